What follows belongs to an exercise in optimizing a design on an open flow for small area; a production flow would make more cautious choices.
The RTL was checked by simulation tests, not by an equivalence proof against the original design.
Runs are listed by start time; runs that overlapped did not see each other's results, and the first one shown may already differ from the original design.
Some runs may be left out. An edit can pass the tests and still lose a function that they never use.
No activity file was given, so power comes from the tool's default toggle rates.

**design/flow/run.sh**
```bash
#!/bin/bash
# synth_recipe.tcl (not shown) runs the flow's synth.tcl, then flattens the netlist and writes it again
# the make line also repeats each setting of config.mk as NAME=value (left out here)
make -C /OpenROAD-flow-scripts/flow DESIGN_CONFIG=/design/flow/config.mk WORK_HOME=/design/flow/orfs CLKGATE_MAP_FILE= SYNTH_SCRIPT=/design/flow/synth_recipe.tcl finish
```
**design/flow/config.mk**
```make
export PLATFORM = sky130hd
export DESIGN_NAME = pico9
export DESIGN_NICKNAME = pico9
export VERILOG_FILES = /design/flow/design.v
export SDC_FILE = /design/flow/constraint.sdc
export NUM_CORES = 4
export LEC_CHECK = 0
export CAP_MARGIN = 20
export CORE_MARGIN = 2
export CORE_UTILIZATION = 40
export SLEW_MARGIN = 20
```
**design/flow/constraint.sdc**
```tcl
create_clock -name core_clock -period 6.5 [get_ports {clk}]
set_input_delay 1.3000 -clock core_clock [delete_from_list [all_inputs] [get_ports {clk}]]
set_output_delay 1.3000 -clock core_clock [all_outputs]
set_load 0.01 [all_outputs]
```
**design/flow/design.v**
```verilog
module pico9(clk, reset, port, iord, iowr, data_in, data_out,
	rom_addr, rom_data, mem_addr, mem_we, mem_rdata);
input clk, reset;
input [8:0] data_in;
output iord, iowr;
output [8:0] data_out;
output [IOMSB-1:0] port;
output [8:0] rom_addr;
input [31:0] rom_data;
output [10:0] mem_addr;
output mem_we;
input [8:0] mem_rdata;
localparam PCMSB = 8;
localparam ADRMSB = 10;
localparam IOMSB = 3;
wire [31:0] i = rom_data;
wire [ADRMSB:0] adr;
wire [8:0] data;
reg [3:0] flags;
wire wr;
localparam M1 = 0;
localparam M2 = 1;
localparam M3 = 2;
localparam M4 = 3;
reg [3:0] s;
reg [1:0] cnt;
wire contd = ~i[31] & |cnt;
always @(posedge clk)
	if (reset) s <= 0;
	else s <= { s[2:1], s[3] & contd | s[0], s[3] & ~contd | ~|s };
always @(posedge clk)
	if (~i[31])
		if (s[M1]) cnt <= i[29:28];
		else if (s[M4]) cnt <= cnt - 2'b1;
reg [PCMSB:0] pc;
wire [PCMSB:0] pc_next = pc + 1'b1;
wire cond_ok = ~i[27] | flags[i[26:25]] ^ i[24];
always @(posedge clk)
	if (reset) pc <= 0;
	else if (s[M3])
		if (i[31] ? ~i[30] | ~i[29] & ~cond_ok : ~|cnt)
			pc <= pc_next;
		else if (&i[31:30])
			if (i[29:28] == 2'b10) begin
				pc[PCMSB:PCMSB-8] <= data;
			end
			else pc <= i[PCMSB:0];
assign rom_addr = pc;
wire isio = ~|adr[ADRMSB:IOMSB+1];
reg io_q;
reg [8:0] data_in_q;
always @(posedge clk) begin
	io_q <= isio & ~adr[IOMSB];
	data_in_q <= data_in;
end
assign data = io_q ? data_in_q : mem_rdata;
assign mem_addr = adr;
assign mem_we = wr;
reg [ADRMSB:0] srcptr, srcadr, dstptr, dstadr;
wire [ADRMSB:0] srcadd_a, srcadd_b, srcadd_y, srcadr_d;
wire [ADRMSB:0] dstadd_a, dstadd_b, dstadd_y;
wire [ADRMSB:0] ptr_d = i[29] ? i[ADRMSB:0] : { data[ADRMSB-8:0], data[7:0] };
assign srcadd_a = |i[10:9] ? srcptr : 0;
assign srcadd_b = { {ADRMSB-8{ |i[10:9] & i[8] }}, i[8:0] };
assign srcadd_y = srcadd_a + srcadd_b;
assign dstadd_a = |i[22:21] ? dstptr : 0;
assign dstadd_b = { {ADRMSB-8{ |i[22:21] & i[20] }}, i[20:12] };
assign dstadd_y = dstadd_a + dstadd_b;
wire shr = ~i[31] & &i[26:25];
wire ptr2 = s[M2] & i[31:30] == 2'b10;
wire ptr3 = s[M3] & i[31:30] == 2'b10;
wire ptr4 = s[M4] & i[31:30] == 2'b10;
wire ptr_ld = (ptr3 | ptr4) & ~i[28];
wire ptr_st = (ptr2 | ptr3) &  i[28];
always @(posedge clk)
	if (reset) srcadr <= 0;
	else if (s[M1] | s[M4] & ~i[31] | s[M2] & i[31:30] == 2'b10)
		srcadr <= s[M1] ? srcadd_y : srcadr + { {ADRMSB{ shr }}, 1'b1 };
always @(posedge clk)
	if (reset) dstadr <= 0;
	else if (s[M1] | s[M4] & ~i[31])
		dstadr <= s[M1] ? dstadd_y : dstadr + { {ADRMSB{ shr }}, 1'b1 };
always @(posedge clk)
	if (reset) srcptr <= 0;
	else if (s[M4] & ~i[31] & i[10] | ptr_ld & ~i[24])
		srcptr <= ptr3 ? { srcptr[ADRMSB:8], ptr_d[7:0] } :
			ptr4 ? { ptr_d[ADRMSB:8], srcptr[7:0] } :
			srcptr + { {ADRMSB{ i[9] }}, 1'b1 };
always @(posedge clk)
	if (reset) dstptr <= 0;
	else if (s[M4] & ~i[31] & i[22] | ptr_ld & i[24])
		dstptr <= ptr3 ? { dstptr[ADRMSB:8], ptr_d[7:0] } :
			ptr4 ? { ptr_d[ADRMSB:8], dstptr[7:0] } :
			dstptr + { {ADRMSB{ i[21] }}, 1'b1 };
assign adr = |s[M4:M3] & ~i[31] | s[M2] & &i[31:30] ? dstadr : srcadr;
assign port = adr[IOMSB-1:0];
assign wr = s[M4] & ~i[31] & i[27] | s[M2] & &i[31:28] | ptr_st;
assign iord = s[M2] & ~i[31] & isio & ~adr[IOMSB] & ~i[11];
assign iowr = wr & isio & adr[IOMSB];
reg [8:0] src;
always @(posedge clk)
	if (s[M3] & ~i[31])
		src <= i[11] ? cnt == i[29:28] ? i[8:0] : 9'b0 : data;
wire cy = flags[2];
wire [8:0] logic_y = i[25] ?
	i[24] ? src | data : src ^ data :
	i[24] ? src & data : src;
wire [9:0] add_y = data + (src ^ {9{ i[24] }}) + (cy ^ i[24]);
wire [8:0] shr_y = { |i[29:28] ? { 1'b0, cy } : { cy, src[8] }, src[7:1] };
wire [9:0] alu_y = i[26] ? i[25] ? shr_y : add_y : logic_y;
wire [8:0] ptr_y = i[24] ? ptr3 ? dstptr[ADRMSB:8] : dstptr[7:0] :
                           ptr3 ? srcptr[ADRMSB:8] : srcptr[7:0];
assign data_out = s[M2] & &i[31:28] ? pc_next[PCMSB:PCMSB-8] :
	ptr_st ? ptr_y : { ~|cnt & alu_y[8], alu_y[7:0] };
always @(posedge clk)
	if (reset) flags <= 0;
	else if (~i[31])
		if (s[M1]) flags <= 4'b0011;
		else if (s[M4])
			flags <= {
				shr ? src[0] : add_y[9],
				shr ? src[0] : add_y[8],
				flags[1] & ~|alu_y[8:0],
				flags[0] & ~|alu_y[7:0]
			};
endmodule
```
==> run notes, run 1 <==
run status no timing/DRC/antenna violations; crit path max-delay cell type clkdlybuf4s50_1; vias in the first global route 7387; worst setup path class in -> out; post-synth cell types 70; final setup skew 0.0117 ns; post-DR vias/cell 5.64; die footprint 0.0217 mm²; Tcrit/Tclk final 0.952; slew at the pin closest to its max-slew limit 1.09 ns; final instance area 0.00965 mm²; antenna violations before repair 1; CP startpoint mem_rdata[0]; Avg Synthesized Cell Area 7.80 µm²; Buf+Inv Stages, Crit Path 3; initial core utilization 0.407; final hold vios 0; register area share after synthesis 0.213; crit-path max cell delay 0.59 ns; Synth Cell Area 0.00823 mm²; Critical Path, Cell by Cell clkdlybuf4s50_1 > mux2i_2 > fa_1 > inv_1 > fa_1 > a211oi_1 > o21ai_0 > a31oi_1 > xor2_1 > o32ai_1 > mux2i_1 > o32ai_2 > clkdlybuf4s50_1; crit path max fanout 3; GRT Total Usage 0.239; Nets 1260; endpoint class of the critical path output pin; Core Region 0.0202 mm²; Max Freq 0.162 GHz; RSZ-0062 raised after global routing no; final hold slack 0.479 ns; Inserted Clock Buffers 9; IR drop worst, VDD 0.000119 V; hpwl dp 19800 µm; ratio of cells with drive above 1 in the final layout 0.0598; hold_buf cts 0; Data arrival, critical path 4.89 ns; crit start category input pin; most frequent cells in the layout nor2_1, nand2_1, ha_1, clkdlybuf4s50_1, a21oi_1; post-CTS sizing 0; Die Ht 147 µm; die width 147 µm; RR Startpoint io_q; Min-Delay Startpoint flags[0]; Async SR Flop Fraction 0; clock root cell clkbuf_16; CP top delay family compound AO/OA/AOI/OAI gates; RePlAce Congestion 0.952; latest clock arrival within the worst-skew pair 0.35 ns; TritonCTS Sinks 82; Post-CTS Setup Bufs 0; Final ANT Viol Nets 0; Setup Total Neg Slack 0 ns; Cell Area, Placed 0.00932 mm²; row cnt 52; EDFF count, synth 11; min Tclk post-route 6.19 ns; Overflow after GRT 0; WP data required 5.20 ns; Mapped Nets 1199; final setup vio count 0; # diodes 0; Avg WL per Cell 18.5 µm; Max-cap violations 0; wirelength, routed 25700 µm; synthesized flop and latch total 82; largest net degree at the start of global routing 63; total number of vias 7852; clock transition at the registers of the reported paths 0.06 ns; htree depth 3; Fill cells 2041; Synth Flop Type dfxtp_1; drt drc 0; global-route wire length before repair 40700 µm; most common cell after layout, fill and taps aside nor2_1; power density over cell area 185 mW/mm²; Slew HR 0.275; number of I/O pins 87; area growth from synthesis to layout 17.3%; drt first pass iters 6; Leak Pwr 3.92 nW; # port buffers 85; Max clock buf depth 2; Slew Viols, Final 0; DR iter-0 viols 628; CTS tree done; Ys Warns 1; Cells after Synth 1055; hold crit path type reg -> reg
-- flip-flops by register name, indices dropped and copies added, names as in the netlist --
signal     flops
srcptr        11
dstptr        11
s              4
pc             9
cnt            2
data_in_q      9
src            9
flags          4
srcadr        11
dstadr        11
io_q           1
-- routing by layer --
metal	vias to the layer above	GRT usage	routed length (µm)
li1	3944	-	-
met1	3627	0.351	12500
met2	254	0.367	11200
met3	27	0.0355	1620
met4	0	0.0606	438
met5	-	0	0
-- through the flow --
stage	worst slack [ns]	util	power, mW	instances
detailed placement	0.216	0.460	1.21	1375
global route	0.0533	0.477	1.89	1391
finish	0.310	0.477	1.78	1391
CTS	0.208	0.476	1.79	1391
floorplan	0.488	-	0.991	1055
global placement	0.237	0.460	1.21	1375
-- cells by family after synthesis --
group | Yosys count | share of synthesized area
AND/OR/NAND/NOR | 335 | 0.191
adder cells (fa/ha/maj) | 92 | 0.147
buffers and inverters | 118 | 0.0573
XOR/XNOR | 69 | 0.0734
flip-flops | 82 | 0.213
multiplexers | 45 | 0.0701
AO/OA/AOI/OAI | 314 | 0.248
-- cell type report --
cell class	count	area (µm²)	share of cell area
tap	270	338	0.0350
inverter	64	240	0.0249
sequential	82	1750	0.182
clock inverter	6	90.1	0.00934
timing repair buffer	104	983	0.102
clock buffer	10	229	0.0237
multi-input combinational	855	6020	0.624
-- power breakdown --
part           switching [mW]  internal (mW)  leakage, nW  total, mW
Combinational           0.344          0.282         3.08      0.626
Clock                   0.234          0.339        0.153      0.572
Sequential             0.0400          0.545        0.682      0.584
Total                   0.618           1.17         3.92       1.78
-- synthesized netlist by cell type (all sizes together), types with 14 or more instances --
cell type  count  area, µm²
a21o          14        105
o211ai        20        150
mux2i         25        250
buf           17       92.6
dfxtp         71       1420
xnor2         43        377
nor2         107        402
nor2b         37        231
o21ai         73        365
a211oi        35        263
nand2b        19        119
inv           63        236
nor3          28        140
nand3         16       80.1
xor2          26        228
nand2         88        330
clkbuf        37        139
ha            84       1050
a21oi         79        395
-- worst min-delay path, delay by kind of cell, from the launching register on --
kind	cells	cell delay, ns
DFF	1	0.33
and+or+nand+nor	2	0.12
-- worst paths after layout --
path	endpoint	slack [ns]	cells past startpoint
max reg2reg	flags[1]	2.83	12
max	data_out[8]	0.31	13
min reg2reg	flags[0]	0.48	2
min	flags[0]	0.48	2
==> inputs of run 2 (changes only) <==
==> design/flow/design.v (replaced) <==
module pico9(clk, reset, port, iord, iowr, data_in, data_out,
	rom_addr, rom_data, mem_addr, mem_we, mem_rdata);
input clk, reset;
input [8:0] data_in;
output iord, iowr;
output [8:0] data_out;
output [IOMSB-1:0] port;
output [8:0] rom_addr;
input [31:0] rom_data;
output [10:0] mem_addr;
output mem_we;
input [8:0] mem_rdata;
localparam IOMSB = 3;
wire [31:0] i = rom_data;
wire [8:0] data;
reg [3:0] flags;
reg [1:0] ph;
reg idle;
reg [1:0] k;			 
wire m1 = ph == 2'd0;
wire m2 = ph == 2'd1;
wire m3 = ph == 2'd2;
wire m4 = ph == 2'd3;
wire alu = ~i[31];
wire pop = i[31] & ~i[30];	 
wire last = k == i[29:28];
wire contd = alu & ~last;
always @(posedge clk) begin
	idle <= reset;
	if (reset | idle) ph <= 2'd0;
	else ph <= { ph[1] ^ ph[0], ~ph[0] | ph[1] & contd };
	if (m1) k <= 2'd0;
	else if (m4 | m2 & i[31]) k <= k + 2'd1;
end
reg [8:0] pc;
wire [8:0] pc_next = pc + 1'b1;
wire cond_ok = ~i[27] | flags[i[26:25]] ^ i[24];
always @(posedge clk)
	if (reset) pc <= 0;
	else if (m3)
		if (i[31] ? ~i[30] | ~i[29] & ~cond_ok : last)
			pc <= pc_next;
		else if (i[31])
			pc <= i[29:28] == 2'b10 ? data : i[8:0];
assign rom_addr = pc;
reg [10:0] srcptr, dstptr;
wire shr = alu & &i[26:25];
wire seld = i[31] ? i[30] : ~m2;
wire [1:0] mode = seld ? i[22:21] : i[10:9];
wire [8:0] off = seld ? i[20:12] : i[8:0];
wire pen = |mode;
wire [10:0] base = pen ? (seld ? dstptr : srcptr) : 11'd0;
wire pmod = alu & mode[1];
wire [2:0] f = pmod ? (shr ? (mode[0] ? 3'd0 : 3'b110) : (mode[0] ? 3'd2 : 3'd0)) :
	(shr ? 3'b111 : 3'd1);
wire [3:0] fk = { f[2], f } * { 2'b00, k };
wire [10:0] adr = base + { {2{ pen & off[8] }}, off } + { {7{ fk[3] }}, fk };
wire isio = ~|adr[10:IOMSB+1];
reg io_q;
reg [8:0] data_in_q;
always @(posedge clk) begin
	io_q <= isio & ~adr[IOMSB];
	data_in_q <= data_in;
end
assign data = io_q ? data_in_q : mem_rdata;
assign mem_addr = adr;
wire ptr_st = pop & i[28] & (ph[1] ^ ph[0]);
wire ptr_ld = pop & ~i[28] & ph[1];
wire [10:0] ptr_d = i[29] ? i[10:0] : { data[2:0], data[7:0] };
wire src_step = m4 & alu & i[10];
wire dst_step = m4 & alu & i[22];
always @(posedge clk)
	if (reset) srcptr <= 0;
	else if (src_step | ptr_ld & ~i[24])
		srcptr <= ptr_ld ? (m3 ? { srcptr[10:8], ptr_d[7:0] } : { ptr_d[10:8], srcptr[7:0] }) :
			srcptr + { {10{ i[9] }}, 1'b1 };
always @(posedge clk)
	if (reset) dstptr <= 0;
	else if (dst_step | ptr_ld & i[24])
		dstptr <= ptr_ld ? (m3 ? { dstptr[10:8], ptr_d[7:0] } : { ptr_d[10:8], dstptr[7:0] }) :
			dstptr + { {10{ i[21] }}, 1'b1 };
wire wr = m4 & alu & i[27] | m2 & &i[31:28] | ptr_st;
assign mem_we = wr;
assign port = adr[IOMSB-1:0];
assign iord = m2 & alu & isio & ~adr[IOMSB] & ~i[11];
assign iowr = wr & isio & adr[IOMSB];
reg [8:0] src;
always @(posedge clk)
	src <= i[11] ? k == 2'd0 ? i[8:0] : 9'b0 : data;
wire cy = flags[2];
wire [8:0] logic_y = i[25] ?
	i[24] ? src | data : src ^ data :
	i[24] ? src & data : src;
wire [9:0] add_y = data + (src ^ {9{ i[24] }}) + (cy ^ i[24]);
wire [8:0] shr_y = { |i[29:28] ? { 1'b0, cy } : { cy, src[8] }, src[7:1] };
wire [8:0] alu_y = i[26] ? i[25] ? shr_y : add_y[8:0] : logic_y;
wire [10:0] ptr_v = i[24] ? dstptr : srcptr;
wire [8:0] ptr_y = m3 ? { 6'd0, ptr_v[10:8] } : { 1'b0, ptr_v[7:0] };
assign data_out = i[31] ? i[30] ? pc_next : ptr_y : { last & alu_y[8], alu_y[7:0] };
always @(posedge clk)
	if (reset) flags <= 0;
	else if (alu)
		if (m1 & ~idle) flags <= 4'b0011;
		else if (m4)
			flags <= {
				shr ? src[0] : add_y[9],
				shr ? src[0] : add_y[8],
				flags[1] & ~|alu_y[8:0],
				flags[0] & ~|alu_y[7:0]
			};
endmodule
==> run 2 against run 1 <==
Net effect: the layout now fails its checks (negative setup slack); clock skew fell by 0.0037 ns; first-iteration DRC count fell by 14%; register-to-register slack got worse by 1.9 ns; die area fell by 22%; wire length fell by 17%; area after synthesis fell by 22%; sequential power fell by 34%; non-clock buffer count rose by 92; setup slack got worse by 1.3 ns; critical path type unchanged; highest routed layer unchanged.
==> run notes, run 2 <==
run status finished with violations (was no timing/DRC/antenna violations); SO Viols negative setup slack; Slew HR 0.423 (was 0.275); Reg area 0.00118 mm² (was 0.00175 mm²); hold depth 1 (was 2); post-synth cell types 69 (was 70); drt first pass iters 5 (was 6); xor/xnor cell area share of the yosys netlist 0.0759 (was 0.0734); GRT Total Usage 0.249 (was 0.239); RePlAce Congestion 0.952 (about the same); Slew Viols, Final 0 (unchanged); endpoint class of the critical path output pin (unchanged); Ys Warns 1 (unchanged); Synth Flop Type dfxtp_1 (unchanged); Synth top area share 0.185 (was 0.173); clock transition at the registers of the reported paths 0.05 ns (was 0.06 ns); synthesized flop and latch total 59 (was 82); hold crit path type reg -> reg (unchanged); Top cell by count, worst path o21ai_2; latest clock arrival within the worst-skew pair 0.34 ns (was 0.35 ns); ratio of cells with drive above 1 in the final layout 0.223 (was 0.0598); top cells by area, synth dfxtp_1, ha_1, mux2i_1 (was dfxtp_1, ha_1, nor2_1); multi-input logic area 0.00497 mm² (was 0.00602 mm²); DR iter-0 viols 543 (was 628); R2R Path End io_q (was flags[1]); clock root cell clkbuf_16 (unchanged); Cells after Synth 801 (was 1055); CTS tree done (unchanged); Overflow after GRT 0 (unchanged); IR drop worst, VDD 0.000116 V (was 0.000119 V); htree depth 3 (unchanged); initial core utilization 0.405 (was 0.407); final instance area 0.00869 mm² (was 0.00965 mm²); area growth from synthesis to layout 35.9% (was 17.3%); Max-cap violations 0 (unchanged); r2r worst-path depth 27 (was 12); EDFF count, synth 0 (was 11); total number of vias 6433 (was 7852); Final ANT Viol Nets 0 (unchanged); hpwl dp 16700 µm (was 19800 µm); min Tclk post-route 7.50 ns (was 6.19 ns); most common cell after layout, fill and taps aside buf_4 (was nor2_1); die footprint 0.0170 mm² (was 0.0217 mm²); Leak Pwr 3.75 nW (was 3.92 nW); leading registers by flop count dstptr: 11 flops, srcptr: 11 flops; simple-gate portion of the synthesized area 0.182 (was 0.191); final core utilization 0.551 (was 0.477); # port buffers 85 (unchanged); post-DR vias/cell 5.41 (was 5.64); most frequent cell after synthesis nor2_1 (unchanged); Synth Cell Area 0.00639 mm² (was 0.00823 mm²); Avg WL per Cell 17.9 µm (was 18.5 µm); Inserted Clock Buffers 9 (unchanged); Mapped Nets 931 (was 1199); Min-Delay Startpoint idle (was flags[0]); Hold Path Sink ph[1] (was flags[0]); register area share after synthesis 0.185 (was 0.213); crit-path max cell delay 0.59 ns (about the same); antenna violations before repair 0 (was 1); post-synthesis mux area share 0.112 (was 0.0701); Avg Synthesized Cell Area 7.98 µm² (was 7.80 µm²); Buf+Inv Stages, Crit Path 7 (was 3); vias in the first global route 6104 (was 7387); Max Freq 0.133 GHz (was 0.162 GHz); crit path max-delay cell type or4_4 (was clkdlybuf4s50_1); CP top delay family simple AND/OR/NAND/NOR gates (was compound AO/OA/AOI/OAI gates); Async SR Flop Fraction 0 (unchanged); final worst slack -0.997 ns (was 0.310 ns); Cell Area, Placed 0.00805 mm² (was 0.00932 mm²); Data arrival, critical path 6.20 ns (was 4.89 ns); Setup Total Neg Slack -3.25 ns (was 0 ns); global-route wire length before repair 32400 µm (was 40700 µm); area leader, netlist dfxtp_1 (unchanged); crit path max fanout 5 (was 3); RR Startpoint ph[1] (was io_q); WP data required 5.20 ns (about the same); CP Depth 26 (was 13); crit start category input pin (unchanged); post-synthesis compound-gate area fraction 0.199 (was 0.248); most frequent cells in the layout buf_4, nor2_1, clkdlybuf4s50_1, inv_1, dfxtp_1 (was nor2_1, nand2_1, ha_1, clkdlybuf4s50_1, a21oi_1); RSZ-0062 raised after global routing yes (was no); leading cell types by count after synthesis nor2_1, inv_1, ha_1, dfxtp_1, o21ai_0 (was nor2_1, nand2_1, ha_1, a21oi_1); adder-cell share of the synthesized area 0.171 (was 0.147); largest net degree at the start of global routing 44 (was 63); Max clock buf depth 2 (unchanged); largest family of logic cells by synthesized area compound AO/OA/AOI/OAI gates (unchanged); Core Region 0.0158 mm² (was 0.0202 mm²); Tcrit/Tclk final 1.15 (was 0.952); final hold slack 0.458 ns (was 0.479 ns); final setup vio count 6 (was 0); Nets 1097 (was 1260); number of I/O pins 87 (unchanged); drt drc 0 (unchanged); wirelength, routed 21300 µm (was 25700 µm); final hold vios 0 (unchanged); Fill cells 1518 (was 2041); worst setup path class in -> out (unchanged); final setup skew 0.00796 ns (was 0.0117 ns); row cnt 46 (was 52); die width 130 µm (was 147 µm); flop2flop setup slack 0.97 ns (was 2.83 ns); TritonCTS Sinks 59 (was 82); Die Ht 130 µm (was 147 µm); # diodes 0 (unchanged); slew at the pin closest to its max-slew limit 0.862 ns (was 1.09 ns); power density over cell area 159 mW/mm² (was 185 mW/mm²)
## run 2: cell families (layout without fill, tap and decap cells)
family | Yosys count | after routing
and+or+nand+nor | 239 | 239
DFF | 59 | 59
adders and majority gates | 78 | 78
xor gates and xnor gates | 53 | 53
buffers and inverters | 113 | 284
muxes | 58 | 58
AOI/OAI and AO/OA | 201 | 201
## run 2: worst max-delay path by stage
stage | slack [ns] | from | to
floorplan | -0.77 | rom_data[31] | iord
global placement | -1.73 | rom_data[31] | iord
detailed placement | -1.79 | rom_data[31] | iord
CTS | -0.94 | rom_data[31] | iowr
global route | -1.23 | rom_data[31] | iowr
finish | -1.0 | rom_data[31] | iowr
## run 2: layout make-up
type / count / share of cell area
multi-input combinational: 629 / 0.572
timing repair buffer: 196 / 0.192
sequential: 59 / 0.136
inverter: 72 / 0.0314
tap: 216 / 0.0311
clock buffer: 9 / 0.0259
clock inverter: 7 / 0.0115
## run 2: what timing repair did
item                       CTS  global route
pin swaps                   28            22
cloned                       0             0
hold buffers                 0             0
setup endpoints to repair   12             9
resized for setup           61            29
buffers inserted            14            10
## run 2: report_power, final
| group | leakage, nW | internal, mW | switching [mW] | total (mW) |
|---|---|---|---|---|
| registers | 0.483 | 0.374 | 0.0128 | 0.387 |
| logic | 3.12 | 0.230 | 0.233 | 0.463 |
| clock network | 0.148 | 0.337 | 0.196 | 0.534 |
| total | 3.75 | 0.942 | 0.442 | 1.38 |
## run 2: through the flow
stage               cells  setup slack [ns]  power, mW
floorplan             801            -0.772      0.649
global placement     1149             -1.73      0.830
detailed placement   1149             -1.79      0.832
CTS                  1178            -0.941       1.37
global route         1188             -1.23       1.45
finish               1188            -0.997       1.38
## run 2: routing by layer
metal,up-vias,part of all wire,GRT usage
met2,212,0.47,0.408
met1,3042,0.45,0.342
li1,3152,-,-
met5,-,0,0
met4,0,0.019,0.0607
met3,27,0.059,0.0444
## run 2: worst reg2reg max path: stages, from the launching register on
cell	delay [ns]
dfxtp_1	0.31
inv_1	0.07
ha_1	0.23
or2b_1	0.29
a21oi_2	0.14
a21oi_2	0.06
ha_1	0.29
o21ai_2	0.12
nor3b_2	0.18
ha_2	0.20
inv_2	0.04
fa_2	0.39
xor2_4	0.18
inv_4	0.07
buf_4	0.14
fa_1	0.49
inv_2	0.05
ha_4	0.21
o21ai_2	0.06
nor2_2	0.08
o21ai_2	0.18
nand2_2	0.08
xnor2_2	0.16
or4_4	0.52
or4_4	0.59
buf_6	0.15
nor2_1	0.08
buf_4	0.14
==> inputs of run 3 (changes only) <==
--- a/design/flow/design.v
+++ b/design/flow/design.v
@@ -12,4 +12,72 @@
 input [8:0] mem_rdata;
 localparam IOMSB = 3;
+function [11:0] bk11;
+	input [10:0] a, b;
+	input c;
+	integer n, d;
+	reg [10:0] g, p, x;
+	begin
+		x = a ^ b;
+		g = a & b;
+		p = x;
+		g[0] = g[0] | p[0] & c;
+		for (d = 1; d < 11; d = d * 2)
+			for (n = 2 * d - 1; n < 11; n = n + 2 * d) begin
+				g[n] = g[n] | p[n] & g[n - d];
+				p[n] = p[n] & p[n - d];
+			end
+		for (d = 4; d > 0; d = d / 2)
+			for (n = 3 * d - 1; n < 11; n = n + 2 * d) begin
+				g[n] = g[n] | p[n] & g[n - d];
+				p[n] = p[n] & p[n - d];
+			end
+		bk11 = { g[10], x ^ { g[9:0], c } };
+	end
+endfunction
+function [9:0] bk9;
+	input [8:0] a, b;
+	input c;
+	integer n, d;
+	reg [8:0] g, p, x;
+	begin
+		x = a ^ b;
+		g = a & b;
+		p = x;
+		g[0] = g[0] | p[0] & c;
+		for (d = 1; d < 9; d = d * 2)
+			for (n = 2 * d - 1; n < 9; n = n + 2 * d) begin
+				g[n] = g[n] | p[n] & g[n - d];
+				p[n] = p[n] & p[n - d];
+			end
+		for (d = 4; d > 0; d = d / 2)
+			for (n = 3 * d - 1; n < 9; n = n + 2 * d) begin
+				g[n] = g[n] | p[n] & g[n - d];
+				p[n] = p[n] & p[n - d];
+			end
+		bk9 = { g[8], x ^ { g[7:0], c } };
+	end
+endfunction
+function [11:0] add11;
+	input [10:0] a, b;
+	input c;
+	integer n;
+	reg [11:0] r;
+	begin
+		r[0] = c;
+		for (n = 0; n < 11; n = n + 1) r[n + 1] = a[n] & b[n] | (a[n] ^ b[n]) & r[n];
+		add11 = { r[11], a ^ b ^ r[10:0] };
+	end
+endfunction
+function [9:0] add9;
+	input [8:0] a, b;
+	input c;
+	integer n;
+	reg [9:0] r;
+	begin
+		r[0] = c;
+		for (n = 0; n < 9; n = n + 1) r[n + 1] = a[n] & b[n] | (a[n] ^ b[n]) & r[n];
+		add9 = { r[9], a ^ b ^ r[8:0] };
+	end
+endfunction
 wire [31:0] i = rom_data;
 wire [8:0] data;
@@ -30,9 +98,9 @@
 	if (reset | idle) ph <= 2'd0;
 	else ph <= { ph[1] ^ ph[0], ~ph[0] | ph[1] & contd };
-	if (m1) k <= 2'd0;
-	else if (m4 | m2 & i[31]) k <= k + 2'd1;
+	if (reset | m4 & ~contd) k <= 2'd0;
+	else if (m4) k <= k + 2'd1;
 end
 reg [8:0] pc;
-wire [8:0] pc_next = pc + 1'b1;
+wire [8:0] pc_next = add9(pc, 9'd0, 1'b1);
 wire cond_ok = ~i[27] | flags[i[26:25]] ^ i[24];
 always @(posedge clk)
@@ -45,6 +113,8 @@
 assign rom_addr = pc;
 reg [10:0] srcptr, dstptr;
+reg [10:0] adr;			 
 wire shr = alu & &i[26:25];
-wire seld = i[31] ? i[30] : ~m2;
+wire nm2 = ph[1] ~^ ph[0];
+wire seld = nm2 ? i[31] & i[30] : alu;
 wire [1:0] mode = seld ? i[22:21] : i[10:9];
 wire [8:0] off = seld ? i[20:12] : i[8:0];
@@ -54,6 +124,13 @@
 wire [2:0] f = pmod ? (shr ? (mode[0] ? 3'd0 : 3'b110) : (mode[0] ? 3'd2 : 3'd0)) :
 	(shr ? 3'b111 : 3'd1);
-wire [3:0] fk = { f[2], f } * { 2'b00, k };
-wire [10:0] adr = base + { {2{ pen & off[8] }}, off } + { {7{ fk[3] }}, fk };
+wire [1:0] j = k + (m4 | m2 & i[31]);
+wire [3:0] fj = { f[2], f } * { 2'b00, j };
+wire [10:0] offx = { {2{ pen & off[8] }}, off };
+wire [10:0] dx = { {7{ fj[3] }}, fj };
+wire [10:0] cs_s = base ^ offx ^ dx;
+wire [10:0] cs_c = base & offx | (base ^ offx) & dx;
+wire [11:0] adr_y = bk11(cs_s, { cs_c[9:0], 1'b0 }, 1'b0);
+always @(posedge clk)
+	adr <= adr_y[10:0];
 wire isio = ~|adr[10:IOMSB+1];
 reg io_q;
@@ -68,5 +145,5 @@
 wire ptr_ld = pop & ~i[28] & ph[1];
 wire [10:0] ptr_d = i[29] ? i[10:0] : { data[2:0], data[7:0] };
-wire src_step = m4 & alu & i[10];
+wire src_step = m2 & alu & i[10];
 wire dst_step = m4 & alu & i[22];
 always @(posedge clk)
@@ -74,10 +151,10 @@
 	else if (src_step | ptr_ld & ~i[24])
 		srcptr <= ptr_ld ? (m3 ? { srcptr[10:8], ptr_d[7:0] } : { ptr_d[10:8], srcptr[7:0] }) :
-			srcptr + { {10{ i[9] }}, 1'b1 };
+			add11(srcptr, { {10{ i[9] }}, 1'b1 }, 1'b0);
 always @(posedge clk)
 	if (reset) dstptr <= 0;
 	else if (dst_step | ptr_ld & i[24])
 		dstptr <= ptr_ld ? (m3 ? { dstptr[10:8], ptr_d[7:0] } : { ptr_d[10:8], dstptr[7:0] }) :
-			dstptr + { {10{ i[21] }}, 1'b1 };
+			add11(dstptr, { {10{ i[21] }}, 1'b1 }, 1'b0);
 wire wr = m4 & alu & i[27] | m2 & &i[31:28] | ptr_st;
 assign mem_we = wr;
@@ -86,11 +163,12 @@
 assign iowr = wr & isio & adr[IOMSB];
 reg [8:0] src;
+wire inv = i[24] & ~(i[26] & i[25]);
 always @(posedge clk)
-	src <= i[11] ? k == 2'd0 ? i[8:0] : 9'b0 : data;
+	src <= (i[11] ? k == 2'd0 ? i[8:0] : 9'b0 : data) ^ {9{ inv }};
 wire cy = flags[2];
 wire [8:0] logic_y = i[25] ?
-	i[24] ? src | data : src ^ data :
-	i[24] ? src & data : src;
-wire [9:0] add_y = data + (src ^ {9{ i[24] }}) + (cy ^ i[24]);
+	i[24] ? ~src | data : src ^ data :
+	i[24] ? ~src & data : src;
+wire [9:0] add_y = bk9(data, src, cy ^ i[24]);
 wire [8:0] shr_y = { |i[29:28] ? { 1'b0, cy } : { cy, src[8] }, src[7:1] };
 wire [8:0] alu_y = i[26] ? i[25] ? shr_y : add_y[8:0] : logic_y;
==> run 3 against run 2 <==
Net effect: the run now finishes clean; first-iteration DRC count decreased by 19%; sequential share of layout area increased by 4.9 points; clock power decreased by 7.1%; largest power group unchanged; highest routed layer unchanged; wire length decreased by 17%.
==> run notes, run 3 <==
run status no timing/DRC/antenna violations (was finished with violations); register area share after synthesis 0.228 (was 0.185); synthesized flop and latch total 70 (was 59); Max-cap violations 0 (unchanged); DR iter-0 viols 440 (was 543); crit start category input pin (unchanged); top cells by area, synth dfxtp_1, fa_1, ha_1 (was dfxtp_1, ha_1, mux2i_1); initial core utilization 0.408 (was 0.405); slew at the pin closest to its max-slew limit 0.848 ns (was 0.862 ns); global-route wire length before repair 27600 µm (was 32400 µm); RePlAce Congestion 0.942 (was 0.952); non-filler cells, final 970 (was 1188); ratio of cells with drive above 1 in the final layout 0.116 (was 0.223); hold crit path type reg -> reg (unchanged); Ys Warns 1 (unchanged); final instance area 0.00759 mm² (was 0.00869 mm²); clock transition at the registers of the reported paths 0.06 ns (was 0.05 ns); Min-Delay Startpoint idle (unchanged); post-DR vias/cell 5.43 (was 5.41); Tcrit/Tclk final 0.962 (was 1.15); Hold Path Sink ph[0] (was ph[1]); M3 GR Usage 0.0551 (was 0.0444); WP data required 5.20 ns (about the same); hold depth 1 (unchanged); vias in the first global route 5128 (was 6104); largest net degree at the start of global routing 35 (was 44); Overflow after GRT 0 (unchanged); Reg area 0.00140 mm² (was 0.00118 mm²); most used routing layer met2 (unchanged); Nets 916 (was 1097); TritonCTS Sinks 70 (was 59); hold_buf cts 0 (unchanged); Fill cells 1443 (was 1518); htree depth 3 (unchanged); most common cell after layout, fill and taps aside clkdlybuf4s50_1 (was buf_4); # port buffers 85 (unchanged); R2R Path End adr[9] (was io_q); Async SR Flop Fraction 0 (unchanged); Mapped Nets 828 (was 931); RR Startpoint ph[1] (unchanged); Max clock buf depth 2 (unchanged); worst setup path class in -> out (unchanged); IR drop worst, VDD 0.000130 V (was 0.000116 V); Post-CTS Setup Bufs 0 (was 14); die width 128 µm (was 130 µm); drt first pass iters 5 (unchanged); min Tclk post-route 6.25 ns (was 7.50 ns); Core Region 0.0151 mm² (was 0.0158 mm²); drt drc 0 (unchanged); clock root cell clkbuf_16 (unchanged); final hold vios 0 (unchanged); Avg WL per Cell 18.2 µm (was 17.9 µm); met2 usage 0.349 (was 0.408); Synth top area share 0.228 (was 0.185); power density over cell area 190 mW/mm² (was 159 mW/mm²); Inst Count DP 954 (was 1149); endpoint class of the critical path output pin (unchanged); flop2flop setup slack 0.93 ns (was 0.97 ns); die footprint 0.0164 mm² (was 0.0170 mm²); area leader, netlist dfxtp_1 (unchanged); Avg Synthesized Cell Area 8.93 µm² (was 7.98 µm²); Leak Pwr 3.29 nW (was 3.75 nW); Synth Flop Type dfxtp_1 (unchanged); Slew HR 0.433 (was 0.423); Die Ht 128 µm (was 130 µm); Cells after Synth 689 (was 801); met1 Use GR 0.295 (was 0.342); multi-input logic area 0.00430 mm² (was 0.00497 mm²); latest clock arrival within the worst-skew pair 0.34 ns (about the same); post-synth cell types 62 (was 69); CTS tree done (unchanged); Cell Area, Placed 0.00727 mm² (was 0.00805 mm²); row cnt 45 (was 46); GRT Total Usage 0.222 (was 0.249); number of I/O pins 87 (unchanged); wirelength, routed 17700 µm (was 21300 µm); total number of vias 5263 (was 6433); # diodes 0 (unchanged); Max Freq 0.160 GHz (was 0.133 GHz); hpwl dp 14500 µm (was 16700 µm); Final ANT Viol Nets 0 (unchanged); crit path max fanout 2 (was 5); Slew Viols, Final 0 (unchanged); RSZ-0062 raised after global routing no (was yes); leading cell types by count after synthesis dfxtp_1, inv_1, nor2_1, ha_1 (was nor2_1, inv_1, ha_1, dfxtp_1, o21ai_0); final setup vio count 0 (was 6); Inserted Clock Buffers 9 (unchanged); Setup Total Neg Slack 0 ns (was -3.25 ns); area growth from synthesis to layout 23.5% (was 35.9%); Data arrival, critical path 4.95 ns (was 6.20 ns); antenna violations before repair 0 (unchanged); leading registers by flop count adr: 11 flops, dstptr: 11 flops, srcptr: 11 flops (was dstptr: 11 flops, srcptr: 11 flops); final setup skew 0.00903 ns (was 0.00796 ns); final core utilization 0.503 (was 0.551); Synth Cell Area 0.00615 mm² (was 0.00639 mm²); most frequent cells in the layout clkdlybuf4s50_1, inv_1, dfxtp_1, nor2_1, ha_1 (was buf_4, nor2_1, clkdlybuf4s50_1, inv_1, dfxtp_1); r2r worst-path depth 23 (was 27); EDFF count, synth 0 (unchanged)
## run 3: cell types whose count changed in the layout (fill, tap and decap cells not counted), sizes merged, moves of 9 or more
| cell | before | now |
|---|---|---|
| nor2 | 76 | 58 |
| and3 | 9 | 0 |
| xnor2 | 30 | 13 |
| buf | 122 | 32 |
| dfxtp | 59 | 70 |
| ha | 62 | 48 |
| fa | 16 | 39 |
| nand2 | 59 | 45 |
| o21ai | 59 | 47 |
| clkdlybuf4s50 | 68 | 82 |
| a21oi | 47 | 36 |
## run 3: cell type report
type,instances,share of cell area
multi-input cells,506,0.566
flip-flops and latches,70,0.185
repair buffers,117,0.143
inverters,73,0.0361
clock buffers,13,0.0330
well taps,188,0.0310
clock inverters,3,0.00577
## run 3: metrics by stage
| step | hold WS [ns] | worst slack [ns] | power, mW |
|---|---|---|---|
| finish | 0.459 | 0.246 | 1.44 |
| detailed placement | 0.456 | -0.389 | 0.946 |
| global route | 0.485 | 0.0317 | 1.52 |
| floorplan | 0.426 | 0.00119 | 0.763 |
| CTS | 0.466 | 0.00927 | 1.45 |
| global placement | 0.446 | -0.361 | 0.934 |
## run 3: critical path, stage by stage
cell and delay (ns):
clkdlybuf4s50_1 0.40, mux2i_1 0.19, inv_1 0.10, fa_2 0.35
fa_2 0.36, a21o_1 0.22, a21oi_2 0.17, o21bai_1 0.08
a21o_1 0.21, a221oi_2 0.29, fa_1 0.46, nor2_1 0.10
a311oi_1 0.05, a21o_1 0.21, o32ai_2 0.27, clkbuf_2 0.18
## run 3: worst max path at each step
stage / start / endpoint / slack [ns]
CTS: mem_rdata[0] / data_out[8] / 0.009
detailed placement: mem_rdata[0] / data_out[8] / -0.39
finish: mem_rdata[0] / data_out[8] / 0.25
floorplan: rom_data[30] / adr[9] / 0.001
global placement: mem_rdata[0] / data_out[8] / -0.36
global route: mem_rdata[0] / data_out[8] / 0.03
## run 3: cell families after synthesis
kind of cell | after synthesis | share of synthesized area
flops | 70 | 0.228
buf+inv | 113 | 0.0777
xor+xnor | 31 | 0.0442
mux | 70 | 0.142
simple gates | 170 | 0.132
compound gates | 148 | 0.152
fa+ha+maj | 87 | 0.225
## run 3: per-layer routing
layer  vias to the layer above  routed length (µm)
met5                         -                   0
met4                         0                 644
met3                        42                1120
met2                       162                8110
met1                      2508                7820
li1                       2551                   -
## run 3: repair_timing
action,in CTS,in global routing
pin swaps,0,2
gates resized for setup,6,8
hold endpoints to repair,0,0
endpoints found under the setup margin,3,3
## run 3: power by group
| part | switching [mW] | internal [mW] |
|---|---|---|
| Sequential | 0.0290 | 0.462 |
| Clock | 0.188 | 0.308 |
| Combinational | 0.232 | 0.220 |
| Total | 0.449 | 0.990 |
==> inputs of run 4 (changes only) <==
--- a/design/flow/config.mk
+++ b/design/flow/config.mk
@@ -8,4 +8,5 @@
 export CAP_MARGIN = 20
 export CORE_MARGIN = 2
-export CORE_UTILIZATION = 40
+export CORE_UTILIZATION = 60
+export CTS_BUF_LIST = sky130_fd_sc_hd__clkbuf_4
 export SLEW_MARGIN = 20
==> run 4 against run 3 <==
Net effect: via count up 4.7%; non-clock buffer count down 4; clock-buffer cell count down 1; combinational power down 0.9%; worst hold slack better by 0.019 ns; setup slack worse by 0.15 ns; critical endpoint unchanged; largest cell class unchanged.
==> run notes, run 4 <==
Tot Pwr 1.23 mW (was 1.44 mW); Critical Path, Cell by Cell clkdlybuf4s50_1 > mux2i_2 > inv_1 > fa_1 > fa_2 > a21o_1 > a21oi_2 > o21bai_1 > a21o_1 > a221oi_4 > fa_1 > nor2_1 > a311oi_1 > a21o_1 > o32ai_1 > buf_2 (was clkdlybuf4s50_1 > mux2i_1 > inv_1 > fa_2 > fa_2 > a21o_1 > a21oi_2 > o21bai_1 > a21o_1 > a221oi_2 > fa_1 > nor2_1 > a311oi_1 > a21o_1 > o32ai_2 > clkbuf_2); hpwl dp 14100 µm (was 14500 µm); WP data required 5.20 ns (about the same); crit path max-delay cell type fa_1 (unchanged); GRT Total Usage 0.329 (was 0.222); die footprint 0.0111 mm² (was 0.0164 mm²); Buf+Inv Stages, Crit Path 3 (unchanged); area growth from synthesis to layout 19.3% (was 23.5%); largest net degree at the start of global routing 35 (unchanged); Setup Total Neg Slack 0 ns (unchanged); Max-cap violations 0 (unchanged); Ys Warns 1 (unchanged); Avg Synthesized Cell Area 8.93 µm² (unchanged); Final ANT Viol Nets 0 (unchanged); Nets 912 (was 916); TritonCTS Sinks 70 (unchanged); Inst Count DP 895 (was 954); Avg WL per Cell 19.4 µm (was 18.2 µm); Mapped Nets 828 (unchanged); drt drc 0 (unchanged); Data arrival, critical path 5.10 ns (was 4.95 ns); final instance area 0.00734 mm² (was 0.00759 mm²); Cells after Synth 689 (unchanged); Async SR Flop Fraction 0 (unchanged); IR drop worst, VDD 0.000107 V (was 0.000130 V); drt first pass iters 6 (was 5); global-route wire length before repair 28100 µm (was 27600 µm); Synth Cell Area 0.00615 mm² (unchanged); register area share after synthesis 0.228 (unchanged); DP Worst Slack -0.526 ns (was -0.389 ns); RSZ-0062 raised after global routing yes (was no); slew at the pin closest to its max-slew limit 0.977 ns (was 0.848 ns); final hold vios 0 (unchanged); M3 GR Usage 0.0594 (was 0.0551); final hold slack 0.478 ns (was 0.459 ns); post-synth cell types 62 (unchanged); Max Freq 0.156 GHz (was 0.160 GHz); EDFF count, synth 0 (unchanged); final setup skew 0.0176 ns (was 0.00903 ns); non-filler cells, final 911 (was 970); Post-CTS Setup Bufs 0 (unchanged); Slew HR 0.347 (was 0.433); endpoint class of the critical path output pin (unchanged); post-DR vias/cell 6.05 (was 5.43); antenna violations before repair 0 (unchanged); Core Region 0.00986 mm² (was 0.0151 mm²); crit-path max cell delay 0.46 ns (about the same); Cell Area, Placed 0.00717 mm² (was 0.00727 mm²); min Tclk post-route 6.40 ns (was 6.25 ns); vias in the first global route 5351 (was 5128); row cnt 36 (was 45); CP top delay family compound AO/OA/AOI/OAI gates (unchanged); Fill cells 764 (was 1443); Tcrit/Tclk final 0.985 (was 0.962); # port buffers 85 (unchanged); Overflow after GRT 0 (unchanged); Inserted Clock Buffers 9 (unchanged); run status no timing/DRC/antenna violations (unchanged); most common cell after layout, fill and taps aside clkdlybuf4s50_1 (unchanged); power density over cell area 168 mW/mm² (was 190 mW/mm²); area leader, netlist dfxtp_1 (unchanged); Die Ht 105 µm (was 128 µm); ratio of cells with drive above 1 in the final layout 0.111 (was 0.116); latest clock arrival within the worst-skew pair 0.44 ns (was 0.34 ns); clock transition at the registers of the reported paths 0.12 ns (was 0.06 ns); Slew Viols, Final 0 (unchanged); Leak Pwr 3.22 nW (was 3.29 nW); Max clock buf depth 2 (unchanged); top cells by area, synth dfxtp_1, fa_1, ha_1 (unchanged); Synth top area share 0.228 (unchanged); number of I/O pins 87 (unchanged); crit path max fanout 2 (unchanged); most used routing layer met2 (unchanged); worst setup path class in -> out (unchanged); htree depth 3 (unchanged); DR iter-0 viols 591 (was 440); CTS tree done (unchanged); final worst slack 0.0950 ns (was 0.246 ns); final setup vio count 0 (unchanged); hold crit path type reg -> reg (unchanged); flop2flop setup slack 0.88 ns (was 0.93 ns); Top cell by count, worst path a21o_1 (unchanged); crit start category input pin (unchanged); initial core utilization 0.623 (was 0.408); wirelength, routed 17700 µm (about the same); clock root cell clkbuf_4 (was clkbuf_16); leading cell types by count after synthesis dfxtp_1, inv_1, nor2_1, ha_1 (unchanged); die width 105 µm (was 128 µm); Synth Flop Type dfxtp_1 (unchanged); leading registers by flop count adr: 11 flops, dstptr: 11 flops, srcptr: 11 flops (unchanged); # diodes 0 (unchanged); total number of vias 5511 (was 5263); final core utilization 0.744 (was 0.503); synthesized flop and latch total 70 (unchanged); most frequent cells in the layout clkdlybuf4s50_1, inv_1, dfxtp_1, nor2_1, ha_1 (unchanged); met2 usage 0.526 (was 0.349); met1 Use GR 0.454 (was 0.295); RePlAce Congestion 0.986 (was 0.942)
-- run 4: final timing paths --
kind	from	end	depth (start not counted)
max reg2reg	ph[1]	adr[9]	22
min	adr[3]	io_q	1
min reg2reg	adr[3]	io_q	1
max	mem_rdata[0]	data_out[8]	16
-- run 4: power breakdown --
part / total, mW / switching [mW] / internal (mW)
clock network: 0.296 / 0.167 / 0.129
registers: 0.490 / 0.0292 / 0.461
logic: 0.448 / 0.232 / 0.216
-- run 4: cell type report --
type / count / area, µm² / share of cell area
repair buffers: 113 / 1060 / 0.145
clock inverters: 4 / 47.5 / 0.00648
clock buffers: 12 / 90.1 / 0.0123
well taps: 133 / 166 / 0.0227
multi-input cells: 506 / 4300 / 0.586
inverters: 73 / 274 / 0.0373
flip-flops and latches: 70 / 1400 / 0.191
-- run 4: repair_timing --
item	4_1_cts	5_1_grt
hold buffers	0	0
resized for setup	9	4
hold endpoints to repair	0	0
pin swaps	2	0
gates cloned	0	0
endpoints found under the setup margin	3	3
-- run 4: layer usage --
layer	vias up	wire (µm)
li1	2537	-
met2	309	8260
met5	-	0
met4	0	465
met3	49	1710
met1	2616	7270
-- run 4: worst register-to-register path: cells and delay by family, from the launching register on --
kind	cells	cell delay (ns)
muxes	1	0.30
and+or+nand+nor	5	0.68
AOI/OAI and AO/OA	4	0.76
xor gates and xnor gates	1	0.15
buffers and inverters	4	0.50
DFF	1	0.47
adders and majority gates	7	2.68
-- run 4: logic make-up (layout without fill, tap and decap cells) --
kind of cell               after synthesis  count (layout)  share of synthesized area
AOI/OAI and AO/OA                      148             148                      0.152
xor gates and xnor gates                31              31                     0.0442
adders and majority gates               87              87                      0.225
buffers and inverters                  113             202                     0.0777
DFF                                     70              70                      0.228
muxes                                   70              70                      0.142
and+or+nand+nor                        170             170                      0.132
==> inputs of run 5 (changes only) <==
--- a/design/flow/config.mk
+++ b/design/flow/config.mk
@@ -8,5 +8,6 @@
 export CAP_MARGIN = 20
 export CORE_MARGIN = 2
-export CORE_UTILIZATION = 60
+export CORE_UTILIZATION = 70
 export CTS_BUF_LIST = sky130_fd_sc_hd__clkbuf_4
+export GPL_TIMING_DRIVEN = 0
 export SLEW_MARGIN = 20
==> run 5 against run 4 <==
Net effect: clock skew up 0.0052 ns; sequential share of layout area up 0.11 points; first-iteration DRC count up 18%; register-to-register slack worse by 0.50 ns; area after synthesis unchanged; total power down 3.0%; via count up 5.9%; highest routed layer unchanged.
==> run notes, run 5 <==
run status no timing/DRC/antenna violations (unchanged); clock network fraction of design power 0.202 (was 0.240); most frequent cells in the layout clkdlybuf4s50_1, dfxtp_1, inv_1, nor2_1, ha_1 (was clkdlybuf4s50_1, inv_1, dfxtp_1, nor2_1, ha_1); TritonCTS Sinks 70 (unchanged); Internal 0.754 mW (was 0.806 mW); Slew Viols, Final 0 (unchanged); WP data required 5.20 ns (about the same); Synth Cell Area 0.00615 mm² (unchanged); R2R Path End adr[9] (unchanged); drt first pass iters 6 (unchanged); crit start category input pin (unchanged); Leak Pwr 3.21 nW (was 3.22 nW); largest net degree at the start of global routing 20 (was 35); power density over cell area 164 mW/mm² (was 168 mW/mm²); post-synth cell types 62 (unchanged); die width 97.7 µm (was 105 µm); Net Sw Frac 0.370 (was 0.347); Tcrit/Tclk final 0.977 (was 0.985); final setup skew 0.0228 ns (was 0.0176 ns); CTS tree done (unchanged); latest clock arrival within the worst-skew pair 0.45 ns (was 0.44 ns); Avg WL per Cell 21.6 µm (was 19.4 µm); Psw 0.444 mW (was 0.428 mW); min Tclk post-route 6.35 ns (was 6.40 ns); drt drc 0 (unchanged); final worst slack 0.149 ns (was 0.0950 ns); initial core utilization 0.712 (was 0.623); register area share after synthesis 0.228 (unchanged); Max clock buf depth 2 (unchanged); ratio of cells with drive above 1 in the final layout 0.109 (was 0.111); # diodes 0 (unchanged); Slew HR 0.367 (was 0.347); wirelength, routed 19400 µm (was 17700 µm); Final ANT Viol Nets 0 (unchanged); IR drop worst, VDD 0.000119 V (was 0.000107 V); synthesized flop and latch total 70 (unchanged); leading cell types by count after synthesis dfxtp_1, inv_1, nor2_1, ha_1 (unchanged); final setup vio count 0 (unchanged); total number of vias 5837 (was 5511); met2 usage 0.658 (was 0.526); Data arrival, critical path 5.05 ns (was 5.10 ns); Hold Path Sink io_q (unchanged); Logic pwr share 0.387 (was 0.363); clock root cell clkbuf_4 (unchanged); Overflow after GRT 0 (unchanged); hold depth 1 (unchanged); Die Ht 97.7 µm (was 105 µm); endpoint class of the critical path output pin (unchanged); antenna violations before repair 0 (unchanged); Nets 922 (was 912); clock transition at the registers of the reported paths 0.12 ns (about the same); Fill cells 521 (was 764); GRT Total Usage 0.416 (was 0.329); Tot Pwr 1.20 mW (was 1.23 mW); RePlAce Congestion 0.974 (was 0.986); area growth from synthesis to layout 18.7% (was 19.3%); EDFF count, synth 0 (unchanged); vias in the first global route 5814 (was 5351); Ys Warns 1 (unchanged); leading registers by flop count adr: 11 flops, dstptr: 11 flops, srcptr: 11 flops (unchanged); Inserted Clock Buffers 9 (unchanged); Synth Flop Type dfxtp_1 (unchanged); Synth top area share 0.228 (unchanged); RR Startpoint ph[1] (unchanged); RSZ-0062 raised after global routing no (was yes); hold crit path type reg -> reg (unchanged); met1 Use GR 0.562 (was 0.454); post-DR vias/cell 6.53 (was 6.05); Mapped Nets 828 (unchanged); r2r worst-path depth 24 (was 22); Core Region 0.00864 mm² (was 0.00986 mm²); hpwl dp 14900 µm (was 14100 µm); crit path max fanout 5 (was 2); DR iter-0 viols 699 (was 591); slew at the pin closest to its max-slew limit 0.949 ns (was 0.977 ns); area leader, netlist dfxtp_1 (unchanged); Avg Synthesized Cell Area 8.93 µm² (unchanged); most used routing layer met2 (unchanged); final hold vios 0 (unchanged); M3 GR Usage 0.0895 (was 0.0594); Max-cap violations 0 (unchanged); global-route wire length before repair 30800 µm (was 28100 µm); flop2flop setup slack 0.38 ns (was 0.88 ns); row cnt 34 (was 36); number of I/O pins 87 (unchanged); Cells after Synth 689 (unchanged); top cells by area, synth dfxtp_1, fa_1, ha_1 (unchanged); Min-Delay Startpoint adr[3] (unchanged); worst setup path class in -> out (unchanged); die footprint 0.00955 mm² (was 0.0111 mm²); Seq pwr share 0.411 (was 0.397); Max Freq 0.157 GHz (was 0.156 GHz); most common cell after layout, fill and taps aside clkdlybuf4s50_1 (unchanged); htree depth 3 (unchanged); # port buffers 78 (was 85); Async SR Flop Fraction 0 (unchanged); DP Worst Slack -1.12 ns (was -0.526 ns)
==> run 5: cell count changes in the layout (fill, tap and decap cells not counted), moves of 2 or more <==
cell	delta
clkinv_1	+3
clkbuf_4	-2
dlymetal6s2s_1	+2
buf_2	+9
buf_4	-15
buf_6	+3
clkdlybuf4s50_1	-10
clkbuf_1	+18
==> run 5: worst max path at each step <==
stage / from / to / slack (ns) / depth (start not counted)
after floorplan: rom_data[30] / adr[9] / 0.001 / 22
after global placement: mem_rdata[0] / data_out[8] / -0.91 / 16
after detailed placement: mem_rdata[0] / data_out[8] / -1.12 / 16
after CTS: mem_rdata[0] / data_out[8] / 0.02 / 16
after global routing: rom_data[24] / data_out[7] / 0.03 / 15
final: mem_rdata[1] / data_out[8] / 0.15 / 15
==> run 5: cells by family (layout without fill, tap and decap cells) <==
| group | count (synthesis) | count (layout) | share of synthesized area |
|---|---|---|---|
| AO/OA/AOI/OAI | 148 | 148 | 0.152 |
| XOR/XNOR | 31 | 31 | 0.0442 |
| adder cells (fa/ha/maj) | 87 | 87 | 0.225 |
| buffers and inverters | 113 | 210 | 0.0777 |
| flip-flops | 70 | 70 | 0.228 |
| multiplexers | 70 | 70 | 0.142 |
| AND/OR/NAND/NOR | 170 | 170 | 0.132 |
==> run 5: area by class of cell <==
cell class                 instances  area [µm²]  share of cell area
multi-input combinational        506        4350               0.596
sequential                        70        1400               0.192
timing repair buffer              84         830               0.114
inverter                          73         274              0.0376
buffer                            39         218              0.0298
tap                              108         135              0.0185
clock buffer                      10        75.1              0.0103
clock inverter                     4        16.3             0.00223
==> run 5: layer usage <==
metal / wire, µm / part of all wire
met1: 7200 / 0.37
met2: 8610 / 0.44
met3: 2610 / 0.13
met4: 930 / 0.048
met5: 0 / 0
==> run 5: what timing repair did <==
action,in CTS,in global routing
gates resized for setup,18,16
endpoints found under the setup margin,9,6
setup buffers,4,2
pin swaps,7,9
hold buffers,0,0
==> run 5: metrics by stage <==
stage	hold WS (ns)	utilization	TNS, ns	instance area (µm²)	std cells
final	0.481	0.845	0	7300	894
after global routing	0.519	0.845	0	7300	894
after CTS	0.477	0.838	0	7230	892
after detailed placement	0.455	0.818	-7.36	7070	875
after global placement	0.441	0.818	-5.37	7070	875
after floorplan	0.426	-	0	6150	689
==> run 5: worst max-delay path: stages <==
cell and delay, ns:
clkdlybuf4s50_1 0.42, mux2i_2 0.41, inv_1 0.18, fa_2 0.40
a21o_1 0.20, a21oi_2 0.18, o21bai_1 0.09, a21o_1 0.26
a221oi_4 0.27, fa_1 0.48, nor2_1 0.15, a311oi_1 0.07
a21o_1 0.22, o32ai_2 0.24, buf_2 0.18
==> run 5: power groups by stage <==
stage                     registers, mW  clock network [mW]  logic [mW]
after floorplan                   0.500                   0       0.263
after global placement            0.497                   0       0.412
after detailed placement          0.500                   0       0.434
after CTS                         0.491               0.233       0.444
after global routing              0.497               0.255       0.502
final                             0.492               0.242       0.464
==> inputs of run 6 (changes only) <==
--- a/design/flow/design.v
+++ b/design/flow/design.v
@@ -115,22 +115,20 @@
 reg [10:0] adr;			 
 wire shr = alu & &i[26:25];
-wire nm2 = ph[1] ~^ ph[0];
-wire seld = nm2 ? i[31] & i[30] : alu;
+wire upd = m3 | m4 & last;
+wire seld = m1 ? i[31] & i[30] : m2 ? alu : m4 & last;
 wire [1:0] mode = seld ? i[22:21] : i[10:9];
-wire [8:0] off = seld ? i[20:12] : i[8:0];
-wire pen = |mode;
+wire [8:0] off = upd ? 9'd0 : seld ? i[20:12] : i[8:0];
+wire pen = upd | |mode;
 wire [10:0] base = pen ? (seld ? dstptr : srcptr) : 11'd0;
-wire pmod = alu & mode[1];
-wire [2:0] f = pmod ? (shr ? (mode[0] ? 3'd0 : 3'b110) : (mode[0] ? 3'd2 : 3'd0)) :
-	(shr ? 3'b111 : 3'd1);
-wire [1:0] j = k + (m4 | m2 & i[31]);
-wire [3:0] fj = { f[2], f } * { 2'b00, j };
+wire neg = upd ? mode[0] : shr;
+wire [2:0] j = k + (m3 | m4 | m2 & i[31]);
+wire [3:0] dj = neg ? 4'd0 - { 1'b0, j } : { 1'b0, j };
 wire [10:0] offx = { {2{ pen & off[8] }}, off };
-wire [10:0] dx = { {7{ fj[3] }}, fj };
+wire [10:0] dx = { {7{ dj[3] }}, dj };
 wire [10:0] cs_s = base ^ offx ^ dx;
 wire [10:0] cs_c = base & offx | (base ^ offx) & dx;
 wire [11:0] adr_y = bk11(cs_s, { cs_c[9:0], 1'b0 }, 1'b0);
 always @(posedge clk)
-	adr <= adr_y[10:0];
+	if (~m3) adr <= adr_y[10:0];
 wire isio = ~|adr[10:IOMSB+1];
 reg io_q;
@@ -145,16 +143,16 @@
 wire ptr_ld = pop & ~i[28] & ph[1];
 wire [10:0] ptr_d = i[29] ? i[10:0] : { data[2:0], data[7:0] };
-wire src_step = m2 & alu & i[10];
-wire dst_step = m4 & alu & i[22];
+wire src_step = m3 & alu & last & i[10];
+wire dst_step = m4 & alu & last & i[22];
 always @(posedge clk)
 	if (reset) srcptr <= 0;
 	else if (src_step | ptr_ld & ~i[24])
 		srcptr <= ptr_ld ? (m3 ? { srcptr[10:8], ptr_d[7:0] } : { ptr_d[10:8], srcptr[7:0] }) :
-			add11(srcptr, { {10{ i[9] }}, 1'b1 }, 1'b0);
+			adr_y[10:0];
 always @(posedge clk)
 	if (reset) dstptr <= 0;
 	else if (dst_step | ptr_ld & i[24])
 		dstptr <= ptr_ld ? (m3 ? { dstptr[10:8], ptr_d[7:0] } : { ptr_d[10:8], dstptr[7:0] }) :
-			add11(dstptr, { {10{ i[21] }}, 1'b1 }, 1'b0);
+			adr_y[10:0];
 wire wr = m4 & alu & i[27] | m2 & &i[31:28] | ptr_st;
 assign mem_we = wr;
==> design/flow/flow/run.sh (new file) <==
#!/bin/bash
# Own layout flow: the standard flow, with the port buffers made from the
# smallest buffer cell instead of the one buffer_ports picks by default.
set -euo pipefail
bash standard.sh synth > synth.log 2>&1
bash standard.sh "BUFFER_PORTS_ARGS=-buffer_cell sky130_fd_sc_hd__buf_1" finish > layout.log 2>&1
==> design/flow/standard.sh (new file) <==
#!/bin/bash
# synth_recipe.tcl (not shown) runs the flow's synth.tcl, then flattens the netlist and writes it again
# the make line also repeats each setting of config.mk as NAME=value (left out here)
make -C /OpenROAD-flow-scripts/flow DESIGN_CONFIG=/design/flow/config.mk WORK_HOME=/design/flow/orfs CLKGATE_MAP_FILE= SYNTH_SCRIPT=/design/flow/synth_recipe.tcl "${@:-finish}"
--- a/design/flow/config.mk
+++ b/design/flow/config.mk
@@ -8,6 +8,5 @@
 export CAP_MARGIN = 20
 export CORE_MARGIN = 2
-export CORE_UTILIZATION = 70
-export CTS_BUF_LIST = sky130_fd_sc_hd__clkbuf_4
-export GPL_TIMING_DRIVEN = 0
+export CORE_UTILIZATION = 60
+export CTS_BUF_LIST = sky130_fd_sc_hd__clkbuf_8
 export SLEW_MARGIN = 20
removed: design/flow/run.sh
==> run 6 against run 5 <==
Net effect: clock-buffer cell count unchanged; first-iteration DRC count shrank 46%; clock power grew 51%; critical path depth up 3; via count decreased by 6.4%; die area rose by 13%; clock skew shrank 0.011 ns; global-route usage down 10 points.
==> run notes, run 6 <==
GRT Total Usage 0.316 (was 0.416); # port buffers 85 (was 78); run status no timing/DRC/antenna violations (unchanged); ratio of cells with drive above 1 in the final layout 0.0794 (was 0.109); final setup skew 0.0116 ns (was 0.0228 ns); Setup Total Neg Slack 0 ns (unchanged); Final ANT Viol Nets 0 (unchanged); Core Region 0.00973 mm² (was 0.00864 mm²); initial core utilization 0.617 (was 0.712); CTS tree done (unchanged); IR drop worst, VDD 0.000130 V (was 0.000119 V); RR Startpoint ph[0] (was ph[1]); Inserted Clock Buffers 9 (unchanged); final hold vios 0 (unchanged); flop2flop setup slack 1.11 ns (was 0.38 ns); area leader, netlist dfxtp_1 (unchanged); DP Worst Slack 0.382 ns (was -1.12 ns); post-synth cell types 72 (was 62); Avg Synthesized Cell Area 8.38 µm² (was 8.93 µm²); most frequent cells in the layout nand2_1, buf_1, inv_1, dfxtp_1, nor2_1 (was clkdlybuf4s50_1, dfxtp_1, inv_1, nor2_1, ha_1); register area share after synthesis 0.252 (was 0.228); hpwl dp 13000 µm (was 14900 µm); Avg WL per Cell 17.8 µm (was 21.6 µm); global-route wire length before repair 27000 µm (was 30800 µm); final worst slack 0.401 ns (was 0.149 ns); slew at the pin closest to its max-slew limit 0.857 ns (was 0.949 ns); die footprint 0.0108 mm² (was 0.00955 mm²); post-CTS sizing 0 (was 18); # diodes 0 (unchanged); latest clock arrival within the worst-skew pair 0.36 ns (was 0.45 ns); Max-cap violations 0 (unchanged); number of I/O pins 87 (unchanged); wirelength, routed 16500 µm (was 19400 µm); area growth from synthesis to layout 10.1% (was 18.7%); Die Ht 104 µm (was 97.7 µm); hold depth 1 (unchanged); die width 104 µm (was 97.7 µm); R2R Path End dstptr[9] (was adr[9]); htree depth 3 (unchanged); vias in the first global route 5269 (was 5814); Synth Cell Area 0.00601 mm² (was 0.00615 mm²); crit path max fanout 4 (was 5); most frequent cell after synthesis nand2_1; Max clock buf depth 2 (unchanged); WP data required 5.20 ns (about the same); Synth top area share 0.197 (was 0.228); Slew HR 0.423 (was 0.367); Cells after Synth 717 (was 689); RePlAce Congestion 0.889 (was 0.974); Min-Delay Startpoint idle (was adr[3]); TritonCTS Sinks 70 (unchanged); Ys Warns 1 (unchanged); EDFF count, synth 11 (was 0); min Tclk post-route 6.10 ns (was 6.35 ns); row cnt 36 (was 34); Post-CTS Setup Bufs 0 (was 4); largest net degree at the start of global routing 43 (was 20); RSZ-0062 raised after global routing no (unchanged); post-DR vias/cell 5.90 (was 6.53); Max Freq 0.164 GHz (was 0.157 GHz); Mapped Nets 838 (was 828); power density over cell area 188 mW/mm² (was 164 mW/mm²); leading registers by flop count adr: 11 flops, dstptr: 11 flops, srcptr: 11 flops (unchanged); top cells by area, synth dfxtp_1, ha_1, mux2i_1 (was dfxtp_1, fa_1, ha_1); drt first pass iters 5 (was 6); Hold Path Sink ph[0] (was io_q); clock transition at the registers of the reported paths 0.09 ns (was 0.12 ns); Slew Viols, Final 0 (unchanged); drt drc 0 (unchanged); Tot Pwr 1.24 mW (was 1.20 mW); Nets 909 (was 922); antenna violations before repair 0 (unchanged); Tcrit/Tclk final 0.938 (was 0.977); Async SR Flop Fraction 0 (unchanged); leading cell types by count after synthesis nand2_1, inv_1, dfxtp_1, nor2_1, o21ai_0 (was dfxtp_1, inv_1, nor2_1, ha_1); worst setup path class in -> out (unchanged); hold_buf cts 0 (unchanged); clock root cell clkbuf_8 (was clkbuf_4); Synth Flop Type dfxtp_1 (unchanged); Overflow after GRT 0 (unchanged); r2r worst-path depth 25 (was 24); Leak Pwr 2.90 nW (was 3.21 nW); final setup vio count 0 (unchanged); DR iter-0 viols 374 (was 699); Data arrival, critical path 4.80 ns (was 5.05 ns); endpoint class of the critical path output pin (unchanged); hold crit path type reg -> reg (unchanged); most common cell after layout, fill and taps aside nand2_1 (was clkdlybuf4s50_1); total number of vias 5461 (was 5837); crit start category input pin (unchanged); synthesized flop and latch total 70 (unchanged); final core utilization 0.680 (was 0.845)
-- run 6: changes by cell type after synthesis, moves of 5 or more --
| cell | before | now |
|---|---|---|
| o31ai_1 | 0 | 5 |
| a22oi_1 | 8 | 3 |
| o21ai_0 | 44 | 50 |
| edfxtp_1 | 0 | 11 |
| o211ai_1 | 6 | 12 |
| nor2b_1 | 12 | 4 |
| mux2_2 | 15 | 3 |
| dfxtp_1 | 70 | 59 |
| nor3_1 | 19 | 8 |
| fa_1 | 39 | 20 |
| a211oi_1 | 22 | 8 |
| buf_2 | 13 | 7 |
| xnor2_1 | 13 | 6 |
| nand2_1 | 44 | 99 |
-- run 6: critical path, stage by stage --
cell	delay [ns]
buf_1	0.07
mux2i_1	0.33
inv_1	0.16
fa_1	0.42
fa_1	0.42
nand2b_1	0.09
a21oi_1	0.08
o21bai_1	0.12
a21oi_1	0.10
o21ai_0	0.16
a21oi_1	0.09
nor2_1	0.18
fa_1	0.47
nor2_1	0.10
a31oi_1	0.04
mux2_2	0.31
o31ai_1	0.19
buf_1	0.17
-- run 6: where the power goes --
group / total [mW] / switching, mW / internal, mW
sequential: 0.500 / 0.0271 / 0.473
clock: 0.365 / 0.179 / 0.187
combinational: 0.379 / 0.228 / 0.151
-- run 6: how the worst max path moves through the flow --
stage / startpoint / end / slack [ns] / cells past startpoint
2_1_floorplan: rom_data[24] / data_out[8] / 0.48 / 18
4_1_cts: mem_rdata[0] / data_out[8] / 0.44 / 18
3_5_place_dp: rom_data[28] / srcptr[9] / 0.38 / 21
6_report: mem_rdata[0] / data_out[8] / 0.40 / 18
3_3_place_gp: mem_rdata[0] / data_out[8] / 0.45 / 18
5_1_grt: mem_rdata[0] / data_out[8] / 0.04 / 18
-- run 6: final cells by class --
| type | instances | area (µm²) |
|---|---|---|
| multi-input combinational | 535 | 4040 |
| timing repair buffer | 99 | 422 |
| clock inverter | 6 | 61.3 |
| tap | 133 | 166 |
| inverter | 73 | 274 |
| sequential | 70 | 1510 |
| clock buffer | 10 | 138 |
| fill | 881 | 3110 |
-- run 6: per-layer routing --
| layer | global-route usage | vias up | wire (µm) |
|---|---|---|---|
| li1 | - | 2617 | - |
| met1 | 0.437 | 2576 | 7230 |
| met2 | 0.513 | 245 | 7650 |
| met3 | 0.0451 | 23 | 1340 |
| met4 | 0.104 | 0 | 282 |
| met5 | 0 | - | 0 |
-- run 6: metrics by stage --
| step | area (µm²) | instances | hold WS, ns |
|---|---|---|---|
| after floorplan | 6010 | 717 | 0.414 |
| after global placement | 6410 | 909 | 0.436 |
| after detailed placement | 6410 | 909 | 0.437 |
| after CTS | 6610 | 925 | 0.452 |
| after global routing | 6620 | 926 | 0.473 |
| final | 6620 | 926 | 0.462 |
-- run 6: cells by family after synthesis --
family | after synthesis | synth area share
simple gates | 224 | 0.171
compound gates | 159 | 0.171
buf+inv | 112 | 0.0754
flops | 70 | 0.252
fa+ha+maj | 69 | 0.169
mux | 60 | 0.126
xor+xnor | 23 | 0.0360
==> inputs of run 7 (changes only) <==
==> design/flow/flow/run.sh (replaced) <==
#!/bin/bash
# Own layout flow: the standard flow with two changes.
# 1. Synthesis is the standard flow's synthesis script with ABC's area-oriented mapping
#    script (flow/abc_area.script) in place of ORFS's speed script; nothing
#    else in synthesis changes, so the registers are the standard ones.
# 2. The port buffers are the smallest buffer cell.
# Each tool's output goes to a log file in the work folder (and ORFS's logs).
set -euo pipefail
W=$PWD
F=$W/flow
sed "s|log_cmd abc {\*}\$abc_args|log_cmd abc -script $F/abc_area.script {*}[lrange \$abc_args 2 end]|" \
  "$FLOW_HOME/scripts/synth.tcl" > "$W/synth_area.tcl"
grep -q "abc_area.script" "$W/synth_area.tcl"
sed "s|source \$::env(SCRIPTS_DIR)/synth.tcl|source $W/synth_area.tcl|" "$W/synth_recipe.tcl" > "$W/my_synth.tcl"
grep -q "synth_area.tcl" "$W/my_synth.tcl"
sed "s|$W/synth_recipe.tcl|$W/my_synth.tcl|" "$W/standard.sh" > "$W/my_standard.sh"
grep -q "my_synth.tcl" "$W/my_standard.sh"
bash "$W/my_standard.sh" synth > "$W/synth.log" 2>&1
bash "$W/my_standard.sh" "BUFFER_PORTS_ARGS=-buffer_cell sky130_fd_sc_hd__buf_1" finish > "$W/layout.log" 2>&1
==> design/flow/flow/abc_area.script (new file) <==
strash
dch
map -a
topo
stime -c
==> run 7 against run 6 <==
Net effect: combinational power shrank 2%; setup slack lost 0.052 ns; critical path depth shrank 3; critical path type unchanged.
==> run notes, run 7 <==
final setup vio count 0 (unchanged); Max-cap violations 0 (unchanged); area leader, netlist dfxtp_1 (unchanged); Seq pwr share 0.409 (was 0.402); Core Region 0.00868 mm² (was 0.00973 mm²); Overflow after GRT 0 (unchanged); power density over cell area 199 mW/mm² (was 188 mW/mm²); global-route wire length before repair 26700 µm (was 27000 µm); slew at the pin closest to its max-slew limit 1.12 ns (was 0.857 ns); endpoint class of the critical path output pin (unchanged); worst setup path class in -> out (unchanged); final setup skew 0.00713 ns (was 0.0116 ns); # diodes 0 (unchanged); Avg WL per Cell 17.4 µm (was 17.8 µm); htree depth 3 (unchanged); ratio of cells with drive above 1 in the final layout 0.0483 (was 0.0794); Async SR Flop Fraction 0 (unchanged); Synth Cell Area 0.00537 mm² (was 0.00601 mm²); crit path max fanout 2 (was 4); hold crit path type reg -> reg (unchanged); Nets 967 (was 909); Data arrival, critical path 4.85 ns (was 4.80 ns); IR drop worst, VDD 0.000122 V (was 0.000130 V); final hold vios 0 (unchanged); vias in the first global route 5423 (was 5269); drt drc 0 (unchanged); DR iter-0 viols 432 (was 374); Net Sw Frac 0.348 (was 0.349); initial core utilization 0.619 (was 0.617); Synth top area share 0.220 (was 0.197); Mapped Nets 852 (was 838); GRT Total Usage 0.350 (was 0.316); leading registers by flop count adr: 11 flops, dstptr: 11 flops, srcptr: 11 flops (unchanged); most frequent cell after synthesis clkinv_1 (was nand2_1); Tcrit/Tclk final 0.946 (was 0.938); row cnt 34 (was 36); Final ANT Viol Nets 0 (unchanged); Max clock buf depth 2 (unchanged); Slew Viols, Final 0 (unchanged); RSZ-0062 raised after global routing no (unchanged); latest clock arrival within the worst-skew pair 0.35 ns (was 0.36 ns); die width 98.6 µm (was 104 µm); WP data required 5.20 ns (about the same); Inst Count DP 943 (was 909); Ys Warns 1 (unchanged); Avg Synthesized Cell Area 7.34 µm² (was 8.38 µm²); Max Freq 0.163 GHz (was 0.164 GHz); Inserted Clock Buffers 9 (unchanged); die footprint 0.00972 mm² (was 0.0108 mm²); post-synth cell types 32 (was 72); area growth from synthesis to layout 14.9% (was 10.1%); Tot Pwr 1.23 mW (was 1.24 mW); TritonCTS Sinks 70 (unchanged); # port buffers 85 (unchanged); most frequent cells in the layout clkinv_1, o21ai_0, nand2_1, buf_1, nor2_1 (was nand2_1, buf_1, inv_1, dfxtp_1, nor2_1); register area share after synthesis 0.282 (was 0.252); Setup Total Neg Slack 0 ns (unchanged); leading cell types by count after synthesis clkinv_1, o21ai_0, nand2_1, nor2_1, a21oi_1 (was nand2_1, inv_1, dfxtp_1, nor2_1, o21ai_0); wirelength, routed 16600 µm (was 16500 µm); total number of vias 5775 (was 5461); Cells after Synth 731 (was 717); top cells by area, synth dfxtp_1, ha_1, o21ai_0 (was dfxtp_1, ha_1, mux2i_1); most common cell after layout, fill and taps aside clkinv_1 (was nand2_1); Die Ht 98.6 µm (was 104 µm); DP Worst Slack 0.0500 ns (was 0.382 ns); final core utilization 0.711 (was 0.680); EDFF count, synth 11 (unchanged); synthesized flop and latch total 70 (unchanged); Psw 0.427 mW (was 0.434 mW); antenna violations before repair 1 (was 0); drt first pass iters 5 (unchanged); non-filler cells, final 957 (was 926); clock root cell clkbuf_8 (unchanged); Slew HR 0.254 (was 0.423); Logic pwr share 0.302 (was 0.304); final worst slack 0.349 ns (was 0.401 ns); number of I/O pins 87 (unchanged); CTS tree done (unchanged); post-DR vias/cell 6.03 (was 5.90); hold_buf cts 0 (unchanged); Leak Pwr 2.40 nW (was 2.90 nW); Internal 0.801 mW (was 0.810 mW); hpwl dp 13200 µm (was 13000 µm); run status no timing/DRC/antenna violations (unchanged); Synth Flop Type dfxtp_1 (unchanged); crit start category input pin (unchanged); min Tclk post-route 6.15 ns (was 6.10 ns); largest net degree at the start of global routing 40 (was 43); clock transition at the registers of the reported paths 0.07 ns (was 0.09 ns); RePlAce Congestion 0.956 (was 0.889); clock network fraction of design power 0.289 (was 0.294)
[run 7: timing repair]
action,in CTS,in global routing
hold endpoints to repair,0,0
setup endpoints to repair,0,2
setup buffers,0,0
resized for setup,0,2
[run 7: cell type report]
type                            count  area [µm²]
Clock buffer                       11         151
Multi-Input combinational cell    541        3410
Fill cell                         788        2510
Sequential cell                    70        1510
Clock inverter                      3        37.5
Timing Repair Buffer              107         484
Tap cell                          108         135
Inverter                          117         439
[run 7: power by group through the flow]
stage	Clock (mW)	Combinational [mW]	Sequential, mW
finish	0.355	0.371	0.502
global route	0.372	0.411	0.506
CTS	0.359	0.364	0.502
detailed placement	0	0.362	0.512
global placement	0	0.347	0.509
floorplan	0	0.228	0.515
[run 7: kinds of logic after synthesis]
group	synth area share
and+or+nand+nor	0.149
xor gates and xnor gates	0.0343
muxes	0.00373
adders and majority gates	0.189
AOI/OAI and AO/OA	0.256
buffers and inverters	0.0860
DFF	0.282
[run 7: worst paths after layout]
path                                     to  cells after the start          from  slack [ns]
worst max-delay path            data_out[8]                     15  mem_rdata[0]        0.35
worst min-delay path              srcptr[6]                      2     srcptr[6]        0.46
worst max register to register    srcptr[9]                     28         ph[1]        0.96
worst min register to register    srcptr[6]                      2     srcptr[6]        0.46
[run 7: critical path: stages]
cell and delay (ns):
buf_1 0.07, o21ai_0 0.21, clkinv_1 0.16, fa_1 0.42, fa_1 0.45, a221oi_1 0.46, o31ai_1 0.19, a21oi_1 0.17
nor2_1 0.05, nor2_1 0.19, fa_1 0.46, o21ai_0 0.15, nand2_1 0.11, o32ai_1 0.27, buf_1 0.19
[run 7: metal layers]
metal  part of all wire  GRT usage  routed length [µm]
met2               0.45      0.552                7550
met4              0.039      0.159                 643
met1               0.41      0.469                6760
met5            0.00078          0                  13
met3              0.099     0.0660                1650
[run 7: per-stage QoR]
stage / cell area (µm²) / hold slack, ns
2_1_floorplan: 5370 / 0.419
3_3_place_gp: 5970 / 0.439
3_5_place_dp: 5970 / 0.448
4_1_cts: 6160 / 0.460
5_1_grt: 6170 / 0.476
6_report: 6170 / 0.465
==> inputs of run 8 (changes only) <==
--- a/design/flow/config.mk
+++ b/design/flow/config.mk
@@ -10,3 +10,6 @@
 export CORE_UTILIZATION = 60
 export CTS_BUF_LIST = sky130_fd_sc_hd__clkbuf_8
+export CTS_CLUSTER_DIAMETER = 150
+export CTS_CLUSTER_SIZE = 40
+export GPL_TIMING_DRIVEN = 0
 export SLEW_MARGIN = 20
==> run 8 against run 7 <==
Net effect: clock power up 15%; total power rose by 4.5%; critical path type unchanged; final cell count fell by 0.73%; sequential share of layout area shrank 0.10 points; first-iteration DRC count increased by 23%; sequential cell count stayed put; die area is the same; critical path depth is 1 lower; global-route usage decreased by 1.2 points.
==> run notes, run 8 <==
final setup vio count 0 (unchanged); # diodes 0 (unchanged); crit path max fanout 40 (was 2); Data arrival, critical path 4.96 ns (was 4.85 ns); IR drop worst, VDD 0.000121 V (was 0.000122 V); largest net degree at the start of global routing 41 (was 40); clock transition at the registers of the reported paths 0.08 ns (was 0.07 ns); Synth top area share 0.220 (unchanged); ratio of cells with drive above 1 in the final layout 0.0594 (was 0.0483); Buf+Inv Stages, Crit Path 2 (was 3); die width 98.6 µm (unchanged); most frequent cell after synthesis clkinv_1 (unchanged); Reg area 0.00151 mm² (unchanged); drt drc 0 (unchanged); Synth Cell Area 0.00537 mm² (unchanged); run status no timing/DRC/antenna violations (unchanged); area growth from synthesis to layout 15.4% (was 14.9%); Synth Flop Type dfxtp_1 (unchanged); hold crit path type reg -> reg (unchanged); adder-cell share of the synthesized area 0.189 (unchanged); final hold vios 0 (unchanged); hpwl dp 12500 µm (was 13200 µm); Fill cells 765 (was 788); antenna violations before repair 1 (unchanged); final setup skew 0.0127 ns (was 0.00713 ns); Inst Count DP 925 (was 943); xor/xnor cell area share of the yosys netlist 0.0343 (unchanged); Min-Delay Startpoint idle (was srcptr[6]); Nets 958 (was 967); top cells by area, synth dfxtp_1, ha_1, o21ai_0 (unchanged); largest family of logic cells by synthesized area compound AO/OA/AOI/OAI gates (unchanged); post-synth cell types 32 (unchanged); Hold Path Sink ph[1] (was srcptr[6]); Avg WL per Cell 17.1 µm (was 17.4 µm); Tcrit/Tclk final 0.963 (was 0.946); die footprint 0.00972 mm² (unchanged); Avg Synthesized Cell Area 7.34 µm² (unchanged); Slew HR 0.309 (was 0.254); leading cell types by count after synthesis clkinv_1, o21ai_0, nand2_1, nor2_1, a21oi_1 (unchanged); most common cell after layout, fill and taps aside clkinv_1 (unchanged); Mapped Nets 852 (unchanged); final core utilization 0.714 (was 0.711); # port buffers 85 (unchanged); TritonCTS Sinks 70 (unchanged); flop2flop setup slack 0.61 ns (was 0.96 ns); vias in the first global route 5229 (was 5423); area leader, netlist dfxtp_1 (unchanged); post-synthesis compound-gate area fraction 0.256 (unchanged); final hold slack 0.454 ns (was 0.465 ns); wirelength, routed 16300 µm (was 16600 µm); simple-gate portion of the synthesized area 0.149 (unchanged); Async SR Flop Fraction 0 (unchanged); crit start category input pin (unchanged); slew at the pin closest to its max-slew limit 1.03 ns (was 1.12 ns); clock root cell clkbuf_8 (unchanged); global-route wire length before repair 26000 µm (was 26700 µm); Inserted Clock Buffers 9 (unchanged); r2r worst-path depth 26 (was 28); GRT Total Usage 0.338 (was 0.350); Core Region 0.00868 mm² (unchanged); number of I/O pins 87 (unchanged); Tot Pwr 1.28 mW (was 1.23 mW); Ys Warns 1 (unchanged); post-synthesis mux area share 0.00373 (unchanged); multi-input logic area 0.00344 mm² (was 0.00341 mm²); row cnt 34 (unchanged); crit path max-delay cell type a221oi_1 (unchanged); initial core utilization 0.619 (unchanged); worst setup path class in -> out (unchanged); most frequent cells in the layout clkinv_1, o21ai_0, nand2_1, buf_1 (was clkinv_1, o21ai_0, nand2_1, buf_1, nor2_1); CP top delay family adder cells (was compound AO/OA/AOI/OAI gates); crit-path max cell delay 0.48 ns (was 0.46 ns); Overflow after GRT 0 (unchanged); Max-cap violations 0 (unchanged); hold depth 1 (was 2); Setup Total Neg Slack 0 ns (unchanged); Final ANT Viol Nets 0 (unchanged); drt first pass iters 5 (unchanged); min Tclk post-route 6.26 ns (was 6.15 ns); leading registers by flop count adr: 11 flops, dstptr: 11 flops, srcptr: 11 flops (unchanged); WP data required 5.20 ns (about the same); htree depth 3 (unchanged); Max clock buf depth 2 (unchanged); endpoint class of the critical path output pin (unchanged); RePlAce Congestion 0.995 (was 0.956); latest clock arrival within the worst-skew pair 0.35 ns (about the same); DR iter-0 viols 531 (was 432); Slew Viols, Final 0 (unchanged); R2R Path End dstptr[9] (was srcptr[9]); power density over cell area 207 mW/mm² (was 199 mW/mm²); Max Freq 0.160 GHz (was 0.163 GHz); Die Ht 98.6 µm (unchanged); Critical Path, Cell by Cell buf_4 > xor2_1 > fa_1 > fa_1 > a221oi_1 > o31ai_1 > a21oi_1 > nor2_1 > nor2_1 > fa_1 > o21ai_0 > nand2_1 > o32ai_1 > buf_1 (was buf_1 > o21ai_0 > clkinv_1 > fa_1 > fa_1 > a221oi_1 > o31ai_1 > a21oi_1 > nor2_1 > nor2_1 > fa_1 > o21ai_0 > nand2_1 > o32ai_1 > buf_1); synthesized flop and latch total 70 (unchanged); register area share after synthesis 0.282 (unchanged); hold_buf cts 0 (unchanged); non-filler cells, final 950 (was 957); Cells after Synth 731 (unchanged); CTS tree done (unchanged); total number of vias 5669 (was 5775); EDFF count, synth 11 (unchanged); post-DR vias/cell 5.97 (was 6.03); RR Startpoint ph[0] (was ph[1]); Top cell by count, worst path fa_1 (unchanged); Leak Pwr 2.40 nW (about the same)
[run 8: through the flow]
step,instance area [µm²],worst slack [ns]
finish,6190,0.240
global route,6190,-0.0145
CTS,6080,0.0567
detailed placement,5840,-1.22
global placement,5820,-1.94
floorplan,5370,0.144
[run 8: area by class of cell]
type / count / area share
clock buffer: 11 / 0.0244
clock inverter: 5 / 0.0119
inverter: 117 / 0.0727
sequential: 70 / 0.244
timing repair buffer: 95 / 0.0662
buffer: 3 / 0.00364
tap: 108 / 0.0218
multi-input combinational: 541 / 0.555
[run 8: per-layer routing]
| metal | wire, µm | GRT usage |
|---|---|---|
| met4 | 424 | 0.111 |
| met1 | 6620 | 0.460 |
| met2 | 7430 | 0.537 |
| met5 | 0 | 0 |
| met3 | 1800 | 0.0787 |
[run 8: worst max-delay path by stage]
| stage | start | to | slack [ns] | cells past startpoint |
|---|---|---|---|---|
| global route | rom_data[29] | dstptr[9] | -0.01 | 28 |
| detailed placement | rom_data[29] | dstptr[9] | -1.22 | 28 |
| CTS | mem_rdata[0] | data_out[8] | 0.06 | 15 |
| finish | rom_data[24] | data_out[8] | 0.24 | 14 |
| global placement | rom_data[29] | srcptr[9] | -1.94 | 25 |
| floorplan | rom_data[29] | dstptr[9] | 0.14 | 25 |
[run 8: kinds of logic (layout without fill, tap and decap cells)]
kind of cell / count (synthesis) / in the layout
simple gates: 203 / 203
xor+xnor: 21 / 21
compound gates: 246 / 246
mux: 2 / 2
buf+inv: 120 / 231
flops: 70 / 70
fa+ha+maj: 69 / 69
[run 8: worst register-to-register path: cells and delay by family (launching register included)]
family                     cells  cell delay [ns]
and+or+nand+nor                6             0.79
DFF                            1             0.34
AOI/OAI and AO/OA              7             1.14
adders and majority gates      7             2.21
buffers and inverters          4             0.88
xor gates and xnor gates       2             0.48
[run 8: what timing repair did]
action	4_1_cts	5_1_grt
buffers inserted	0	9
endpoints found under the setup margin	15	11
resized for setup	12	15
pin swaps	0	2
[run 8: report_power, final]
group | internal, mW | switching, mW
Sequential | 0.476 | 0.0243
Combinational | 0.135 | 0.240
Clock | 0.235 | 0.173
==> inputs of run 9 (changes only) <==
--- a/design/flow/design.v
+++ b/design/flow/design.v
@@ -133,10 +133,10 @@
 wire isio = ~|adr[10:IOMSB+1];
 reg io_q;
-reg [8:0] data_in_q;
+reg [IOMSB-1:0] port_q;
 always @(posedge clk) begin
 	io_q <= isio & ~adr[IOMSB];
-	data_in_q <= data_in;
+	port_q <= adr[IOMSB-1:0];
 end
-assign data = io_q ? data_in_q : mem_rdata;
+assign data = io_q ? data_in : mem_rdata;
 assign mem_addr = adr;
 wire ptr_st = pop & i[28] & (ph[1] ^ ph[0]);
@@ -157,5 +157,5 @@
 wire wr = m4 & alu & i[27] | m2 & &i[31:28] | ptr_st;
 assign mem_we = wr;
-assign port = adr[IOMSB-1:0];
+assign port = m3 & ~(pop & i[28]) ? port_q : adr[IOMSB-1:0];
 assign iord = m2 & alu & isio & ~adr[IOMSB] & ~i[11];
 assign iowr = wr & isio & adr[IOMSB];
==> design/flow/flow/run.sh (replaced) <==
#!/bin/bash
# Own layout flow: the standard flow with three changes.
# 1. Synthesis is the standard flow's synthesis script with ABC's area-oriented mapping
#    script (flow/abc_area.script) in place of ORFS's speed script, and
# 2. without ORFS's extraction of full and half adder cells, so that ABC maps
#    all the logic. Neither touches the registers, which stay the standard
#    synthesis's, with the same names and cells.
# 3. The port buffers are the smallest buffer cell.
# Each tool's output goes to a log file in the work folder (and ORFS's logs).
set -euo pipefail
W=$PWD
F=$W/flow
sed -e "s|log_cmd abc {\*}\$abc_args|log_cmd abc -script $F/abc_area.script {*}[lrange \$abc_args 2 end]|" \
    -e 's|^\( *\)extract_fa {\*}\[dont_use_extract_fa_args\]$|\1# extract_fa left out|' \
  "$FLOW_HOME/scripts/synth.tcl" > "$W/synth_area.tcl"
grep -q "abc_area.script" "$W/synth_area.tcl"
grep -q "extract_fa left out" "$W/synth_area.tcl"
sed "s|source \$::env(SCRIPTS_DIR)/synth.tcl|source $W/synth_area.tcl|" "$W/synth_recipe.tcl" > "$W/my_synth.tcl"
grep -q "synth_area.tcl" "$W/my_synth.tcl"
sed "s|$W/synth_recipe.tcl|$W/my_synth.tcl|" "$W/standard.sh" > "$W/my_standard.sh"
grep -q "my_synth.tcl" "$W/my_standard.sh"
bash "$W/my_standard.sh" synth > "$W/synth.log" 2>&1
bash "$W/my_standard.sh" "BUFFER_PORTS_ARGS=-buffer_cell sky130_fd_sc_hd__buf_1" finish > "$W/layout.log" 2>&1
==> design/flow/flow/abc_area.script (replaced) <==
&get -n
&st
&dch
&nf -R 1000 -p
&put
topo
stime -c
--- a/design/flow/config.mk
+++ b/design/flow/config.mk
@@ -10,6 +10,3 @@
 export CORE_UTILIZATION = 60
 export CTS_BUF_LIST = sky130_fd_sc_hd__clkbuf_8
-export CTS_CLUSTER_DIAMETER = 150
-export CTS_CLUSTER_SIZE = 40
-export GPL_TIMING_DRIVEN = 0
 export SLEW_MARGIN = 20
==> run 9 against run 8 <==
Net effect: critical endpoint unchanged; largest cell class unchanged; sequential share of layout area is 0.54 points higher; core utilization rose by 0.82 points; largest power group unchanged; final cell count decreased by 10%; global-route usage grew 0.96 points; die area fell by 10%.
==> run notes, run 9 <==
run status no timing/DRC/antenna violations (unchanged); endpoint class of the critical path output pin (unchanged); leading cell types by count after synthesis nor2_1, nand2_1, o21ai_0, xnor2_1, dfxtp_1 (was clkinv_1, o21ai_0, nand2_1, nor2_1, a21oi_1); Synth top area share 0.222 (was 0.220); RSZ-0062 raised after global routing no; Post-CTS Setup Bufs 0 (unchanged); die width 93.3 µm (was 98.6 µm); Leak Pwr 1.95 nW (was 2.40 nW); crit start category input pin (unchanged); area leader, netlist dfxtp_1 (unchanged); most frequent cells in the layout nor2_1, nand2_1, buf_1, o21ai_0, xnor2_1 (was clkinv_1, o21ai_0, nand2_1, buf_1); drt drc 0 (unchanged); worst setup path class in -> out (unchanged); CP startpoint data_in[0] (was rom_data[24]); clock transition at the registers of the reported paths 0.08 ns (about the same); crit-path max cell delay 0.39 ns (was 0.48 ns); Setup crit end data_out[8] (unchanged); RePlAce Congestion 0.950 (was 0.995); antenna violations before repair 0 (was 1); Die Ht 93.3 µm (was 98.6 µm); Avg WL per Cell 17.4 µm (was 17.1 µm); final hold vios 0 (unchanged); drt first pass iters 5 (unchanged); total number of vias 5316 (was 5669); row cnt 32 (was 34); largest net degree at the start of global routing 40 (was 41); Ys Warns 1 (unchanged); Max-cap violations 0 (unchanged); Tcrit/Tclk final 0.944 (was 0.963); flop2flop setup slack 1.66 ns (was 0.61 ns); Critical Path, Cell by Cell buf_1 > mux2i_1 > xnor2_1 > nand2_1 > o21ai_0 > nand2_1 > o21ai_0 > nand2_1 > o21ai_0 > o21ai_1 > o21a_1 > a21o_1 > o21ai_0 > a21oi_2 > a21o_1 > o21ai_0 > xnor2_1 > o211ai_1 > o21ai_0 > o32ai_1 > buf_1 (was buf_4 > xor2_1 > fa_1 > fa_1 > a221oi_1 > o31ai_1 > a21oi_1 > nor2_1 > nor2_1 > fa_1 > o21ai_0 > nand2_1 > o32ai_1 > buf_1); crit path max-delay cell type o32ai_1 (was a221oi_1); leading registers by flop count adr: 11 flops, dstptr: 11 flops, srcptr: 11 flops (unchanged); vias in the first global route 5005 (was 5229); Core Region 0.00773 mm² (was 0.00868 mm²); CTS tree done (unchanged); crit path max fanout 3 (was 40); wirelength, routed 14900 µm (was 16300 µm); Top cell by count, worst path o21ai_0 (was fa_1); number of I/O pins 87 (unchanged); area growth from synthesis to layout 16.5% (was 15.4%); Synth Flop Type dfxtp_1 (unchanged); die footprint 0.00871 mm² (was 0.00972 mm²); multi-input logic area 0.00337 mm² (was 0.00344 mm²); Mapped Nets 689 (was 852); Avg Synthesized Cell Area 7.52 µm² (was 7.34 µm²); Overflow after GRT 0 (unchanged); post-DR vias/cell 6.22 (was 5.97); post-synth cell types 46 (was 32); Slew Viols, Final 0 (unchanged); ratio of cells with drive above 1 in the final layout 0.0491 (was 0.0594); Inst Count DP 838 (was 925); CP Depth 21 (was 14); final setup vio count 0 (unchanged); hold crit path type reg -> reg (unchanged); power density over cell area 218 mW/mm² (was 207 mW/mm²); hpwl dp 11400 µm (was 12500 µm); # port buffers 85 (unchanged); GRT Total Usage 0.348 (was 0.338); Async SR Flop Fraction 0 (unchanged); R2R Path End dstptr[10] (was dstptr[9]); IR drop worst, VDD 0.000167 V (was 0.000121 V); global-route wire length before repair 23600 µm (was 26000 µm); clock root cell clkbuf_8 (unchanged); register area share after synthesis 0.290 (was 0.282); CP top delay family compound AO/OA/AOI/OAI gates (was adder cells); Buf+Inv Stages, Crit Path 2 (unchanged); r2r worst-path depth 24 (was 26); TritonCTS Sinks 64 (was 70); slew at the pin closest to its max-slew limit 1.13 ns (was 1.03 ns); initial core utilization 0.620 (was 0.619); Fill cells 661 (was 765); most common cell after layout, fill and taps aside nor2_1 (was clkinv_1); top cells by area, synth dfxtp_1, xnor2_1, o21ai_0 (was dfxtp_1, ha_1, o21ai_0); Inserted Clock Buffers 9 (unchanged); EDFF count, synth 11 (unchanged); Cells after Synth 637 (was 731); most frequent cell after synthesis nor2_1 (was clkinv_1); Reg area 0.00139 mm² (was 0.00151 mm²); Nets 800 (was 958); Final ANT Viol Nets 0 (unchanged); Max clock buf depth 2 (unchanged); # diodes 0 (unchanged); non-filler cells, final 855 (was 950); min Tclk post-route 6.13 ns (was 6.26 ns); Synth Cell Area 0.00479 mm² (was 0.00537 mm²); Data arrival, critical path 4.83 ns (was 4.96 ns); Slew HR 0.243 (was 0.309); Max Freq 0.163 GHz (was 0.160 GHz); final setup skew 0.00907 ns (was 0.0127 ns); synthesized flop and latch total 64 (was 70); WP data required 5.20 ns (about the same); Setup Total Neg Slack 0 ns (unchanged); DR iter-0 viols 400 (was 531); htree depth 3 (unchanged); latest clock arrival within the worst-skew pair 0.35 ns (about the same); RR Startpoint k[0] (was ph[0])
[run 9: cell types whose count changed after synthesis, moves of 8 or more]
cell / delta
a21oi_1: -32
a211oi_1: +11
fa_1: -20
o211ai_1: -10
nand2b_1: +16
ha_1: -49
nor2_1: +13
nor2b_1: +8
clkinv_1: -106
xnor2_1: +46
mux2i_1: +27
o21ai_0: -29
[run 9: worst min-delay path by stage]
| stage | cells past startpoint | endpoint | startpoint | slack, ns |
|---|---|---|---|---|
| 2_1_floorplan | 1 | ph[0] | idle | 0.42 |
| 3_3_place_gp | 0 | port_q[0] | adr[0] | 0.38 |
| 3_5_place_dp | 0 | port_q[1] | adr[1] | 0.38 |
| 4_1_cts | 0 | port_q[1] | adr[1] | 0.40 |
| 5_1_grt | 0 | port_q[2] | adr[2] | 0.43 |
| 6_report | 0 | port_q[1] | adr[1] | 0.40 |
[run 9: metrics by stage]
stage	hold slack [ns]	area, µm²	util	total power [mW]	worst slack, ns
6_report	0.399	5580	0.722	1.21	0.367
4_1_cts	0.400	5570	0.721	1.21	0.331
3_5_place_dp	0.381	5350	0.692	0.828	0.355
2_1_floorplan	0.415	4790	-	0.712	0.993
3_3_place_gp	0.377	5350	0.692	0.814	0.616
5_1_grt	0.426	5580	0.722	1.28	0.0362
[run 9: layout make-up]
type	count	share of cell area
clock inverters	7	0.0170
repair buffers	100	0.0774
multi-input cells	562	0.604
inverters	11	0.00740
clock buffers	9	0.0222
flip-flops and latches	64	0.249
well taps	102	0.0229
[run 9: layer usage]
layer	vias to the layer above	part of all wire	GRT usage
li1	2528	-	-
met1	2433	0.40	0.461
met2	321	0.46	0.566
met3	34	0.11	0.0637
met4	0	0.020	0.130
met5	-	0	0
[run 9: kinds of logic after synthesis]
logic type	after synthesis	share of synthesized area
xor gates and xnor gates	72	0.132
and+or+nand+nor	256	0.234
adders and majority gates	1	0.00209
buffers and inverters	11	0.00862
muxes	36	0.0865
AOI/OAI and AO/OA	197	0.247
DFF	64	0.290
[run 9: worst reg2reg max path, stage by stage, from the launching register on]
cell	delay, ns
dfxtp_1	0.56
xnor2_1	0.19
nand2_1	0.18
nor2_1	0.25
o32a_1	0.23
buf_4	0.26
nand2_1	0.08
and4_1	0.34
nor4_1	0.45
nand2b_1	0.20
nor2_1	0.06
o21ai_0	0.26
nand2_1	0.16
nor2_1	0.16
nand2_1	0.07
o211ai_1	0.12
a31o_1	0.19
clkinv_1	0.09
nor3_1	0.17
a21oi_1	0.08
xnor2_1	0.20
nand2_1	0.07
o21ai_0	0.13
nand2_1	0.10
a21oi_1	0.17
[run 9: power by group]
part / switching [mW] / leakage (nW) / internal [mW]
Clock: 0.170 / 0.110 / 0.217
Sequential: 0.0293 / 0.549 / 0.440
Combinational: 0.220 / 1.29 / 0.139
[run 9: timing repair]
item | in CTS | in global routing
setup endpoints to repair | 0 | 1
hold endpoints to repair | 0 | 0
hold buffers | 0 | 0
resized for setup | 0 | 2
==> inputs of run 10 (changes only) <==
--- a/design/flow/flow/run.sh
+++ b/design/flow/flow/run.sh
@@ -7,4 +7,5 @@
 #    synthesis's, with the same names and cells.
 # 3. The port buffers are the smallest buffer cell.
+# 4. Clock tree synthesis inserts no dummy loads.
 # Each tool's output goes to a log file in the work folder (and ORFS's logs).
 set -euo pipefail
@@ -21,3 +22,5 @@
 grep -q "my_synth.tcl" "$W/my_standard.sh"
 bash "$W/my_standard.sh" synth > "$W/synth.log" 2>&1
-bash "$W/my_standard.sh" "BUFFER_PORTS_ARGS=-buffer_cell sky130_fd_sc_hd__buf_1" finish > "$W/layout.log" 2>&1
+bash "$W/my_standard.sh" "BUFFER_PORTS_ARGS=-buffer_cell sky130_fd_sc_hd__buf_1" \
+  "CTS_ARGS=-sink_clustering_enable -repair_clock_nets -buf_list sky130_fd_sc_hd__clkbuf_8 -dont_use_dummy_load" \
+  finish > "$W/layout.log" 2>&1
==> design/flow/flow/abc_area.script (replaced) <==
&get -n
&st
&deepsyn -T 20
&dch
&nf -R 1000 -p
&put
topo
stime -c
--- a/design/flow/config.mk
+++ b/design/flow/config.mk
@@ -10,3 +10,4 @@
 export CORE_UTILIZATION = 60
 export CTS_BUF_LIST = sky130_fd_sc_hd__clkbuf_8
+export GPL_TIMING_DRIVEN = 0
 export SLEW_MARGIN = 20
==> run 10 against run 9 <==
Net effect: now fails the layout checks on negative setup slack; die area is 3.9% lower; setup slack worse by 0.53 ns; global-route usage is 1.9 points higher; register-to-register slack worse by 1.7 ns; clock-buffer cell count stayed put; maximum frequency is 7.9% lower; synthesized cell count is 6.3% lower; first-iteration DRC count is 100% higher; final area is 3.5% higher; worst hold slack worse by 0.0021 ns; final cell count is 3.4% lower; sequential power is 6.0% higher; critical endpoint is now srcptr[10]; largest cell class unchanged.
==> run notes, run 10 <==
run status finished with violations (was no timing/DRC/antenna violations); SO Viols negative setup slack; EDFF count, synth 11 (unchanged); global-route wire length before repair 24400 µm (was 23600 µm); Overflow after GRT 0 (unchanged); largest family of logic cells by synthesized area compound AO/OA/AOI/OAI gates (unchanged); initial core utilization 0.627 (was 0.620); most frequent cell after synthesis nand2_1 (was nor2_1); ratio of cells with drive above 1 in the final layout 0.136 (was 0.0491); final worst slack -0.158 ns (was 0.367 ns); crit start category input pin (unchanged); min Tclk post-route 6.66 ns (was 6.13 ns); antenna violations before repair 0 (unchanged); CTS tree done (unchanged); Top cell by count, worst path xnor2_2 (was o21ai_0); clock root cell clkbuf_8 (unchanged); Mapped Nets 649 (was 689); final hold vios 0 (unchanged); clock transition at the registers of the reported paths 0.07 ns (was 0.08 ns); final instance area 0.00578 mm² (was 0.00558 mm²); htree depth 3 (unchanged); final setup skew 0.0270 ns (was 0.00907 ns); RePlAce Congestion 0.966 (was 0.950); worst setup path class in -> reg (was in -> out); wirelength, routed 17000 µm (was 14900 µm); Leak Pwr 2.07 nW (was 1.95 nW); IR drop worst, VDD 0.000134 V (was 0.000167 V); # port buffers 85 (unchanged); most common cell after layout, fill and taps aside buf_1 (was nor2_1); post-synthesis mux area share 0.0474 (was 0.0865); hpwl dp 11500 µm (was 11400 µm); Avg WL per Cell 20.6 µm (was 17.4 µm); hold crit path type reg -> reg (unchanged); crit path max fanout 21 (was 3); simple-gate portion of the synthesized area 0.228 (was 0.234); WP data required 6.73 ns (was 5.20 ns); Tcrit/Tclk final 1.02 (was 0.944); drt drc 0 (unchanged); leading cell types by count after synthesis nand2_1, nor2_1, o21ai_0, dfxtp_1, a21oi_1 (was nor2_1, nand2_1, o21ai_0, xnor2_1, dfxtp_1); flop2flop setup slack -0.02 ns (was 1.66 ns); top cells by area, synth dfxtp_1, edfxtp_1, nand2_1 (was dfxtp_1, xnor2_1, o21ai_0); largest net degree at the start of global routing 29 (was 40); synthesized flop and latch total 64 (unchanged); Synth top area share 0.231 (was 0.222); register area share after synthesis 0.303 (was 0.290); crit-path max cell delay 0.31 ns (was 0.39 ns); Core Region 0.00733 mm² (was 0.00773 mm²); DR iter-0 viols 811 (was 400); Cell Area, Placed 0.00506 mm² (was 0.00535 mm²); final hold slack 0.397 ns (was 0.399 ns); area growth from synthesis to layout 25.6% (was 16.5%); RSZ-0062 raised after global routing yes (was no); RR Startpoint ph[1] (was k[0]); # diodes 0 (unchanged); row cnt 31 (was 32); Avg Synthesized Cell Area 7.70 µm² (was 7.52 µm²); Final ANT Viol Nets 0 (unchanged); Synth Flop Type dfxtp_1 (unchanged); Slew HR 0.132 (was 0.243); Setup crit end srcptr[10] (was data_out[8]); R2R Path End srcptr[10] (was dstptr[10]); r2r worst-path depth 30 (was 24); number of I/O pins 87 (unchanged); slew at the pin closest to its max-slew limit 1.29 ns (was 1.13 ns); Synth Cell Area 0.00460 mm² (was 0.00479 mm²); xor/xnor cell area share of the yosys netlist 0.105 (was 0.132); leading registers by flop count adr: 11 flops, dstptr: 11 flops, srcptr: 11 flops (unchanged); Data arrival, critical path 6.89 ns (was 4.83 ns); crit path max-delay cell type a221oi_2 (was o32ai_1); adder-cell share of the synthesized area 0.00435 (was 0.00209); vias in the first global route 4979 (was 5005); Inserted Clock Buffers 9 (unchanged); area leader, netlist dfxtp_1 (unchanged); Max clock buf depth 2 (unchanged); Cells after Synth 597 (was 637); drt first pass iters 9 (was 5); most frequent cells in the layout buf_1, nand2_1, nor2_1, dfxtp_1, o21ai_0 (was nor2_1, nand2_1, buf_1, o21ai_0, xnor2_1); power density over cell area 221 mW/mm² (was 218 mW/mm²); TritonCTS Sinks 64 (unchanged); final setup vio count 2 (was 0); Nets 781 (was 800); Slew Viols, Final 0 (unchanged); Ys Warns 1 (unchanged); total number of vias 5670 (was 5316); GRT Total Usage 0.367 (was 0.348); post-synth cell types 56 (was 46); latest clock arrival within the worst-skew pair 0.35 ns (about the same); die width 91.5 µm (was 93.3 µm); Max-cap violations 0 (unchanged); die footprint 0.00838 mm² (was 0.00871 mm²); Die Ht 91.5 µm (was 93.3 µm); post-synthesis compound-gate area fraction 0.300 (was 0.247); Async SR Flop Fraction 0 (unchanged); CP startpoint rom_data[31] (was data_in[0]); post-DR vias/cell 6.86 (was 6.22); Max Freq 0.150 GHz (was 0.163 GHz); endpoint class of the critical path register (was output pin)
==> run 10: cell count changes after synthesis, moves of 7 or more <==
cell      change
xnor2_1      -24
mux2i_1      -23
o21ai_0      -23
nor2_1       -18
a22oi_1      +17
a211oi_1     -15
a22o_1       +14
nand2_1      -14
a222oi_1     +12
mux2_1        +9
nor2b_1       +8
xor2_1        +7
==> run 10: layer usage <==
layer  wire (µm)  up-vias  track usage  part of all wire
met2        7550      505        0.582              0.44
met1        6290     2545        0.495              0.37
met5           0        -            0                 0
met3        2240      117       0.0739              0.13
li1            -     2503            -                 -
met4         960        0        0.130             0.056
==> run 10: where the power goes <==
group          total [mW]  switching [mW]  internal (mW)
sequential          0.497          0.0426          0.454
combinational       0.517           0.305          0.212
clock               0.260           0.137          0.123
total                1.27           0.484          0.790
==> run 10: critical path: cells and delay by family <==
kind	cells	cell delay, ns
AOI/OAI and AO/OA	13	2.06
and+or+nand+nor	9	1.48
buffers and inverters	5	0.77
xor gates and xnor gates	7	1.27
==> run 10: worst min path at each step <==
stage	from	to	slack [ns]	cells after the start
after CTS	adr[1]	port_q[1]	0.40	0
final	adr[1]	port_q[1]	0.40	0
after detailed placement	adr[1]	port_q[1]	0.38	0
after global placement	adr[0]	port_q[0]	0.36	0
after global routing	adr[1]	port_q[1]	0.42	0
after floorplan	idle	ph[1]	0.41	1
==> run 10: final cells by class <==
cell class	instances	area [µm²]
repair buffers	121	621
fillers	485	1560
inverters	16	61.3
well taps	99	124
multi-input cells	517	3450
flip-flops and latches	64	1390
clock buffers	9	124
==> run 10: cell families after synthesis <==
family          count (synthesis)
fa+ha+maj                       2
flops                          64
xor+xnor                       55
buf+inv                        16
simple gates                  232
compound gates                209
mux                            19
==> run 10: timing repair <==
action                     4_1_cts  5_1_grt
setup endpoints to repair        9        7
gates resized for setup         41       37
setup buffers                   14       22
hold buffers                     0        0
pin swaps                        9       23
==> run 10: metrics by stage <==
stage | worst slack [ns] | power [mW] | setup TNS (ns) | utilization | instances
after floorplan | 0.00118 | 0.755 | 0 | - | 597
after detailed placement | -1.79 | 0.880 | -11.95 | 0.691 | 781
final | -0.158 | 1.27 | -0.314 | 0.788 | 826
after global placement | -1.70 | 0.870 | -10.60 | 0.690 | 781
after CTS | 0.0151 | 1.17 | 0 | 0.742 | 804
after global routing | -0.401 | 1.32 | -1.39 | 0.788 | 826
==> inputs of run 11 (changes only) <==
==> design/flow/flow/abc_area.script (replaced) <==
&get -n
&st
&dch
&nf -R 1000 -p
&put
topo
stime -c
==> run 11 against run 10 <==
Net effect: the run now finishes clean; core utilization decreased by 8.2 points; die area grew 4.0%; sequential cell count stayed put; non-clock buffer count is 34 lower; register-to-register slack better by 1.4 ns; critical path type is now in -> out; highest routed layer unchanged.
==> run notes, run 11 <==
DR iter-0 viols 451 (was 811); most frequent cell after synthesis nor2_1 (was nand2_1); Core Region 0.00773 mm² (was 0.00733 mm²); most common cell after layout, fill and taps aside nand2_1 (was buf_1); R2R Path End dstptr[10] (was srcptr[10]); CTS tree done (unchanged); Mapped Nets 689 (was 649); Max-cap violations 0 (unchanged); total number of vias 5336 (was 5670); hold depth 0 (unchanged); largest net degree at the start of global routing 40 (was 29); Setup Total Neg Slack 0 ns (was -0.314 ns); DP Worst Slack -0.337 ns (was -1.79 ns); Nets 787 (was 781); clock transition at the registers of the reported paths 0.06 ns (was 0.07 ns); IR drop worst, VDD 0.000113 V (was 0.000134 V); initial core utilization 0.620 (was 0.627); Synth Flop Type dfxtp_1 (unchanged); drt first pass iters 5 (was 9); Leak Pwr 1.87 nW (was 2.07 nW); die width 93.3 µm (was 91.5 µm); leading cell types by count after synthesis nor2_1, nand2_1, o21ai_0, xnor2_1, dfxtp_1 (was nand2_1, nor2_1, o21ai_0, dfxtp_1, a21oi_1); # diodes 0 (unchanged); Cells after Synth 637 (was 597); post-synth cell types 46 (was 56); top cells by area, synth dfxtp_1, xnor2_1, o21ai_0 (was dfxtp_1, edfxtp_1, nand2_1); row cnt 32 (was 31); Final ANT Viol Nets 0 (unchanged); Ys Warns 1 (unchanged); number of I/O pins 87 (unchanged); clock root cell clkbuf_8 (unchanged); antenna violations before repair 0 (unchanged); Tcrit/Tclk final 0.963 (was 1.02); Overflow after GRT 0 (unchanged); Max Freq 0.160 GHz (was 0.150 GHz); Hold Path Sink port_q[0] (was port_q[1]); # port buffers 85 (unchanged); global-route wire length before repair 24100 µm (was 24400 µm); Min-Delay Startpoint adr[0] (was adr[1]); Slew Viols, Final 0 (unchanged); die footprint 0.00871 mm² (was 0.00838 mm²); vias in the first global route 4859 (was 4979); final hold vios 0 (unchanged); Slew HR 0.282 (was 0.132); synthesized flop and latch total 64 (unchanged); Fill cells 675 (was 485); GRT Total Usage 0.354 (was 0.367); final worst slack 0.239 ns (was -0.158 ns); RePlAce Congestion 0.953 (was 0.966); power density over cell area 201 mW/mm² (was 221 mW/mm²); Data arrival, critical path 4.96 ns (was 6.89 ns); final instance area 0.00546 mm² (was 0.00578 mm²); TritonCTS Sinks 64 (unchanged); hold_buf cts 0 (unchanged); r2r worst-path depth 19 (was 30); non-filler cells, final 835 (was 826); crit path max fanout 25 (was 21); final setup vio count 0 (was 2); most frequent cells in the layout nand2_1, nor2_1, buf_1, o21ai_0, xnor2_1 (was buf_1, nand2_1, nor2_1, dfxtp_1, o21ai_0); htree depth 3 (unchanged); Avg Synthesized Cell Area 7.52 µm² (was 7.70 µm²); hpwl dp 11200 µm (was 11500 µm); wirelength, routed 15100 µm (was 17000 µm); Inserted Clock Buffers 9 (unchanged); endpoint class of the critical path output pin (was register); final setup skew 0.0199 ns (was 0.0270 ns); drt drc 0 (unchanged); Async SR Flop Fraction 0 (unchanged); Avg WL per Cell 18.1 µm (was 20.6 µm); min Tclk post-route 6.26 ns (was 6.66 ns); register area share after synthesis 0.290 (was 0.303); Die Ht 93.3 µm (was 91.5 µm); final core utilization 0.706 (was 0.788); hold crit path type reg -> reg (unchanged); run status no timing/DRC/antenna violations (was finished with violations); latest clock arrival within the worst-skew pair 0.35 ns (about the same); Synth Cell Area 0.00479 mm² (was 0.00460 mm²); leading registers by flop count adr: 11 flops, dstptr: 11 flops, srcptr: 11 flops (unchanged); Max clock buf depth 2 (unchanged); Cell Area, Placed 0.00527 mm² (was 0.00506 mm²); post-DR vias/cell 6.39 (was 6.86); slew at the pin closest to its max-slew limit 1.07 ns (was 1.29 ns); ratio of cells with drive above 1 in the final layout 0.0396 (was 0.136); crit start category input pin (unchanged); worst setup path class in -> out (was in -> reg); WP data required 5.20 ns (was 6.73 ns); Synth top area share 0.222 (was 0.231); RR Startpoint ph[1] (unchanged); EDFF count, synth 11 (unchanged); flop2flop setup slack 1.36 ns (was -0.02 ns); Inst Count DP 825 (was 781); area growth from synthesis to layout 13.9% (was 25.6%); area leader, netlist dfxtp_1 (unchanged)
==> run 11: logic make-up after synthesis <==
logic type / Yosys count / share of synthesized area
simple gates: 256 / 0.234
xor+xnor: 72 / 0.132
fa+ha+maj: 1 / 0.00209
compound gates: 197 / 0.247
flops: 64 / 0.290
buf+inv: 11 / 0.00862
mux: 36 / 0.0865
==> run 11: final cells by class <==
cell class / instances / area (µm²) / share of cell area
clock buffers: 9 / 124 / 0.0227
inverters: 11 / 41.3 / 0.00757
multi-input cells: 562 / 3430 / 0.628
flip-flops and latches: 64 / 1390 / 0.255
well taps: 102 / 128 / 0.0234
repair buffers: 87 / 345 / 0.0633
==> run 11: how the worst max path moves through the flow <==
stage | start | to | slack [ns] | depth (start not counted)
2_1_floorplan | data_in[0] | data_out[8] | 0.99 | 19
5_1_grt | rom_data[24] | data_out[8] | -0.08 | 20
3_5_place_dp | rom_data[29] | dstptr[10] | -0.34 | 24
4_1_cts | rom_data[24] | data_out[8] | 0.03 | 20
3_3_place_gp | rom_data[31] | dstptr[10] | -0.77 | 22
6_report | rom_data[24] | data_out[8] | 0.24 | 20
==> run 11: worst max-delay path: stages <==
cell and delay [ns]:
clkbuf_4 0.30, xor2_1 0.23, nand2_1 0.11, o21ai_0 0.14, nand2_1 0.08, o21ai_0 0.16, nand2_1 0.10, o21ai_0 0.19
o21ai_2 0.27, o21a_1 0.21, a21o_1 0.09, o21ai_0 0.14, a21oi_2 0.25, a21o_1 0.13, o21ai_0 0.21, xnor2_1 0.22
o211ai_1 0.18, o21ai_0 0.18, o32ai_1 0.29, buf_1 0.20
==> run 11: report_power, final <==
| part | switching (mW) | total (mW) | internal [mW] |
|---|---|---|---|
| sequential | 0.0286 | 0.469 | 0.441 |
| clock | 0.138 | 0.261 | 0.123 |
| combinational | 0.226 | 0.365 | 0.139 |
| total | 0.392 | 1.10 | 0.703 |
==> run 11: metrics by stage <==
stage,hold WS [ns],power [mW]
2_1_floorplan,0.415,0.712
3_3_place_gp,0.379,0.808
3_5_place_dp,0.392,0.823
4_1_cts,0.390,1.08
5_1_grt,0.416,1.15
6_report,0.398,1.10
==> run 11: per-layer routing <==
layer  vias up  global-route usage  wire [µm]
li1       2502                   -          -
met5         -                   0          0
met4         0               0.124        343
met1      2482               0.489       6340
met2       312               0.554       6860
met3        40              0.0693       1550
==> run 11: repair_timing <==
action                                  CTS  global route
endpoints found under the setup margin    5            13
resized for setup                         3            10
pin swaps                                 0             1
buffers inserted                          0             1
==> inputs of run 12 (changes only) <==
--- a/design/flow/flow/run.sh
+++ b/design/flow/flow/run.sh
@@ -23,4 +23,4 @@
 bash "$W/my_standard.sh" synth > "$W/synth.log" 2>&1
 bash "$W/my_standard.sh" "BUFFER_PORTS_ARGS=-buffer_cell sky130_fd_sc_hd__buf_1" \
-  "CTS_ARGS=-sink_clustering_enable -repair_clock_nets -buf_list sky130_fd_sc_hd__clkbuf_8 -dont_use_dummy_load" \
+  "CTS_ARGS=-sink_clustering_enable -repair_clock_nets -root_buf sky130_fd_sc_hd__clkbuf_8 -buf_list sky130_fd_sc_hd__clkbuf_4 -dont_use_dummy_load" \
   finish > "$W/layout.log" 2>&1
--- a/design/flow/config.mk
+++ b/design/flow/config.mk
@@ -9,5 +9,4 @@
 export CORE_MARGIN = 2
 export CORE_UTILIZATION = 60
-export CTS_BUF_LIST = sky130_fd_sc_hd__clkbuf_8
 export GPL_TIMING_DRIVEN = 0
 export SLEW_MARGIN = 20
==> run 12 against run 11 <==
Net effect: setup slack did not move; area after synthesis did not move; critical path type unchanged; via count did not move; register-to-register slack barely moved; still clean; global-route usage did not move; clock power barely moved; largest power group unchanged.
==> run notes, run 12 <==
most common cell after layout, fill and taps aside nand2_1 (unchanged); Synth Flop Type dfxtp_1 (unchanged); IR drop worst, VDD 0.000113 V (unchanged); top cells by area, synth dfxtp_1, xnor2_1, o21ai_0 (unchanged); RePlAce Congestion 0.953 (unchanged); antenna violations before repair 0 (unchanged); flop2flop setup slack 1.36 ns (about the same); Data arrival, critical path 4.96 ns (about the same); area growth from synthesis to layout 13.9% (unchanged); endpoint class of the critical path output pin (unchanged); WP data required 5.20 ns (about the same); adder-cell share of the synthesized area 0.00209 (unchanged); initial core utilization 0.620 (unchanged); worst setup path class in -> out (unchanged); Ys Warns 1 (unchanged); Nets 787 (unchanged); final setup vio count 0 (unchanged); wirelength, routed 15100 µm (unchanged); Final ANT Viol Nets 0 (unchanged); post-synth cell types 46 (unchanged); slew at the pin closest to its max-slew limit 1.07 ns (unchanged); Max clock buf depth 2 (unchanged); Tcrit/Tclk final 0.963 (unchanged); largest net degree at the start of global routing 40 (unchanged); final worst slack 0.239 ns (unchanged); Synth Cell Area 0.00479 mm² (unchanged); hold crit path type reg -> reg (unchanged); row cnt 32 (unchanged); DR iter-0 viols 451 (unchanged); Avg Synthesized Cell Area 7.52 µm² (unchanged); hpwl dp 11200 µm (unchanged); final hold vios 0 (unchanged); TritonCTS Sinks 64 (unchanged); hold_buf cts 0 (unchanged); Min-Delay Startpoint adr[0] (unchanged); xor/xnor cell area share of the yosys netlist 0.132 (unchanged); hold depth 0 (unchanged); Max-cap violations 0 (unchanged); most frequent cells in the layout nand2_1, nor2_1, buf_1, o21ai_0, xnor2_1 (unchanged); register area share after synthesis 0.290 (unchanged); latest clock arrival within the worst-skew pair 0.35 ns (about the same); Cells after Synth 637 (unchanged); ratio of cells with drive above 1 in the final layout 0.0396 (unchanged); vias in the first global route 4859 (unchanged); leading registers by flop count adr: 11 flops, dstptr: 11 flops, srcptr: 11 flops (unchanged); final core utilization 0.706 (unchanged); die width 93.3 µm (unchanged); total number of vias 5336 (unchanged); Async SR Flop Fraction 0 (unchanged); RR Startpoint ph[1] (unchanged); Leak Pwr 1.87 nW (unchanged); die footprint 0.00871 mm² (unchanged); simple-gate portion of the synthesized area 0.234 (unchanged); htree depth 3 (unchanged); Inserted Clock Buffers 9 (unchanged); most frequent cell after synthesis nor2_1 (unchanged); Overflow after GRT 0 (unchanged); leading cell types by count after synthesis nor2_1, nand2_1, o21ai_0, xnor2_1, dfxtp_1 (unchanged); Mapped Nets 689 (unchanged); Core Region 0.00773 mm² (unchanged); crit start category input pin (unchanged); largest family of logic cells by synthesized area compound AO/OA/AOI/OAI gates (unchanged); R2R Path End dstptr[10] (unchanged); Slew Viols, Final 0 (unchanged); Slew HR 0.282 (unchanged); Die Ht 93.3 µm (unchanged); run status no timing/DRC/antenna violations (unchanged); Hold Path Sink port_q[0] (unchanged); post-DR vias/cell 6.39 (unchanged); # diodes 0 (unchanged); clock transition at the registers of the reported paths 0.06 ns (about the same); GRT Total Usage 0.354 (unchanged); r2r worst-path depth 19 (unchanged); area leader, netlist dfxtp_1 (unchanged); post-synthesis mux area share 0.0865 (unchanged); min Tclk post-route 6.26 ns (unchanged); final setup skew 0.0199 ns (unchanged); Synth top area share 0.222 (unchanged); global-route wire length before repair 24100 µm (unchanged); DP Worst Slack -0.337 ns (unchanged); number of I/O pins 87 (unchanged); CTS tree done (unchanged); Avg WL per Cell 18.1 µm (unchanged); drt drc 0 (unchanged); Tot Pwr 1.10 mW (unchanged); # port buffers 85 (unchanged); post-synthesis compound-gate area fraction 0.247 (unchanged); Max Freq 0.160 GHz (unchanged); clock root cell clkbuf_8 (unchanged); crit path max fanout 25 (unchanged); power density over cell area 201 mW/mm² (unchanged); drt first pass iters 5 (unchanged); EDFF count, synth 11 (unchanged); synthesized flop and latch total 64 (unchanged)
-- run 12: cell counts after synthesis --
No cell type changed its count.
-- run 12: metal layers --
metal / wire [µm] / GRT usage
met2: 6860 / 0.554
met3: 1550 / 0.0693
met4: 343 / 0.124
met5: 0 / 0
met1: 6340 / 0.489
-- run 12: power by group --
group	total, mW	leakage (nW)	internal [mW]	switching [mW]
Clock	0.261	0.0647	0.123	0.138
Combinational	0.365	1.26	0.139	0.226
Sequential	0.469	0.549	0.441	0.0286
Total	1.10	1.87	0.703	0.392
-- run 12: what timing repair did --
| action | in CTS | in global routing |
|---|---|---|
| cloned | 0 | 0 |
| setup endpoints to repair | 5 | 13 |
| pin swaps | 0 | 1 |
| resized for setup | 3 | 10 |
| buffers inserted | 0 | 1 |
-- run 12: cell type report --
class                           instances  area [µm²]
Timing Repair Buffer                   87         345
Tap cell                              102         128
Sequential cell                        64        1390
Clock buffer                            9         124
Fill cell                             675        2270
Inverter                               11        41.3
Multi-Input combinational cell        562        3430
-- run 12: cell families (layout without fill, tap and decap cells) --
family,after synthesis,count (layout)
buffers and inverters,11,107
xor gates and xnor gates,72,72
DFF,64,64
adders and majority gates,1,1
AOI/OAI and AO/OA,197,197
muxes,36,36
and+or+nand+nor,256,256
-- run 12: how the worst max path moves through the flow --
stage	depth (start not counted)	from	slack [ns]	end
detailed placement	24	rom_data[29]	-0.34	dstptr[10]
finish	20	rom_data[24]	0.24	data_out[8]
CTS	20	rom_data[24]	0.03	data_out[8]
global route	20	rom_data[24]	-0.08	data_out[8]
global placement	22	rom_data[31]	-0.77	dstptr[10]
floorplan	19	data_in[0]	0.99	data_out[8]
-- run 12: metrics by stage --
stage	instance area, µm²	cells	hold WS, ns	TNS (ns)
detailed placement	5270	825	0.392	-1.98
global route	5460	835	0.416	-0.0763
global placement	5240	824	0.379	-9.00
finish	5460	835	0.398	0
CTS	5410	834	0.390	0
floorplan	4790	637	0.415	0
-- run 12: worst max-delay path: stages --
cell      delay (ns)
clkbuf_4        0.30
xor2_1          0.23
nand2_1         0.11
o21ai_0         0.14
nand2_1         0.08
o21ai_0         0.16
nand2_1         0.10
o21ai_0         0.19
o21ai_2         0.27
o21a_1          0.21
a21o_1          0.09
o21ai_0         0.14
a21oi_2         0.25
a21o_1          0.13
o21ai_0         0.21
xnor2_1         0.22
o211ai_1        0.18
o21ai_0         0.18
o32ai_1         0.29
buf_1           0.20
==> inputs of run 13 (changes only) <==
--- a/design/flow/design.v
+++ b/design/flow/design.v
@@ -84,5 +84,4 @@
 reg [3:0] flags;
 reg [1:0] ph;
-reg idle;
 reg [1:0] k;			 
 wire m1 = ph == 2'd0;
@@ -93,10 +92,11 @@
 wire pop = i[31] & ~i[30];	 
 wire last = k == i[29:28];
+wire first = k == 2'd0;
 wire contd = alu & ~last;
 always @(posedge clk) begin
-	idle <= reset;
-	if (reset | idle) ph <= 2'd0;
+	if (reset | m1 & |k) ph <= 2'd0;
 	else ph <= { ph[1] ^ ph[0], ~ph[0] | ph[1] & contd };
-	if (reset | m4 & ~contd) k <= 2'd0;
+	if (reset) k <= 2'd1;
+	else if (m1 | m4 & ~contd) k <= 2'd0;
 	else if (m4) k <= k + 2'd1;
 end
@@ -163,6 +163,6 @@
 wire inv = i[24] & ~(i[26] & i[25]);
 always @(posedge clk)
-	src <= (i[11] ? k == 2'd0 ? i[8:0] : 9'b0 : data) ^ {9{ inv }};
-wire cy = flags[2];
+	src <= (i[11] ? first ? i[8:0] : 9'b0 : data) ^ {9{ inv }};
+wire cy = ~first & flags[2];
 wire [8:0] logic_y = i[25] ?
 	i[24] ? ~src | data : src ^ data :
@@ -176,12 +176,10 @@
 always @(posedge clk)
 	if (reset) flags <= 0;
-	else if (alu)
-		if (m1 & ~idle) flags <= 4'b0011;
-		else if (m4)
-			flags <= {
-				shr ? src[0] : add_y[9],
-				shr ? src[0] : add_y[8],
-				flags[1] & ~|alu_y[8:0],
-				flags[0] & ~|alu_y[7:0]
-			};
+	else if (alu & m4)
+		flags <= {
+			shr ? src[0] : add_y[9],
+			shr ? src[0] : add_y[8],
+			(first | flags[1]) & ~|alu_y[8:0],
+			(first | flags[0]) & ~|alu_y[7:0]
+		};
 endmodule
--- a/design/flow/flow/run.sh
+++ b/design/flow/flow/run.sh
@@ -23,4 +23,4 @@
 bash "$W/my_standard.sh" synth > "$W/synth.log" 2>&1
 bash "$W/my_standard.sh" "BUFFER_PORTS_ARGS=-buffer_cell sky130_fd_sc_hd__buf_1" \
-  "CTS_ARGS=-sink_clustering_enable -repair_clock_nets -root_buf sky130_fd_sc_hd__clkbuf_8 -buf_list sky130_fd_sc_hd__clkbuf_4 -dont_use_dummy_load" \
+  "CTS_ARGS=-sink_clustering_enable -repair_clock_nets -buf_list sky130_fd_sc_hd__clkbuf_8 -dont_use_dummy_load" \
   finish > "$W/layout.log" 2>&1
--- a/design/flow/config.mk
+++ b/design/flow/config.mk
@@ -9,4 +9,5 @@
 export CORE_MARGIN = 2
 export CORE_UTILIZATION = 60
+export CTS_BUF_LIST = sky130_fd_sc_hd__clkbuf_8
 export GPL_TIMING_DRIVEN = 0
 export SLEW_MARGIN = 20
==> run 13 against run 12 <==
Net effect: sequential power increased by about 20%; still clean; combinational power increased by 140%; critical path depth decreased by 2; clock power increased by 2%; register-to-register slack got worse by 0.84 ns; core utilization decreased by 0.65 points; largest power group is now combinational cells; die area decreased by 0.35%; final area decreased by 0.92%; area after synthesis decreased by 0.37%; global-route usage increased by 0.90 points; sequential share of layout area decreased by 0.13 points; clock skew increased by 0.011 ns.
==> run notes, run 13 <==
clock root cell clkbuf_8 (unchanged); xor/xnor cell area share of the yosys netlist 0.136 (was 0.132); Async SR Flop Fraction 0 (unchanged); crit-path max cell delay 0.70 ns (was 0.30 ns); Leak Pwr 1.90 nW (was 1.87 nW); crit path max-delay cell type mux2i_1 (was clkbuf_4); Max-cap violations 0 (unchanged); ratio of cells with drive above 1 in the final layout 0.0339 (was 0.0396); # port buffers 85 (unchanged); vias in the first global route 4835 (was 4859); number of I/O pins 87 (unchanged); Cells after Synth 643 (was 637); Synth top area share 0.218 (was 0.222); Die Ht 93.2 µm (was 93.3 µm); hold crit path type reg -> reg (unchanged); Core Region 0.00773 mm² (unchanged); final setup vio count 0 (unchanged); Critical Path, Cell by Cell buf_1 > mux2i_1 > xnor2_1 > nand2_1 > o21ai_0 > o21ai_0 > o21a_1 > a21o_1 > o21ai_0 > a21oi_1 > nor2_1 > nor2_1 > xnor2_1 > nand2_1 > o41ai_1 > a21oi_1 > o32ai_1 > buf_1 (was clkbuf_4 > xor2_1 > nand2_1 > o21ai_0 > nand2_1 > o21ai_0 > nand2_1 > o21ai_0 > o21ai_2 > o21a_1 > a21o_1 > o21ai_0 > a21oi_2 > a21o_1 > o21ai_0 > xnor2_1 > o211ai_1 > o21ai_0 > o32ai_1 > buf_1); clock transition at the registers of the reported paths 0.08 ns (was 0.06 ns); Synth Cell Area 0.00477 mm² (was 0.00479 mm²); Ys Warns 1 (unchanged); drt first pass iters 6 (was 5); leading cell types by count after synthesis nor2_1, o21ai_0, nand2_1, a21oi_1, dfxtp_1 (was nor2_1, nand2_1, o21ai_0, xnor2_1, dfxtp_1); min Tclk post-route 6.12 ns (was 6.26 ns); post-DR vias/cell 6.28 (was 6.39); drt drc 0 (unchanged); crit path max fanout 7 (was 25); Tot Pwr 1.69 mW (was 1.10 mW); final hold vios 0 (unchanged); Avg Synthesized Cell Area 7.42 µm² (was 7.52 µm²); EDFF count, synth 11 (unchanged); wirelength, routed 15400 µm (was 15100 µm); Final ANT Viol Nets 0 (unchanged); total number of vias 5277 (was 5336); row cnt 32 (unchanged); hold_buf cts 0 (unchanged); Post-CTS Setup Bufs 0 (unchanged); global-route wire length before repair 24500 µm (was 24100 µm); run status no timing/DRC/antenna violations (unchanged); adder-cell share of the synthesized area 0.00420 (was 0.00209); Tcrit/Tclk final 0.942 (was 0.963); Max clock buf depth 2 (unchanged); Overflow after GRT 0 (unchanged); area leader, netlist dfxtp_1 (unchanged); most frequent cells in the layout nor2_1, o21ai_0, buf_1, nand2_1, a21oi_1 (was nand2_1, nor2_1, buf_1, o21ai_0, xnor2_1); most common cell after layout, fill and taps aside nor2_1 (was nand2_1); final setup skew 0.0312 ns (was 0.0199 ns); worst setup path class in -> out (unchanged); latest clock arrival within the worst-skew pair 0.36 ns (was 0.35 ns); DP Worst Slack -0.879 ns (was -0.337 ns); post-synthesis compound-gate area fraction 0.255 (was 0.247); most frequent cell after synthesis nor2_1 (unchanged); antenna violations before repair 0 (unchanged); leading registers by flop count adr: 11 flops, dstptr: 11 flops, srcptr: 11 flops (unchanged); final hold slack 0.407 ns (was 0.398 ns); slew at the pin closest to its max-slew limit 1.07 ns (about the same); synthesized flop and latch total 63 (was 64); RSZ-0062 raised after global routing no; initial core utilization 0.618 (was 0.620); final worst slack 0.375 ns (was 0.239 ns); Nets 792 (was 787); # diodes 0 (unchanged); Slew HR 0.286 (was 0.282); die footprint 0.00868 mm² (was 0.00871 mm²); endpoint class of the critical path output pin (unchanged); CP top delay family compound AO/OA/AOI/OAI gates (unchanged); RePlAce Congestion 0.943 (was 0.953); power density over cell area 313 mW/mm² (was 201 mW/mm²); CTS tree done (unchanged); top cells by area, synth dfxtp_1, o21ai_0, nor2_1 (was dfxtp_1, xnor2_1, o21ai_0); WP data required 5.20 ns (about the same); simple-gate portion of the synthesized area 0.226 (was 0.234); Data arrival, critical path 4.82 ns (was 4.96 ns); post-synth cell types 45 (was 46); Avg WL per Cell 18.3 µm (was 18.1 µm); largest family of logic cells by synthesized area compound AO/OA/AOI/OAI gates (unchanged); Setup Total Neg Slack 0 ns (unchanged); register area share after synthesis 0.287 (was 0.290); htree depth 3 (unchanged); Buf+Inv Stages, Crit Path 2 (unchanged); die width 93.2 µm (was 93.3 µm); hpwl dp 11400 µm (was 11200 µm); post-synthesis mux area share 0.0826 (was 0.0865); GRT Total Usage 0.363 (was 0.354); crit start category input pin (unchanged); DR iter-0 viols 525 (was 451); IR drop worst, VDD 0.000209 V (was 0.000113 V); Slew Viols, Final 0 (unchanged); Max Freq 0.163 GHz (was 0.160 GHz); Mapped Nets 695 (was 689); Top cell by count, worst path o21ai_0 (unchanged); largest net degree at the start of global routing 26 (was 40); area growth from synthesis to layout 13.3% (was 13.9%); Inserted Clock Buffers 9 (unchanged); Synth Flop Type dfxtp_1 (unchanged); TritonCTS Sinks 63 (was 64)
run 13: cell count changes in the layout (fill, tap and decap cells not counted), sizes merged, moves of 4 or more:
cell,delta
a21oi,+19
nand2,-18
nor2,+13
xor2,+11
o21ai,+10
xnor2,-9
a211oi,-8
nor2b,+7
nand2b,-5
a22oi,-4
o211ai,-4
run 13: metal layers:
metal	track usage	vias up	routed length [µm]
li1	-	2503	-
met1	0.504	2409	6370
met2	0.568	322	6840
met3	0.0733	43	1670
met4	0.120	0	476
met5	0	-	0
run 13: layout make-up:
| class | instances | area (µm²) |
|---|---|---|
| Multi-Input combinational cell | 569 | 3390 |
| Fill cell | 691 | 2320 |
| Sequential cell | 63 | 1370 |
| Timing Repair Buffer | 86 | 344 |
| Tap cell | 102 | 128 |
| Clock buffer | 9 | 124 |
| Inverter | 11 | 45.0 |
run 13: through the flow:
step                instance area, µm²   util  std cells
floorplan                         4770      -        643
global placement                  5220  0.675        830
detailed placement                5240  0.679        831
CTS                               5380  0.696        840
global route                      5410  0.700        840
finish                            5410  0.700        840
run 13: logic make-up (layout without fill, tap and decap cells):
family / count (synthesis) / count (layout)
and+or+nand+nor: 248 / 248
muxes: 34 / 34
adders and majority gates: 2 / 2
AOI/OAI and AO/OA: 211 / 211
xor gates and xnor gates: 74 / 74
DFF: 63 / 63
buffers and inverters: 11 / 106
run 13: power by group:
| part | switching (mW) | internal, mW | leakage [nW] |
|---|---|---|---|
| clock network | 0.142 | 0.123 | 0.0647 |
| logic | 0.542 | 0.326 | 1.29 |
| registers | 0.0634 | 0.497 | 0.540 |
| total | 0.747 | 0.946 | 1.90 |
run 13: path summary, 6_finish.rpt:
path | slack (ns) | depth (start not counted) | endpoint | start
max | 0.38 | 18 | data_out[8] | data_in[2]
min | 0.41 | 0 | port_q[1] | adr[1]
max reg2reg | 0.52 | 20 | dstptr[10] | ph[1]
min reg2reg | 0.41 | 0 | port_q[1] | adr[1]
run 13: timing repair:
action | CTS | global route
resized for setup | 5 | 12
endpoints found under the setup margin | 12 | 6
cloned | 0 | 0
==> inputs of run 14 (changes only) <==
==> design/flow/flow/abc_area.script (replaced) <==
&get -n
&st
&deepsyn -T 20
&dch
&nf -R 1000 -p
&put
topo
stime -c
==> run 14 against run 13 <==
Net effect: critical path type is now in -> reg; via count shrank 1.7%; area after synthesis fell by 4.7%; sequential share of layout area is 0.13 points higher; first-iteration DRC count grew 8.0%; sequential power down 5.2%; critical endpoint is now dstptr[10]; largest cell class unchanged.
==> run notes, run 14 <==
Max Freq 0.157 GHz (was 0.163 GHz); Inserted Clock Buffers 9 (unchanged); Final ANT Viol Nets 0 (unchanged); clock transition at the registers of the reported paths 0.07 ns (was 0.08 ns); TritonCTS Sinks 63 (unchanged); CP startpoint rom_data[29] (was data_in[2]); most frequent cells in the layout buf_1, nor2_1, nand2_1, o21ai_0, dfxtp_1 (was nor2_1, o21ai_0, buf_1, nand2_1, a21oi_1); final setup skew 0.0164 ns (was 0.0312 ns); Setup Total Neg Slack 0 ns (unchanged); Avg WL per Cell 19.6 µm (was 18.3 µm); area growth from synthesis to layout 18.3% (was 13.3%); adder-cell share of the synthesized area 0.0110 (was 0.00420); Fill cells 618 (was 691); synthesized flop and latch total 63 (unchanged); hpwl dp 11500 µm (was 11400 µm); slew at the pin closest to its max-slew limit 0.928 ns (was 1.07 ns); Cells after Synth 587 (was 643); final core utilization 0.738 (was 0.700); Ys Warns 1 (unchanged); multi-input logic area 0.00329 mm² (was 0.00339 mm²); # port buffers 85 (unchanged); power density over cell area 271 mW/mm² (was 313 mW/mm²); xor/xnor cell area share of the yosys netlist 0.108 (was 0.136); endpoint class of the critical path register (was output pin); number of I/O pins 87 (unchanged); CTS tree done (unchanged); Nets 748 (was 792); most frequent cell after synthesis nor2_1 (unchanged); Cell Area, Placed 0.00500 mm² (was 0.00524 mm²); post-synthesis compound-gate area fraction 0.281 (was 0.255); top cells by area, synth dfxtp_1, edfxtp_1, o21ai_0 (was dfxtp_1, o21ai_0, nor2_1); crit start category input pin (unchanged); Slew Viols, Final 0 (unchanged); Setup crit end dstptr[10] (was data_out[8]); vias in the first global route 4897 (was 4835); drt drc 0 (unchanged); # diodes 0 (unchanged); simple-gate portion of the synthesized area 0.237 (was 0.226); Max clock buf depth 2 (unchanged); global-route wire length before repair 24700 µm (was 24500 µm); RePlAce Congestion 0.939 (was 0.943); wirelength, routed 15500 µm (was 15400 µm); Mapped Nets 639 (was 695); Max-cap violations 0 (unchanged); Reg area 0.00137 mm² (unchanged); post-synth cell types 49 (was 45); largest family of logic cells by synthesized area compound AO/OA/AOI/OAI gates (unchanged); die width 91.1 µm (was 93.2 µm); total number of vias 5186 (was 5277); post-synthesis mux area share 0.0542 (was 0.0826); antenna violations before repair 0 (unchanged); crit path max fanout 14 (was 7); latest clock arrival within the worst-skew pair 0.34 ns (was 0.36 ns); row cnt 31 (was 32); leading cell types by count after synthesis nor2_1, nand2_1, o21ai_0, dfxtp_1, a21oi_1 (was nor2_1, o21ai_0, nand2_1, a21oi_1, dfxtp_1); Synth Flop Type dfxtp_1 (unchanged); area leader, netlist dfxtp_1 (unchanged); final setup vio count 0 (unchanged); clock root cell clkbuf_8 (unchanged); leading registers by flop count adr: 11 flops, dstptr: 11 flops, srcptr: 11 flops (unchanged); Core Region 0.00729 mm² (was 0.00773 mm²); flop2flop setup slack 0.48 ns (was 0.52 ns); Synth top area share 0.229 (was 0.218); WP data required 6.76 ns (was 5.20 ns); final instance area 0.00538 mm² (was 0.00541 mm²); initial core utilization 0.624 (was 0.618); hold crit path type reg -> reg (unchanged); htree depth 3 (unchanged); Async SR Flop Fraction 0 (unchanged); Die Ht 91.1 µm (was 93.2 µm); die footprint 0.00829 mm² (was 0.00868 mm²); DR iter-0 viols 567 (was 525); EDFF count, synth 11 (unchanged); IR drop worst, VDD 0.000162 V (was 0.000209 V); R2R Path End dstptr[10] (unchanged); final hold vios 0 (unchanged); largest net degree at the start of global routing 22 (was 26); Synth Cell Area 0.00455 mm² (was 0.00477 mm²); Avg Synthesized Cell Area 7.75 µm² (was 7.42 µm²); Data arrival, critical path 6.61 ns (was 4.82 ns); r2r worst-path depth 22 (was 20); most common cell after layout, fill and taps aside buf_1 (was nor2_1); register area share after synthesis 0.302 (was 0.287); post-DR vias/cell 6.54 (was 6.28); ratio of cells with drive above 1 in the final layout 0.0764 (was 0.0339); worst setup path class in -> reg (was in -> out); GRT Total Usage 0.375 (was 0.363); Leak Pwr 1.84 nW (was 1.90 nW); final hold slack 0.392 ns (was 0.407 ns); Tcrit/Tclk final 0.977 (was 0.942); RR Startpoint ph[1] (unchanged); drt first pass iters 6 (unchanged); min Tclk post-route 6.35 ns (was 6.12 ns); Slew HR 0.376 (was 0.286); run status no timing/DRC/antenna violations (unchanged); Overflow after GRT 0 (unchanged)
[run 14: cell count changes in the layout (fill, tap and decap cells not counted), moves of 8 or more]
cell     change
a21oi_1     -23
a22o_1      +15
a22oi_1     +12
buf_4       +14
mux2_1       +8
mux2i_1     -17
nand2_1      -8
nor2_1      -29
o21ai_0     -31
xnor2_1     -15
[run 14: worst min path at each step]
| stage | to | start | depth (start not counted) | slack, ns |
|---|---|---|---|---|
| 6_report | port_q[2] | adr[2] | 0 | 0.39 |
| 5_1_grt | port_q[2] | adr[2] | 0 | 0.40 |
| 4_1_cts | port_q[2] | adr[2] | 0 | 0.39 |
| 3_5_place_dp | port_q[2] | adr[2] | 0 | 0.38 |
| 3_3_place_gp | port_q[2] | adr[2] | 0 | 0.37 |
| 2_1_floorplan | port_q[0] | adr[0] | 0 | 0.43 |
[run 14: area by class of cell]
class	instances	area share
clock buffers	9	0.0230
inverters	9	0.00768
multi-input cells	515	0.611
flip-flops and latches	63	0.255
well taps	99	0.0230
repair buffers	98	0.0800
[run 14: cells by family after synthesis]
logic type               after synthesis
AND/OR/NAND/NOR                      234
AO/OA/AOI/OAI                        198
flip-flops                            63
XOR/XNOR                              56
multiplexers                          22
buffers and inverters                  9
adder cells (fa/ha/maj)                5
[run 14: power breakdown]
part | internal [mW] | switching [mW]
Combinational | 0.257 | 0.403
Clock | 0.123 | 0.139
Sequential | 0.477 | 0.0550
[run 14: through the flow]
step                      std cells  setup slack [ns]  power (mW)
after global placement          771             -1.87        1.07
after CTS                       785            0.0268        1.39
after global routing            793            -0.186        1.53
after detailed placement        771             -1.73        1.10
after floorplan                 587            0.0635       0.913
final                           793             0.150        1.46
[run 14: timing repair]
item / CTS / global route
pin swaps: 3 / 6
hold buffers: 0 / 0
resized for setup: 25 / 24
endpoints found under the setup margin: 18 / 7
buffers inserted: 5 / 8
[run 14: worst max-delay path, cell delays in order]
cell	delay (ns)
buf_4	0.18
xor2_1	0.17
nor2_2	0.22
nand3_2	0.14
nand2_4	0.14
buf_4	0.13
o32ai_4	0.10
a21oi_4	0.20
a22o_1	0.23
clkinv_1	0.09
maj3_1	0.41
xor2_2	0.22
o21ai_1	0.22
mux2i_1	0.15
a22oi_1	0.29
maj3_2	0.31
mux2i_2	0.09
xor2_1	0.18
and2_0	0.17
o31ai_2	0.30
a21oi_2	0.13
a21oi_2	0.21
o21ai_0	0.13
and2_0	0.18
mux2i_1	0.16
xor2_1	0.25
o21ai_1	0.14
o21ai_1	0.16
[run 14: metal layers]
metal / global-route usage / part of all wire
met3: 0.0747 / 0.10
met2: 0.598 / 0.46
met5: 0 / 0
met4: 0.167 / 0.031
met1: 0.492 / 0.41
==> inputs of run 15 (changes only) <==
--- a/design/flow/design.v
+++ b/design/flow/design.v
@@ -141,6 +141,6 @@
 assign mem_addr = adr;
 wire ptr_st = pop & i[28] & (ph[1] ^ ph[0]);
-wire ptr_ld = pop & ~i[28] & ph[1];
-wire [10:0] ptr_d = i[29] ? i[10:0] : { data[2:0], data[7:0] };
+wire ptr_ld = pop & ~i[28] & m4;
+wire [10:0] ptr_d = i[29] ? i[10:0] : { data[2:0], src[7:0] };
 wire src_step = m3 & alu & last & i[10];
 wire dst_step = m4 & alu & last & i[22];
@@ -148,10 +148,10 @@
 	if (reset) srcptr <= 0;
 	else if (src_step | ptr_ld & ~i[24])
-		srcptr <= ptr_ld ? (m3 ? { srcptr[10:8], ptr_d[7:0] } : { ptr_d[10:8], srcptr[7:0] }) :
+		srcptr <= ptr_ld ? ptr_d :
 			adr_y[10:0];
 always @(posedge clk)
 	if (reset) dstptr <= 0;
 	else if (dst_step | ptr_ld & i[24])
-		dstptr <= ptr_ld ? (m3 ? { dstptr[10:8], ptr_d[7:0] } : { ptr_d[10:8], dstptr[7:0] }) :
+		dstptr <= ptr_ld ? ptr_d :
 			adr_y[10:0];
 wire wr = m4 & alu & i[27] | m2 & &i[31:28] | ptr_st;
@@ -161,7 +161,7 @@
 assign iowr = wr & isio & adr[IOMSB];
 reg [8:0] src;
-wire inv = i[24] & ~(i[26] & i[25]);
+wire inv = alu & i[24] & ~(i[26] & i[25]);
 always @(posedge clk)
-	src <= (i[11] ? first ? i[8:0] : 9'b0 : data) ^ {9{ inv }};
+	src <= (alu & i[11] ? first ? i[8:0] : 9'b0 : data) ^ {9{ inv }};
 wire cy = ~first & flags[2];
 wire [8:0] logic_y = i[25] ?
==> run 15 against run 14 <==
Net effect: via count down 0.21%; still clean on timing, DRC and antenna; largest cell class unchanged; total power up 11%; clock skew up 0.013 ns; sequential cell count unchanged; final area down 1.4%; highest routed layer unchanged; maximum frequency up 1.3%.
==> run notes, run 15 <==
die width 90.5 µm (was 91.1 µm); largest net degree at the start of global routing 23 (was 22); Inserted Clock Buffers 9 (unchanged); run status no timing/DRC/antenna violations (unchanged); hpwl dp 11300 µm (was 11500 µm); antenna violations before repair 0 (unchanged); number of I/O pins 87 (unchanged); RR Startpoint ph[1] (unchanged); non-filler cells, final 783 (was 793); Slew HR 0.251 (was 0.376); Die Ht 90.5 µm (was 91.1 µm); GRT Total Usage 0.371 (was 0.375); Final ANT Viol Nets 0 (unchanged); most frequent cells in the layout nand2_1, buf_1, nor2_1, dfxtp_1, o21ai_0 (was buf_1, nor2_1, nand2_1, o21ai_0, dfxtp_1); drt drc 0 (unchanged); final hold slack 0.399 ns (was 0.392 ns); Avg Synthesized Cell Area 7.75 µm² (about the same); Internal 0.919 mW (was 0.858 mW); IR drop worst, VDD 0.000209 V (was 0.000162 V); post-synth cell types 45 (was 49); Max-cap violations 0 (unchanged); hold crit path type reg -> reg (unchanged); Async SR Flop Fraction 0 (unchanged); final hold vios 0 (unchanged); crit start category input pin (unchanged); Ys Warns 1 (unchanged); area leader, netlist dfxtp_1 (unchanged); Tcrit/Tclk final 0.964 (was 0.977); synthesized flop and latch total 63 (unchanged); Data arrival, critical path 6.50 ns (was 6.61 ns); Leak Pwr 1.85 nW (was 1.84 nW); area growth from synthesis to layout 18.2% (was 18.3%); # port buffers 85 (unchanged); final setup vio count 0 (unchanged); initial core utilization 0.618 (was 0.624); worst setup path class in -> reg (unchanged); EDFF count, synth 11 (unchanged); Fill cells 629 (was 618); Max clock buf depth 2 (unchanged); Psw 0.695 mW (was 0.597 mW); latest clock arrival within the worst-skew pair 0.36 ns (was 0.34 ns); ratio of cells with drive above 1 in the final layout 0.0789 (was 0.0764); register area share after synthesis 0.306 (was 0.302); endpoint class of the critical path register (unchanged); DR iter-0 viols 627 (was 567); most frequent cell after synthesis nand2_1 (was nor2_1); CTS tree done (unchanged); Logic pwr share 0.496 (was 0.453); Mapped Nets 631 (was 639); crit path max-delay cell type maj3_2 (was maj3_1); Tot Pwr 1.61 mW (was 1.46 mW); Cells after Synth 579 (was 587); Synth Cell Area 0.00449 mm² (was 0.00455 mm²); TritonCTS Sinks 63 (unchanged); Seq pwr share 0.339 (was 0.366); vias in the first global route 4779 (was 4897); slew at the pin closest to its max-slew limit 1.12 ns (was 0.928 ns); top cells by area, synth dfxtp_1, nand2_1, edfxtp_1 (was dfxtp_1, edfxtp_1, o21ai_0); # diodes 0 (unchanged); CP startpoint rom_data[31] (was rom_data[29]); Slew Viols, Final 0 (unchanged); row cnt 31 (unchanged); hold_buf cts 0 (unchanged); power density over cell area 304 mW/mm² (was 271 mW/mm²); Synth Flop Type dfxtp_1 (unchanged); final core utilization 0.731 (was 0.738); Min-Delay Startpoint adr[2] (unchanged); RePlAce Congestion 0.951 (was 0.939); drt first pass iters 9 (was 6); Nets 738 (was 748); clock network fraction of design power 0.165 (was 0.181); Max Freq 0.160 GHz (was 0.157 GHz); leading registers by flop count adr: 11 flops, dstptr: 11 flops, srcptr: 11 flops (unchanged); die footprint 0.00818 mm² (was 0.00829 mm²); htree depth 3 (unchanged); Top cell by count, worst path nor2_1; crit-path max cell delay 0.36 ns (was 0.41 ns); crit path max fanout 22 (was 14); Core Region 0.00725 mm² (was 0.00729 mm²); Net Sw Frac 0.431 (was 0.411); final setup skew 0.0292 ns (was 0.0164 ns); post-DR vias/cell 6.61 (was 6.54); most common cell after layout, fill and taps aside nand2_1 (was buf_1); wirelength, routed 15400 µm (was 15500 µm); Avg WL per Cell 19.7 µm (was 19.6 µm); Synth top area share 0.232 (was 0.229); Overflow after GRT 0 (unchanged); hold depth 0 (unchanged); WP data required 6.73 ns (was 6.76 ns); clock transition at the registers of the reported paths 0.08 ns (was 0.07 ns); min Tclk post-route 6.27 ns (was 6.35 ns); r2r worst-path depth 31 (was 22); total number of vias 5175 (was 5186); Inst Count DP 763 (was 771); global-route wire length before repair 24100 µm (was 24700 µm); leading cell types by count after synthesis nand2_1, nor2_1, dfxtp_1, o21ai_0, a21oi_1 (was nor2_1, nand2_1, o21ai_0, dfxtp_1, a21oi_1); clock root cell clkbuf_8 (unchanged)
run 15: changes by cell type in the layout (fill, tap and decap cells not counted), moves of 4 or more:
cell and delta:
xnor2_1 -5, nor2_1 -18, a22oi_1 +14, clkinv_1 +10, and2_0 +4, o21ai_0 -9
or3_1 -5, nor2b_1 -9, a221oi_1 +7, a21oi_1 -5, a32o_1 -4, nand2_1 +23
o211ai_1 -6
run 15: path summary, 6_finish.rpt:
check                             endpoint  slack, ns
worst max-delay path            srcptr[10]       0.23
worst min-delay path             port_q[2]       0.40
worst max register to register  srcptr[10]       0.42
worst min register to register   port_q[2]       0.40
run 15: cells by family (layout without fill, tap and decap cells):
kind of cell    after synthesis  in the layout  share of synthesized area
compound gates              196            196                      0.292
xor+xnor                     53             53                      0.103
fa+ha+maj                     4              4                    0.00893
buf+inv                      18            123                     0.0151
flops                        63             63                      0.306
mux                          19             19                     0.0485
simple gates                226            226                      0.226
run 15: power by group through the flow:
stage	Combinational (mW)	Sequential, mW	Clock (mW)
after global routing	0.867	0.558	0.278
after floorplan	0.459	0.559	0
final	0.800	0.548	0.266
after global placement	0.653	0.547	0
after CTS	0.708	0.544	0.264
after detailed placement	0.672	0.552	0
run 15: routing by layer:
metal | track usage | wire [µm] | vias up
li1 | - | - | 2369
met2 | 0.598 | 6930 | 341
met5 | 0 | 0 | -
met3 | 0.0743 | 1640 | 57
met1 | 0.484 | 6240 | 2408
met4 | 0.158 | 595 | 0
run 15: per-stage QoR:
step	cell area [µm²]	TNS, ns	setup slack [ns]
2_1_floorplan	4490	0	0.0581
3_3_place_gp	4930	-18.28	-1.63
3_5_place_dp	4930	-20.19	-1.70
4_1_cts	5150	0	0.00650
5_1_grt	5300	-0.116	-0.0587
6_report	5300	0	0.234
run 15: final cells by class:
type,instances,area (µm²),share of cell area
clock buffers,9,124,0.0234
repair buffers,96,423,0.0797
multi-input cells,498,3190,0.602
inverters,18,70.1,0.0132
flip-flops and latches,63,1370,0.259
well taps,99,124,0.0234
run 15: what timing repair did:
action,in CTS,in global routing
pin swaps,3,16
endpoints found under the setup margin,20,16
buffers inserted,4,7
gates cloned,0,0
resized for setup,25,29
run 15: critical path, delay by kind of cell:
kind	cells	cell delay, ns
mux	1	0.22
buf+inv	2	0.23
fa+ha+maj	1	0.36
compound gates	11	1.93
simple gates	14	1.87
xor+xnor	3	0.59
==> inputs of run 16 (changes only) <==
--- a/design/flow/config.mk
+++ b/design/flow/config.mk
@@ -8,5 +8,5 @@
 export CAP_MARGIN = 20
 export CORE_MARGIN = 2
-export CORE_UTILIZATION = 60
+export CORE_UTILIZATION = 50
 export CTS_BUF_LIST = sky130_fd_sc_hd__clkbuf_8
 export GPL_TIMING_DRIVEN = 0
==> run 16 against run 15 <==
Net effect: still clean on timing, DRC and antenna; core utilization is 12 points lower; maximum frequency is 0.24% lower; wire length is 1.8% higher; global-route usage is 5.1 points lower; total power is 1.8% higher; non-clock buffer count is 3 higher.
==> run notes, run 16 <==
crit path max fanout 22 (unchanged); Fill cells 837 (was 629); Avg Synthesized Cell Area 7.75 µm² (unchanged); flop2flop setup slack 0.40 ns (was 0.42 ns); most frequent cell after synthesis nand2_1 (unchanged); RSZ-0062 raised after global routing yes; area leader, netlist dfxtp_1 (unchanged); synthesized flop and latch total 63 (unchanged); min Tclk post-route 6.28 ns (was 6.27 ns); area growth from synthesis to layout 19.6% (was 18.2%); Top cell by count, worst path nor2_1 (unchanged); Data arrival, critical path 6.52 ns (was 6.50 ns); Synth Cell Area 0.00449 mm² (unchanged); final hold vios 0 (unchanged); vias in the first global route 4787 (was 4779); endpoint class of the critical path register (unchanged); RePlAce Congestion 0.979 (was 0.951); leading registers by flop count adr: 11 flops, dstptr: 11 flops, srcptr: 11 flops (unchanged); Slew Viols, Final 0 (unchanged); Max Freq 0.159 GHz (was 0.160 GHz); Slew HR 0.280 (was 0.251); Final ANT Viol Nets 0 (unchanged); Leak Pwr 1.87 nW (was 1.85 nW); slew at the pin closest to its max-slew limit 1.07 ns (was 1.12 ns); GRT Total Usage 0.320 (was 0.371); row cnt 34 (was 31); Async SR Flop Fraction 0 (unchanged); non-filler cells, final 795 (was 783); wirelength, routed 15700 µm (was 15400 µm); global-route wire length before repair 24500 µm (was 24100 µm); crit path max-delay cell type maj3_2 (unchanged); most frequent cells in the layout nand2_1, buf_1, nor2_1, dfxtp_1, o21ai_0 (unchanged); CTS tree done (unchanged); Setup Total Neg Slack 0 ns (unchanged); worst setup path class in -> reg (unchanged); Max clock buf depth 2 (unchanged); # port buffers 85 (unchanged); Max-cap violations 0 (unchanged); most common cell after layout, fill and taps aside nand2_1 (unchanged); EDFF count, synth 11 (unchanged); hold crit path type reg -> reg (unchanged); drt drc 0 (unchanged); Core Region 0.00872 mm² (was 0.00725 mm²); drt first pass iters 7 (was 9); Cells after Synth 579 (unchanged); top cells by area, synth dfxtp_1, nand2_1, edfxtp_1 (unchanged); power density over cell area 306 mW/mm² (was 304 mW/mm²); IR drop worst, VDD 0.000157 V (was 0.000209 V); Mapped Nets 631 (unchanged); TritonCTS Sinks 63 (unchanged); Tcrit/Tclk final 0.966 (was 0.964); Ys Warns 1 (unchanged); total number of vias 5097 (was 5175); post-synth cell types 45 (unchanged); Nets 741 (was 738); # diodes 0 (unchanged); ratio of cells with drive above 1 in the final layout 0.0902 (was 0.0789); final setup skew 0.0255 ns (was 0.0292 ns); latest clock arrival within the worst-skew pair 0.35 ns (was 0.36 ns); number of I/O pins 87 (unchanged); antenna violations before repair 0 (unchanged); clock root cell clkbuf_8 (unchanged); register area share after synthesis 0.306 (unchanged); DR iter-0 viols 495 (was 627); Overflow after GRT 0 (unchanged); WP data required 6.74 ns (was 6.73 ns); Inst Count DP 772 (was 763); crit start category input pin (unchanged); Die Ht 98.7 µm (was 90.5 µm); htree depth 3 (unchanged); final instance area 0.00536 mm² (was 0.00530 mm²); Avg WL per Cell 19.7 µm (about the same); clock transition at the registers of the reported paths 0.07 ns (was 0.08 ns); die footprint 0.00974 mm² (was 0.00818 mm²); run status no timing/DRC/antenna violations (unchanged); Synth top area share 0.232 (unchanged); post-DR vias/cell 6.41 (was 6.61); initial core utilization 0.514 (was 0.618); Cell Area, Placed 0.00495 mm² (was 0.00493 mm²); crit-path max cell delay 0.36 ns (about the same); leading cell types by count after synthesis nand2_1, nor2_1, dfxtp_1, o21ai_0, a21oi_1 (unchanged); final setup vio count 0 (unchanged); Synth Flop Type dfxtp_1 (unchanged); hpwl dp 11800 µm (was 11300 µm); largest net degree at the start of global routing 23 (unchanged); die width 98.7 µm (was 90.5 µm); Inserted Clock Buffers 9 (unchanged)
## run 16: cells by family after synthesis
family / count (synthesis) / share of synthesized area
AOI/OAI and AO/OA: 196 / 0.292
and+or+nand+nor: 226 / 0.226
xor gates and xnor gates: 53 / 0.103
muxes: 19 / 0.0485
buffers and inverters: 18 / 0.0151
DFF: 63 / 0.306
adders and majority gates: 4 / 0.00893
## run 16: critical path, delay by kind of cell
family                   cells  cell delay [ns]
AND/OR/NAND/NOR             14             1.62
XOR/XNOR                     4             0.73
AO/OA/AOI/OAI                9             1.35
buffers and inverters        2             0.36
multiplexers                 2             0.51
adder cells (fa/ha/maj)      2             0.64
## run 16: timing repair
item	CTS	global route
hold buffers	0	0
setup endpoints to repair	20	14
pin swaps	3	16
buffers inserted	4	10
resized for setup	27	28
## run 16: path summary, 6_finish.rpt
check,start,to,cells past startpoint
max,rom_data[31],dstptr[10],33
min,adr[0],port_q[0],0
max reg2reg,ph[1],dstptr[10],32
min reg2reg,adr[0],port_q[0],0
## run 16: through the flow
stage               total power, mW  utilization  hold WS (ns)  worst slack [ns]
floorplan                      1.02            -         0.429            0.0581
global route                   1.74        0.615         0.407           -0.0507
CTS                            1.53        0.592         0.391            0.0293
finish                         1.64        0.615         0.392             0.218
detailed placement             1.23        0.567         0.376             -1.83
global placement               1.21        0.566         0.365             -1.69
## run 16: metal layers
metal | track usage | share of wire | vias up
met5 | 0 | 0 | -
met4 | 0.132 | 0.038 | 0
met3 | 0.0532 | 0.093 | 51
met2 | 0.492 | 0.45 | 287
met1 | 0.447 | 0.42 | 2381
li1 | - | - | 2378
## run 16: area by class of cell
type                            instances  area, µm²  area share
Timing Repair Buffer                   99        439      0.0819
Inverter                               18       70.1      0.0131
Tap cell                              108        135      0.0252
Multi-Input combinational cell        498       3220       0.601
Sequential cell                        63       1370       0.256
Clock buffer                            9        124      0.0231
## run 16: power breakdown
group,leakage [nW],switching [mW],internal (mW)
combinational,1.26,0.502,0.326
sequential,0.541,0.0612,0.487
clock,0.0647,0.143,0.123
total,1.87,0.706,0.937

re-timing with driven ports:
The results above use ideal ports. As a check the final layouts listed here were re-extracted and re-timed, cells and wires unchanged.
Step 1 assumes that a clkbuf_16 drives the clock port and a buf_2 every other input.
Step 2 also shifts input and output timing later by t, the mid clock arrival at the registers, as if the neighbouring blocks saw the same clock.
Slacks: ideal / step 1 / step 2; pairs: ideal / step 1.
| run | shift t [ns] | slack for setup (ns) | worst setup path after step 2 | worst slew at a driven data input, ns |
|---|---|---|---|---|
| run 1 | 0.389 | 0.310 / 0.287 / 0.287 | input to output | 0.05 |
| run 2 | 0.377 | -0.997 / -1.049 / -1.049 | input to output | 0.07 |
| run 3 | 0.381 | 0.246 / 0.226 / 0.087 | input to register | 0.04 |
| run 4 | 0.466 | 0.095 / 0.073 / 0.073 | input to output | 0.04 |
| run 5 | 0.472 | 0.149 / 0.128 / -0.036 | input to register | 0.04 |
| run 6 | 0.386 | 0.401 / 0.379 / 0.322 | input to register | 0.04 |
| run 7 | 0.377 | 0.349 / 0.329 / 0.138 | input to register | 0.04 |
| run 8 | 0.378 | 0.240 / 0.218 / 0.143 | input to register | 0.03 |
| run 9 | 0.374 | 0.367 / 0.347 / 0.347 | input to output | 0.04 |
| run 10 | 0.368 | -0.158 / -0.145 / -0.513 | input to register | 0.06 |
| run 11 | 0.371 | 0.239 / 0.219 / 0.219 | input to output | 0.04 |
| run 12 | 0.371 | 0.239 / 0.219 / 0.219 | input to output | 0.04 |
| run 13 | 0.371 | 0.375 / 0.354 / 0.055 | input to register | 0.03 |
| run 14 | 0.371 | 0.150 / 0.164 / -0.207 | input to register | 0.03 |
| run 15 | 0.380 | 0.234 / 0.236 / -0.144 | input to register | 0.05 |
| run 16 | 0.370 | 0.218 / 0.214 / -0.156 | input to register | 0.04 |
With both steps, setup timing fails in run 5, run 14, run 15 and run 16, where it was met with ideal ports. For run 15, which loses most, drivers alone change the setup slack by +0.002 ns; drivers and shift together by -0.378 ns.
